This is an optimization exercise on Yosys and OpenROAD, whose aim is small area, not a production implementation. Where RTL was checked, it was by simulation tests only, not by an equivalence proof against the original. Runs are listed by start time; runs that overlapped did not see each other's results, and the first one shown may already differ from the original design. Some runs may be left out. An edit can pass the tests and still lose a function that they never use. No functional check of the RTL was part of runs 1, 5 and 6. Power is estimated from default activity; no workload was simulated.

===== flow/design.v =====
module add #( 
    parameter BIT_WIDTH = 12,
    parameter BIAS_WIDTH = 12,
    parameter ACC_WIDTH = 17  
)(
    input clk,
    input rst_n,
    input in_enable,
    input new_bias,
    input signed [BIT_WIDTH-1:0] x_in,
    input signed [BIAS_WIDTH-1:0] bias_in,
    output signed [BIT_WIDTH-1:0] y_out_relu
);
reg signed [ACC_WIDTH-1:0] acc;
wire signed [BIT_WIDTH-1:0] y_out;
always @(posedge clk or negedge rst_n) begin
    if (!rst_n) begin
        acc <= 'b0;
    end
    else if (in_enable == 1'b1) begin
        if (new_bias == 1) begin
            acc <= x_in + bias_in;
        end
        else begin
            acc <= x_in + acc;
        end
    end
end
assign y_out = (|acc[ACC_WIDTH-1:BIT_WIDTH-1] == 1) ? 12'h7FF : acc[BIT_WIDTH-1:0];
assign y_out_relu = (acc[ACC_WIDTH-1]==0)? y_out : 0 ;  
endmodule
module conv #( 
    parameter IN_WIDTH = 12,
    parameter WEIGHT_WIDTH = 12,
    parameter MAC_WIDTH = 26,  
    parameter OUT_WIDTH = 12,
    parameter FRA_WIDTH = 8,  
    parameter N = 5  
)(
    input clk,
    input rst_n,
    input [N*IN_WIDTH-1:0] x_in,
    input [N*WEIGHT_WIDTH-1:0] h_in,
    output signed [OUT_WIDTH-1:0] y_out
);
wire signed [IN_WIDTH-1:0] x_w [0:N-1];
wire signed [WEIGHT_WIDTH-1:0] h_w [0:N-1];
wire signed [(IN_WIDTH + WEIGHT_WIDTH)-1:0] mul_line [0:N-1];
wire signed [MAC_WIDTH-1:0] sum_line [0:N-1];
genvar l;
generate
    for (l = 0; l < N; l = l + 1) begin : mul
        assign x_w[l] = x_in[l*IN_WIDTH+:IN_WIDTH];
        assign h_w[l] = h_in[(N-l-1)*WEIGHT_WIDTH+:WEIGHT_WIDTH];
        assign mul_line[l] = x_w[l] * h_w[l];
    end
endgenerate
assign sum_line[0] = mul_line[0];
genvar k;
generate
    for (k = 1; k < N; k = k + 1) begin : sum
        assign sum_line[k] = sum_line[k-1] + mul_line[k];
    end
endgenerate
assign y_out = sum_line[N-1][FRA_WIDTH+:OUT_WIDTH] + sum_line[N-1][FRA_WIDTH-1];  
endmodule
module cnn_fifo #( 
    parameter IN_WIDTH = 12,
    parameter N = 5  
)(
    input clk,
    input rst_n,
    input [IN_WIDTH-1:0] x_in,
    input  in_enable,
    output [IN_WIDTH*N-1:0] x_out
);
reg [IN_WIDTH-1:0] fifo_cell [0:N-1];
genvar i;
generate 
    for (i = 1; i < N; i = i + 1) begin : fifo
        always @(posedge clk or negedge rst_n) begin
            if (!rst_n) begin
                fifo_cell[i] <= 'b0;
            end
            else if (in_enable == 1) begin
                fifo_cell[i] <= fifo_cell[i-1];
            end
        end
    end
endgenerate
always @(posedge clk or negedge rst_n) begin
    if (!rst_n) begin
        fifo_cell[0] <= 'b0;
    end
    else if (in_enable == 1) begin
        fifo_cell[0] <= x_in;
    end
end
genvar j;
generate 
    for (j=0; j<N; j=j+1) begin : output_assign
        assign x_out[j*IN_WIDTH +: IN_WIDTH] = fifo_cell[j];
    end
endgenerate
endmodule
module maxpool #(     
    parameter BIT_WIDTH = 12,
    parameter N = 3,  
    parameter POOL_INIT = 0  
)(
    input clk,
    input rst_n,
    input in_enable,
    output out_enable,
    input [BIT_WIDTH-1:0] data_in,
    output [BIT_WIDTH-1:0] data_out
);
localparam RESET_VAL = {(BIT_WIDTH){1'b0}};
reg [1:0] pool_cyc_cnt;
wire pool_last_cyc;
wire [BIT_WIDTH-1:0] current_max;
reg [BIT_WIDTH-1:0] current_max_reg;
wire [BIT_WIDTH-1:0] next_max;
reg in_enable_reg;
always @(posedge clk or negedge rst_n) begin
    if (!rst_n) begin
        pool_cyc_cnt <= POOL_INIT;
    end
    else if(in_enable == 1) begin
        if (pool_last_cyc) begin
            pool_cyc_cnt <= 'b0;
        end
        else begin
            pool_cyc_cnt <= pool_cyc_cnt + 1'b1;
        end
    end
end
always @(posedge clk or negedge rst_n) begin
    if (!rst_n) begin
        current_max_reg <= 'b0;
    end
    else if(in_enable == 1) begin
        current_max_reg <= next_max;
    end
end
always @(posedge clk or negedge rst_n) begin
    if (!rst_n) begin
        in_enable_reg <= 1'b0;
    end
    else begin
        if(in_enable == 1) begin
            in_enable_reg <= 1'b1;
        end
        else begin
            in_enable_reg <= 1'b0;
        end
    end
end
assign current_max = pool_last_cyc ? RESET_VAL : current_max_reg ;
assign next_max = (data_in > current_max) ? data_in : current_max;
assign pool_last_cyc = ((pool_cyc_cnt + 1'b1) >= N);
assign out_enable = pool_last_cyc;  
assign data_out = current_max_reg;
endmodule
module dwt_cell #( 
    parameter IN_WIDTH = 12,
    parameter COEFF_WIDTH = 12,
    parameter MAC_WIDTH = 26,     
    parameter OUT_WIDTH = 12,
    parameter FRA_WIDTH = 8,   
    parameter N = 4,   
    parameter [COEFF_WIDTH*N -1 :0] H_IN = {12'h7C,12'hD6,12'h39,12'hFDF},
    parameter DWT_INIT = 1'b0   
)(
    input clk,
    input rst_n,
    input in_enable,
    output out_enable,
    input signed [IN_WIDTH-1:0] x_in,
    output signed [OUT_WIDTH-1:0] y_out
);
reg dwt_cyc_cnt;
reg dwt_cyc_cnt_dly1;
wire out_enable_w;
wire signed [COEFF_WIDTH-1:0] h_wire [0:N-1];
reg signed [OUT_WIDTH-1:0] y_out_reg;
reg  signed [IN_WIDTH-1:0] tap_line [0:N-1];
wire signed [(IN_WIDTH + COEFF_WIDTH)-1:0] mul_line [0:N-1];
wire signed [MAC_WIDTH-1:0] sum_line [0:N-1];
always @(posedge clk or negedge rst_n) begin
    if (!rst_n) begin
        dwt_cyc_cnt <= DWT_INIT;
    end
    else if(in_enable == 1) begin
        dwt_cyc_cnt <= dwt_cyc_cnt + 1'b1;
    end
end
always @(posedge clk or negedge rst_n) begin
    if (!rst_n) begin
        dwt_cyc_cnt_dly1 <= 1'b0;
    end
    else begin
        dwt_cyc_cnt_dly1 <= dwt_cyc_cnt;
    end
end
always @(*) begin
    tap_line[0] <= x_in;
end
genvar j;
generate
    for (j = 1; j < N; j = j + 1) begin : tap
        always @(posedge clk or negedge rst_n) begin
            if (!rst_n) begin
                tap_line[j] <= 'b0;
            end
            else if (in_enable == 1) begin
                tap_line[j] <= tap_line[j-1];
            end
        end
    end
endgenerate
always @(posedge clk or negedge rst_n) begin
    if (!rst_n) begin
        y_out_reg <= 'b0;
    end
    else if (dwt_cyc_cnt == 1 && in_enable == 1) begin
        y_out_reg <= sum_line[N-1][FRA_WIDTH+:OUT_WIDTH] + sum_line[N-1][FRA_WIDTH -1];
    end
end
genvar i;
generate
    for (i = 0; i < N; i = i + 1) begin : assign_h
        assign h_wire[i] = H_IN[i*COEFF_WIDTH +: COEFF_WIDTH];
    end
endgenerate
genvar l;
generate
    for (l = 0; l < N; l = l + 1) begin : mul
        assign mul_line[l] = tap_line[l] * h_wire[N-l-1];
    end
endgenerate
assign sum_line[0] = mul_line[0];
genvar k;
generate
    for (k = 1; k < N; k = k + 1) begin : sum
        assign sum_line[k] = sum_line[k-1] + mul_line[k];
    end
endgenerate
assign out_enable_w = (dwt_cyc_cnt_dly1 == 1 & dwt_cyc_cnt == 0) ? 1'b1 : 1'b0;
assign out_enable = out_enable_w;
assign y_out = y_out_reg;
endmodule
module dwt_nstage #( 
    parameter IN_WIDTH = 12,
    parameter OUT_WIDTH = 12,
    parameter COEFF_WIDTH = 12,
    parameter FRA_WIDTH = 8,  
    parameter MAC_WIDTH = 26,  
    parameter DEPTH = 4,
    parameter [DEPTH-1:0] DWT_INIT = {1'b0,1'b1,1'b0,1'b0}
)(
    input clk,
    input rst_n,
    input in_enable,
    output out_enable,
    input signed [IN_WIDTH-1:0] x_in,
    output [OUT_WIDTH-1:0] dwt_a_out,
    output [OUT_WIDTH-1:0] dwt_d_out
);
localparam N_DWT = 4;
parameter [COEFF_WIDTH*N_DWT -1 :0] H_IN_LP  = {12'hfdf, 12'h039, 12'h0d6, 12'h07c};
parameter [COEFF_WIDTH*N_DWT -1 :0] H_IN_HP  = {12'hf84, 12'h0d6, 12'hfc7, 12'hfdf};
wire cell_enable [0:DEPTH];
wire signed [OUT_WIDTH-1:0] cell_out [0:DEPTH];
wire signed [OUT_WIDTH-1:0] cell_hp_out; 
genvar i;
generate
    for (i=0;i<DEPTH;i=i+1) begin : LP_cells
        dwt_cell #(
            .IN_WIDTH(IN_WIDTH), 
            .COEFF_WIDTH(COEFF_WIDTH), 
            .MAC_WIDTH(MAC_WIDTH), 
            .OUT_WIDTH(OUT_WIDTH), 
            .FRA_WIDTH(FRA_WIDTH), 
            .H_IN(H_IN_LP),
            .N(N_DWT),
            .DWT_INIT(DWT_INIT[i])
        ) dwt_cell_inst (
            .clk(clk),
            .rst_n(rst_n),
            .in_enable(cell_enable[i]),
            .out_enable(cell_enable[i+1]),
            .x_in(cell_out[i]), 
            .y_out(cell_out[i+1])
        ); 
    end
endgenerate
dwt_cell #(
    .IN_WIDTH(IN_WIDTH), 
    .COEFF_WIDTH(COEFF_WIDTH), 
    .MAC_WIDTH(MAC_WIDTH), 
    .OUT_WIDTH(OUT_WIDTH), 
    .FRA_WIDTH(FRA_WIDTH), 
    .H_IN(H_IN_HP),
    .N(N_DWT),
    .DWT_INIT(DWT_INIT[DEPTH-1])
) dwt_cell_hp_inst (
    .clk(clk), 
    .rst_n(rst_n),
    .in_enable(cell_enable[DEPTH-1]),
    .out_enable(),
    .x_in(cell_out[DEPTH-1]),
    .y_out(cell_hp_out)
); 
assign cell_enable[0] = in_enable;
assign cell_out[0] = x_in;
assign out_enable = cell_enable[DEPTH];
assign dwt_a_out = cell_out[DEPTH];
assign dwt_d_out = cell_hp_out;
endmodule
module param_mem #(
    parameter WIDTH = 60,
    parameter DEPTH = 66,
    parameter ADR_WIDTH = 13
)(
    input clk,
    input cen,
    input rdwen,
    input [ADR_WIDTH-1:0] a,
    input [WIDTH-1:0] d,
    input [WIDTH-1:0] bw,
    output reg [WIDTH-1:0] q
);
reg [WIDTH-1:0] mem [0:DEPTH-1];
always @(posedge clk) begin
    if (!cen) begin
        if (!rdwen) begin
            if (a < DEPTH)
                mem[a] <= (mem[a] & ~bw) | (d & bw);
        end
        else begin
            if (a < DEPTH)
                q <= mem[a];
            else
                q <= {WIDTH{1'b0}};
        end
    end
end
endmodule
module nn_param_ram #(
    parameter WIDTH = 12,
    parameter MEM_ADR_MAX_WIDTH = 13,
    parameter N = 5  
)(
    input clk,
    input rst_n,
    input [2:0] main_fsm_state,
    input mem_ram_dest_i,
    input [MEM_ADR_MAX_WIDTH-1:0] mem_ram_adr_i,
    input [5-1:0] mem_ram_adr_offset_i,
    input [WIDTH-1:0] mem_ram_data_i,
    input [9:0] ch_in_i,
    input [9:0] ch_out_i,
    output [N*WIDTH-1:0] weight_o,
    output [WIDTH-1:0] bias_o
);
localparam MAIN_FSM_STA_IDLE = 3'b000;
localparam MAIN_FSM_STA_CONV1 = 3'b001;
localparam MAIN_FSM_STA_CONV2 = 3'b010;
localparam MAIN_FSM_STA_CONV3 = 3'b011;
localparam MAIN_FSM_STA_CONV4 = 3'b100;
localparam MAIN_FSM_STA_FC = 3'b101;
localparam MAIN_FSM_STA_MEMWR = 3'b110;
localparam MAIN_FSM_STA_CL = 3'b111;
localparam FSM_STATE_WIDTH = 6;
localparam integer BLOCK_CHN_0 = 2;   
localparam integer BLOCK_CHN_1 = 4;   
localparam integer BLOCK_CHN_2 = 4;   
localparam integer BLOCK_CHN_3 = 4;   
localparam integer BLOCK_CHN_4 = 5;   
localparam integer BLOCK_CHN_5 = 2;   
localparam CONV_K = 5;
localparam FC_K = 3;
localparam COEFF_FRA_WIDTH = 8;
localparam integer WEIGHT_OFFSET_0 = 0;
localparam integer WEIGHT_OFFSET_1 = 8;
localparam integer WEIGHT_OFFSET_2 = 24;
localparam integer WEIGHT_OFFSET_3 = 40;
localparam integer WEIGHT_OFFSET_4 = 60;
localparam integer WEIGHT_OFFSET_5 = 66;
localparam integer BIAS_OFFSET_0 = 0;
localparam integer BIAS_OFFSET_1 = 4;
localparam integer BIAS_OFFSET_2 = 8;
localparam integer BIAS_OFFSET_3 = 12;
localparam integer BIAS_OFFSET_4 = 17;
localparam integer BIAS_OFFSET_5 = 19;
localparam integer N_WEIGHTS = WEIGHT_OFFSET_5;
localparam integer N_BIAS = BIAS_OFFSET_5;
wire mem_cen_b;
wire [13-1:0] weight_ram_inst_a;
wire [60-1:0] weight_ram_inst_q;
wire [8-1:0] bias_ram_inst_a;
wire [16-1:0] bias_ram_inst_q;
reg [13-1:0] weight_a_offset;
reg [13-1:0] weight_a_chout_mul;
reg [8-1:0] bias_a_offset;
wire weight_ram_inst_wren;
wire bias_ram_inst_wren;
wire [60-1:0] ram_inst_bw;
wire [60-1:0] ram_inst_d;
wire ram_inst_deepsleep;
wire ram_inst_powergate;
wire mem_wr;
param_mem #(
    .WIDTH(60),
    .DEPTH(N_WEIGHTS),
    .ADR_WIDTH(13)
) weight_ram_inst (
    .clk(clk),
    .cen(mem_cen_b),
    .rdwen(weight_ram_inst_wren),
    .a(weight_ram_inst_a),
    .d(ram_inst_d),
    .bw(ram_inst_bw),
    .q(weight_ram_inst_q)
);
param_mem #(
    .WIDTH(16),
    .DEPTH(N_BIAS),
    .ADR_WIDTH(8)
) bias_ram_inst (
    .clk(clk),
    .cen(mem_cen_b),
    .rdwen(bias_ram_inst_wren),
    .a(bias_ram_inst_a),
    .d(ram_inst_d[16-1:0]),
    .bw(ram_inst_bw[16-1:0]),
    .q(bias_ram_inst_q)
);
always @(*) begin
    case(main_fsm_state)
        MAIN_FSM_STA_CONV1 : begin
            weight_a_offset <= WEIGHT_OFFSET_0;
            bias_a_offset <= BIAS_OFFSET_0;
            weight_a_chout_mul <= BLOCK_CHN_0;
        end
        MAIN_FSM_STA_CONV2 : begin
            weight_a_offset <= WEIGHT_OFFSET_1;
            bias_a_offset <= BIAS_OFFSET_1;
            weight_a_chout_mul <= BLOCK_CHN_1;
        end
        MAIN_FSM_STA_CONV3 : begin
            weight_a_offset <= WEIGHT_OFFSET_2;
            bias_a_offset <= BIAS_OFFSET_2;
            weight_a_chout_mul <= BLOCK_CHN_2;
        end
        MAIN_FSM_STA_CONV4 : begin
            weight_a_offset <= WEIGHT_OFFSET_3;
            bias_a_offset <= BIAS_OFFSET_3;
            weight_a_chout_mul <= BLOCK_CHN_3;
        end
        MAIN_FSM_STA_FC : begin
            weight_a_offset <= WEIGHT_OFFSET_4;
            bias_a_offset <= BIAS_OFFSET_4;
            weight_a_chout_mul <= FC_K*BLOCK_CHN_4/N;
        end
        default begin
            weight_a_offset <= 12'd0;
            bias_a_offset <= 7'd0;
            weight_a_chout_mul <= 12'd0;
        end
    endcase
end
assign ram_inst_bw = {{(60-WIDTH){1'b0}},{(WIDTH){1'b1}}} << WIDTH*mem_ram_adr_offset_i;
assign ram_inst_d = {{(60-WIDTH){1'b0}},{mem_ram_data_i}} << WIDTH*mem_ram_adr_offset_i;
assign ram_inst_deepsleep = 1'b0;
assign ram_inst_powergate = 1'b0;
assign mem_wr = (main_fsm_state != MAIN_FSM_STA_MEMWR);  
assign mem_cen_b = (main_fsm_state == MAIN_FSM_STA_IDLE) & mem_wr;
assign weight_ram_inst_wren = mem_ram_dest_i ? mem_wr : 1'b1;
assign bias_ram_inst_wren = (~mem_ram_dest_i) ? mem_wr : 1'b1;
assign weight_ram_inst_a = (mem_wr == 0) ? mem_ram_adr_i : (ch_out_i*weight_a_chout_mul + ch_in_i + weight_a_offset);
assign bias_ram_inst_a = (mem_wr == 0) ? mem_ram_adr_i : (ch_out_i + bias_a_offset);
assign weight_o = (!mem_cen_b) ? weight_ram_inst_q : {(N*WIDTH){1'b0}};
assign bias_o = (!mem_cen_b) ? bias_ram_inst_q[12-1:0] : {(WIDTH){1'b0}};
endmodule
module cnn_top #(
    parameter IN_WIDTH = 12,
    parameter OUT_WIDTH = 12,
    parameter COEFF_WIDTH = 12,
    parameter FRA_WIDTH = 8,  
    parameter N = 5,  
    parameter MAC_WIDTH = 26,  
    parameter MAC_WIDTH_FC = 23,
    parameter ACC_WIDTH = 20,  
    parameter MEM_ADR_MAX_WIDTH = 13,
    parameter Nb_MAC = 1  
)(
    input clk,
    input rst_n,
    input mode_i,  
    input mem_ram_dest_i,  
    input [MEM_ADR_MAX_WIDTH-1:0] mem_ram_adr_i,
    input [5-1:0] mem_ram_adr_offset_i,
    input mem_ram_data_en_i,
    input [IN_WIDTH-1:0] mem_ram_data_i,
    input ecg_ready_i,
    output ecg_predict_en_o,
    input signed [IN_WIDTH-1:0] ecg_data_i,
    output [1:0] ecg_predict_label_o,
    output [2*OUT_WIDTH-1:0] ecg_predict_score_o
);
localparam MAIN_FSM_STA_IDLE = 3'b000;
localparam MAIN_FSM_STA_CONV1 = 3'b001;
localparam MAIN_FSM_STA_CONV2 = 3'b010;
localparam MAIN_FSM_STA_CONV3 = 3'b011;
localparam MAIN_FSM_STA_CONV4 = 3'b100;
localparam MAIN_FSM_STA_FC = 3'b101;
localparam MAIN_FSM_STA_MEMWR = 3'b110;
localparam MAIN_FSM_STA_CL = 3'b111;
localparam FSM_STATE_WIDTH = 6;
localparam integer BLOCK_CHN_0 = 2;   
localparam integer BLOCK_CHN_1 = 4;   
localparam integer BLOCK_CHN_2 = 4;   
localparam integer BLOCK_CHN_3 = 4;   
localparam integer BLOCK_CHN_4 = 5;   
localparam integer BLOCK_CHN_5 = 2;   
localparam CONV_K = 5;
localparam FC_K = 3;
localparam COEFF_FRA_WIDTH = 8;
localparam integer WEIGHT_OFFSET_0 = 0;
localparam integer WEIGHT_OFFSET_1 = 8;
localparam integer WEIGHT_OFFSET_2 = 24;
localparam integer WEIGHT_OFFSET_3 = 40;
localparam integer WEIGHT_OFFSET_4 = 60;
localparam integer WEIGHT_OFFSET_5 = 66;
localparam integer BIAS_OFFSET_0 = 0;
localparam integer BIAS_OFFSET_1 = 4;
localparam integer BIAS_OFFSET_2 = 8;
localparam integer BIAS_OFFSET_3 = 12;
localparam integer BIAS_OFFSET_4 = 17;
localparam integer BIAS_OFFSET_5 = 19;
localparam integer N_WEIGHTS = WEIGHT_OFFSET_5;
localparam integer N_BIAS = BIAS_OFFSET_5;
localparam CYC_FC = 14; 
localparam CYC_CL = 5; 
reg [2:0] main_fsm_state;
reg [2:0] main_fsm_next_state;
wire conv_state;
wire fc_state;
wire active_state;
wire conv_next_state;
wire fc_next_state;
wire active_next_state;
wire conv_ch_in_cnt_en;
reg [9:0] conv_ch_in_cnt;
reg [9:0] conv_ch_in_cnt_dly1;
reg [10:0] conv_ch_in_cnt_max;
wire conv_ch_out_cnt_en;
reg [9:0] conv_ch_out_cnt;
reg [10:0] conv_ch_out_cnt_max;
wire conv_start;
wire conv_ch_in_first_cyc;
wire conv_ch_in_last_cyc;
reg conv_ch_in_last_cyc_dly1, conv_ch_in_last_cyc_dly2;
wire conv_ch_out_last_cyc;
wire conv_cnt_done;
wire conv_fc_done;
wire add_en_w;
reg add_en;
wire add_new_bias;
reg [9:0] pool_in_cnt;
reg pool_en;
wire pool_done;
reg pool_done_reg;
wire pool_last_cyc;
wire pool_cnt_en;
reg pool_cnt_valid;
wire [4:1] next_conv_en;
wire next_fc_en;
wire dwt_nstage_inst_in_enable;
wire signed [OUT_WIDTH-1:0] dwt_nstage_inst_a_out;
wire signed [OUT_WIDTH-1:0] dwt_nstage_inst_d_out;
wire [N*IN_WIDTH-1:0] conv1_in [0:BLOCK_CHN_0-1];
wire [N*IN_WIDTH-1:0] conv2_in [0:BLOCK_CHN_1-1];
wire [N*IN_WIDTH-1:0] conv3_in [0:BLOCK_CHN_2-1];
wire [N*IN_WIDTH-1:0] conv4_in [0:BLOCK_CHN_3-1];
wire [FC_K*IN_WIDTH-1:0] fc_in [0:BLOCK_CHN_4-1];
wire [IN_WIDTH-1:0] fc_in_vec [0:FC_K*BLOCK_CHN_4-1];
wire [N*IN_WIDTH-1:0] fc_data_sel_in [0:CYC_FC-1];
wire pred_en [0:BLOCK_CHN_5-1];
reg [OUT_WIDTH-1:0] pred [0:BLOCK_CHN_5-1];
reg [0:BLOCK_CHN_5-1] out_en_reg;
wire [N*IN_WIDTH-1:0] nn_param_mem_inst_weight_data;
wire [IN_WIDTH-1:0] nn_param_mem_inst_bias_data;
wire [OUT_WIDTH-1:0] conv_inst_result_out [0:Nb_MAC-1];
reg [N*IN_WIDTH-1:0] pe_array_conv_data_in [0:Nb_MAC-1];
wire [N*COEFF_WIDTH-1:0] pe_array_conv_weight_in [0:Nb_MAC-1];
wire [COEFF_WIDTH-1:0] pe_array_conv_bias_in [0:Nb_MAC-1];
wire [OUT_WIDTH-1:0] pe_array_accum_out [0:Nb_MAC-1];
reg [N*IN_WIDTH-1:0] conv1_to_pe [0:Nb_MAC-1];
reg [N*IN_WIDTH-1:0] conv2_to_pe [0:Nb_MAC-1];
reg [N*IN_WIDTH-1:0] conv3_to_pe [0:Nb_MAC-1];
reg [N*IN_WIDTH-1:0] conv4_to_pe [0:Nb_MAC-1];
reg [N*IN_WIDTH-1:0] fc_to_pe [0:Nb_MAC-1];
wire [BLOCK_CHN_1-1:0] pool1_en;
wire [BLOCK_CHN_2-1:0] pool2_en;
wire [BLOCK_CHN_3-1:0] pool3_en;
wire [BLOCK_CHN_4-1:0] pool4_en;
wire [BLOCK_CHN_1-1:0] pool1_out_en;
wire [BLOCK_CHN_2-1:0] pool2_out_en;
wire [BLOCK_CHN_3-1:0] pool3_out_en;
wire [BLOCK_CHN_4-1:0] pool4_out_en;
reg [OUT_WIDTH-1:0] pe_to_pool1 [0:BLOCK_CHN_1-1];
reg [OUT_WIDTH-1:0] pe_to_pool2 [0:BLOCK_CHN_2-1];
reg [OUT_WIDTH-1:0] pe_to_pool3 [0:BLOCK_CHN_3-1];
reg [OUT_WIDTH-1:0] pe_to_pool4 [0:BLOCK_CHN_4-1];
reg [OUT_WIDTH-1:0] pe_to_pred [0:BLOCK_CHN_5-1];
wire [OUT_WIDTH-1:0] pool1_to_conv2_fifo [0:BLOCK_CHN_1-1];
wire [OUT_WIDTH-1:0] pool2_to_conv3_fifo [0:BLOCK_CHN_2-1];
wire [OUT_WIDTH-1:0] pool3_to_conv4_fifo [0:BLOCK_CHN_3-1];
wire [OUT_WIDTH-1:0] pool4_to_fc_fifo [0:BLOCK_CHN_4-1];
dwt_nstage #(
    .IN_WIDTH(IN_WIDTH),
    .COEFF_WIDTH(COEFF_WIDTH),
    .OUT_WIDTH(OUT_WIDTH),
    .FRA_WIDTH(FRA_WIDTH),
    .MAC_WIDTH(MAC_WIDTH),
    .DEPTH(4),
    .DWT_INIT({1'b0,1'b0,1'b1,1'b0})
) dwt_nstage_inst (
    .clk(clk),
    .rst_n(rst_n),
    .in_enable(dwt_nstage_inst_in_enable),
    .out_enable(next_conv_en[1]),
    .x_in(ecg_data_i),
    .dwt_a_out(dwt_nstage_inst_a_out),
    .dwt_d_out(dwt_nstage_inst_d_out)
);
cnn_fifo #(
    .IN_WIDTH(IN_WIDTH),
    .N(N)
) CONV1_fifo_A (
    .clk(clk),
    .rst_n(rst_n),
    .x_in(dwt_nstage_inst_a_out),
    .in_enable(next_conv_en[1]),
    .x_out(conv1_in[0])
);
cnn_fifo #(
    .IN_WIDTH(IN_WIDTH),
    .N(N)
) CONV1_fifo_D (
    .clk(clk),
    .rst_n(rst_n),
    .x_in(dwt_nstage_inst_d_out),
    .in_enable(next_conv_en[1]),
    .x_out(conv1_in[1])
);
genvar i,j;
generate
    for (i=0; i<BLOCK_CHN_1; i = i+1) begin : P1_FIFO
        maxpool #(
            .BIT_WIDTH(IN_WIDTH),
            .N(3),
            .POOL_INIT(2)
        ) pool_inst (
            .clk(clk),
            .rst_n(rst_n),
            .in_enable(pool1_en[i]),
            .out_enable(pool1_out_en[i]),
            .data_in(pe_to_pool1[i]),
            .data_out(pool1_to_conv2_fifo[i])
        );
    end
endgenerate
generate
    for (i=0; i<BLOCK_CHN_1; i = i+1) begin : CONV2_input_fifo
        cnn_fifo #(
            .IN_WIDTH(IN_WIDTH),
            .N(N)
        ) fifo_inst (
            .clk(clk),
            .rst_n(rst_n),
            .x_in(pool1_to_conv2_fifo[i]),
            .in_enable(next_conv_en[2]),
            .x_out(conv2_in[i])
        );
    end
endgenerate
generate
    for (i=0; i<BLOCK_CHN_2; i = i+1) begin : P2_FIFO
        maxpool #(
            .BIT_WIDTH(IN_WIDTH),
            .N(3),
            .POOL_INIT(2)
        ) pool_inst (
            .clk(clk),
            .rst_n(rst_n),
            .in_enable(pool2_en[i]),
            .out_enable(pool2_out_en[i]),
            .data_in(pe_to_pool2[i]),
            .data_out(pool2_to_conv3_fifo[i])
        );
    end
endgenerate
generate
    for (i=0; i<BLOCK_CHN_2; i = i+1) begin : CONV3_input_fifo
        cnn_fifo #(
            .IN_WIDTH(IN_WIDTH),
            .N(N)
        ) fifo_inst (
            .clk(clk),
            .rst_n(rst_n),
            .x_in(pool2_to_conv3_fifo[i]),
            .in_enable(next_conv_en[3]),
            .x_out(conv3_in[i])
        );
    end
endgenerate
generate
    for (i=0; i<BLOCK_CHN_3; i = i+1) begin : P3_FIFO
        maxpool #(
            .BIT_WIDTH(IN_WIDTH),
            .N(3),
            .POOL_INIT(2)
        ) pool_inst (
            .clk(clk),
            .rst_n(rst_n),
            .in_enable(pool3_en[i]),
            .out_enable(pool3_out_en[i]),
            .data_in(pe_to_pool3[i]),
            .data_out(pool3_to_conv4_fifo[i])
        );
    end
endgenerate
generate
    for (i=0; i<BLOCK_CHN_3; i = i+1) begin : CONV4_input_fifo
        cnn_fifo #(
            .IN_WIDTH(IN_WIDTH),
            .N(N)
        ) fifo_inst (
            .clk(clk),
            .rst_n(rst_n),
            .x_in(pool3_to_conv4_fifo[i]),
            .in_enable(next_conv_en[4]),
            .x_out(conv4_in[i])
        );
    end
endgenerate
generate
    for (i=0; i<BLOCK_CHN_4; i = i+1) begin : P4_FIFO
        maxpool #(
            .BIT_WIDTH(IN_WIDTH),
            .N(3),
            .POOL_INIT(2)
        ) pool_inst (
            .clk(clk),
            .rst_n(rst_n),
            .in_enable(pool4_en[i]),
            .out_enable(pool4_out_en[i]),
            .data_in(pe_to_pool4[i]),
            .data_out(pool4_to_fc_fifo[i])
        );
    end
endgenerate
generate
    for (i=0; i<BLOCK_CHN_4; i = i+1) begin : FC_input_fifo
        cnn_fifo #(
            .IN_WIDTH(IN_WIDTH),
            .N(FC_K)
        ) fc_fifo (
            .clk(clk),
            .rst_n(rst_n),
            .x_in(pool4_to_fc_fifo[i]),
            .in_enable(next_fc_en),
            .x_out(fc_in[i])
        );
    end
endgenerate
nn_param_ram #(
    .WIDTH(12),
    .MEM_ADR_MAX_WIDTH(13),
    .N(5)  
) nn_param_ram_inst (
    .clk(clk),
    .rst_n(rst_n),
    .main_fsm_state(main_fsm_state),
    .mem_ram_dest_i(mem_ram_dest_i),
    .mem_ram_adr_i(mem_ram_adr_i),
    .mem_ram_adr_offset_i(mem_ram_adr_offset_i),
    .mem_ram_data_i(mem_ram_data_i),
    .ch_in_i(conv_ch_in_cnt),
    .ch_out_i(conv_ch_out_cnt),
    .weight_o(nn_param_mem_inst_weight_data),
    .bias_o(nn_param_mem_inst_bias_data)
);
generate
    for (i=0; i<Nb_MAC; i=i+1) begin : PE_ARRAY
        conv #(
            .IN_WIDTH(IN_WIDTH),
            .WEIGHT_WIDTH(COEFF_WIDTH),
            .MAC_WIDTH(MAC_WIDTH),
            .OUT_WIDTH(OUT_WIDTH),
            .FRA_WIDTH(FRA_WIDTH),
            .N(N)
        ) conv_inst (
            .clk(clk),
            .rst_n(rst_n),
            .x_in(pe_array_conv_data_in[i]),
            .h_in(pe_array_conv_weight_in[i]),
            .y_out(conv_inst_result_out[i])
        );
        add #(
            .BIT_WIDTH(IN_WIDTH),
            .BIAS_WIDTH(IN_WIDTH),
            .ACC_WIDTH(ACC_WIDTH)
        ) add_inst (
            .clk(clk),
            .rst_n(rst_n),
            .in_enable(add_en),
            .new_bias(add_new_bias),
            .x_in(conv_inst_result_out[i]),
            .bias_in(pe_array_conv_bias_in[i]),
            .y_out_relu(pe_array_accum_out[i])
        );
    end
endgenerate
always @(posedge clk or negedge rst_n) begin
    if (!rst_n)
        main_fsm_state <= MAIN_FSM_STA_IDLE;
    else
        main_fsm_state <= main_fsm_next_state;
end
always @(*) begin
    case(main_fsm_state)
        MAIN_FSM_STA_IDLE : begin
            if ((mem_ram_data_en_i & mode_i) == 1)
                main_fsm_next_state = MAIN_FSM_STA_MEMWR;
            else if (next_conv_en[1] == 1)
                main_fsm_next_state = MAIN_FSM_STA_CONV1;
            else
                main_fsm_next_state = main_fsm_state;
        end
        MAIN_FSM_STA_CONV1 : begin
            if (pool_done_reg == 1)
                if (next_conv_en[2] == 1)
                    main_fsm_next_state = MAIN_FSM_STA_CONV2;
                else
                    main_fsm_next_state = MAIN_FSM_STA_IDLE;
            else
                main_fsm_next_state = main_fsm_state;
        end
        MAIN_FSM_STA_CONV2 : begin
            if (pool_done_reg == 1)
                if (next_conv_en[3] == 1)
                    main_fsm_next_state = MAIN_FSM_STA_CONV3;
                else
                    main_fsm_next_state = MAIN_FSM_STA_IDLE;
            else
                main_fsm_next_state = main_fsm_state;
        end
        MAIN_FSM_STA_CONV3 : begin
            if (pool_done_reg == 1)
                if (next_conv_en[4] == 1)
                    main_fsm_next_state = MAIN_FSM_STA_CONV4;
                else
                    main_fsm_next_state = MAIN_FSM_STA_IDLE;
            else
                main_fsm_next_state = main_fsm_state;
        end
        MAIN_FSM_STA_CONV4 : begin
            if (pool_done_reg == 1)
                if (next_fc_en == 1)
                    main_fsm_next_state = MAIN_FSM_STA_FC;
                else
                    main_fsm_next_state = MAIN_FSM_STA_IDLE;
            else
                main_fsm_next_state = main_fsm_state;
        end
        MAIN_FSM_STA_FC : begin
            if (conv_fc_done == 1)
                main_fsm_next_state = MAIN_FSM_STA_IDLE;
            else
                main_fsm_next_state = main_fsm_state;
        end
        MAIN_FSM_STA_MEMWR : begin
            main_fsm_next_state = MAIN_FSM_STA_IDLE;
        end
        default begin
            main_fsm_next_state = MAIN_FSM_STA_IDLE;
        end
    endcase
end
always @(posedge clk or negedge rst_n) begin
    if (!rst_n) begin
        conv_ch_in_cnt <= 10'd0;
    end
    else if (conv_ch_in_cnt_en == 1) begin
        if (conv_ch_in_last_cyc) begin
            conv_ch_in_cnt <= 10'd0;
        end
        else begin
            conv_ch_in_cnt <= conv_ch_in_cnt + 10'd1;
        end
    end
end
always @(posedge clk or negedge rst_n) begin
    if (!rst_n) begin
        conv_ch_out_cnt <= 10'd0;
    end
    else if (conv_ch_out_cnt_en == 1) begin
        if (conv_ch_out_last_cyc) begin
            conv_ch_out_cnt <= 10'd0;
        end
        else begin
            conv_ch_out_cnt <= conv_ch_out_cnt + Nb_MAC;
        end
    end
end
always @(posedge clk or negedge rst_n) begin
    if (!rst_n) begin
        conv_ch_in_cnt_dly1 <= 10'd0;
    end
    else begin
        if (conv_start & conv_cnt_done) begin
            conv_ch_in_cnt_dly1 <= 10'd0;
        end
        else begin
            conv_ch_in_cnt_dly1 <= conv_ch_in_cnt;
        end
    end
end
always @(posedge clk or negedge rst_n) begin
    if (!rst_n) begin
        conv_ch_in_last_cyc_dly1 <= 1'b0;
    end
    else begin
        conv_ch_in_last_cyc_dly1 <= conv_ch_in_last_cyc;
    end
end
always @(posedge clk or negedge rst_n) begin
    if (!rst_n) begin
        conv_ch_in_last_cyc_dly2 <= 1'b0;
    end
    else begin
        conv_ch_in_last_cyc_dly2 <= conv_ch_in_last_cyc_dly1;
    end
end
always @(posedge clk or negedge rst_n) begin
    if (!rst_n) begin
        pool_cnt_valid <= 1'b0;
    end
    else begin
        if ((conv_ch_in_last_cyc_dly1 == 0) & (conv_ch_in_last_cyc_dly2 == 1)) begin
            pool_cnt_valid <= 1'b1;
        end
        else if (pool_last_cyc) begin
            pool_cnt_valid <= 1'b0;
        end
        else begin
            pool_cnt_valid <= pool_cnt_valid;
        end
    end
end
always @(posedge clk or negedge rst_n) begin
    if (!rst_n) begin
        pool_en <= 1'b0;
    end
    else begin
        pool_en <= (conv_ch_in_last_cyc_dly1 == 1) & (conv_ch_in_last_cyc_dly2 == 0);
    end
end
always @(posedge clk or negedge rst_n) begin
    if (!rst_n) begin
        conv_ch_in_cnt_max <= 11'd0;
        conv_ch_out_cnt_max <= 11'd0;
    end
    else begin
        case(main_fsm_next_state)
            MAIN_FSM_STA_CONV1 : begin
                conv_ch_in_cnt_max <= BLOCK_CHN_0-1;
                conv_ch_out_cnt_max <= BLOCK_CHN_1-1;
            end
            MAIN_FSM_STA_CONV2 : begin
                conv_ch_in_cnt_max <= BLOCK_CHN_1-1;
                conv_ch_out_cnt_max <= BLOCK_CHN_2-1;
            end
            MAIN_FSM_STA_CONV3 : begin
                conv_ch_in_cnt_max <= BLOCK_CHN_2-1;
                conv_ch_out_cnt_max <= BLOCK_CHN_3-1;
            end
            MAIN_FSM_STA_CONV4 : begin
                conv_ch_in_cnt_max <= BLOCK_CHN_3-1;
                conv_ch_out_cnt_max <= BLOCK_CHN_4-1;
            end
            MAIN_FSM_STA_FC : begin
                conv_ch_in_cnt_max <= 14; 
                conv_ch_out_cnt_max <= BLOCK_CHN_5-1;
            end
            default begin
                conv_ch_in_cnt_max <= 11'd0;
                conv_ch_out_cnt_max <= 11'd0;
            end
        endcase
    end
end
always @(posedge clk or negedge rst_n) begin
    if (!rst_n) begin
        add_en <= 1'b0;
    end
    else begin
        add_en <= add_en_w;
    end
end
always @(posedge clk or negedge rst_n) begin
    if (!rst_n) begin
        pool_in_cnt <= 10'd0;
    end
    else if (pool_cnt_en == 1) begin
        if (pool_last_cyc | conv_start) begin
            pool_in_cnt <= 10'd0;
        end
        else begin
            pool_in_cnt <= pool_in_cnt + Nb_MAC;
        end
    end
end
always @(posedge clk or negedge rst_n) begin
    if (!rst_n) begin
        pool_done_reg <= 1'b0;
    end
    else begin
        pool_done_reg <= pool_done;
    end
end
generate
    for (i=0; i<BLOCK_CHN_5; i = i+1) begin : pred_data_reg
        always @(posedge clk or negedge rst_n) begin
            if (!rst_n) begin
                pred[i] <= {(OUT_WIDTH){1'b0}};
            end
            else if (pred_en[i]) begin
                pred[i] <= pe_to_pred[i];
            end
        end
    end
endgenerate
generate
    for (i=0; i<BLOCK_CHN_5; i = i+1) begin : out_enable_reg
        always @(posedge clk or negedge rst_n) begin
            if (!rst_n) begin
                out_en_reg[i] <= 1'b0;
            end
            else begin
                if (active_state) begin
                    if (pred_en[i]) begin
                        out_en_reg[i] <= 1'b1;
                    end
                    else begin
                        out_en_reg[i] <= out_en_reg[i];
                    end
                end
                else begin
                    out_en_reg[i] <= 1'b0;
                end
            end
        end
    end
endgenerate
generate
    for (i=0; i<Nb_MAC; i = i+1) begin : conv_data_in_mux
        always @(*) begin
            case(main_fsm_state)
                MAIN_FSM_STA_CONV1 : begin
                    if (i >= BLOCK_CHN_1) begin
                        pe_array_conv_data_in[i] = {(N*IN_WIDTH){1'b0}};
                    end
                    else begin
                        pe_array_conv_data_in[i] = conv1_to_pe[i];
                    end
                end
                MAIN_FSM_STA_CONV2 : begin
                    if (i >= BLOCK_CHN_2) begin
                        pe_array_conv_data_in[i] = {(N*IN_WIDTH){1'b0}};
                    end
                    else begin
                        pe_array_conv_data_in[i] = conv2_to_pe[i];
                    end
                end
                MAIN_FSM_STA_CONV3 : begin
                    if (i >= BLOCK_CHN_3) begin
                        pe_array_conv_data_in[i] = {(N*IN_WIDTH){1'b0}};
                    end
                    else begin
                        pe_array_conv_data_in[i] = conv3_to_pe[i];
                    end
                end
                MAIN_FSM_STA_CONV4 : begin
                    if (i >= BLOCK_CHN_4) begin
                        pe_array_conv_data_in[i] = {(N*IN_WIDTH){1'b0}};
                    end
                    else begin
                        pe_array_conv_data_in[i] = conv4_to_pe[i];
                    end
                end
                MAIN_FSM_STA_FC : begin
                    pe_array_conv_data_in[i] = fc_to_pe[i];
                end
                default begin
                    pe_array_conv_data_in[i] = {(N*IN_WIDTH){1'b0}};
                end
            endcase
        end
    end
endgenerate
generate
    for (i=0; i<Nb_MAC; i = i+1) begin : fifo_data_out_mux
        always @(*) begin
            conv1_to_pe[i] = conv1_in[conv_ch_in_cnt_dly1];
            conv2_to_pe[i] = conv2_in[conv_ch_in_cnt_dly1];
            conv3_to_pe[i] = conv3_in[conv_ch_in_cnt_dly1];
            conv4_to_pe[i] = conv4_in[conv_ch_in_cnt_dly1];
            fc_to_pe[i] = {fc_data_sel_in[4],fc_data_sel_in[3],fc_data_sel_in[2],fc_data_sel_in[1],fc_data_sel_in[0]};  
        end
    end
endgenerate
generate
    for (i=0; i<BLOCK_CHN_1; i = i+1) begin : pool1_data_in_mux
        always @(*) begin
            if (i >= pool_in_cnt && i < pool_in_cnt+Nb_MAC) begin
                pe_to_pool1[i] = pe_array_accum_out[i-pool_in_cnt];
            end
            else begin
                pe_to_pool1[i] = {(IN_WIDTH){1'b0}};
            end
        end
    end
endgenerate
generate
    for (i=0; i<BLOCK_CHN_2; i = i+1) begin : pool2_data_in_mux
        always @(*) begin
            if (i >= pool_in_cnt && i < pool_in_cnt+Nb_MAC) begin
                pe_to_pool2[i] = pe_array_accum_out[i-pool_in_cnt];
            end
            else begin
                pe_to_pool2[i] = {(IN_WIDTH){1'b0}};
            end
        end
    end
endgenerate
generate
    for (i=0; i<BLOCK_CHN_3; i = i+1) begin : pool3_data_in_mux
        always @(*) begin
            if (i >= pool_in_cnt && i < pool_in_cnt+Nb_MAC) begin
                pe_to_pool3[i] = pe_array_accum_out[i-pool_in_cnt];
            end
            else begin
                pe_to_pool3[i] = {(IN_WIDTH){1'b0}};
            end
        end
    end
endgenerate
generate
    for (i=0; i<BLOCK_CHN_4; i = i+1) begin : pool4_data_in_mux
        always @(*) begin
            if (i >= pool_in_cnt && i < pool_in_cnt+Nb_MAC) begin
                pe_to_pool4[i] = pe_array_accum_out[i-pool_in_cnt];
            end
            else begin
                pe_to_pool4[i] = {(IN_WIDTH){1'b0}};
            end
        end
    end
endgenerate
generate
    for (i=0; i<BLOCK_CHN_5; i = i+1) begin : pred_data_in_mux
        always @(*) begin
            if (i >= pool_in_cnt && i < pool_in_cnt+Nb_MAC) begin
                pe_to_pred[i] = pe_array_accum_out[i-pool_in_cnt];
            end
            else begin
                pe_to_pred[i] = {(IN_WIDTH){1'b0}};
            end
        end
    end
endgenerate
assign dwt_nstage_inst_in_enable = ecg_ready_i & ~mode_i;
assign pe_array_conv_weight_in[0] = nn_param_mem_inst_weight_data;
assign pe_array_conv_bias_in[0] = nn_param_mem_inst_bias_data;
generate
    for (i=0; i<BLOCK_CHN_1; i = i+1) begin : pool1_en_mux
        assign pool1_en[i] = (i >= pool_in_cnt && i < pool_in_cnt+Nb_MAC) ? pool_en & (main_fsm_state == MAIN_FSM_STA_CONV1) : 1'b0;
    end
endgenerate
generate
    for (i=0; i<BLOCK_CHN_2; i = i+1) begin : pool2_en_mux
        assign pool2_en[i] = (i >= pool_in_cnt && i < pool_in_cnt+Nb_MAC) ? pool_en & (main_fsm_state == MAIN_FSM_STA_CONV2) : 1'b0;
    end
endgenerate
generate
    for (i=0; i<BLOCK_CHN_3; i = i+1) begin : pool3_en_mux
        assign pool3_en[i] = (i >= pool_in_cnt && i < pool_in_cnt+Nb_MAC) ? pool_en & (main_fsm_state == MAIN_FSM_STA_CONV3) : 1'b0;
    end
endgenerate
generate
    for (i=0; i<BLOCK_CHN_4; i = i+1) begin : pool4_en_mux
        assign pool4_en[i] = (i >= pool_in_cnt && i < pool_in_cnt+Nb_MAC) ? pool_en & (main_fsm_state == MAIN_FSM_STA_CONV4) : 1'b0;
    end
endgenerate
generate
    for (i=0; i<BLOCK_CHN_4; i = i+1) begin : fc_in_vectorized
        for (j=0; j<FC_K; j = j+1) begin : fc_in_vectorized
            assign fc_in_vec[i*FC_K+(FC_K-1-j)] = fc_in[i][j*(IN_WIDTH)+:IN_WIDTH];
        end
    end
endgenerate
generate
    for (i=0; i<N; i = i+1) begin : fc_data_vec_sel_in
        assign fc_data_sel_in[i] = (conv_ch_in_cnt_dly1*N+i > conv_ch_in_cnt_max) ? {(IN_WIDTH){1'b0}} : fc_in_vec[conv_ch_in_cnt_dly1*N+i];
    end
endgenerate
assign conv_state = (main_fsm_state == MAIN_FSM_STA_CONV1) | (main_fsm_state == MAIN_FSM_STA_CONV2) | (main_fsm_state == MAIN_FSM_STA_CONV3) | (main_fsm_state == MAIN_FSM_STA_CONV4);
assign fc_state = (main_fsm_state == MAIN_FSM_STA_FC);
assign active_state = conv_state | fc_state;
assign conv_next_state = (main_fsm_next_state == MAIN_FSM_STA_CONV1) | (main_fsm_next_state == MAIN_FSM_STA_CONV2) | (main_fsm_next_state == MAIN_FSM_STA_CONV3) | (main_fsm_next_state == MAIN_FSM_STA_CONV4);
assign fc_next_state = (main_fsm_next_state == MAIN_FSM_STA_FC);
assign active_next_state = conv_next_state | fc_next_state;
assign conv_start = (main_fsm_state != main_fsm_next_state) & active_next_state;
assign conv_ch_in_cnt_en = conv_start | (active_state & ~conv_cnt_done);  
assign conv_ch_out_cnt_en = conv_start | (active_state & conv_ch_in_last_cyc & ~conv_ch_out_last_cyc);  
assign conv_ch_in_first_cyc = (conv_ch_in_cnt == 0);
assign conv_ch_in_last_cyc = (conv_state) ? (conv_ch_in_cnt >= conv_ch_in_cnt_max) : ((conv_ch_in_cnt * N) > conv_ch_in_cnt_max);  
assign conv_ch_out_last_cyc = ((conv_ch_out_cnt + Nb_MAC) > conv_ch_out_cnt_max);
assign conv_cnt_done = conv_ch_in_last_cyc & conv_ch_out_last_cyc;
assign pool_last_cyc = ((pool_in_cnt + Nb_MAC) > conv_ch_out_cnt_max);
assign pool_cnt_en = (pool_en & ~pool_last_cyc) | conv_start;
assign pool_done = conv_ch_in_last_cyc & pool_last_cyc & pool_en;
assign add_en_w = (active_state & ((~(conv_ch_in_last_cyc_dly1 & conv_ch_out_last_cyc)) | pool_cnt_valid ));  
assign add_new_bias = ((conv_ch_in_cnt_dly1 == 0) & active_state);  
generate
    for (i=0; i<BLOCK_CHN_5; i = i+1) begin : pred_en_ctrl
        assign pred_en[i] = (fc_state & conv_ch_in_last_cyc & (conv_ch_out_cnt == i));  
    end
endgenerate
assign next_conv_en[2] = &pool1_out_en & pool_done_reg & (main_fsm_state == MAIN_FSM_STA_CONV1);
assign next_conv_en[3] = &pool2_out_en & pool_done_reg & (main_fsm_state == MAIN_FSM_STA_CONV2);
assign next_conv_en[4] = &pool3_out_en & pool_done_reg & (main_fsm_state == MAIN_FSM_STA_CONV3);
assign next_fc_en = &pool4_out_en & pool_done_reg & (main_fsm_state == MAIN_FSM_STA_CONV4);
assign conv_fc_done = &out_en_reg & (main_fsm_state == MAIN_FSM_STA_FC);
assign ecg_predict_en_o = conv_fc_done;
assign ecg_predict_label_o[0] = (pred[0] > pred[1]) ; 
assign ecg_predict_label_o[1] = (pred[1] > pred[0]) ; 
assign ecg_predict_score_o = {pred[1], pred[0]};
endmodule

===== flow/run.sh =====
#!/bin/bash
# synth_recipe.tcl (not shown) runs the flow's synth.tcl, then flattens the netlist and writes it again
# the make line also repeats each setting of config.mk as NAME=value (left out here)
make -C /OpenROAD-flow-scripts/flow DESIGN_CONFIG=/design/flow/config.mk WORK_HOME=/design/flow/orfs CLKGATE_MAP_FILE= SYNTH_SCRIPT=/design/flow/synth_recipe.tcl finish

===== flow/config.mk =====
export PLATFORM = sky130hd
export DESIGN_NAME = cnn_top
export DESIGN_NICKNAME = cnn_top
export VERILOG_FILES = /design/flow/design.v
export SDC_FILE = /design/flow/constraint.sdc
export NUM_CORES = 4
export LEC_CHECK = 0
export CAP_MARGIN = 40
export CORE_MARGIN = 2
export CORE_UTILIZATION = 30
export PLACE_DENSITY = 0.5
export SLEW_MARGIN = 40

===== flow/constraint.sdc =====
create_clock -name core_clock -period 20.0 [get_ports {clk}]
set_input_delay 4.0000 -clock core_clock [delete_from_list [all_inputs] [get_ports {clk}]]
set_output_delay 4.0000 -clock core_clock [all_outputs]
set_load 0.01 [all_outputs]

==> flow_metrics.tcl, run 1 <==
set metrics [dict create \
    syn_inst 22219 \
    rsz0062_at_grt "false" \
    io_buffers 74 \
    post-cts-setup-buffers 0 \
    initial_core_util 0.301 \
    nets 25520 \
    num_rows 366 \
    reg2regPathDepth 53 \
    gp_congestion 0.854 \
    synth_seq_area_share 0.561 \
    clock-sinks 5832 \
    vias 191629 \
    r2r-end "PE_ARRAY[0].add_inst.acc[19]" \
    fin_crit_sh 0.789 \
    fin_crit_ns 15.77 \
    crit_buf_inv 5 \
    synth_top_area_share 0.429 \
    largest_register_ffs 3960 \
    crit_type "reg -> reg" \
    grt_pass1_wl_mm 1480 \
    worst_hold_path_type "reg -> reg" \
    boundaryPins 75 \
    worstPathRequired_ns 20.98 \
    worst-path-stages 53 \
    min_delay_path_depth 0 \
    synth-edff-count 4260 \
    postCtsHoldBufs 0 \
    synth_flop_cell "edfxtp_1" \
    drv_slew 0 \
    synth_top_cell_by_area "edfxtp_1" \
    viasPerCell 5.27 \
    async_flop_share 0.270 \
    grt_start_max_net_pins 168 \
    synth_seq_cells 5832 \
    synth.top_cells.by_area "edfxtp_1, dfrtp_1, fa_1" \
    max_cap_violations 0 \
    finalSetupViolations 0 \
    die_area_sq_um 1000000 \
    finalHoldViolCount 0 \
    drive_gt1_frac 0.141 \
    grt_usage 0.204 \
    cp-endpoint "PE_ARRAY[0].add_inst.acc[19]" \
    drt_first_pass_iters 8 \
    area_growth_pct 14.2 \
    reg2reg_from "conv_ch_in_cnt_dly1[1]" \
    worst_pin_slew_ns 1.04 \
    tns_ns 0 \
    ant_nets 0 \
    yosysUniqueCellTypes 91 \
    path_max_fanout 44 \
    hpwlAfterDp_mm 670 \
    cts_root_buffer "clkbuf_16" \
    drt_first_iter_violations 20427 \
    cts_max_path_buffers 5 \
    cts_max_level 6 \
    cpPeakStageDelay_ns 0.84 \
    fp.coreArea_sq_um 992000 \
    numCtsBuffers 663 \
    wirelength_mm 1050 \
    status "no timing/DRC/antenna violations" \
    die_w_mm 1.00 \
    crit_arrival_ns 16.75 \
    endpoint_kind "register" \
    gr-total-overflow 0 \
    crit_top_cell "ha_1" \
    synth_warnings 42 \
    clk_pin_slew_ns 0.07 \
    synth.avg_cell_area_sq_um 13.4 \
    syn_area_sq_um 298000 \
    antenna_found_initial 68 \
    cp_top_family "adder cells" \
    rrSetupSlack_ns 4.23 \
    cts_tree "yes" \
    crit_path_start_kind "register" \
    regMostFlops "nn_param_ram_inst.weight_ram_inst.mem" \
    clkLatencyLatePin_ns 1.16 \
    chipHeight_mm 1.00 \
    wl_per_cell_um 28.8 \
    timing.fmax_ghz 0.0634 \
    grt_pass1_vias 191988 \
    post-route-drc-count 0 \
    setup.worst_path.start "conv_ch_in_cnt_dly1[1]" \
    cp_slowest_cell "dfrtp_4" \
    finClkSkew_ns 0.163 \
    final_common_cell "edfxtp_1" \
    final_cell_mix "edfxtp_1, inv_1, nand2_1" \
    cts_resized 0 \
    slew-limit-headroom 0.304 \
]
cell families (layout without fill, tap and decap cells):
kind of cell,after synthesis,count (layout),share of synthesized area
AO/OA/AOI/OAI,3978,3978,0.0914
XOR/XNOR,507,507,0.0150
adder cells (fa/ha/maj),2902,2902,0.162
buffers and inverters,3422,4227,0.0435
flip-flops,5832,5832,0.561
multiplexers,1521,1521,0.0645
other,1,90,0.0000126
AND/OR/NAND/NOR,4056,4056,0.0630
layer usage:
metal / GRT usage / wire, um
met4: 0.0772 / 44000
met2: 0.328 / 486000
met1: 0.273 / 431000
met3: 0.0398 / 84300
met5: 0 / 237
worst min path at each step:
stage                              from                        to  slack (ns)
5_1_grt        conv_ch_in_last_cyc_dly1  conv_ch_in_last_cyc_dly2        0.38
3_3_place_gp   conv_ch_in_last_cyc_dly1  conv_ch_in_last_cyc_dly2        0.36
6_report       conv_ch_in_last_cyc_dly1  conv_ch_in_last_cyc_dly2        0.38
3_5_place_dp   conv_ch_in_last_cyc_dly1  conv_ch_in_last_cyc_dly2        0.37
2_1_floorplan  conv_ch_in_last_cyc_dly1  conv_ch_in_last_cyc_dly2        0.35
4_1_cts        conv_ch_in_last_cyc_dly1  conv_ch_in_last_cyc_dly2        0.38
synth_stat cells (187+ instances only):
library cell and number:
ha_1 1303, nand4_1 325, nor2_1 758, mux2_2 1134, a221oi_1 345, clkbuf_1 796
dfrtp_1 1554, a21oi_1 881, a22o_1 285, xnor2_1 379, nand2b_1 297, fa_1 1595
edfxtp_1 4260, inv_1 2372, nand3_1 187, a22oi_1 1056, mux4_2 208, nand2_1 1781
o21ai_0 525
final cells by class:
type | instances | area, sq um
antenna | 73 | 183
clock buffer | 878 | 18100
clock inverter | 253 | 2250
fill | 96616 | 652000
inverter | 2372 | 8900
multi-input combinational | 12981 | 120000
sequential | 5832 | 167000
tap | 13248 | 16600
timing repair buffer | 724 | 7300
metrics by stage:
stage               area, sq um  hold slack (ns)   util  worst slack (ns)  std cells
floorplan                298000            0.354      -              6.08      22235
global placement         318000            0.364  0.321              3.62      35088
detailed placement       320000            0.371  0.322              4.12      35146
CTS                      340000            0.382  0.343              4.02      36277
global route             341000            0.385  0.343              3.16      36320
finish                   341000            0.378  0.343              4.23      36361
Power of run 1 is left out: the tool's default activity adds up to more than one toggle a clock period on the data nets, which glitch-free logic cannot reach.
==> run 2: changes to the inputs <==
==> flow/design.v (replaced) <==
module cnn_top (
    input clk,
    input rst_n,
    input mode_i,
    input mem_ram_dest_i,
    input [12:0] mem_ram_adr_i,
    input [4:0] mem_ram_adr_offset_i,
    input mem_ram_data_en_i,
    input [11:0] mem_ram_data_i,
    input ecg_ready_i,
    output ecg_predict_en_o,
    input signed [11:0] ecg_data_i,
    output [1:0] ecg_predict_label_o,
    output [23:0] ecg_predict_score_o
);
localparam NW = 48;      
localparam NB = 14;      
integer k, t, e;
reg [6:0] ph;
always @(posedge clk or negedge rst_n) begin
    if (!rst_n)
        ph <= 7'd0;
    else
        ph <= (ph == NW-1) ? 7'd0 : ph + 7'd1;
end
wire wr    = mode_i & mem_ram_data_en_i;
wire wr_w  = wr & mem_ram_dest_i;
wire wr_b  = wr & ~mem_ram_dest_i;
wire [7:0] tgt_raw = {1'b0, mem_ram_adr_i[6:0]} + 8'd47 - {1'b0, ph};
wire [6:0] tgt = (tgt_raw >= 8'd48) ? (tgt_raw - 8'd48) : tgt_raw[6:0];
wire in_ring = (mem_ram_adr_i[6:0] < 7'd48);
reg [4:0] tap_dec;
always @(*) begin
    for (t = 0; t < 5; t = t + 1)
        tap_dec[t] = (mem_ram_adr_offset_i == t);
end
reg [NW/2-1:0] pos_dec;
always @(*) begin
    for (k = 0; k < NW/2; k = k + 1)
        pos_dec[k] = wr_w & in_ring & (tgt == 2*k);
end
reg [NW*60-1:0] ring;
always @(posedge clk) begin
    for (k = 0; k < NW; k = k + 1)
        for (t = 0; t < 5; t = t + 1)
            if ((k % 2 == 0) && pos_dec[k/2] && tap_dec[t])
                ring[(k*5+t)*12 +: 12] <= mem_ram_data_i;
            else
                ring[(k*5+t)*12 +: 12] <= ring[(((k+1)%NW)*5+t)*12 +: 12];
end
wire [59:0] wword = ring[59:0];
reg [11:0] fcw [0:3];
always @(posedge clk) begin
    if (wr_w && mem_ram_adr_offset_i == 5'd4) begin
        if (mem_ram_adr_i[6:0] == 7'd60) fcw[0] <= mem_ram_data_i;
        if (mem_ram_adr_i[6:0] == 7'd61) fcw[1] <= mem_ram_data_i;
        if (mem_ram_adr_i[6:0] == 7'd63) fcw[2] <= mem_ram_data_i;
        if (mem_ram_adr_i[6:0] == 7'd64) fcw[3] <= mem_ram_data_i;
    end
end
reg [11:0] bmem [0:NB-1];
reg [11:0] bfc [0:1];
always @(posedge clk) begin
    for (k = 0; k < NB; k = k + 1)
        if (wr_b && (mem_ram_adr_i[4:0] == k))
            bmem[k] <= mem_ram_data_i;
    if (wr_b && (mem_ram_adr_i[4:0] == 5'd17))
        bfc[0] <= mem_ram_data_i;
    if (wr_b && (mem_ram_adr_i[4:0] == 5'd18))
        bfc[1] <= mem_ram_data_i;
end
reg [11:0] dt [0:15];       
reg [2:0]  dvc [0:3];       
reg [3:0]  dcnt;            
reg        dbusy;
reg [2:0]  des;             
reg [1:0]  dej;             
reg signed [20:0] dacc;
wire din_en = ecg_ready_i & ~mode_i;
wire [1:0] dline = (des == 3'd4) ? 2'd3 : des[1:0];
wire [11:0] dop_raw = dt[{dline, dej}];
wire        dop_vld = ({1'b0, dej} < dvc[dline]);
wire signed [11:0] dop = dop_vld ? dop_raw : 12'd0;
reg signed [8:0] dcoef;
always @(*) begin
    case ({des == 3'd4, dej})
        3'b000: dcoef = -9'sd33;
        3'b001: dcoef =  9'sd57;
        3'b010: dcoef =  9'sd214;
        3'b011: dcoef =  9'sd124;
        3'b100: dcoef = -9'sd124;
        3'b101: dcoef =  9'sd214;
        3'b110: dcoef = -9'sd57;
        default: dcoef = -9'sd33;
    endcase
end
wire signed [20:0] dprod = dop * dcoef;
wire signed [20:0] dsum  = ((dej == 2'd0) ? 21'sd0 : dacc) + dprod;
wire [11:0] dy = dsum[19:8] + dsum[7];
wire dlast = dbusy & (dej == 2'd3);
wire [3:0] dev;
assign dev[0] = din_en;
assign dev[1] = dlast & (des == 3'd0);
assign dev[2] = dlast & (des == 3'd1);
assign dev[3] = dlast & (des == 3'd2);
wire a_out_en = dlast & (des == 3'd3);
wire d_out_en = dlast & (des == 3'd4);
always @(posedge clk) begin
    for (k = 0; k < 4; k = k + 1)
        if (dev[k]) begin
            dt[4*k+3] <= dt[4*k+2];
            dt[4*k+2] <= dt[4*k+1];
            dt[4*k+1] <= dt[4*k+0];
            dt[4*k+0] <= (k == 0) ? ecg_data_i : dy;
        end
end
always @(posedge clk or negedge rst_n) begin
    if (!rst_n) begin
        for (k = 0; k < 4; k = k + 1)
            dvc[k] <= 3'd0;
        dcnt  <= 4'b0010;
        dbusy <= 1'b0;
        des   <= 3'd0;
        dej   <= 2'd0;
    end
    else begin
        for (k = 0; k < 4; k = k + 1)
            if (dev[k]) begin
                dcnt[k] <= ~dcnt[k];
                if (dvc[k] != 3'd4)
                    dvc[k] <= dvc[k] + 3'd1;
            end
        if (dbusy)
            dej <= dej + 2'd1;
        if (din_en & dcnt[0]) begin
            dbusy <= 1'b1;
            des   <= 3'd0;
            dej   <= 2'd0;
        end
        else if (dlast) begin
            if (des == 3'd3)
                des <= 3'd4;
            else if (des == 3'd4)
                dbusy <= 1'b0;
            else if (dcnt[des+1])
                des <= des + 3'd1;
            else
                dbusy <= 1'b0;
        end
    end
end
always @(posedge clk) begin
    if (dbusy)
        dacc <= dsum;
end
reg [11:0] f1 [0:9];        
reg [11:0] f2 [0:19];       
reg [11:0] f3 [0:19];
reg [11:0] f4 [0:19];
reg [11:0] f5 [0:3];        
reg [2:0] c1, c2, c3, c4;   
reg [1:0] c5;               
reg [1:0] pc1, pc2, pc3, pc4;
reg pend, run, fcrun, fc_out, u4b, pdone;
reg fpass;
wire start = (ph == NW-1) & (pend | d_out_en);
wire act2 = (pc1 == 2'd1);
wire act3 = act2 & (pc2 == 2'd1);
wire act4 = act3 & (pc3 == 2'd1);
wire act5 = act4 & (pc4 == 2'd1);
always @(posedge clk or negedge rst_n) begin
    if (!rst_n) begin
        pend <= 1'b0;
        run <= 1'b0;
        fcrun <= 1'b0;
        fc_out <= 1'b0;
        u4b <= 1'b0;
        pdone <= 1'b0;
        fpass <= 1'b1;
        pc1 <= 2'd2;
        pc2 <= 2'd2;
        pc3 <= 2'd2;
        pc4 <= 2'd2;
    end
    else begin
        pend <= (pend | d_out_en) & ~start;
        fc_out <= fcrun & (ph == 7'd3);
        u4b <= run & (ph == NW-1) & act4;
        pdone <= run & (ph == NW-1);
        if (ph == NW-1) begin
            run <= start;
            fcrun <= run & act5;
        end
        else if (ph == 7'd3)
            fcrun <= 1'b0;
        if (pdone)
            fpass <= 1'b0;
        if (pdone) begin
            pc1 <= (pc1 == 2'd2) ? 2'd0 : pc1 + 2'd1;
            if (act2) pc2 <= (pc2 == 2'd2) ? 2'd0 : pc2 + 2'd1;
            if (act3) pc3 <= (pc3 == 2'd2) ? 2'd0 : pc3 + 2'd1;
            if (act4) pc4 <= (pc4 == 2'd2) ? 2'd0 : pc4 + 2'd1;
        end
    end
end
wire l1 = (ph < 7'd8);
wire l2 = (ph >= 7'd8)  & (ph < 7'd24);
wire l3 = (ph >= 7'd24) & (ph < 7'd40);
wire first = fcrun ? ~ph[0] : l1 ? ~ph[0] : (ph[1:0] == 2'd0);
wire [3:0] bidx = l1 ? {2'd0, ph[2:1]} : (ph[5:2] + 4'd2);
wire [11:0] bias = fcrun ? bfc[ph[1]] : bmem[bidx];
reg [11:0] xl [0:4];
wire [11:0] fcx = ph[0] ? f5[3] : ((c5 == 2'd3) ? f5[2] : 12'd0);
always @(*) begin
    for (e = 0; e < 5; e = e + 1) begin
        if (fcrun)
            xl[e] = (e == 0) ? fcx : 12'd0;
        else if (l1)
            xl[e] = (e < c1) ? f1[5*ph[0]+e] : 12'd0;
        else if (l2)
            xl[e] = (e < c2) ? f2[5*ph[1:0]+e] : 12'd0;
        else if (l3)
            xl[e] = (e < c3) ? f3[5*ph[1:0]+e] : 12'd0;
        else
            xl[e] = (e < c4) ? f4[5*ph[1:0]+e] : 12'd0;
    end
end
wire [11:0] w4 = fcrun ? fcw[ph[1:0]] : wword[48 +: 12];
wire signed [11:0] mx0 = xl[0], mx1 = xl[1], mx2 = xl[2], mx3 = xl[3], mx4 = xl[4];
wire signed [11:0] mw4 = w4, mw3 = wword[36 +: 12], mw2 = wword[24 +: 12], mw1 = wword[12 +: 12], mw0 = wword[0 +: 12];
wire signed [25:0] msum = mx0 * mw4 + mx1 * mw3 + mx2 * mw2 + mx3 * mw1 + mx4 * mw0;
wire [11:0] my = msum[19:8] + msum[7];
reg signed [14:0] acc;
always @(posedge clk) begin
    if (run | fcrun)
        acc <= (fpass & (ph == 7'd0)) ? 15'd0 : (first ? {{3{bias[11]}}, bias} : acc) + {{3{my[11]}}, my};
end
wire [11:0] relu = acc[14] ? 12'd0 : (|acc[13:11]) ? 12'h7FF : {1'b0, acc[10:0]};
wire u1 = run & (ph >= 7'd2)  & (ph <= 7'd8)  & ~ph[0];                   
wire u2 = run & act2 & (ph >= 7'd12) & (ph <= 7'd24) & (ph[1:0] == 2'd0);  
wire u3 = run & act3 & (ph >= 7'd28) & (ph <= 7'd40) & (ph[1:0] == 2'd0);  
wire u4a = run & act4 & (ph == 7'd44);                                    
wire u4 = u4a | u4b;                                                       
wire u5 = fcrun & (ph == 7'd2);                                            
wire [1:0] uo = u1 ? (ph[2:1] - 2'd1) : u2 ? (ph[3:2] - 2'd3) : u3 ? (ph[3:2] - 2'd3) : {1'b0, u4b};
wire [1:0] upc = u1 ? pc1 : u2 ? pc2 : u3 ? pc3 : pc4;
wire ustart = (upc == 2'd2);
wire [11:0] ucur = u1 ? f2[5*uo] : u2 ? f3[5*uo] : u3 ? f4[5*uo] : (u4b ? f5[3] : f5[0]);
wire [11:0] umax = (ustart || relu > ucur) ? relu : ucur;
always @(posedge clk) begin
    for (k = 0; k < 4; k = k + 1) begin
        if (u1 && uo == k) begin
            if (ustart)
                for (e = 4; e > 0; e = e - 1)
                    f2[5*k+e] <= f2[5*k+e-1];
            f2[5*k] <= umax;
        end
        if (u2 && uo == k) begin
            if (ustart)
                for (e = 4; e > 0; e = e - 1)
                    f3[5*k+e] <= f3[5*k+e-1];
            f3[5*k] <= umax;
        end
        if (u3 && uo == k) begin
            if (ustart)
                for (e = 4; e > 0; e = e - 1)
                    f4[5*k+e] <= f4[5*k+e-1];
            f4[5*k] <= umax;
        end
    end
    if (u4a) begin
        if (ustart) begin
            f5[2] <= f5[1];
            f5[1] <= f5[0];
        end
        f5[0] <= umax;
    end
    if (u4b)
        f5[3] <= umax;
    if (a_out_en) begin
        for (e = 4; e > 0; e = e - 1)
            f1[e] <= f1[e-1];
        f1[0] <= dy;
    end
    if (d_out_en) begin
        for (e = 4; e > 0; e = e - 1)
            f1[5+e] <= f1[5+e-1];
        f1[5] <= dy;
    end
end
always @(posedge clk or negedge rst_n) begin
    if (!rst_n) begin
        c1 <= 3'd0; c2 <= 3'd0; c3 <= 3'd0; c4 <= 3'd0; c5 <= 2'd0;
    end
    else begin
        if (d_out_en && c1 != 3'd5) c1 <= c1 + 3'd1;
        if (u1 && uo == 2'd0 && ustart && c2 != 3'd5) c2 <= c2 + 3'd1;
        if (u2 && uo == 2'd0 && ustart && c3 != 3'd5) c3 <= c3 + 3'd1;
        if (u3 && uo == 2'd0 && ustart && c4 != 3'd5) c4 <= c4 + 3'd1;
        if (u4a && ustart && c5 != 2'd3) c5 <= c5 + 2'd1;
    end
end
reg [11:0] pred0;
always @(posedge clk) begin
    if (u5)
        pred0 <= relu;
end
assign ecg_predict_en_o = fc_out;
assign ecg_predict_score_o = {relu, pred0};
assign ecg_predict_label_o[0] = (pred0 > relu);
assign ecg_predict_label_o[1] = (relu > pred0);
endmodule
--- a/flow/config.mk
+++ b/flow/config.mk
@@ -7,2 +7,3 @@
 export LEC_CHECK = 0
+export ABC_AREA = 1
 export CAP_MARGIN = 40
==> flow_metrics.tcl, run 2 <==
set metrics [dict create \
    max_cap_violations 0 \
    wirelength_mm 615 \
    fp.coreArea_sq_um 578000 \
    wl_met2_mm 266 \
    postCtsHoldBufs 0 \
    stdcell_area_sq_um 199000 \
    crit_path_start_kind "register" \
    drive_gt1_frac 0.0766 \
    drv_slew 0 \
    gr-total-overflow 0 \
    worst_pin_slew_ns 0.990 \
    initial_core_util 0.301 \
    vias 127421 \
    tns_ns 0 \
    cpPeakStageDelay_ns 0.76 \
    cts_root_buffer "clkbuf_16" \
    ant_nets 0 \
    post-cts-setup-buffers 0 \
    io_buffers 66 \
    synth_warnings 12 \
    worstPathRequired_ns 20.76 \
    synth_seq_area_share 0.575 \
    synth.avg_cell_area_sq_um 10.1 \
    chipHeight_um 766 \
    timing.fmax_ghz 0.0608 \
    rsz0062_at_grt "false" \
    cts_max_path_buffers 4 \
    endpoint_kind "register" \
    grt_usage 0.205 \
    boundaryPins 75 \
    wl_per_cell_um 24.4 \
    fin_crit_sh 0.823 \
    synth_top_cell_by_area "dfxtp_1" \
    cts_max_level 5 \
    syn_area_sq_um 174000 \
    viasPerCell 5.05 \
    route.met3.wl_mm 59.8 \
    clk_pin_slew_ns 0.06 \
    dpl_cell_area_sq_um 184000 \
    largest_register_ffs 2880 \
    stdcell_count 25212 \
    synth_commonest_cells "nand2_1, dfxtp_1, o21ai_0" \
    slew-limit-headroom 0.333 \
    area_growth_pct 14.2 \
    synth_flop_cell "dfxtp_1" \
    synth-edff-count 1366 \
    grt_pass1_wl_mm 890 \
    clkLatencyLatePin_ns 1.07 \
    hpwlAfterDp_mm 410 \
    syn_inst 17183 \
    finalHoldViolCount 0 \
    drt_first_pass_iters 12 \
    rrSetupSlack_ns 3.55 \
    num_rows 279 \
    grt_start_max_net_pins 82 \
    finalSetupViolations 0 \
    grt_pass1_vias 125329 \
    final_cell_mix "nand2_1, dfxtp_1, o21ai_0" \
    final_common_cell "nand2_1" \
    r2r-end "acc[14]" \
    die_w_um 766 \
    cts_tree "yes" \
    drt_first_iter_violations 14438 \
    regMostFlops "ring" \
    holdWs_ns 0.275 \
    synth.most_common_cell "nand2_1" \
    worst_hold_path_type "reg -> reg" \
    path_max_fanout 28 \
    synth.top_cells.by_area "dfxtp_1, edfxtp_1, fa_1" \
    gp_congestion 0.972 \
    finClkSkew_ns 0.111 \
    crit_type "reg -> reg" \
    reg2reg_from "ph[0]" \
    fin_crit_ns 16.45 \
    cp_slowest_cell "clkinv_1" \
    cts_resized 0 \
    hold_end "ring[1532]" \
    nets 18269 \
    status "no timing/DRC/antenna violations" \
    placedCellCount 24402 \
    yosysUniqueCellTypes 87 \
    m1WireLength_mm 258 \
    synth_top_area_share 0.331 \
    worstHoldStart "ring[1592]" \
    post-route-drc-count 0 \
    min_delay_path_depth 0 \
    top_layer_used "met5" \
    clock-sinks 4304 \
    crit_top_cell "nand2_1" \
    antenna_found_initial 46 \
    synth_seq_cells 4304 \
    numCtsBuffers 428 \
    reg2regPathDepth 57 \
    die_area_sq_um 587000 \
    async_flop_share 0.0135 \
    crit_arrival_ns 17.21 \
]
## run 2: cell count changes in the layout (fill, tap and decap cells not counted), moves of 1119 or more
| cell | change |
|---|---|
| edfxtp_1 | -2894 |
| dfxtp_1 | +2880 |
| nand2_1 | +2058 |
| dfrtp_1 | -1501 |
| o21ai_0 | +1324 |
| mux2_2 | -1119 |
## run 2: kinds of logic (layout without fill, tap and decap cells)
family	after synthesis	in the layout	share of synthesized area
other	1	16	0.0000215
flip-flops	4304	4304	0.575
AND/OR/NAND/NOR	5551	5551	0.129
multiplexers	7	7	0.000410
AO/OA/AOI/OAI	3412	3412	0.115
adder cells (fa/ha/maj)	1110	1110	0.114
buffers and inverters	2665	2952	0.0598
XOR/XNOR	133	133	0.00678
## run 2: through the flow
| step | util | setup slack, ns |
|---|---|---|
| floorplan | - | 7.09 |
| CTS | 0.343 | 3.99 |
| finish | 0.344 | 3.55 |
| global placement | 0.318 | 3.83 |
| global route | 0.344 | 2.99 |
| detailed placement | 0.318 | 3.99 |
## run 2: cell type report
cell class	instances	area, sq um
sequential	4304	100000
tap	7727	9670
inverter	1769	6740
multi-input combinational	10215	64500
antenna	14	35.0
clock inverter	212	2340
timing repair buffer	393	3300
fill	58418	379000
clock buffer	578	12100
## run 2: worst max path at each step
stage	endpoint	startpoint	depth (start not counted)	slack [ns]
floorplan	acc[14]	ph[0]	68	7.09
global placement	acc[14]	ph[1]	65	3.83
detailed placement	acc[14]	ph[1]	65	3.99
CTS	acc[14]	ph[1]	65	3.99
global route	acc[14]	ph[1]	65	2.99
finish	acc[14]	ph[0]	57	3.55
## run 2: critical path: cells and delay by family (launching register included)
family                     cells  cell delay (ns)
adders and majority gates     13             5.99
buffers and inverters         10             3.37
DFF                            1             0.52
xor gates and xnor gates       3             0.65
AOI/OAI and AO/OA             11             2.43
and+or+nand+nor               20             3.01
## run 2: per-layer routing
| layer | vias up | GRT usage |
|---|---|---|
| met5 | - | 0 |
| met4 | 44 | 0.0877 |
| met3 | 1667 | 0.0519 |
| met2 | 6130 | 0.315 |
| met1 | 62600 | 0.274 |
| li1 | 56980 | - |
Power of run 2 is not shown: the default activity estimate is doubtful for this run.
==> run 3: too many edits to list; what changed since run 2 <==
flow/design.v: 312 -> 1924 lines; modules unchanged: 0
  mac5: new, 1301 lines, shown in part
  dmac: new, 273 lines
  cnn_top: edited, 312 -> 350 lines
==> module mac5 as of run 3, first 45 of 1301 lines <==
module mac5 (
    input [59:0] x,
    input [59:0] w,
    output [11:0] y
);
wire n0 = w[1] & ~(w[0] & 1'b0);
wire n1 = w[0] ^ 1'b0;
wire n2 = (w[1] & ~w[0] & ~1'b0) | (~w[1] & w[0] & 1'b0);
wire n3 = (n1 & x[0]) ^ n0;
wire n4 = ((n1 & x[1]) | (n2 & x[0])) ^ n0;
wire n5 = ((n1 & x[2]) | (n2 & x[1])) ^ n0;
wire n6 = ((n1 & x[3]) | (n2 & x[2])) ^ n0;
wire n7 = ((n1 & x[4]) | (n2 & x[3])) ^ n0;
wire n8 = ((n1 & x[5]) | (n2 & x[4])) ^ n0;
wire n9 = ((n1 & x[6]) | (n2 & x[5])) ^ n0;
wire n10 = ((n1 & x[7]) | (n2 & x[6])) ^ n0;
wire n11 = ((n1 & x[8]) | (n2 & x[7])) ^ n0;
wire n12 = ((n1 & x[9]) | (n2 & x[8])) ^ n0;
wire n13 = ((n1 & x[10]) | (n2 & x[9])) ^ n0;
wire n14 = ((n1 & x[11]) | (n2 & x[10])) ^ n0;
wire n15 = ((n1 & x[11]) | (n2 & x[11])) ^ n0;
wire n16 = ~n15;
wire n17 = w[3] & ~(w[2] & w[1]);
wire n18 = w[2] ^ w[1];
wire n19 = (w[3] & ~w[2] & ~w[1]) | (~w[3] & w[2] & w[1]);
wire n20 = (n18 & x[0]) ^ n17;
wire n21 = ((n18 & x[1]) | (n19 & x[0])) ^ n17;
wire n22 = ((n18 & x[2]) | (n19 & x[1])) ^ n17;
wire n23 = ((n18 & x[3]) | (n19 & x[2])) ^ n17;
wire n24 = ((n18 & x[4]) | (n19 & x[3])) ^ n17;
wire n25 = ((n18 & x[5]) | (n19 & x[4])) ^ n17;
wire n26 = ((n18 & x[6]) | (n19 & x[5])) ^ n17;
wire n27 = ((n18 & x[7]) | (n19 & x[6])) ^ n17;
wire n28 = ((n18 & x[8]) | (n19 & x[7])) ^ n17;
wire n29 = ((n18 & x[9]) | (n19 & x[8])) ^ n17;
wire n30 = ((n18 & x[10]) | (n19 & x[9])) ^ n17;
wire n31 = ((n18 & x[11]) | (n19 & x[10])) ^ n17;
wire n32 = ((n18 & x[11]) | (n19 & x[11])) ^ n17;
wire n33 = ~n32;
wire n34 = w[5] & ~(w[4] & w[3]);
wire n35 = w[4] ^ w[3];
wire n36 = (w[5] & ~w[4] & ~w[3]) | (~w[5] & w[4] & w[3]);
wire n37 = (n35 & x[0]) ^ n34;
wire n38 = ((n35 & x[1]) | (n36 & x[0])) ^ n34;
wire n39 = ((n35 & x[2]) | (n36 & x[1])) ^ n34;
==> module dmac as of run 3 <==
module dmac (
    input [11:0] x,
    input [8:0] c,
    input [20:0] a,
    output [20:0] s
);
wire n0 = c[1] & ~(c[0] & 1'b0);
wire n1 = c[0] ^ 1'b0;
wire n2 = (c[1] & ~c[0] & ~1'b0) | (~c[1] & c[0] & 1'b0);
wire n3 = (n1 & x[0]) ^ n0;
wire n4 = ((n1 & x[1]) | (n2 & x[0])) ^ n0;
wire n5 = ((n1 & x[2]) | (n2 & x[1])) ^ n0;
wire n6 = ((n1 & x[3]) | (n2 & x[2])) ^ n0;
wire n7 = ((n1 & x[4]) | (n2 & x[3])) ^ n0;
wire n8 = ((n1 & x[5]) | (n2 & x[4])) ^ n0;
wire n9 = ((n1 & x[6]) | (n2 & x[5])) ^ n0;
wire n10 = ((n1 & x[7]) | (n2 & x[6])) ^ n0;
wire n11 = ((n1 & x[8]) | (n2 & x[7])) ^ n0;
wire n12 = ((n1 & x[9]) | (n2 & x[8])) ^ n0;
wire n13 = ((n1 & x[10]) | (n2 & x[9])) ^ n0;
wire n14 = ((n1 & x[11]) | (n2 & x[10])) ^ n0;
wire n15 = ((n1 & x[11]) | (n2 & x[11])) ^ n0;
wire n16 = ~n15;
wire n17 = c[3] & ~(c[2] & c[1]);
wire n18 = c[2] ^ c[1];
wire n19 = (c[3] & ~c[2] & ~c[1]) | (~c[3] & c[2] & c[1]);
wire n20 = (n18 & x[0]) ^ n17;
wire n21 = ((n18 & x[1]) | (n19 & x[0])) ^ n17;
wire n22 = ((n18 & x[2]) | (n19 & x[1])) ^ n17;
wire n23 = ((n18 & x[3]) | (n19 & x[2])) ^ n17;
wire n24 = ((n18 & x[4]) | (n19 & x[3])) ^ n17;
wire n25 = ((n18 & x[5]) | (n19 & x[4])) ^ n17;
wire n26 = ((n18 & x[6]) | (n19 & x[5])) ^ n17;
wire n27 = ((n18 & x[7]) | (n19 & x[6])) ^ n17;
wire n28 = ((n18 & x[8]) | (n19 & x[7])) ^ n17;
wire n29 = ((n18 & x[9]) | (n19 & x[8])) ^ n17;
wire n30 = ((n18 & x[10]) | (n19 & x[9])) ^ n17;
wire n31 = ((n18 & x[11]) | (n19 & x[10])) ^ n17;
wire n32 = ((n18 & x[11]) | (n19 & x[11])) ^ n17;
wire n33 = ~n32;
wire n34 = c[5] & ~(c[4] & c[3]);
wire n35 = c[4] ^ c[3];
wire n36 = (c[5] & ~c[4] & ~c[3]) | (~c[5] & c[4] & c[3]);
wire n37 = (n35 & x[0]) ^ n34;
wire n38 = ((n35 & x[1]) | (n36 & x[0])) ^ n34;
wire n39 = ((n35 & x[2]) | (n36 & x[1])) ^ n34;
wire n40 = ((n35 & x[3]) | (n36 & x[2])) ^ n34;
wire n41 = ((n35 & x[4]) | (n36 & x[3])) ^ n34;
wire n42 = ((n35 & x[5]) | (n36 & x[4])) ^ n34;
wire n43 = ((n35 & x[6]) | (n36 & x[5])) ^ n34;
wire n44 = ((n35 & x[7]) | (n36 & x[6])) ^ n34;
wire n45 = ((n35 & x[8]) | (n36 & x[7])) ^ n34;
wire n46 = ((n35 & x[9]) | (n36 & x[8])) ^ n34;
wire n47 = ((n35 & x[10]) | (n36 & x[9])) ^ n34;
wire n48 = ((n35 & x[11]) | (n36 & x[10])) ^ n34;
wire n49 = ((n35 & x[11]) | (n36 & x[11])) ^ n34;
wire n50 = ~n49;
wire n51 = c[7] & ~(c[6] & c[5]);
wire n52 = c[6] ^ c[5];
wire n53 = (c[7] & ~c[6] & ~c[5]) | (~c[7] & c[6] & c[5]);
wire n54 = (n52 & x[0]) ^ n51;
wire n55 = ((n52 & x[1]) | (n53 & x[0])) ^ n51;
wire n56 = ((n52 & x[2]) | (n53 & x[1])) ^ n51;
wire n57 = ((n52 & x[3]) | (n53 & x[2])) ^ n51;
wire n58 = ((n52 & x[4]) | (n53 & x[3])) ^ n51;
wire n59 = ((n52 & x[5]) | (n53 & x[4])) ^ n51;
wire n60 = ((n52 & x[6]) | (n53 & x[5])) ^ n51;
wire n61 = ((n52 & x[7]) | (n53 & x[6])) ^ n51;
wire n62 = ((n52 & x[8]) | (n53 & x[7])) ^ n51;
wire n63 = ((n52 & x[9]) | (n53 & x[8])) ^ n51;
wire n64 = ((n52 & x[10]) | (n53 & x[9])) ^ n51;
wire n65 = ((n52 & x[11]) | (n53 & x[10])) ^ n51;
wire n66 = ((n52 & x[11]) | (n53 & x[11])) ^ n51;
wire n67 = ~n66;
wire n68 = c[8] & ~(c[8] & c[7]);
wire n69 = c[8] ^ c[7];
wire n70 = (c[8] & ~c[8] & ~c[7]) | (~c[8] & c[8] & c[7]);
wire n71 = (n69 & x[0]) ^ n68;
wire n72 = ((n69 & x[1]) | (n70 & x[0])) ^ n68;
wire n73 = ((n69 & x[2]) | (n70 & x[1])) ^ n68;
wire n74 = ((n69 & x[3]) | (n70 & x[2])) ^ n68;
wire n75 = ((n69 & x[4]) | (n70 & x[3])) ^ n68;
wire n76 = ((n69 & x[5]) | (n70 & x[4])) ^ n68;
wire n77 = ((n69 & x[6]) | (n70 & x[5])) ^ n68;
wire n78 = ((n69 & x[7]) | (n70 & x[6])) ^ n68;
wire n79 = ((n69 & x[8]) | (n70 & x[7])) ^ n68;
wire n80 = ((n69 & x[9]) | (n70 & x[8])) ^ n68;
wire n81 = ((n69 & x[10]) | (n70 & x[9])) ^ n68;
wire n82 = ((n69 & x[11]) | (n70 & x[10])) ^ n68;
wire n83 = ((n69 & x[11]) | (n70 & x[11])) ^ n68;
wire n84 = ~n83;
wire n85 = n11 ^ n26;
wire n86 = n11 & n26;
wire n87 = n12 ^ n27;
wire n88 = n12 & n27;
wire n89 = n13 ^ n28;
wire n90 = n13 & n28;
wire n91 = n14 ^ n29;
wire n92 = n14 & n29;
wire n93 = n16 ^ n30 ^ n45;
wire n94 = (n16 & n30) | (n16 & n45) | (n30 & n45);
wire n95 = n31 ^ n46;
wire n96 = n31 & n46;
wire n97 = n7 ^ n22;
wire n98 = n7 & n22;
wire n99 = n8 ^ n23;
wire n100 = n8 & n23;
wire n101 = n9 ^ n24 ^ n39;
wire n102 = (n9 & n24) | (n9 & n39) | (n24 & n39);
wire n103 = n54 ^ n51;
wire n104 = n54 & n51;
wire n105 = n10 ^ n25 ^ n40;
wire n106 = (n10 & n25) | (n10 & n40) | (n25 & n40);
wire n107 = n55 ^ a[7];
wire n108 = n55 & a[7];
wire n109 = n85 ^ n41 ^ n56;
wire n110 = (n85 & n41) | (n85 & n56) | (n41 & n56);
wire n111 = n71 ^ n68 ^ a[8];
wire n112 = (n71 & n68) | (n71 & a[8]) | (n68 & a[8]);
wire n113 = n86 ^ n87 ^ n42;
wire n114 = (n86 & n87) | (n86 & n42) | (n87 & n42);
wire n115 = n57 ^ n72 ^ a[9];
wire n116 = (n57 & n72) | (n57 & a[9]) | (n72 & a[9]);
wire n117 = n88 ^ n89 ^ n43;
wire n118 = (n88 & n89) | (n88 & n43) | (n89 & n43);
wire n119 = n58 ^ n73 ^ a[10];
wire n120 = (n58 & n73) | (n58 & a[10]) | (n73 & a[10]);
wire n121 = n90 ^ n91 ^ n44;
wire n122 = (n90 & n91) | (n90 & n44) | (n91 & n44);
wire n123 = n59 ^ n74 ^ a[11];
wire n124 = (n59 & n74) | (n59 & a[11]) | (n74 & a[11]);
wire n125 = n92 ^ n93 ^ n60;
wire n126 = (n92 & n93) | (n92 & n60) | (n93 & n60);
wire n127 = n75 ^ a[12] ^ 1'b1;
wire n128 = (n75 & a[12]) | (n75 & 1'b1) | (a[12] & 1'b1);
wire n129 = n94 ^ n95 ^ n61;
wire n130 = (n94 & n95) | (n94 & n61) | (n95 & n61);
wire n131 = n76 ^ a[13] ^ 1'b1;
wire n132 = (n76 & a[13]) | (n76 & 1'b1) | (a[13] & 1'b1);
wire n133 = n96 ^ n33 ^ n47;
wire n134 = (n96 & n33) | (n96 & n47) | (n33 & n47);
wire n135 = n62 ^ n77 ^ a[14];
wire n136 = (n62 & n77) | (n62 & a[14]) | (n77 & a[14]);
wire n137 = n48 ^ n63 ^ n78;
wire n138 = (n48 & n63) | (n48 & n78) | (n63 & n78);
wire n139 = a[15] ^ 1'b1;
wire n140 = a[15] & 1'b1;
wire n141 = n50 ^ n64 ^ n79;
wire n142 = (n50 & n64) | (n50 & n79) | (n64 & n79);
wire n143 = n65 ^ n80;
wire n144 = n65 & n80;
wire n145 = n5 ^ n20;
wire n146 = n5 & n20;
wire n147 = n6 ^ n21;
wire n148 = n6 & n21;
wire n149 = n97 ^ n37 ^ n34;
wire n150 = (n97 & n37) | (n97 & n34) | (n37 & n34);
wire n151 = n98 ^ n99 ^ n38;
wire n152 = (n98 & n99) | (n98 & n38) | (n99 & n38);
wire n153 = n100 ^ n101 ^ n103;
wire n154 = (n100 & n101) | (n100 & n103) | (n101 & n103);
wire n155 = n102 ^ n104 ^ n105;
wire n156 = (n102 & n104) | (n102 & n105) | (n104 & n105);
wire n157 = n106 ^ n108 ^ n109;
wire n158 = (n106 & n108) | (n106 & n109) | (n108 & n109);
wire n159 = n110 ^ n112 ^ n113;
wire n160 = (n110 & n112) | (n110 & n113) | (n112 & n113);
wire n161 = n114 ^ n116 ^ n117;
wire n162 = (n114 & n116) | (n114 & n117) | (n116 & n117);
wire n163 = n118 ^ n120 ^ n121;
wire n164 = (n118 & n120) | (n118 & n121) | (n120 & n121);
wire n165 = n122 ^ n124 ^ n125;
wire n166 = (n122 & n124) | (n122 & n125) | (n124 & n125);
wire n167 = n126 ^ n128 ^ n129;
wire n168 = (n126 & n128) | (n126 & n129) | (n128 & n129);
wire n169 = n130 ^ n132 ^ n133;
wire n170 = (n130 & n132) | (n130 & n133) | (n132 & n133);
wire n171 = n134 ^ n136 ^ n137;
wire n172 = (n134 & n136) | (n134 & n137) | (n136 & n137);
wire n173 = n138 ^ n140 ^ n141;
wire n174 = (n138 & n140) | (n138 & n141) | (n140 & n141);
wire n175 = n142 ^ n143 ^ a[17];
wire n176 = (n142 & n143) | (n142 & a[17]) | (n143 & a[17]);
wire n177 = n144 ^ n67 ^ n81;
wire n178 = (n144 & n67) | (n144 & n81) | (n67 & n81);
wire n179 = n82 ^ a[19];
wire n180 = n82 & a[19];
wire n181 = n3 ^ n0;
wire n182 = n3 & n0;
wire n183 = n4 ^ a[1];
wire n184 = n4 & a[1];
wire n185 = n145 ^ n17 ^ a[2];
wire n186 = (n145 & n17) | (n145 & a[2]) | (n17 & a[2]);
wire n187 = n146 ^ n147 ^ a[3];
wire n188 = (n146 & n147) | (n146 & a[3]) | (n147 & a[3]);
wire n189 = n148 ^ n149 ^ a[4];
wire n190 = (n148 & n149) | (n148 & a[4]) | (n149 & a[4]);
wire n191 = n150 ^ n151 ^ a[5];
wire n192 = (n150 & n151) | (n150 & a[5]) | (n151 & a[5]);
wire n193 = n152 ^ n153 ^ a[6];
wire n194 = (n152 & n153) | (n152 & a[6]) | (n153 & a[6]);
wire n195 = n154 ^ n155 ^ n107;
wire n196 = (n154 & n155) | (n154 & n107) | (n155 & n107);
wire n197 = n156 ^ n157 ^ n111;
wire n198 = (n156 & n157) | (n156 & n111) | (n157 & n111);
wire n199 = n158 ^ n159 ^ n115;
wire n200 = (n158 & n159) | (n158 & n115) | (n159 & n115);
wire n201 = n160 ^ n161 ^ n119;
wire n202 = (n160 & n161) | (n160 & n119) | (n161 & n119);
wire n203 = n162 ^ n163 ^ n123;
wire n204 = (n162 & n163) | (n162 & n123) | (n163 & n123);
wire n205 = n164 ^ n165 ^ n127;
wire n206 = (n164 & n165) | (n164 & n127) | (n165 & n127);
wire n207 = n166 ^ n167 ^ n131;
wire n208 = (n166 & n167) | (n166 & n131) | (n167 & n131);
wire n209 = n168 ^ n169 ^ n135;
wire n210 = (n168 & n169) | (n168 & n135) | (n169 & n135);
wire n211 = n170 ^ n171 ^ n139;
wire n212 = (n170 & n171) | (n170 & n139) | (n171 & n139);
wire n213 = n172 ^ n173 ^ a[16];
wire n214 = (n172 & n173) | (n172 & a[16]) | (n173 & a[16]);
wire n215 = n174 ^ n175 ^ 1'b1;
wire n216 = (n174 & n175) | (n174 & 1'b1) | (n175 & 1'b1);
wire n217 = n176 ^ n177 ^ a[18];
wire n218 = (n176 & n177) | (n176 & a[18]) | (n177 & a[18]);
wire n219 = n178 ^ n179 ^ 1'b1;
wire n220 = (n178 & n179) | (n178 & 1'b1) | (n179 & 1'b1);
wire n221 = n180 ^ n84 ^ a[20];
wire n222 = (n180 & n84) | (n180 & a[20]) | (n84 & a[20]);
wire n223 = n181 ^ a[0];
wire n224 = n181 & a[0];
wire n225 = n182 ^ n183 ^ n224;
wire n226 = (n182 & n183) | (n182 & n224) | (n183 & n224);
wire n227 = n184 ^ n185 ^ n226;
wire n228 = (n184 & n185) | (n184 & n226) | (n185 & n226);
wire n229 = n186 ^ n187 ^ n228;
wire n230 = (n186 & n187) | (n186 & n228) | (n187 & n228);
wire n231 = n188 ^ n189 ^ n230;
wire n232 = (n188 & n189) | (n188 & n230) | (n189 & n230);
wire n233 = n190 ^ n191 ^ n232;
wire n234 = (n190 & n191) | (n190 & n232) | (n191 & n232);
wire n235 = n192 ^ n193 ^ n234;
wire n236 = (n192 & n193) | (n192 & n234) | (n193 & n234);
wire n237 = n194 ^ n195 ^ n236;
wire n238 = (n194 & n195) | (n194 & n236) | (n195 & n236);
wire n239 = n196 ^ n197 ^ n238;
wire n240 = (n196 & n197) | (n196 & n238) | (n197 & n238);
wire n241 = n198 ^ n199 ^ n240;
wire n242 = (n198 & n199) | (n198 & n240) | (n199 & n240);
wire n243 = n200 ^ n201 ^ n242;
wire n244 = (n200 & n201) | (n200 & n242) | (n201 & n242);
wire n245 = n202 ^ n203 ^ n244;
wire n246 = (n202 & n203) | (n202 & n244) | (n203 & n244);
wire n247 = n204 ^ n205 ^ n246;
wire n248 = (n204 & n205) | (n204 & n246) | (n205 & n246);
wire n249 = n206 ^ n207 ^ n248;
wire n250 = (n206 & n207) | (n206 & n248) | (n207 & n248);
wire n251 = n208 ^ n209 ^ n250;
wire n252 = (n208 & n209) | (n208 & n250) | (n209 & n250);
wire n253 = n210 ^ n211 ^ n252;
wire n254 = (n210 & n211) | (n210 & n252) | (n211 & n252);
wire n255 = n212 ^ n213 ^ n254;
wire n256 = (n212 & n213) | (n212 & n254) | (n213 & n254);
wire n257 = n214 ^ n215 ^ n256;
wire n258 = (n214 & n215) | (n214 & n256) | (n215 & n256);
wire n259 = n216 ^ n217 ^ n258;
wire n260 = (n216 & n217) | (n216 & n258) | (n217 & n258);
wire n261 = n218 ^ n219 ^ n260;
wire n262 = (n218 & n219) | (n218 & n260) | (n219 & n260);
wire n263 = n220 ^ n221 ^ n262;
wire n264 = (n220 & n221) | (n220 & n262) | (n221 & n262);
assign s = {n263, n261, n259, n257, n255, n253, n251, n249, n247, n245, n243, n241, n239, n237, n235, n233, n231, n229, n227, n225, n223};
endmodule
==> module cnn_top, changes in run 3 <==
@@ -18,2 +18,26 @@
 integer k, t, e;
+function [20:0] radd;        
+    input [20:0] a, b;
+    input ci;
+    integer i;
+    reg c;
+    begin
+        c = ci;
+        for (i = 0; i < 21; i = i + 1) begin
+            radd[i] = a[i] ^ b[i] ^ c;
+            c = (a[i] & b[i]) | (a[i] & c) | (b[i] & c);
+        end
+    end
+endfunction
+function gt12;               
+    input [11:0] a, b;
+    integer i;
+    reg c;
+    begin
+        c = 1'b1;            
+        for (i = 0; i < 12; i = i + 1)
+            c = (b[i] & ~a[i]) | (b[i] & c) | (~a[i] & c);
+        gt12 = ~c;
+    end
+endfunction
 reg [6:0] ph;
@@ -77,3 +101,3 @@
 reg [1:0]  dej;             
-reg signed [20:0] dacc;
+reg [20:0] dacc;
 wire din_en = ecg_ready_i & ~mode_i;
@@ -96,5 +120,5 @@
 end
-wire signed [20:0] dprod = dop * dcoef;
-wire signed [20:0] dsum  = ((dej == 2'd0) ? 21'sd0 : dacc) + dprod;
-wire [11:0] dy = dsum[19:8] + dsum[7];
+wire [20:0] dsum;
+dmac u_dmac (.x(dop), .c(dcoef), .a((dej == 2'd0) ? 21'd128 : dacc), .s(dsum));
+wire [11:0] dy = dsum[19:8];
 wire dlast = dbusy & (dej == 2'd3);
@@ -151,6 +175,4 @@
 end
-always @(posedge clk) begin
-    if (dbusy)
-        dacc <= dsum;
-end
+always @(posedge clk)
+    dacc <= dsum;
 reg [11:0] f1 [0:9];        
@@ -213,14 +235,23 @@
 wire [11:0] fcx = ph[0] ? f5[3] : ((c5 == 2'd3) ? f5[2] : 12'd0);
+wire l4 = ~l1 & ~l2 & ~l3;
+reg [13:0] xs;
+always @(*) begin
+    xs[0] = ~fcrun & l1 & ~ph[0];
+    xs[1] = ~fcrun & l1 &  ph[0];
+    for (k = 0; k < 4; k = k + 1) begin
+        xs[2+k]  = ~fcrun & l2 & (ph[1:0] == k);
+        xs[6+k]  = ~fcrun & l3 & (ph[1:0] == k);
+        xs[10+k] = ~fcrun & l4 & (ph[1:0] == k);
+    end
+end
 always @(*) begin
     for (e = 0; e < 5; e = e + 1) begin
-        if (fcrun)
-            xl[e] = (e == 0) ? fcx : 12'd0;
-        else if (l1)
-            xl[e] = (e < c1) ? f1[5*ph[0]+e] : 12'd0;
-        else if (l2)
-            xl[e] = (e < c2) ? f2[5*ph[1:0]+e] : 12'd0;
-        else if (l3)
-            xl[e] = (e < c3) ? f3[5*ph[1:0]+e] : 12'd0;
-        else
-            xl[e] = (e < c4) ? f4[5*ph[1:0]+e] : 12'd0;
+        xl[e] = (e == 0 && fcrun) ? fcx : 12'd0;
+        for (k = 0; k < 2; k = k + 1)
+            xl[e] = xl[e] | (f1[5*k+e] & {12{xs[k] & (e < c1)}});
+        for (k = 0; k < 4; k = k + 1) begin
+            xl[e] = xl[e] | (f2[5*k+e] & {12{xs[2+k] & (e < c2)}});
+            xl[e] = xl[e] | (f3[5*k+e] & {12{xs[6+k] & (e < c3)}});
+            xl[e] = xl[e] | (f4[5*k+e] & {12{xs[10+k] & (e < c4)}});
+        end
     end
@@ -228,10 +259,9 @@
 wire [11:0] w4 = fcrun ? fcw[ph[1:0]] : wword[48 +: 12];
-wire signed [11:0] mx0 = xl[0], mx1 = xl[1], mx2 = xl[2], mx3 = xl[3], mx4 = xl[4];
-wire signed [11:0] mw4 = w4, mw3 = wword[36 +: 12], mw2 = wword[24 +: 12], mw1 = wword[12 +: 12], mw0 = wword[0 +: 12];
-wire signed [25:0] msum = mx0 * mw4 + mx1 * mw3 + mx2 * mw2 + mx3 * mw1 + mx4 * mw0;
-wire [11:0] my = msum[19:8] + msum[7];
+wire [11:0] my;
+mac5 u_mac (.x({xl[4], xl[3], xl[2], xl[1], xl[0]}),
+            .w({wword[0 +: 12], wword[12 +: 12], wword[24 +: 12], wword[36 +: 12], w4}),
+            .y(my));
 reg signed [14:0] acc;
 always @(posedge clk) begin
-    if (run | fcrun)
-        acc <= (fpass & (ph == 7'd0)) ? 15'd0 : (first ? {{3{bias[11]}}, bias} : acc) + {{3{my[11]}}, my};
+        acc <= (fpass & (ph == 7'd0)) ? 15'd0 : radd(first ? {{9{bias[11]}}, bias} : {{6{acc[14]}}, acc}, {{9{my[11]}}, my}, 1'b0);
 end
@@ -247,4 +277,12 @@
 wire ustart = (upc == 2'd2);
-wire [11:0] ucur = u1 ? f2[5*uo] : u2 ? f3[5*uo] : u3 ? f4[5*uo] : (u4b ? f5[3] : f5[0]);
-wire [11:0] umax = (ustart || relu > ucur) ? relu : ucur;
+reg [11:0] ucur;
+always @(*) begin
+    ucur = u4b ? f5[3] : f5[0];
+    for (k = 0; k < 4; k = k + 1) begin
+        if (u1 && uo == k) ucur = f2[5*k];
+        if (u2 && uo == k) ucur = f3[5*k];
+        if (u3 && uo == k) ucur = f4[5*k];
+    end
+end
+wire [11:0] umax = (ustart || gt12(relu, ucur)) ? relu : ucur;
 always @(posedge clk) begin
@@ -309,4 +347,4 @@
 assign ecg_predict_score_o = {relu, pred0};
-assign ecg_predict_label_o[0] = (pred0 > relu);
-assign ecg_predict_label_o[1] = (relu > pred0);
+assign ecg_predict_label_o[0] = gt12(pred0, relu);
+assign ecg_predict_label_o[1] = gt12(relu, pred0);
 endmodule
==> flow_metrics.tcl, run 3 <==
set metrics [dict create \
    status "no timing/DRC/antenna violations" \
    worst_pin_slew_ns 0.910 \
    p_leak_nw 62.0 \
    post-route-drc-count 0 \
    numCtsBuffers 424 \
    synth_seq_cells 4304 \
    finClkSkew_ns 0.113 \
    rsz0062_at_grt "false" \
    synth.top_cells.by_area "dfxtp_1, edfxtp_1, nand2_1" \
    boundaryPins 75 \
    final_common_cell "dfxtp_1" \
    final_cell_mix "dfxtp_1, nand2_1, o21ai_0" \
    crit_arrival_ns 17.80 \
    endpoint_kind "register" \
    fin_crit_sh 0.846 \
    nets 13763 \
    fillCellCount 49623 \
    syn_inst 13135 \
    stdcell_area_sq_um 173000 \
    cts_tree "yes" \
    hpwlAfterDp_mm 295 \
    die_area_sq_um 506000 \
    cts_max_path_buffers 4 \
    drt_first_pass_iters 6 \
    grt_usage 0.167 \
    area_growth_pct 15.4 \
    layout_setup_ws_ns 3.07 \
    ir_worst_vdd_mv 0.897 \
    synth_flop_cell "dfxtp_1" \
    post-place-ws_ns 2.93 \
    die_w_um 711 \
    crit_top_cell "fa_1" \
    synth_warnings 12 \
    clock-sinks 4304 \
    drive_gt1_frac 0.0848 \
    postCtsHoldBufs 0 \
    synth-edff-count 1331 \
    worst_hold_path_type "reg -> reg" \
    cts_resized 0 \
    yosysUniqueCellTypes 73 \
    gr-total-overflow 0 \
    cpPeakStageDelay_ns 0.87 \
    synth_top_area_share 0.389 \
    finalHoldViolCount 0 \
    max_cap_violations 0 \
    fin_crit_ns 16.93 \
    chipHeight_um 711 \
    fp.coreArea_sq_um 498000 \
    finalSetupViolations 0 \
    crit_type "reg -> reg" \
    drv_slew 0 \
    crit_path_start_kind "register" \
    synth_seq_area_share 0.665 \
    viasPerCell 4.64 \
    synth_top_cell_by_area "dfxtp_1" \
    largest_register_ffs 2880 \
    grt_pass1_vias 89781 \
    wirelength_mm 433 \
    wl_per_cell_um 21.4 \
    clk_pin_slew_ns 0.06 \
    io_buffers 66 \
    path_max_fanout 19 \
    synth.most_common_cell "dfxtp_1" \
    cts_root_buffer "clkbuf_16" \
    antenna_found_initial 32 \
    synth.avg_cell_area_sq_um 11.4 \
    timing.fmax_ghz 0.0591 \
    cts_max_level 5 \
    regMostFlops "ring" \
    ant_nets 0 \
    grt_pass1_wl_mm 632 \
    initial_core_util 0.301 \
    slew-limit-headroom 0.390 \
    syn_area_sq_um 150000 \
    vias 93598 \
    p_per_area_nw_per_um2 163 \
    synth_commonest_cells "dfxtp_1, nand2_1, o21ai_0" \
    drt_first_iter_violations 8099 \
    dpl_cell_area_sq_um 159000 \
    clkLatencyLatePin_ns 1.05 \
    async_flop_share 0.0135 \
    grt_start_max_net_pins 70 \
    cp_slowest_cell "dfrtp_1" \
    post-cts-setup-buffers 0 \
    gp_congestion 0.943 \
    post-route-util 0.348 \
    worstPathRequired_ns 20.88 \
    num_rows 259 \
    tns_ns 0 \
]
run 3: cell families after synthesis:
kind of cell	count (synthesis)	synth area share
AOI/OAI and AO/OA	2538	0.0987
DFF	4304	0.665
muxes	14	0.00102
and+or+nand+nor	3576	0.0988
adders and majority gates	537	0.0655
xor gates and xnor gates	462	0.0270
other	1	0.0000250
buffers and inverters	1703	0.0436
run 3: through the flow:
stage / std cells / total power [mW] / hold WS (ns)
2_1_floorplan: 13136 / 19.8 / 0.310
3_3_place_gp: 19389 / 20.2 / 0.310
3_5_place_dp: 19399 / 20.5 / 0.312
4_1_cts: 20177 / 28.6 / 0.206
5_1_grt: 20186 / 29.7 / 0.206
6_report: 20192 / 28.2 / 0.217
run 3: worst max-delay path, delay by kind of cell, from the launching register on:
| family | cells | cell delay [ns] |
|---|---|---|
| flops | 1 | 0.87 |
| xor+xnor | 8 | 1.53 |
| fa+ha+maj | 22 | 9.56 |
| simple gates | 9 | 1.41 |
| buf+inv | 12 | 1.87 |
| compound gates | 5 | 1.59 |
run 3: final timing paths:
kind	startpoint	to	slack (ns)	depth (start not counted)
max	ph[1]	acc[14]	3.07	56
min	ring[2450]	ring[2390]	0.22	0
max reg2reg	ph[1]	acc[14]	3.07	56
min reg2reg	ring[2450]	ring[2390]	0.22	0
max in group asynchronous	rst_n	fcrun	15.98	2
min in group asynchronous	rst_n	fc_out	2.95	1
run 3: metal layers:
| layer | vias up | share of wire | GRT usage | wire length (um) |
|---|---|---|---|---|
| li1 | 44031 | - | - | - |
| met1 | 46334 | 0.47 | 0.242 | 205000 |
| met2 | 2594 | 0.44 | 0.256 | 189000 |
| met3 | 625 | 0.054 | 0.0229 | 23300 |
| met4 | 14 | 0.035 | 0.0556 | 15200 |
| met5 | - | 0.00021 | 0 | 89 |
run 3: layout make-up:
type	instances	area, sq um	share of cell area
Sequential cell	4304	99800	0.577
Multi-Input combinational cell	7129	44300	0.256
Clock buffer	586	12000	0.0692
Tap cell	6655	8330	0.0481
Inverter	998	3810	0.0220
Timing Repair Buffer	321	2700	0.0156
Clock inverter	192	2120	0.0123
Antenna cell	7	17.5	0.000101
run 3: power by group:
part | internal (mW) | switching [mW]
logic | 3.12 | 6.77
clock network | 4.53 | 3.42
registers | 10.3 | 0.0703
total | 17.9 | 10.3
==> run 4: changes to the inputs <==
--- a/flow/config.mk
+++ b/flow/config.mk
@@ -10,4 +10,6 @@
 export CORE_MARGIN = 2
-export CORE_UTILIZATION = 30
-export PLACE_DENSITY = 0.5
+export CORE_UTILIZATION = 55
+export CTS_CLUSTER_DIAMETER = 100
+export CTS_CLUSTER_SIZE = 30
+export PLACE_DENSITY = 0.7
 export SLEW_MARGIN = 40
==> flow_metrics.tcl, run 4 <==
set metrics [dict create \
    stdcell_count 16532 \
    largest_register_ffs 2880 \
    gp_congestion 1.04 \
    slew-limit-headroom 0.371 \
    grt_pass1_vias 90636 \
    cts_max_path_buffers 4 \
    numCtsBuffers 176 \
    rsz0062_at_grt "false" \
    nets 13486 \
    synth_warnings 12 \
    setup.worst_path.start "ph[1]" \
    clk_pin_slew_ns 0.11 \
    postCtsHoldBufs 0 \
    max_cap_violations 0 \
    finalHoldViolCount 0 \
    fillCellCount 21853 \
    fin_crit_ns 17.13 \
    post-route-drc-count 0 \
    viasPerCell 5.70 \
    worst_hold_path_type "reg -> reg" \
    vias 94204 \
    gr-total-overflow 0 \
    drive_gt1_frac 0.0509 \
    grt_pass1_wl_mm 598 \
    synth_commonest_cells "dfxtp_1, nand2_1, o21ai_0" \
    grt_usage 0.289 \
    rrSetupSlack_ns 2.87 \
    crit_type "reg -> reg" \
    worst_pin_slew_ns 0.941 \
    synth_seq_area_share 0.665 \
    timing.fmax_ghz 0.0584 \
    synth_flop_cell "dfxtp_1" \
    p_per_area_nw_per_um2 150 \
    grt_start_max_net_pins 82 \
    crit_path_start_kind "register" \
    yosysUniqueCellTypes 73 \
    wirelength_mm 406 \
    ir_worst_vdd_mv 0.973 \
    die_area_sq_um 277000 \
    syn_inst 13135 \
    drv_slew 0 \
    crit_top_cell "fa_1" \
    r2r-end "acc[14]" \
    fin_crit_sh 0.857 \
    crit_arrival_ns 17.90 \
    status "no timing/DRC/antenna violations" \
    cp-endpoint "acc[14]" \
    cpPeakStageDelay_ns 0.81 \
    ant_nets 0 \
    endpoint_kind "register" \
    final_cell_mix "dfxtp_1, nand2_1, o21ai_0" \
    reg2regPathDepth 56 \
    die_w_um 526 \
    boundaryPins 75 \
    cts_resized 0 \
    finalSetupViolations 0 \
    async_flop_share 0.0135 \
    num_rows 191 \
    synth.top_cells.by_area "dfxtp_1, edfxtp_1, nand2_1" \
    placedCellCount 16291 \
    cts_tree "yes" \
    cts_root_buffer "clkbuf_16" \
    reg2reg_from "ph[1]" \
    synth.avg_cell_area_sq_um 11.4 \
    finClkSkew_ns 0.0834 \
    antenna_found_initial 22 \
    drt_first_iter_violations 11944 \
    clock-sinks 4304 \
    synth.most_common_cell "dfxtp_1" \
    post-cts-setup-buffers 0 \
    synth_seq_cells 4304 \
    final_common_cell "dfxtp_1" \
    worstPathRequired_ns 20.77 \
    drt_first_pass_iters 8 \
    path_max_fanout 21 \
    io_buffers 66 \
    cts_max_level 4 \
    synth-edff-count 1331 \
    hpwlAfterDp_mm 278 \
    synth_top_area_share 0.389 \
    initial_core_util 0.553 \
    regMostFlops "ring" \
    cp_slowest_cell "dfrtp_1" \
    clkLatencyLatePin_ns 0.91 \
    syn_area_sq_um 150000 \
    tns_ns 0 \
    wl_per_cell_um 24.6 \
    p_leak_nw 57.4 \
    chipHeight_um 526 \
    fp.coreArea_sq_um 271000 \
    synth_top_cell_by_area "dfxtp_1" \
    area_growth_pct 6.46 \
]
run 4: worst min path at each step:
| stage | from | endpoint | slack, ns | cells after the start |
|---|---|---|---|---|
| floorplan | ring[160] | ring[100] | 0.31 | 0 |
| global placement | ring[1335] | ring[1275] | 0.31 | 0 |
| detailed placement | ring[2045] | ring[1985] | 0.31 | 0 |
| CTS | ring[172] | ring[112] | 0.30 | 0 |
| global route | ring[172] | ring[112] | 0.31 | 0 |
| finish | ring[172] | ring[112] | 0.29 | 0 |
run 4: per-layer routing:
layer	routed length, um	vias up	GRT usage	part of all wire
met5	27	-	0	0.000066
met2	173000	4132	0.424	0.42
met3	37100	600	0.0485	0.091
met1	182000	46312	0.437	0.45
li1	-	43156	-	-
met4	14800	4	0.0943	0.036
run 4: logic make-up (layout without fill, tap and decap cells):
group,count (synthesis),after routing,synth area share
AO/OA/AOI/OAI,2538,2538,0.0987
XOR/XNOR,462,462,0.0270
AND/OR/NAND/NOR,3576,3576,0.0988
multiplexers,14,14,0.00102
adder cells (fa/ha/maj),537,537,0.0655
other,1,6,0.0000250
flip-flops,4304,4304,0.665
buffers and inverters,1703,1525,0.0436
run 4: layout make-up:
cell class                 count  area [sq um]  share of cell area
antenna                        4          10.0           0.0000627
inverter                     998          3810              0.0239
clock buffer                 208          4550              0.0285
sequential                  4304         99800               0.625
multi-input combinational   7129         44200               0.277
tap                         3570          4470              0.0280
clock inverter                27           418             0.00262
timing repair buffer         292          2400              0.0150
run 4: worst max-delay path: cells and delay by family, from the launching register on:
family | cells | cell delay (ns)
adders and majority gates | 22 | 9.52
buffers and inverters | 12 | 2.12
AOI/OAI and AO/OA | 5 | 1.58
xor gates and xnor gates | 8 | 1.52
and+or+nand+nor | 9 | 1.42
DFF | 1 | 0.81
run 4: power breakdown:
group	switching (mW)	total, mW	internal [mW]
Sequential	0.0734	10.2	10.2
Clock	2.59	4.27	1.68
Combinational	6.49	9.50	3.01
run 4: metrics by stage:
step / area [sq um] / power, mW / util / hold slack (ns) / worst slack [ns]
final: 160000 / 24.0 / 0.589 / 0.292 / 2.87
after detailed placement: 155000 / 20.2 / 0.570 / 0.312 / 2.82
after floorplan: 150000 / 19.8 / - / 0.310 / 5.35
after global placement: 154000 / 19.9 / 0.569 / 0.310 / 2.76
after CTS: 159000 / 24.3 / 0.588 / 0.297 / 2.85
after global routing: 160000 / 25.4 / 0.589 / 0.307 / 2.34
==> run 5: changes to the inputs <==
--- a/flow/design.v
+++ b/flow/design.v
@@ -1301,275 +1301,2 @@
 endmodule
-module dmac (
-    input [11:0] x,
-    input [8:0] c,
-    input [20:0] a,
-    output [20:0] s
-);
-wire n0 = c[1] & ~(c[0] & 1'b0);
-wire n1 = c[0] ^ 1'b0;
-wire n2 = (c[1] & ~c[0] & ~1'b0) | (~c[1] & c[0] & 1'b0);
-wire n3 = (n1 & x[0]) ^ n0;
-wire n4 = ((n1 & x[1]) | (n2 & x[0])) ^ n0;
-wire n5 = ((n1 & x[2]) | (n2 & x[1])) ^ n0;
-wire n6 = ((n1 & x[3]) | (n2 & x[2])) ^ n0;
-wire n7 = ((n1 & x[4]) | (n2 & x[3])) ^ n0;
-wire n8 = ((n1 & x[5]) | (n2 & x[4])) ^ n0;
-wire n9 = ((n1 & x[6]) | (n2 & x[5])) ^ n0;
-wire n10 = ((n1 & x[7]) | (n2 & x[6])) ^ n0;
-wire n11 = ((n1 & x[8]) | (n2 & x[7])) ^ n0;
-wire n12 = ((n1 & x[9]) | (n2 & x[8])) ^ n0;
-wire n13 = ((n1 & x[10]) | (n2 & x[9])) ^ n0;
-wire n14 = ((n1 & x[11]) | (n2 & x[10])) ^ n0;
-wire n15 = ((n1 & x[11]) | (n2 & x[11])) ^ n0;
-wire n16 = ~n15;
-wire n17 = c[3] & ~(c[2] & c[1]);
-wire n18 = c[2] ^ c[1];
-wire n19 = (c[3] & ~c[2] & ~c[1]) | (~c[3] & c[2] & c[1]);
-wire n20 = (n18 & x[0]) ^ n17;
-wire n21 = ((n18 & x[1]) | (n19 & x[0])) ^ n17;
-wire n22 = ((n18 & x[2]) | (n19 & x[1])) ^ n17;
-wire n23 = ((n18 & x[3]) | (n19 & x[2])) ^ n17;
-wire n24 = ((n18 & x[4]) | (n19 & x[3])) ^ n17;
-wire n25 = ((n18 & x[5]) | (n19 & x[4])) ^ n17;
-wire n26 = ((n18 & x[6]) | (n19 & x[5])) ^ n17;
-wire n27 = ((n18 & x[7]) | (n19 & x[6])) ^ n17;
-wire n28 = ((n18 & x[8]) | (n19 & x[7])) ^ n17;
-wire n29 = ((n18 & x[9]) | (n19 & x[8])) ^ n17;
-wire n30 = ((n18 & x[10]) | (n19 & x[9])) ^ n17;
-wire n31 = ((n18 & x[11]) | (n19 & x[10])) ^ n17;
-wire n32 = ((n18 & x[11]) | (n19 & x[11])) ^ n17;
-wire n33 = ~n32;
-wire n34 = c[5] & ~(c[4] & c[3]);
-wire n35 = c[4] ^ c[3];
-wire n36 = (c[5] & ~c[4] & ~c[3]) | (~c[5] & c[4] & c[3]);
-wire n37 = (n35 & x[0]) ^ n34;
-wire n38 = ((n35 & x[1]) | (n36 & x[0])) ^ n34;
-wire n39 = ((n35 & x[2]) | (n36 & x[1])) ^ n34;
-wire n40 = ((n35 & x[3]) | (n36 & x[2])) ^ n34;
-wire n41 = ((n35 & x[4]) | (n36 & x[3])) ^ n34;
-wire n42 = ((n35 & x[5]) | (n36 & x[4])) ^ n34;
-wire n43 = ((n35 & x[6]) | (n36 & x[5])) ^ n34;
-wire n44 = ((n35 & x[7]) | (n36 & x[6])) ^ n34;
-wire n45 = ((n35 & x[8]) | (n36 & x[7])) ^ n34;
-wire n46 = ((n35 & x[9]) | (n36 & x[8])) ^ n34;
-wire n47 = ((n35 & x[10]) | (n36 & x[9])) ^ n34;
-wire n48 = ((n35 & x[11]) | (n36 & x[10])) ^ n34;
-wire n49 = ((n35 & x[11]) | (n36 & x[11])) ^ n34;
-wire n50 = ~n49;
-wire n51 = c[7] & ~(c[6] & c[5]);
-wire n52 = c[6] ^ c[5];
-wire n53 = (c[7] & ~c[6] & ~c[5]) | (~c[7] & c[6] & c[5]);
-wire n54 = (n52 & x[0]) ^ n51;
-wire n55 = ((n52 & x[1]) | (n53 & x[0])) ^ n51;
-wire n56 = ((n52 & x[2]) | (n53 & x[1])) ^ n51;
-wire n57 = ((n52 & x[3]) | (n53 & x[2])) ^ n51;
-wire n58 = ((n52 & x[4]) | (n53 & x[3])) ^ n51;
-wire n59 = ((n52 & x[5]) | (n53 & x[4])) ^ n51;
-wire n60 = ((n52 & x[6]) | (n53 & x[5])) ^ n51;
-wire n61 = ((n52 & x[7]) | (n53 & x[6])) ^ n51;
-wire n62 = ((n52 & x[8]) | (n53 & x[7])) ^ n51;
-wire n63 = ((n52 & x[9]) | (n53 & x[8])) ^ n51;
-wire n64 = ((n52 & x[10]) | (n53 & x[9])) ^ n51;
-wire n65 = ((n52 & x[11]) | (n53 & x[10])) ^ n51;
-wire n66 = ((n52 & x[11]) | (n53 & x[11])) ^ n51;
-wire n67 = ~n66;
-wire n68 = c[8] & ~(c[8] & c[7]);
-wire n69 = c[8] ^ c[7];
-wire n70 = (c[8] & ~c[8] & ~c[7]) | (~c[8] & c[8] & c[7]);
-wire n71 = (n69 & x[0]) ^ n68;
-wire n72 = ((n69 & x[1]) | (n70 & x[0])) ^ n68;
-wire n73 = ((n69 & x[2]) | (n70 & x[1])) ^ n68;
-wire n74 = ((n69 & x[3]) | (n70 & x[2])) ^ n68;
-wire n75 = ((n69 & x[4]) | (n70 & x[3])) ^ n68;
-wire n76 = ((n69 & x[5]) | (n70 & x[4])) ^ n68;
-wire n77 = ((n69 & x[6]) | (n70 & x[5])) ^ n68;
-wire n78 = ((n69 & x[7]) | (n70 & x[6])) ^ n68;
-wire n79 = ((n69 & x[8]) | (n70 & x[7])) ^ n68;
-wire n80 = ((n69 & x[9]) | (n70 & x[8])) ^ n68;
-wire n81 = ((n69 & x[10]) | (n70 & x[9])) ^ n68;
-wire n82 = ((n69 & x[11]) | (n70 & x[10])) ^ n68;
-wire n83 = ((n69 & x[11]) | (n70 & x[11])) ^ n68;
-wire n84 = ~n83;
-wire n85 = n11 ^ n26;
-wire n86 = n11 & n26;
-wire n87 = n12 ^ n27;
-wire n88 = n12 & n27;
-wire n89 = n13 ^ n28;
-wire n90 = n13 & n28;
-wire n91 = n14 ^ n29;
-wire n92 = n14 & n29;
-wire n93 = n16 ^ n30 ^ n45;
-wire n94 = (n16 & n30) | (n16 & n45) | (n30 & n45);
-wire n95 = n31 ^ n46;
-wire n96 = n31 & n46;
-wire n97 = n7 ^ n22;
-wire n98 = n7 & n22;
-wire n99 = n8 ^ n23;
-wire n100 = n8 & n23;
-wire n101 = n9 ^ n24 ^ n39;
-wire n102 = (n9 & n24) | (n9 & n39) | (n24 & n39);
-wire n103 = n54 ^ n51;
-wire n104 = n54 & n51;
-wire n105 = n10 ^ n25 ^ n40;
-wire n106 = (n10 & n25) | (n10 & n40) | (n25 & n40);
-wire n107 = n55 ^ a[7];
-wire n108 = n55 & a[7];
-wire n109 = n85 ^ n41 ^ n56;
-wire n110 = (n85 & n41) | (n85 & n56) | (n41 & n56);
-wire n111 = n71 ^ n68 ^ a[8];
-wire n112 = (n71 & n68) | (n71 & a[8]) | (n68 & a[8]);
-wire n113 = n86 ^ n87 ^ n42;
-wire n114 = (n86 & n87) | (n86 & n42) | (n87 & n42);
-wire n115 = n57 ^ n72 ^ a[9];
-wire n116 = (n57 & n72) | (n57 & a[9]) | (n72 & a[9]);
-wire n117 = n88 ^ n89 ^ n43;
-wire n118 = (n88 & n89) | (n88 & n43) | (n89 & n43);
-wire n119 = n58 ^ n73 ^ a[10];
-wire n120 = (n58 & n73) | (n58 & a[10]) | (n73 & a[10]);
-wire n121 = n90 ^ n91 ^ n44;
-wire n122 = (n90 & n91) | (n90 & n44) | (n91 & n44);
-wire n123 = n59 ^ n74 ^ a[11];
-wire n124 = (n59 & n74) | (n59 & a[11]) | (n74 & a[11]);
-wire n125 = n92 ^ n93 ^ n60;
-wire n126 = (n92 & n93) | (n92 & n60) | (n93 & n60);
-wire n127 = n75 ^ a[12] ^ 1'b1;
-wire n128 = (n75 & a[12]) | (n75 & 1'b1) | (a[12] & 1'b1);
-wire n129 = n94 ^ n95 ^ n61;
-wire n130 = (n94 & n95) | (n94 & n61) | (n95 & n61);
-wire n131 = n76 ^ a[13] ^ 1'b1;
-wire n132 = (n76 & a[13]) | (n76 & 1'b1) | (a[13] & 1'b1);
-wire n133 = n96 ^ n33 ^ n47;
-wire n134 = (n96 & n33) | (n96 & n47) | (n33 & n47);
-wire n135 = n62 ^ n77 ^ a[14];
-wire n136 = (n62 & n77) | (n62 & a[14]) | (n77 & a[14]);
-wire n137 = n48 ^ n63 ^ n78;
-wire n138 = (n48 & n63) | (n48 & n78) | (n63 & n78);
-wire n139 = a[15] ^ 1'b1;
-wire n140 = a[15] & 1'b1;
-wire n141 = n50 ^ n64 ^ n79;
-wire n142 = (n50 & n64) | (n50 & n79) | (n64 & n79);
-wire n143 = n65 ^ n80;
-wire n144 = n65 & n80;
-wire n145 = n5 ^ n20;
-wire n146 = n5 & n20;
-wire n147 = n6 ^ n21;
-wire n148 = n6 & n21;
-wire n149 = n97 ^ n37 ^ n34;
-wire n150 = (n97 & n37) | (n97 & n34) | (n37 & n34);
-wire n151 = n98 ^ n99 ^ n38;
-wire n152 = (n98 & n99) | (n98 & n38) | (n99 & n38);
-wire n153 = n100 ^ n101 ^ n103;
-wire n154 = (n100 & n101) | (n100 & n103) | (n101 & n103);
-wire n155 = n102 ^ n104 ^ n105;
-wire n156 = (n102 & n104) | (n102 & n105) | (n104 & n105);
-wire n157 = n106 ^ n108 ^ n109;
-wire n158 = (n106 & n108) | (n106 & n109) | (n108 & n109);
-wire n159 = n110 ^ n112 ^ n113;
-wire n160 = (n110 & n112) | (n110 & n113) | (n112 & n113);
-wire n161 = n114 ^ n116 ^ n117;
-wire n162 = (n114 & n116) | (n114 & n117) | (n116 & n117);
-wire n163 = n118 ^ n120 ^ n121;
-wire n164 = (n118 & n120) | (n118 & n121) | (n120 & n121);
-wire n165 = n122 ^ n124 ^ n125;
-wire n166 = (n122 & n124) | (n122 & n125) | (n124 & n125);
-wire n167 = n126 ^ n128 ^ n129;
-wire n168 = (n126 & n128) | (n126 & n129) | (n128 & n129);
-wire n169 = n130 ^ n132 ^ n133;
-wire n170 = (n130 & n132) | (n130 & n133) | (n132 & n133);
-wire n171 = n134 ^ n136 ^ n137;
-wire n172 = (n134 & n136) | (n134 & n137) | (n136 & n137);
-wire n173 = n138 ^ n140 ^ n141;
-wire n174 = (n138 & n140) | (n138 & n141) | (n140 & n141);
-wire n175 = n142 ^ n143 ^ a[17];
-wire n176 = (n142 & n143) | (n142 & a[17]) | (n143 & a[17]);
-wire n177 = n144 ^ n67 ^ n81;
-wire n178 = (n144 & n67) | (n144 & n81) | (n67 & n81);
-wire n179 = n82 ^ a[19];
-wire n180 = n82 & a[19];
-wire n181 = n3 ^ n0;
-wire n182 = n3 & n0;
-wire n183 = n4 ^ a[1];
-wire n184 = n4 & a[1];
-wire n185 = n145 ^ n17 ^ a[2];
-wire n186 = (n145 & n17) | (n145 & a[2]) | (n17 & a[2]);
-wire n187 = n146 ^ n147 ^ a[3];
-wire n188 = (n146 & n147) | (n146 & a[3]) | (n147 & a[3]);
-wire n189 = n148 ^ n149 ^ a[4];
-wire n190 = (n148 & n149) | (n148 & a[4]) | (n149 & a[4]);
-wire n191 = n150 ^ n151 ^ a[5];
-wire n192 = (n150 & n151) | (n150 & a[5]) | (n151 & a[5]);
-wire n193 = n152 ^ n153 ^ a[6];
-wire n194 = (n152 & n153) | (n152 & a[6]) | (n153 & a[6]);
-wire n195 = n154 ^ n155 ^ n107;
-wire n196 = (n154 & n155) | (n154 & n107) | (n155 & n107);
-wire n197 = n156 ^ n157 ^ n111;
-wire n198 = (n156 & n157) | (n156 & n111) | (n157 & n111);
-wire n199 = n158 ^ n159 ^ n115;
-wire n200 = (n158 & n159) | (n158 & n115) | (n159 & n115);
-wire n201 = n160 ^ n161 ^ n119;
-wire n202 = (n160 & n161) | (n160 & n119) | (n161 & n119);
-wire n203 = n162 ^ n163 ^ n123;
-wire n204 = (n162 & n163) | (n162 & n123) | (n163 & n123);
-wire n205 = n164 ^ n165 ^ n127;
-wire n206 = (n164 & n165) | (n164 & n127) | (n165 & n127);
-wire n207 = n166 ^ n167 ^ n131;
-wire n208 = (n166 & n167) | (n166 & n131) | (n167 & n131);
-wire n209 = n168 ^ n169 ^ n135;
-wire n210 = (n168 & n169) | (n168 & n135) | (n169 & n135);
-wire n211 = n170 ^ n171 ^ n139;
-wire n212 = (n170 & n171) | (n170 & n139) | (n171 & n139);
-wire n213 = n172 ^ n173 ^ a[16];
-wire n214 = (n172 & n173) | (n172 & a[16]) | (n173 & a[16]);
-wire n215 = n174 ^ n175 ^ 1'b1;
-wire n216 = (n174 & n175) | (n174 & 1'b1) | (n175 & 1'b1);
-wire n217 = n176 ^ n177 ^ a[18];
-wire n218 = (n176 & n177) | (n176 & a[18]) | (n177 & a[18]);
-wire n219 = n178 ^ n179 ^ 1'b1;
-wire n220 = (n178 & n179) | (n178 & 1'b1) | (n179 & 1'b1);
-wire n221 = n180 ^ n84 ^ a[20];
-wire n222 = (n180 & n84) | (n180 & a[20]) | (n84 & a[20]);
-wire n223 = n181 ^ a[0];
-wire n224 = n181 & a[0];
-wire n225 = n182 ^ n183 ^ n224;
-wire n226 = (n182 & n183) | (n182 & n224) | (n183 & n224);
-wire n227 = n184 ^ n185 ^ n226;
-wire n228 = (n184 & n185) | (n184 & n226) | (n185 & n226);
-wire n229 = n186 ^ n187 ^ n228;
-wire n230 = (n186 & n187) | (n186 & n228) | (n187 & n228);
-wire n231 = n188 ^ n189 ^ n230;
-wire n232 = (n188 & n189) | (n188 & n230) | (n189 & n230);
-wire n233 = n190 ^ n191 ^ n232;
-wire n234 = (n190 & n191) | (n190 & n232) | (n191 & n232);
-wire n235 = n192 ^ n193 ^ n234;
-wire n236 = (n192 & n193) | (n192 & n234) | (n193 & n234);
-wire n237 = n194 ^ n195 ^ n236;
-wire n238 = (n194 & n195) | (n194 & n236) | (n195 & n236);
-wire n239 = n196 ^ n197 ^ n238;
-wire n240 = (n196 & n197) | (n196 & n238) | (n197 & n238);
-wire n241 = n198 ^ n199 ^ n240;
-wire n242 = (n198 & n199) | (n198 & n240) | (n199 & n240);
-wire n243 = n200 ^ n201 ^ n242;
-wire n244 = (n200 & n201) | (n200 & n242) | (n201 & n242);
-wire n245 = n202 ^ n203 ^ n244;
-wire n246 = (n202 & n203) | (n202 & n244) | (n203 & n244);
-wire n247 = n204 ^ n205 ^ n246;
-wire n248 = (n204 & n205) | (n204 & n246) | (n205 & n246);
-wire n249 = n206 ^ n207 ^ n248;
-wire n250 = (n206 & n207) | (n206 & n248) | (n207 & n248);
-wire n251 = n208 ^ n209 ^ n250;
-wire n252 = (n208 & n209) | (n208 & n250) | (n209 & n250);
-wire n253 = n210 ^ n211 ^ n252;
-wire n254 = (n210 & n211) | (n210 & n252) | (n211 & n252);
-wire n255 = n212 ^ n213 ^ n254;
-wire n256 = (n212 & n213) | (n212 & n254) | (n213 & n254);
-wire n257 = n214 ^ n215 ^ n256;
-wire n258 = (n214 & n215) | (n214 & n256) | (n215 & n256);
-wire n259 = n216 ^ n217 ^ n258;
-wire n260 = (n216 & n217) | (n216 & n258) | (n217 & n258);
-wire n261 = n218 ^ n219 ^ n260;
-wire n262 = (n218 & n219) | (n218 & n260) | (n219 & n260);
-wire n263 = n220 ^ n221 ^ n262;
-wire n264 = (n220 & n221) | (n220 & n262) | (n221 & n262);
-assign s = {n263, n261, n259, n257, n255, n253, n251, n249, n247, n245, n243, n241, n239, n237, n235, n233, n231, n229, n227, n225, n223};
-endmodule
 module cnn_top (
@@ -1590,3 +1317,2 @@
 localparam NW = 48;      
-localparam NB = 14;      
 integer k, t, e;
@@ -1649,22 +1375,72 @@
 wire [59:0] wword = ring[59:0];
-reg [11:0] fcw [0:3];
+function [3:0] bslot;
+    input [3:0] b;
+    begin
+        case (b)
+            4'd0:  bslot = 4'd0;
+            4'd1:  bslot = 4'd2;
+            4'd2:  bslot = 4'd4;
+            4'd3:  bslot = 4'd6;
+            4'd4:  bslot = 4'd8;
+            4'd5:  bslot = 4'd12;
+            4'd6:  bslot = 4'd1;
+            4'd7:  bslot = 4'd5;
+            4'd8:  bslot = 4'd9;
+            4'd9:  bslot = 4'd13;
+            4'd10: bslot = 4'd3;
+            4'd11: bslot = 4'd7;
+            4'd12: bslot = 4'd10;
+            4'd13: bslot = 4'd14;
+            default: bslot = 4'd15;
+        endcase
+    end
+endfunction
+wire [3:0] btgt = bslot(mem_ram_adr_i[3:0]) + ~ph[3:0];    
+wire bwr = wr_b & (mem_ram_adr_i[6:0] < 7'd14);
+reg [16*12-1:0] bring;
 always @(posedge clk) begin
+    for (k = 0; k < 16; k = k + 1)
+        if ((k % 2 == 0) && bwr && (btgt == k))
+            bring[k*12 +: 12] <= mem_ram_data_i;
+        else
+            bring[k*12 +: 12] <= bring[((k+1)%16)*12 +: 12];
+end
+wire [11:0] cbias = bring[11:0];
+reg [2:0] ph6;
+always @(posedge clk or negedge rst_n) begin
+    if (!rst_n)
+        ph6 <= 3'd0;
+    else
+        ph6 <= (ph6 == 3'd5) ? 3'd0 : ph6 + 3'd1;
+end
+reg [2:0] fslot;
+reg fwr;
+always @(*) begin
+    fwr = 1'b0;
+    fslot = 3'd0;
     if (wr_w && mem_ram_adr_offset_i == 5'd4) begin
-        if (mem_ram_adr_i[6:0] == 7'd60) fcw[0] <= mem_ram_data_i;
-        if (mem_ram_adr_i[6:0] == 7'd61) fcw[1] <= mem_ram_data_i;
-        if (mem_ram_adr_i[6:0] == 7'd63) fcw[2] <= mem_ram_data_i;
-        if (mem_ram_adr_i[6:0] == 7'd64) fcw[3] <= mem_ram_data_i;
+        if (mem_ram_adr_i[6:0] == 7'd60) begin fwr = 1'b1; fslot = 3'd0; end
+        if (mem_ram_adr_i[6:0] == 7'd61) begin fwr = 1'b1; fslot = 3'd1; end
+        if (mem_ram_adr_i[6:0] == 7'd63) begin fwr = 1'b1; fslot = 3'd2; end
+        if (mem_ram_adr_i[6:0] == 7'd64) begin fwr = 1'b1; fslot = 3'd3; end
+    end
+    if (wr_b) begin
+        if (mem_ram_adr_i[6:0] == 7'd17) begin fwr = 1'b1; fslot = 3'd4; end
+        if (mem_ram_adr_i[6:0] == 7'd18) begin fwr = 1'b1; fslot = 3'd5; end
     end
 end
-reg [11:0] bmem [0:NB-1];
-reg [11:0] bfc [0:1];
+wire [3:0] ftgt_raw = {1'b0, fslot} + 4'd5 - {1'b0, ph6};
+wire [2:0] ftgt = (ftgt_raw >= 4'd6) ? (ftgt_raw[2:0] - 3'd6) : ftgt_raw[2:0];
+reg [6*12-1:0] fring;
 always @(posedge clk) begin
-    for (k = 0; k < NB; k = k + 1)
-        if (wr_b && (mem_ram_adr_i[4:0] == k))
-            bmem[k] <= mem_ram_data_i;
-    if (wr_b && (mem_ram_adr_i[4:0] == 5'd17))
-        bfc[0] <= mem_ram_data_i;
-    if (wr_b && (mem_ram_adr_i[4:0] == 5'd18))
-        bfc[1] <= mem_ram_data_i;
-end
+    for (k = 0; k < 6; k = k + 1)
+        if ((k % 2 == 0) && fwr && (ftgt == k))
+            fring[k*12 +: 12] <= mem_ram_data_i;
+        else
+            fring[k*12 +: 12] <= fring[((k+1)%6)*12 +: 12];
+end
+wire [11:0] fcw_now = fring[11:0];
+wire [11:0] fcb_now = fring[36 +: 12];
+reg run, fcrun;             
+wire mac_free = ~run & ~fcrun;
 reg [11:0] dt [0:15];       
@@ -1672,36 +1448,21 @@
 reg [3:0]  dcnt;            
-reg        dbusy;
+reg        dbusy;           
 reg [2:0]  des;             
-reg [1:0]  dej;             
-reg [20:0] dacc;
+reg [11:0] sq [0:3];
+reg [1:0]  sq_wr, sq_rd;
+reg [2:0]  sq_n;
 wire din_en = ecg_ready_i & ~mode_i;
-wire [1:0] dline = (des == 3'd4) ? 2'd3 : des[1:0];
-wire [11:0] dop_raw = dt[{dline, dej}];
-wire        dop_vld = ({1'b0, dej} < dvc[dline]);
-wire signed [11:0] dop = dop_vld ? dop_raw : 12'd0;
-reg signed [8:0] dcoef;
-always @(*) begin
-    case ({des == 3'd4, dej})
-        3'b000: dcoef = -9'sd33;
-        3'b001: dcoef =  9'sd57;
-        3'b010: dcoef =  9'sd214;
-        3'b011: dcoef =  9'sd124;
-        3'b100: dcoef = -9'sd124;
-        3'b101: dcoef =  9'sd214;
-        3'b110: dcoef = -9'sd57;
-        default: dcoef = -9'sd33;
-    endcase
-end
-wire [20:0] dsum;
-dmac u_dmac (.x(dop), .c(dcoef), .a((dej == 2'd0) ? 21'd128 : dacc), .s(dsum));
-wire [11:0] dy = dsum[19:8];
-wire dlast = dbusy & (dej == 2'd3);
+wire sq_pop = ~dbusy & (sq_n != 3'd0);
+wire deval = dbusy & mac_free;          
+wire [11:0] dy;                         
 wire [3:0] dev;
-assign dev[0] = din_en;
-assign dev[1] = dlast & (des == 3'd0);
-assign dev[2] = dlast & (des == 3'd1);
-assign dev[3] = dlast & (des == 3'd2);
-wire a_out_en = dlast & (des == 3'd3);
-wire d_out_en = dlast & (des == 3'd4);
+assign dev[0] = sq_pop;
+assign dev[1] = deval & (des == 3'd0);
+assign dev[2] = deval & (des == 3'd1);
+assign dev[3] = deval & (des == 3'd2);
+wire a_out_en = deval & (des == 3'd3);
+wire d_out_en = deval & (des == 3'd4);
 always @(posedge clk) begin
+    if (din_en)
+        sq[sq_wr] <= ecg_data_i;
     for (k = 0; k < 4; k = k + 1)
@@ -1711,3 +1472,3 @@
             dt[4*k+1] <= dt[4*k+0];
-            dt[4*k+0] <= (k == 0) ? ecg_data_i : dy;
+            dt[4*k+0] <= (k == 0) ? sq[sq_rd] : dy;
         end
@@ -1721,3 +1482,5 @@
         des   <= 3'd0;
-        dej   <= 2'd0;
+        sq_wr <= 2'd0;
+        sq_rd <= 2'd0;
+        sq_n  <= 3'd0;
     end
@@ -1730,10 +1493,14 @@
             end
-        if (dbusy)
-            dej <= dej + 2'd1;
-        if (din_en & dcnt[0]) begin
-            dbusy <= 1'b1;
-            des   <= 3'd0;
-            dej   <= 2'd0;
+        if (din_en)
+            sq_wr <= sq_wr + 2'd1;
+        if (sq_pop)
+            sq_rd <= sq_rd + 2'd1;
+        sq_n <= sq_n + {2'd0, din_en} - {2'd0, sq_pop};
+        if (sq_pop) begin
+            if (dcnt[0]) begin
+                dbusy <= 1'b1;
+                des   <= 3'd0;
+            end
         end
-        else if (dlast) begin
+        else if (deval) begin
             if (des == 3'd3)
@@ -1749,4 +1516,2 @@
 end
-always @(posedge clk)
-    dacc <= dsum;
 reg [11:0] f1 [0:9];        
@@ -1759,3 +1524,3 @@
 reg [1:0] pc1, pc2, pc3, pc4;
-reg pend, run, fcrun, fc_out, u4b, pdone;
+reg pend, fc_out, u4b, pdone;
 reg fpass;
@@ -1805,4 +1570,6 @@
 wire first = fcrun ? ~ph[0] : l1 ? ~ph[0] : (ph[1:0] == 2'd0);
-wire [3:0] bidx = l1 ? {2'd0, ph[2:1]} : (ph[5:2] + 4'd2);
-wire [11:0] bias = fcrun ? bfc[ph[1]] : bmem[bidx];
+wire cbadd = run & ((ph == 7'd0) | (ph == 7'd2) | (ph == 7'd4) | (ph == 7'd6) | (ph == 7'd8) | (ph == 7'd12) |
+                    (ph == 7'd17) | (ph == 7'd21) | (ph == 7'd25) | (ph == 7'd29) | (ph == 7'd35) | (ph == 7'd39) |
+                    (ph == 7'd42) | (ph == 7'd46));
+wire [11:0] bterm = fcrun ? (((ph[1:0] == 2'd1) | (ph[1:0] == 2'd2)) ? fcb_now : 12'd0) : (cbadd ? cbias : 12'd0);
 reg [11:0] xl [0:4];
@@ -1811,9 +1578,10 @@
 reg [13:0] xs;
+wire [1:0] dline = (des == 3'd4) ? 2'd3 : des[1:0];
 always @(*) begin
-    xs[0] = ~fcrun & l1 & ~ph[0];
-    xs[1] = ~fcrun & l1 &  ph[0];
+    xs[0] = run & l1 & ~ph[0];
+    xs[1] = run & l1 &  ph[0];
     for (k = 0; k < 4; k = k + 1) begin
-        xs[2+k]  = ~fcrun & l2 & (ph[1:0] == k);
-        xs[6+k]  = ~fcrun & l3 & (ph[1:0] == k);
-        xs[10+k] = ~fcrun & l4 & (ph[1:0] == k);
+        xs[2+k]  = run & l2 & (ph[1:0] == k);
+        xs[6+k]  = run & l3 & (ph[1:0] == k);
+        xs[10+k] = run & l4 & (ph[1:0] == k);
     end
@@ -1829,2 +1597,4 @@
             xl[e] = xl[e] | (f4[5*k+e] & {12{xs[10+k] & (e < c4)}});
+            if (e < 4)
+                xl[e] = xl[e] | (dt[4*k+e] & {12{deval & (dline == k) & (e < dvc[k])}});
         end
@@ -1832,6 +1602,12 @@
 end
-wire [11:0] w4 = fcrun ? fcw[ph[1:0]] : wword[48 +: 12];
+wire [11:0] w4 = fcrun ? fcw_now : wword[48 +: 12];
+wire dhp = (des == 3'd4);
+wire [11:0] mw0 = ~deval ? w4              : dhp ? -12'sd124 : -12'sd33;
+wire [11:0] mw1 = ~deval ? wword[36 +: 12] : dhp ?  12'sd214 :  12'sd57;
+wire [11:0] mw2 = ~deval ? wword[24 +: 12] : dhp ? -12'sd57  :  12'sd214;
+wire [11:0] mw3 = ~deval ? wword[12 +: 12] : dhp ? -12'sd33  :  12'sd124;
 wire [11:0] my;
+assign dy = my;
 mac5 u_mac (.x({xl[4], xl[3], xl[2], xl[1], xl[0]}),
-            .w({wword[0 +: 12], wword[12 +: 12], wword[24 +: 12], wword[36 +: 12], w4}),
+            .w({wword[0 +: 12], mw3, mw2, mw1, mw0}),
             .y(my));
@@ -1839,3 +1615,4 @@
 always @(posedge clk) begin
-        acc <= (fpass & (ph == 7'd0)) ? 15'd0 : radd(first ? {{9{bias[11]}}, bias} : {{6{acc[14]}}, acc}, {{9{my[11]}}, my}, 1'b0);
+        acc <= (fpass & (ph == 7'd0)) ? 15'd0 :
+               radd(radd(first ? 21'd0 : {{6{acc[14]}}, acc}, {{9{my[11]}}, my}, 1'b0), {{9{bterm[11]}}, bterm}, 1'b0);
 end
--- a/flow/config.mk
+++ b/flow/config.mk
@@ -10,6 +10,6 @@
 export CORE_MARGIN = 2
-export CORE_UTILIZATION = 55
-export CTS_CLUSTER_DIAMETER = 100
+export CORE_UTILIZATION = 60
+export CTS_CLUSTER_DIAMETER = 50
 export CTS_CLUSTER_SIZE = 30
-export PLACE_DENSITY = 0.7
+export PLACE_DENSITY = 0.75
 export SLEW_MARGIN = 40
==> flow_metrics.tcl, run 5 <==
set metrics [dict create \
    endpoint_kind "register" \
    timing.fmax_ghz 0.0577 \
    fp.coreArea_sq_um 241000 \
    final_cell_mix "dfxtp_1, nand2_1, o21ai_0" \
    met3_usage 0.0881 \
    chipHeight_um 496 \
    synth_top_area_share 0.435 \
    status "no timing/DRC/antenna violations" \
    synth_seq_cells 4364 \
    cpPeakStageDelay_ns 0.71 \
    wirelength_mm 428 \
    wl_per_cell_um 26.5 \
    regMostFlops "ring" \
    num_rows 180 \
    finalHoldViolCount 0 \
    drt_first_iter_violations 11716 \
    syn_area_sq_um 146000 \
    synth_top_cell_by_area "dfxtp_1" \
    ant_nets 0 \
    boundaryPins 75 \
    postCtsHoldBufs 0 \
    drv_slew 0 \
    antenna_found_initial 16 \
    fin_crit_sh 0.867 \
    slew-limit-headroom 0.391 \
    synth.avg_cell_area_sq_um 11.4 \
    grtUsageMet1 0.511 \
    finClkSkew_ns 0.136 \
    drive_gt1_frac 0.0783 \
    synth.top_cells.by_area "dfxtp_1, edfxtp_1, nand2_1" \
    crit_arrival_ns 18.27 \
    finalSetupViolations 0 \
    async_flop_share 0.0151 \
    io_buffers 66 \
    cts_resized 0 \
    crit_type "reg -> reg" \
    final_common_cell "dfxtp_1" \
    post-cts-setup-buffers 0 \
    grt.busiest_layer "met1" \
    nets 13213 \
    grt_usage 0.344 \
    tns_ns 0 \
    cts_tree "yes" \
    synth.most_common_cell "dfxtp_1" \
    largest_register_ffs 2880 \
    rrSetupSlack_ns 2.67 \
    cp_slowest_cell "a221o_1" \
    yosysUniqueCellTypes 67 \
    rsz0062_at_grt "false" \
    area_growth_pct 11.2 \
    die_area_sq_um 246000 \
    grt_pass1_vias 90336 \
    cts_max_path_buffers 4 \
    cts_root_buffer "clkbuf_16" \
    path_max_fanout 19 \
    syn_inst 12753 \
    hpwlAfterDp_mm 290 \
    grtUsageMet2 0.500 \
    viasPerCell 5.84 \
    worst_pin_slew_ns 0.913 \
    post-route-drc-count 0 \
    gr-total-overflow 0 \
    worstPathRequired_ns 20.94 \
    gp_congestion 0.999 \
    fin_crit_ns 17.33 \
    synth_flop_cell "dfxtp_1" \
    die_w_um 496 \
    crit_top_cell "fa_1" \
    vias 94280 \
    clock-sinks 4364 \
    cts_max_level 5 \
    synth_commonest_cells "dfxtp_1, nand2_1, o21ai_0" \
    numCtsBuffers 322 \
    synth_warnings 9 \
    clkLatencyLatePin_ns 1.00 \
    clk_pin_slew_ns 0.09 \
    drt_first_pass_iters 8 \
    worst_hold_path_type "reg -> reg" \
    synth_seq_area_share 0.681 \
    grt_pass1_wl_mm 618 \
    initial_core_util 0.604 \
    crit_path_start_kind "register" \
    grt_start_max_net_pins 84 \
    max_cap_violations 0 \
    synth-edff-count 1139 \
]
==> run 5: logic make-up (layout without fill, tap and decap cells) <==
kind of cell    after synthesis  after routing  share of synthesized area
other cells                   1              9                  0.0000258
buf+inv                    1446           1631                     0.0377
simple gates               3506           3506                     0.0972
flops                      4364           4364                      0.681
compound gates             2536           2536                     0.0987
fa+ha+maj                   476            476                     0.0598
xor+xnor                    415            415                     0.0250
mux                           9              9                   0.000662
==> run 5: metal layers <==
layer	share of wire	routed length, um	up-vias
met1	0.44	188000	46449
met3	0.11	45600	787
met4	0.032	13900	12
met5	0.00020	85	-
met2	0.42	181000	4641
li1	-	-	42391
==> run 5: cell type report <==
class | instances | area [sq um]
clock buffer | 338 | 8220
fill | 17164 | 78900
inverter | 771 | 2960
tap | 3185 | 3990
clock inverter | 236 | 3320
timing repair buffer | 286 | 2500
sequential | 4364 | 99100
multi-input combinational | 6944 | 41700
antenna | 7 | 17.5
==> run 5: worst paths after layout <==
kind,start,to,depth (start not counted)
worst max-delay path,ph[0],acc[14],54
worst min-delay path,ring[2656],ring[2596],0
worst max register to register,ph[0],acc[14],54
worst min register to register,ring[2656],ring[2596],0
max in group asynchronous,rst_n,dvc[2][2],2
min in group asynchronous,rst_n,c2[0],1
==> run 5: metrics by stage <==
| stage | hold WS, ns | util | cells | worst slack, ns | instance area, sq um |
|---|---|---|---|---|---|
| floorplan | 0.310 | - | 12754 | 2.99 | 146000 |
| global placement | 0.310 | 0.621 | 15531 | 2.54 | 150000 |
| detailed placement | 0.312 | 0.623 | 15545 | 2.71 | 150000 |
| CTS | 0.248 | 0.671 | 16119 | 2.75 | 162000 |
| global route | 0.263 | 0.672 | 16125 | 2.14 | 162000 |
| finish | 0.253 | 0.672 | 16131 | 2.67 | 162000 |
==> run 5: critical path: cells and delay by family (launching register included) <==
| family | cells | cell delay [ns] |
|---|---|---|
| DFF | 1 | 0.62 |
| AOI/OAI and AO/OA | 11 | 1.79 |
| xor gates and xnor gates | 4 | 0.80 |
| buffers and inverters | 9 | 1.83 |
| adders and majority gates | 24 | 10.80 |
| and+or+nand+nor | 6 | 1.36 |
Power of run 5 is not shown: default switching activity piles up to over one toggle a cycle in this logic, so the estimate is an artifact.
==> run 6: changes to the inputs <==
--- a/flow/config.mk
+++ b/flow/config.mk
@@ -11,4 +11,5 @@
 export CORE_UTILIZATION = 60
+export CTS_BUF_LIST = sky130_fd_sc_hd__clkbuf_8
 export CTS_CLUSTER_DIAMETER = 50
-export CTS_CLUSTER_SIZE = 30
+export CTS_CLUSTER_SIZE = 20
 export PLACE_DENSITY = 0.75
==> flow_metrics.tcl, run 6 <==
set metrics [dict create \
    status "no timing/DRC/antenna violations" \
    synth.avg_cell_area_sq_um 11.4 \
    grt_start_max_net_pins 84 \
    fin_crit_ns 17.31 \
    crit_arrival_ns 18.37 \
    syn_inst 12753 \
    cts_max_path_buffers 4 \
    regMostFlops "ring" \
    finClkSkew_ns 0.137 \
    timing.fmax_ghz 0.0578 \
    clock-sinks 4364 \
    synth.top_cells.by_area "dfxtp_1, edfxtp_1, nand2_1" \
    cts_resized 0 \
    dpl_cell_area_sq_um 150000 \
    synth_top_cell_by_area "dfxtp_1" \
    stdcell_area_sq_um 157000 \
    max_cap_violations 0 \
    reg2reg_from "ph[0]" \
    reg2regPathDepth 54 \
    largest_register_ffs 2880 \
    cp-endpoint "acc[14]" \
    grt_usage 0.339 \
    drt_first_iter_violations 11176 \
    final_common_cell "dfxtp_1" \
    crit_path_start_kind "register" \
    worst_hold_path_type "reg -> reg" \
    path_max_fanout 19 \
    synth_seq_area_share 0.681 \
    cts_max_level 5 \
    fillCellCount 17883 \
    fp.coreArea_sq_um 241000 \
    chipHeight_um 496 \
    initial_core_util 0.604 \
    rsz0062_at_grt "false" \
    yosysUniqueCellTypes 67 \
    grt_pass1_wl_mm 607 \
    cpPeakStageDelay_ns 0.70 \
    postCtsHoldBufs 0 \
    setup.worst_path.start "ph[0]" \
    final_cell_mix "dfxtp_1, nand2_1, o21ai_0" \
    viasPerCell 5.80 \
    wirelength_mm 421 \
    die_w_um 496 \
    cp_slowest_cell "a221o_1" \
    crit_top_cell "fa_1" \
    nets 13230 \
    vias 93468 \
    cts_tree "yes" \
    ant_nets 0 \
    synth.most_common_cell "dfxtp_1" \
    die_area_sq_um 246000 \
    rrSetupSlack_ns 2.69 \
    r2r-end "acc[14]" \
    io_buffers 66 \
    antenna_found_initial 19 \
    endpoint_kind "register" \
    worstHoldStart "ring[2059]" \
    drv_slew 0 \
    gr-total-overflow 0 \
    synth_commonest_cells "dfxtp_1, nand2_1, o21ai_0" \
    numCtsBuffers 338 \
    synth_top_area_share 0.435 \
    drive_gt1_frac 0.0755 \
    clkLatencyLatePin_ns 1.14 \
    drt_first_pass_iters 6 \
    finalHoldViolCount 0 \
    finalSetupViolations 0 \
    async_flop_share 0.0151 \
    crit_type "reg -> reg" \
    synth_warnings 9 \
    grt_pass1_vias 88843 \
    hpwlAfterDp_mm 290 \
    worstPathRequired_ns 21.06 \
    boundaryPins 75 \
    worst_pin_slew_ns 0.942 \
    post-route-drc-count 0 \
    min_delay_path_depth 0 \
    synth_flop_cell "dfxtp_1" \
    synth-edff-count 1139 \
    clk_pin_slew_ns 0.11 \
    wl_per_cell_um 26.2 \
    cts_root_buffer "clkbuf_8" \
    syn_area_sq_um 146000 \
    fin_crit_sh 0.865 \
    tns_ns 0 \
    post-cts-setup-buffers 0 \
    gp_congestion 0.999 \
    num_rows 180 \
    slew-limit-headroom 0.372 \
    area_growth_pct 8.11 \
    synth_seq_cells 4364 \
]
==> run 6: cell counts after synthesis <==
No cell type changed its count.
==> run 6: through the flow <==
stage | util | hold slack [ns] | setup WS [ns] | std cells
finish | 0.653 | 0.256 | 2.69 | 16113
global route | 0.653 | 0.253 | 2.05 | 16106
CTS | 0.652 | 0.254 | 2.72 | 16099
detailed placement | 0.623 | 0.312 | 2.71 | 15545
global placement | 0.621 | 0.310 | 2.54 | 15531
floorplan | - | 0.310 | 2.99 | 12754
==> run 6: cells by family after synthesis <==
logic type	synth area share
buf+inv	0.0377
mux	0.000662
xor+xnor	0.0250
flops	0.681
other cells	0.0000258
fa+ha+maj	0.0598
simple gates	0.0972
compound gates	0.0987
==> run 6: how the worst min path moves through the flow <==
stage            endpoint  slack, ns
3_3_place_gp    ring[589]       0.31
2_1_floorplan  bring[108]       0.31
5_1_grt        ring[1999]       0.25
4_1_cts        ring[1999]       0.25
6_report       ring[1999]       0.26
3_5_place_dp   ring[2602]       0.31
==> run 6: area by class of cell <==
| type | count | area (sq um) | area share |
|---|---|---|---|
| flip-flops and latches | 4364 | 99100 | 0.630 |
| clock buffers | 352 | 4840 | 0.0308 |
| inverters | 771 | 2960 | 0.0188 |
| clock inverters | 202 | 2200 | 0.0140 |
| well taps | 3185 | 3990 | 0.0253 |
| diodes | 8 | 20.0 | 0.000127 |
| multi-input cells | 6944 | 41700 | 0.265 |
| repair buffers | 287 | 2510 | 0.0159 |
==> run 6: critical path: cells and delay by family (launching register included) <==
kind	cells	cell delay, ns
AO/OA/AOI/OAI	11	1.78
XOR/XNOR	4	0.79
adder cells (fa/ha/maj)	24	10.91
buffers and inverters	9	1.70
flip-flops	1	0.62
AND/OR/NAND/NOR	6	1.34
==> run 6: routing by layer <==
| layer | part of all wire | vias to the layer above | track usage |
|---|---|---|---|
| met4 | 0.032 | 16 | 0.0981 |
| li1 | - | 42285 | - |
| met2 | 0.42 | 4560 | 0.486 |
| met1 | 0.44 | 45824 | 0.510 |
| met3 | 0.11 | 783 | 0.0848 |
| met5 | 0.00023 | - | 0 |
Power of run 6 is left out for the same reason.
==> run 7: changes to the inputs <==
--- a/flow/design.v
+++ b/flow/design.v
@@ -1517,6 +1517,6 @@
 reg [11:0] f1 [0:9];        
-reg [11:0] f2 [0:19];       
-reg [11:0] f3 [0:19];
-reg [11:0] f4 [0:19];
-reg [11:0] f5 [0:3];        
+reg [10:0] f2 [0:19];       
+reg [10:0] f3 [0:19];
+reg [10:0] f4 [0:19];
+reg [10:0] f5 [0:3];        
 reg [2:0] c1, c2, c3, c4;   
@@ -1691,3 +1691,3 @@
 end
-reg [11:0] pred0;
+reg [10:0] pred0;
 always @(posedge clk) begin
@@ -1697,3 +1697,3 @@
 assign ecg_predict_en_o = fc_out;
-assign ecg_predict_score_o = {relu, pred0};
+assign ecg_predict_score_o = {relu, 1'b0, pred0};
 assign ecg_predict_label_o[0] = gt12(pred0, relu);
==> flow/config.mk (replaced) <==
export PLATFORM = sky130hd
export DESIGN_NAME = cnn_top
export DESIGN_NICKNAME = cnn_top
export VERILOG_FILES = /design/flow/design.v
export SDC_FILE = /design/flow/constraint.sdc
export NUM_CORES = 4
export LEC_CHECK = 0
export ABC_AREA = 1
export CAP_MARGIN = 20
export CORE_MARGIN = 2
export CORE_UTILIZATION = 55
export CTS_CLUSTER_DIAMETER = 100
export CTS_CLUSTER_SIZE = 25
export PLACE_DENSITY = 0.7
export SLEW_MARGIN = 20
==> flow_metrics.tcl, run 7 <==
set metrics [dict create \
    status "no timing/DRC/antenna violations" \
    nets 13121 \
    ant_nets 0 \
    numCtsBuffers 191 \
    syn_area_sq_um 144000 \
    postCtsHoldBufs 0 \
    wirelength_mm 424 \
    grt_usage 0.317 \
    largest_register_ffs 2880 \
    clock-sinks 4300 \
    r2r-end "acc[14]" \
    syn_inst 12789 \
    final_cell_mix "dfxtp_1, nand2_1, o21ai_0" \
    area_growth_pct 6.92 \
    drv_slew 0 \
    cts_max_level 4 \
    final_common_cell "dfxtp_1" \
    hpwlAfterDp_mm 297 \
    cpPeakStageDelay_ns 0.88 \
    viasPerCell 5.68 \
    synth.top_cells.by_area "dfxtp_1, edfxtp_1, nand2_1" \
    gr-total-overflow 0 \
    crit_top_cell "fa_1" \
    cts_root_buffer "clkbuf_16" \
    post-route-drc-count 0 \
    worst_pin_slew_ns 1.22 \
    multi_input_area_sq_um 41200 \
    clkLatencyLatePin_ns 0.95 \
    grt_pass1_wl_mm 610 \
    cts_tree "yes" \
    rsz0062_at_grt "false" \
    crit_type "reg -> reg" \
    drive_gt1_frac 0.0492 \
    vias 91727 \
    post-route-util 0.592 \
    gp_congestion 1.04 \
    wl_per_cell_um 26.2 \
    fin_crit_ns 17.25 \
    crit_arrival_ns 18.02 \
    grt_pass1_vias 86800 \
    drt_first_pass_iters 6 \
    synth_seq_area_share 0.675 \
    drt_first_iter_violations 11647 \
    synth_top_cell_by_area "dfxtp_1" \
    num_rows 187 \
    regMostFlops "ring" \
    chipHeight_um 516 \
    synth_seq_cells 4300 \
    slew-limit-headroom 0.189 \
    fillCellCount 20978 \
    tns_ns 0 \
    cts_max_path_buffers 3 \
    synth_warnings 9 \
    synth.most_common_cell "dfxtp_1" \
    setup.worst_path.start "c2[0]" \
    post-cts-setup-buffers 0 \
    worstPathRequired_ns 20.77 \
    fp.coreArea_sq_um 260000 \
    cts_resized 0 \
    crit_path_start_kind "register" \
    max_cap_violations 0 \
    synth-edff-count 1075 \
    synth_flop_cell "dfxtp_1" \
    worstHoldStart "ring[892]" \
    fin_crit_sh 0.863 \
    dpl_cell_area_sq_um 148000 \
    grt_start_max_net_pins 85 \
    async_flop_share 0.0153 \
    regArea_sq_um 97200 \
    endpoint_kind "register" \
    reg2reg_from "c2[0]" \
    path_max_fanout 12 \
    finalHoldViolCount 0 \
    io_buffers 66 \
    worst_hold_path_type "reg -> reg" \
    die_w_um 516 \
    hold_end "ring[832]" \
    cp_slowest_cell "xor2_2" \
    reg2regPathDepth 55 \
    min_delay_path_depth 0 \
    synth_commonest_cells "dfxtp_1, nand2_1, o21ai_0" \
    antenna_found_initial 15 \
    clk_pin_slew_ns 0.10 \
    stdcell_area_sq_um 154000 \
    synth_top_area_share 0.439 \
    timing.fmax_ghz 0.0580 \
    yosysUniqueCellTypes 72 \
    die_area_sq_um 266000 \
    rrSetupSlack_ns 2.75 \
    synth.avg_cell_area_sq_um 11.3 \
    initial_core_util 0.554 \
    finClkSkew_ns 0.0947 \
    finalSetupViolations 0 \
    holdWs_ns 0.244 \
    boundaryPins 75 \
]
-- run 7: worst max-delay path by stage --
stage	slack [ns]	endpoint	cells past startpoint
global route	2.01	acc[14]	54
floorplan	4.19	acc[14]	46
CTS	3.00	acc[14]	55
detailed placement	3.04	acc[14]	55
finish	2.75	acc[14]	55
global placement	3.07	acc[14]	54
-- run 7: critical path, delay by kind of cell (launching register included) --
family,cells,cell delay (ns)
buf+inv,8,1.08
compound gates,9,1.50
xor+xnor,9,2.50
fa+ha+maj,22,9.54
simple gates,7,1.96
flops,1,0.45
-- run 7: area by class of cell --
cell class,instances,area share
antenna,5,0.0000813
sequential,4300,0.631
clock buffer,225,0.0319
clock inverter,21,0.00338
inverter,881,0.0219
multi-input combinational,6941,0.268
timing repair buffer,282,0.0148
tap,3496,0.0284
-- run 7: metrics by stage --
step	instances	worst slack, ns
after floorplan	12790	4.19
after global placement	15900	3.07
after detailed placement	15900	3.04
after CTS	16146	3.00
after global routing	16149	2.01
final	16151	2.75
-- run 7: layer usage --
metal	vias to the layer above	track usage	share of wire
met1	45196	0.481	0.45
li1	41639	-	-
met5	-	0	0.00019
met2	4297	0.452	0.42
met4	4	0.102	0.034
met3	591	0.0673	0.098
-- run 7: cell families (layout without fill, tap and decap cells) --
| family | Yosys count | in the layout | share of synthesized area |
|---|---|---|---|
| buf+inv | 1549 | 1409 | 0.0413 |
| fa+ha+maj | 476 | 476 | 0.0604 |
| compound gates | 2504 | 2504 | 0.0976 |
| flops | 4300 | 4300 | 0.675 |
| mux | 5 | 5 | 0.000382 |
| other cells | 1 | 7 | 0.0000261 |
| xor+xnor | 415 | 415 | 0.0253 |
| simple gates | 3539 | 3539 | 0.0998 |
Power of run 7 is left out for the same reason.
==> run 8: changes to the inputs <==
--- a/flow/config.mk
+++ b/flow/config.mk
@@ -8,3 +8,3 @@
 export ABC_AREA = 1
-export CAP_MARGIN = 20
+export CAP_MARGIN = 5
 export CORE_MARGIN = 2
@@ -14,2 +14,2 @@
 export PLACE_DENSITY = 0.7
-export SLEW_MARGIN = 20
+export SLEW_MARGIN = 5
==> flow_metrics.tcl, run 8 <==
set metrics [dict create \
    slew-limit-headroom 0.157 \
    worst_hold_path_type "reg -> reg" \
    crit_path_start_kind "register" \
    initial_core_util 0.554 \
    num_rows 187 \
    drive_gt1_frac 0.0489 \
    cts_resized 0 \
    die_w_um 516 \
    finalSetupViolations 0 \
    finClkSkew_ns 0.0946 \
    post-cts-setup-buffers 0 \
    cts_tree "yes" \
    synth_top_area_share 0.439 \
    rsz0062_at_grt "false" \
    viasPerCell 5.67 \
    synth_flop_cell "dfxtp_1" \
    grt_pass1_vias 86800 \
    max_cap_violations 0 \
    antenna_found_initial 15 \
    vias 91618 \
    postCtsHoldBufs 0 \
    gp_congestion 1.04 \
    layout_setup_ws_ns 2.74 \
    worstPathRequired_ns 20.77 \
    nets 13121 \
    synth.most_common_cell "dfxtp_1" \
    grt_start_max_net_pins 85 \
    cts_max_level 4 \
    syn_inst 12789 \
    syn_area_sq_um 144000 \
    worst_pin_slew_ns 1.26 \
    synth_commonest_cells "dfxtp_1, nand2_1, o21ai_0" \
    synth_warnings 9 \
    finalHoldViolCount 0 \
    cts_root_buffer "clkbuf_16" \
    boundaryPins 75 \
    yosysUniqueCellTypes 72 \
    synth_top_cell_by_area "dfxtp_1" \
    clkLatencyLatePin_ns 0.95 \
    grt_pass1_wl_mm 610 \
    hpwlAfterDp_mm 297 \
    die_area_sq_um 266000 \
    post-route-drc-count 0 \
    drt_first_pass_iters 6 \
    holdWs_ns 0.242 \
    io_buffers 66 \
    crit_top_cell "fa_1" \
    clock-sinks 4300 \
    fin_crit_sh 0.863 \
    cp_slowest_cell "xor2_2" \
    grt_usage 0.317 \
    crit_arrival_ns 18.03 \
    status "no timing/DRC/antenna violations" \
    clk_pin_slew_ns 0.10 \
    wirelength_mm 423 \
    synth_seq_area_share 0.675 \
    endpoint_kind "register" \
    path_max_fanout 12 \
    fin_crit_ns 17.26 \
    final_common_cell "dfxtp_1" \
    area_growth_pct 6.91 \
    synth.avg_cell_area_sq_um 11.3 \
    synth.top_cells.by_area "dfxtp_1, edfxtp_1, nand2_1" \
    crit_type "reg -> reg" \
    synth-edff-count 1075 \
    cts_max_path_buffers 3 \
    drt_first_iter_violations 11653 \
    fp.coreArea_sq_um 260000 \
    synth_seq_cells 4300 \
    async_flop_share 0.0153 \
    largest_register_ffs 2880 \
    final_cell_mix "dfxtp_1, nand2_1, o21ai_0" \
    gr-total-overflow 0 \
    post-place-ws_ns 3.04 \
    timing.fmax_ghz 0.0579 \
    tns_ns 0 \
    ant_nets 0 \
    drv_slew 0 \
    regMostFlops "ring" \
    wl_per_cell_um 26.2 \
    cpPeakStageDelay_ns 0.88 \
    chipHeight_um 516 \
    post-route-util 0.592 \
    numCtsBuffers 191 \
]
## run 8: cell count changes in the layout (fill, tap and decap cells not counted), sizes merged
cell and change:
diode -1
## run 8: per-stage QoR
step,cell area [sq um],instances
final,154000,16150
after global routing,154000,16149
after CTS,154000,16146
after detailed placement,148000,15900
after global placement,148000,15900
after floorplan,144000,12790
## run 8: final timing paths
check                      cells after the start       from   endpoint  slack, ns
setup / recovery                              55      c2[0]    acc[14]       2.74
setup reg to reg                              55      c2[0]    acc[14]       2.74
hold / removal                                 0  ring[892]  ring[832]       0.24
hold reg to reg                                0  ring[892]  ring[832]       0.24
max in group asynchronous                      2      rst_n     pc2[0]      15.85
min in group asynchronous                      1      rst_n      c4[1]       2.99
## run 8: cells by family after synthesis
kind of cell               Yosys count  synth area share
DFF                               4300             0.675
and+or+nand+nor                   3539            0.0998
AOI/OAI and AO/OA                 2504            0.0976
buffers and inverters             1549            0.0413
adders and majority gates          476            0.0604
xor gates and xnor gates           415            0.0253
muxes                                5          0.000382
other                                1         0.0000261
## run 8: layer usage
layer	track usage	vias to the layer above	share of wire
li1	-	41631	-
met1	0.481	45049	0.45
met2	0.452	4332	0.41
met3	0.0673	604	0.099
met4	0.102	2	0.035
met5	0	-	0.000031
## run 8: layout make-up
| cell class | count | area (sq um) |
|---|---|---|
| Inverter | 881 | 3370 |
| Antenna cell | 4 | 10.0 |
| Sequential cell | 4300 | 97200 |
| Clock buffer | 225 | 4910 |
| Fill cell | 20982 | 106000 |
| Clock inverter | 21 | 520 |
| Timing Repair Buffer | 282 | 2280 |
| Tap cell | 3496 | 4370 |
| Multi-Input combinational cell | 6941 | 41200 |
## run 8: worst max-delay path, delay by kind of cell, from the launching register on
kind,cells,cell delay [ns]
adders and majority gates,22,9.54
xor gates and xnor gates,9,2.50
and+or+nand+nor,7,1.97
AOI/OAI and AO/OA,9,1.50
buffers and inverters,8,1.08
DFF,1,0.46
Power of run 8 is left out for the same reason.
==> run 9: changes to the inputs <==
--- a/flow/config.mk
+++ b/flow/config.mk
@@ -8,8 +8,8 @@
 export ABC_AREA = 1
-export CAP_MARGIN = 5
+export CAP_MARGIN = 20
 export CORE_MARGIN = 2
-export CORE_UTILIZATION = 55
+export CORE_UTILIZATION = 65
 export CTS_CLUSTER_DIAMETER = 100
 export CTS_CLUSTER_SIZE = 25
-export PLACE_DENSITY = 0.7
-export SLEW_MARGIN = 5
+export PLACE_DENSITY = 0.8
+export SLEW_MARGIN = 20
==> flow_metrics.tcl, run 9 <==
set metrics [dict create \
    async_flop_share 0.0153 \
    synth_seq_cells 4300 \
    synth_warnings 9 \
    gp_congestion 1.02 \
    worstPathRequired_ns 20.79 \
    crit_path_start_kind "register" \
    rsz0062_at_grt "false" \
    synth.most_common_cell "dfxtp_1" \
    syn_inst 12789 \
    grt_pass1_vias 91051 \
    stdcell_area_sq_um 153000 \
    placedCellCount 15377 \
    cts_resized 0 \
    grt_pass1_wl_mm 620 \
    crit_top_cell "fa_1" \
    crit_buf_inv 12 \
    crit_type "reg -> reg" \
    wl_per_cell_um 27.5 \
    clkLatencyLatePin_ns 0.90 \
    cts_tree "yes" \
    path_max_fanout 11 \
    worstHoldStart "ring[261]" \
    dpl_cell_area_sq_um 148000 \
    cts_root_buffer "clkbuf_16" \
    wirelength_mm 431 \
    viasPerCell 6.00 \
    setup.worst_path.start "ph[1]" \
    syn_area_sq_um 144000 \
    worst_hold_path_type "reg -> reg" \
    regMostFlops "ring" \
    chipHeight_um 475 \
    worst-path-stages 51 \
    grt_usage 0.381 \
    area_growth_pct 6.54 \
    drive_gt1_frac 0.0503 \
    nets 13139 \
    yosysUniqueCellTypes 72 \
    gr-total-overflow 0 \
    synth_top_area_share 0.439 \
    largest_register_ffs 2880 \
    worst_pin_slew_ns 1.24 \
    antenna_found_initial 27 \
    die_area_sq_um 225000 \
    numCtsBuffers 191 \
    grt_start_max_net_pins 93 \
    initial_core_util 0.654 \
    cp_slowest_cell "nor4_2" \
    num_rows 172 \
    synth_commonest_cells "dfxtp_1, nand2_1, o21ai_0" \
    synth_flop_cell "dfxtp_1" \
    fp.coreArea_sq_um 220000 \
    drt_first_iter_violations 12058 \
    cpPeakStageDelay_ns 0.93 \
    synth.top_cells.by_area "dfxtp_1, edfxtp_1, nand2_1" \
    r2r-end "acc[14]" \
    postCtsHoldBufs 0 \
    synth-edff-count 1075 \
    rrSetupSlack_ns 2.91 \
    cts_max_path_buffers 3 \
    boundaryPins 75 \
    reg2reg_from "ph[1]" \
    synth_seq_area_share 0.675 \
    finClkSkew_ns 0.0684 \
    fin_crit_sh 0.855 \
    clk_pin_slew_ns 0.10 \
    synth.avg_cell_area_sq_um 11.3 \
    final_cell_mix "dfxtp_1, nand2_1, o21ai_0" \
    die_w_um 475 \
    drt_first_pass_iters 9 \
    hpwlAfterDp_mm 300 \
    finalHoldViolCount 0 \
    ant_nets 0 \
    cp-endpoint "acc[14]" \
    cts_max_level 4 \
    tns_ns 0 \
    crit_arrival_ns 17.88 \
    synth_top_cell_by_area "dfxtp_1" \
    post-route-drc-count 0 \
    final_common_cell "dfxtp_1" \
    post-cts-setup-buffers 0 \
    timing.fmax_ghz 0.0585 \
    reg2regPathDepth 51 \
    io_buffers 66 \
    slew-limit-headroom 0.169 \
    endpoint_kind "register" \
    max_cap_violations 0 \
    stdcell_count 15637 \
    finalSetupViolations 0 \
    status "no timing/DRC/antenna violations" \
    fin_crit_ns 17.09 \
    cp_top_family "adder cells" \
    vias 93869 \
    clock-sinks 4300 \
    drv_slew 0 \
]
-- run 9: changes by cell type in the layout (fill, tap and decap cells not counted), moves of 5 or more --
cell,delta
buf_4,+12
buf_6,+5
diode_2,+7
nor2_2,-6
nor2_1,+6
nand3_1,-5
nand3_2,+5
clkinv_16,-5
-- run 9: how the worst min path moves through the flow --
| stage | cells past startpoint | slack [ns] | end |
|---|---|---|---|
| finish | 0 | 0.28 | ring[201] |
| CTS | 0 | 0.30 | ring[62] |
| global route | 0 | 0.29 | ring[62] |
| global placement | 0 | 0.31 | ring[2029] |
| detailed placement | 0 | 0.31 | ring[1504] |
| floorplan | 0 | 0.31 | bring[108] |
-- run 9: per-layer routing --
metal	up-vias	part of all wire	global-route usage
li1	41712	-	-
met1	46123	0.41	0.533
met2	5066	0.44	0.577
met3	954	0.097	0.0730
met4	14	0.054	0.177
met5	-	0.00021	0
-- run 9: cell families after synthesis --
logic type	count (synthesis)	synth area share
flops	4300	0.675
simple gates	3539	0.0998
compound gates	2504	0.0976
buf+inv	1549	0.0413
fa+ha+maj	476	0.0604
xor+xnor	415	0.0253
mux	5	0.000382
other cells	1	0.0000261
-- run 9: area by class of cell --
class,count,area (sq um)
Timing Repair Buffer,300,2440
Clock inverter,21,442
Clock buffer,225,4940
Tap cell,2958,3700
Inverter,881,3370
Antenna cell,11,27.5
Sequential cell,4300,97200
Multi-Input combinational cell,6941,41200
Fill cell,14848,66600
-- run 9: stage by stage --
| stage | worst slack (ns) | hold slack, ns | utilization |
|---|---|---|---|
| floorplan | 4.19 | 0.310 | - |
| global placement | 3.30 | 0.310 | 0.672 |
| detailed placement | 3.12 | 0.312 | 0.672 |
| CTS | 3.09 | 0.295 | 0.697 |
| global route | 2.30 | 0.292 | 0.697 |
| finish | 2.91 | 0.284 | 0.697 |
Power of run 9 is left out for the same reason.
==> run 10: changes to the inputs <==
--- a/flow/config.mk
+++ b/flow/config.mk
@@ -10,6 +10,6 @@
 export CORE_MARGIN = 2
-export CORE_UTILIZATION = 65
+export CORE_UTILIZATION = 45
 export CTS_CLUSTER_DIAMETER = 100
 export CTS_CLUSTER_SIZE = 25
-export PLACE_DENSITY = 0.8
+export PLACE_DENSITY = 0.6
 export SLEW_MARGIN = 20
==> flow_metrics.tcl, run 10 <==
set metrics [dict create \
    hpwlAfterDp_mm 319 \
    cts_max_path_buffers 4 \
    worst_hold_path_type "reg -> reg" \
    worst_pin_slew_ns 1.22 \
    gr-total-overflow 0 \
    drv_slew 0 \
    grt_pass1_vias 88917 \
    crit_path_start_kind "register" \
    r2r-end "acc[14]" \
    synth_warnings 9 \
    timing.fmax_ghz 0.0567 \
    finClkSkew_ns 0.0827 \
    drt_first_iter_violations 9766 \
    grt_pass1_wl_mm 643 \
    grt.busiest_layer "met2" \
    async_flop_share 0.0153 \
    fillCellCount 28428 \
    final_cell_mix "dfxtp_1, nand2_1, o21ai_0" \
    cts_max_level 4 \
    synth_top_area_share 0.439 \
    vias 91306 \
    gp_congestion 1.05 \
    grt_usage 0.273 \
    status "no timing/DRC/antenna violations" \
    clkLatencyLatePin_ns 0.93 \
    reg2regPathDepth 52 \
    slew-limit-headroom 0.178 \
    synth_commonest_cells "dfxtp_1, nand2_1, o21ai_0" \
    cts_root_buffer "clkbuf_16" \
    met3_usage 0.0373 \
    fin_crit_ns 17.65 \
    io_buffers 66 \
    synth_seq_cells 4300 \
    synth-edff-count 1075 \
    ant_nets 0 \
    crit_arrival_ns 18.42 \
    fin_crit_sh 0.883 \
    fp.coreArea_sq_um 318000 \
    synth.most_common_cell "dfxtp_1" \
    num_rows 207 \
    synth_flop_cell "dfxtp_1" \
    multi_input_area_sq_um 41200 \
    finalHoldViolCount 0 \
    cts_resized 0 \
    boundaryPins 75 \
    syn_inst 12789 \
    cpPeakStageDelay_ns 0.87 \
    clk_pin_slew_ns 0.11 \
    drt_first_pass_iters 8 \
    clock-sinks 4300 \
    regArea_sq_um 97200 \
    reg2reg_from "ph[0]" \
    tns_ns 0 \
    die_w_um 570 \
    wirelength_mm 450 \
    syn_area_sq_um 144000 \
    rrSetupSlack_ns 2.35 \
    max_cap_violations 0 \
    grtUsageMet1 0.373 \
    crit_type "reg -> reg" \
    worstPathRequired_ns 20.77 \
    endpoint_kind "register" \
    post-cts-setup-buffers 0 \
    crit_top_cell "fa_1" \
    synth_top_cell_by_area "dfxtp_1" \
    synth_seq_area_share 0.675 \
    synth.avg_cell_area_sq_um 11.3 \
    drive_gt1_frac 0.0505 \
    post-route-drc-count 0 \
    wl_per_cell_um 26.7 \
    cts_tree "yes" \
    numCtsBuffers 197 \
    setup.worst_path.start "ph[0]" \
    path_max_fanout 17 \
    chipHeight_um 570 \
    cp_slowest_cell "dfrtp_1" \
    initial_core_util 0.453 \
    antenna_found_initial 12 \
    largest_register_ffs 2880 \
    synth.top_cells.by_area "dfxtp_1, edfxtp_1, nand2_1" \
    viasPerCell 5.41 \
    regMostFlops "ring" \
    grtUsageMet2 0.427 \
    cp-endpoint "acc[14]" \
    postCtsHoldBufs 0 \
    final_common_cell "dfxtp_1" \
    area_growth_pct 7.65 \
    yosysUniqueCellTypes 72 \
    nets 13143 \
    rsz0062_at_grt "false" \
    grt_start_max_net_pins 93 \
    finalSetupViolations 0 \
    die_area_sq_um 324000 \
]
## run 10: cell counts after synthesis
No cell type changed its count.
## run 10: logic make-up after synthesis
kind of cell | after synthesis | synth area share
AND/OR/NAND/NOR | 3539 | 0.0998
XOR/XNOR | 415 | 0.0253
buffers and inverters | 1549 | 0.0413
flip-flops | 4300 | 0.675
other | 1 | 0.0000261
AO/OA/AOI/OAI | 2504 | 0.0976
multiplexers | 5 | 0.000382
adder cells (fa/ha/maj) | 476 | 0.0604
## run 10: how the worst min path moves through the flow
stage	start	to	slack [ns]	depth (start not counted)
finish	ring[125]	ring[65]	0.27	0
global route	ring[125]	ring[65]	0.27	0
CTS	ring[125]	ring[65]	0.27	0
detailed placement	bring[172]	bring[160]	0.31	0
global placement	ring[1734]	ring[1674]	0.31	0
floorplan	bring[120]	bring[108]	0.31	0
## run 10: metal layers
| layer | wire length [um] | share of wire | vias up |
|---|---|---|---|
| met4 | 26500 | 0.059 | 2 |
| met5 | 13 | 0.000029 | - |
| li1 | - | - | 41674 |
| met1 | 193000 | 0.43 | 45397 |
| met3 | 29700 | 0.066 | 750 |
| met2 | 200000 | 0.45 | 3483 |
## run 10: area by class of cell
type / count / area share
multi-input combinational: 6941 / 0.266
antenna: 8 / 0.000129
timing repair buffer: 298 / 0.0155
sequential: 4300 / 0.627
clock inverter: 19 / 0.00229
clock buffer: 243 / 0.0334
tap: 4180 / 0.0338
inverter: 881 / 0.0217
## run 10: worst max-delay path: cells and delay by family (launching register included)
kind	cells	cell delay, ns
flops	1	0.87
xor+xnor	4	0.80
compound gates	8	2.31
fa+ha+maj	24	11.00
buf+inv	10	1.91
simple gates	6	0.59
## run 10: stage by stage
stage	utilization	instance area [sq um]	instances	hold slack, ns	worst slack (ns)
floorplan	-	144000	12790	0.310	4.19
global placement	0.470	149000	16600	0.310	2.43
detailed placement	0.470	149000	16600	0.312	2.53
CTS	0.487	155000	16862	0.266	2.44
global route	0.487	155000	16864	0.271	1.75
finish	0.487	155000	16870	0.268	2.35
Power of run 10 is left out for the same reason.
==> run 11: changes to the inputs <==
--- a/flow/design.v
+++ b/flow/design.v
@@ -1376,20 +1376,21 @@
 function [3:0] bslot;
-    input [3:0] b;
+    input [4:0] b;
     begin
         case (b)
-            4'd0:  bslot = 4'd0;
-            4'd1:  bslot = 4'd2;
-            4'd2:  bslot = 4'd4;
-            4'd3:  bslot = 4'd6;
-            4'd4:  bslot = 4'd8;
-            4'd5:  bslot = 4'd12;
-            4'd6:  bslot = 4'd1;
-            4'd7:  bslot = 4'd5;
-            4'd8:  bslot = 4'd9;
-            4'd9:  bslot = 4'd13;
-            4'd10: bslot = 4'd3;
-            4'd11: bslot = 4'd7;
-            4'd12: bslot = 4'd10;
-            4'd13: bslot = 4'd14;
-            default: bslot = 4'd15;
+            5'd0:  bslot = 4'd0;
+            5'd1:  bslot = 4'd2;
+            5'd2:  bslot = 4'd4;
+            5'd3:  bslot = 4'd6;
+            5'd4:  bslot = 4'd8;
+            5'd5:  bslot = 4'd13;
+            5'd6:  bslot = 4'd1;
+            5'd7:  bslot = 4'd5;
+            5'd8:  bslot = 4'd9;
+            5'd9:  bslot = 4'd14;
+            5'd10: bslot = 4'd3;
+            5'd11: bslot = 4'd7;
+            5'd12: bslot = 4'd10;
+            5'd13: bslot = 4'd15;
+            5'd17: bslot = 4'd11;
+            default: bslot = 4'd12;     
         endcase
@@ -1397,4 +1398,4 @@
 endfunction
-wire [3:0] btgt = bslot(mem_ram_adr_i[3:0]) + ~ph[3:0];    
-wire bwr = wr_b & (mem_ram_adr_i[6:0] < 7'd14);
+wire [3:0] btgt = bslot(mem_ram_adr_i[4:0]) + ~ph[3:0];    
+wire bwr = wr_b & ((mem_ram_adr_i[6:0] < 7'd14) | (mem_ram_adr_i[6:0] == 7'd17) | (mem_ram_adr_i[6:0] == 7'd18));
 reg [16*12-1:0] bring;
@@ -1408,10 +1409,4 @@
 wire [11:0] cbias = bring[11:0];
-reg [2:0] ph6;
-always @(posedge clk or negedge rst_n) begin
-    if (!rst_n)
-        ph6 <= 3'd0;
-    else
-        ph6 <= (ph6 == 3'd5) ? 3'd0 : ph6 + 3'd1;
-end
-reg [2:0] fslot;
+wire [11:0] fcb_now = bring[10*12 +: 12];
+reg [1:0] fslot;
 reg fwr;
@@ -1419,19 +1414,14 @@
     fwr = 1'b0;
-    fslot = 3'd0;
+    fslot = 2'd0;
     if (wr_w && mem_ram_adr_offset_i == 5'd4) begin
-        if (mem_ram_adr_i[6:0] == 7'd60) begin fwr = 1'b1; fslot = 3'd0; end
-        if (mem_ram_adr_i[6:0] == 7'd61) begin fwr = 1'b1; fslot = 3'd1; end
-        if (mem_ram_adr_i[6:0] == 7'd63) begin fwr = 1'b1; fslot = 3'd2; end
-        if (mem_ram_adr_i[6:0] == 7'd64) begin fwr = 1'b1; fslot = 3'd3; end
-    end
-    if (wr_b) begin
-        if (mem_ram_adr_i[6:0] == 7'd17) begin fwr = 1'b1; fslot = 3'd4; end
-        if (mem_ram_adr_i[6:0] == 7'd18) begin fwr = 1'b1; fslot = 3'd5; end
+        if (mem_ram_adr_i[6:0] == 7'd60) begin fwr = 1'b1; fslot = 2'd0; end
+        if (mem_ram_adr_i[6:0] == 7'd61) begin fwr = 1'b1; fslot = 2'd1; end
+        if (mem_ram_adr_i[6:0] == 7'd63) begin fwr = 1'b1; fslot = 2'd2; end
+        if (mem_ram_adr_i[6:0] == 7'd64) begin fwr = 1'b1; fslot = 2'd3; end
     end
 end
-wire [3:0] ftgt_raw = {1'b0, fslot} + 4'd5 - {1'b0, ph6};
-wire [2:0] ftgt = (ftgt_raw >= 4'd6) ? (ftgt_raw[2:0] - 3'd6) : ftgt_raw[2:0];
-reg [6*12-1:0] fring;
+wire [1:0] ftgt = fslot + ~ph[1:0];
+reg [4*12-1:0] fring;
 always @(posedge clk) begin
-    for (k = 0; k < 6; k = k + 1)
+    for (k = 0; k < 4; k = k + 1)
         if ((k % 2 == 0) && fwr && (ftgt == k))
@@ -1439,6 +1429,5 @@
         else
-            fring[k*12 +: 12] <= fring[((k+1)%6)*12 +: 12];
+            fring[k*12 +: 12] <= fring[((k+1)%4)*12 +: 12];
 end
 wire [11:0] fcw_now = fring[11:0];
-wire [11:0] fcb_now = fring[36 +: 12];
 reg run, fcrun;             
@@ -1570,5 +1559,5 @@
 wire first = fcrun ? ~ph[0] : l1 ? ~ph[0] : (ph[1:0] == 2'd0);
-wire cbadd = run & ((ph == 7'd0) | (ph == 7'd2) | (ph == 7'd4) | (ph == 7'd6) | (ph == 7'd8) | (ph == 7'd12) |
-                    (ph == 7'd17) | (ph == 7'd21) | (ph == 7'd25) | (ph == 7'd29) | (ph == 7'd35) | (ph == 7'd39) |
-                    (ph == 7'd42) | (ph == 7'd46));
+wire cbadd = run & ((ph == 7'd0) | (ph == 7'd2) | (ph == 7'd4) | (ph == 7'd6) | (ph == 7'd8) | (ph == 7'd13) |
+                    (ph == 7'd17) | (ph == 7'd21) | (ph == 7'd25) | (ph == 7'd30) | (ph == 7'd35) | (ph == 7'd39) |
+                    (ph == 7'd42) | (ph == 7'd47));
 wire [11:0] bterm = fcrun ? (((ph[1:0] == 2'd1) | (ph[1:0] == 2'd2)) ? fcb_now : 12'd0) : (cbadd ? cbias : 12'd0);
--- a/flow/config.mk
+++ b/flow/config.mk
@@ -10,6 +10,6 @@
 export CORE_MARGIN = 2
-export CORE_UTILIZATION = 45
+export CORE_UTILIZATION = 55
 export CTS_CLUSTER_DIAMETER = 100
 export CTS_CLUSTER_SIZE = 25
-export PLACE_DENSITY = 0.6
+export PLACE_DENSITY = 0.7
 export SLEW_MARGIN = 20
==> flow_metrics.tcl, run 11 <==
set metrics [dict create \
    synth_seq_area_share 0.676 \
    synth_seq_cells 4273 \
    tns_ns 0 \
    worst_hold_path_type "reg -> reg" \
    cp_slowest_cell "nor4_2" \
    r2r-end "acc[14]" \
    finClkSkew_ns 0.118 \
    postCtsHoldBufs 0 \
    synth.top_cells.by_area "dfxtp_1, edfxtp_1, nand2_1" \
    syn_area_sq_um 143000 \
    post-route-drc-count 0 \
    worstPathRequired_ns 20.77 \
    cts_max_level 4 \
    synth.most_common_cell "dfxtp_1" \
    fin_crit_sh 0.894 \
    nets 12963 \
    chipHeight_um 514 \
    boundaryPins 75 \
    min_delay_path_depth 0 \
    hpwlAfterDp_mm 294 \
    crit_path_start_kind "register" \
    fp.coreArea_sq_um 259000 \
    crit_top_cell "fa_1" \
    finalSetupViolations 0 \
    vias 89553 \
    num_rows 187 \
    slew-limit-headroom 0.0725 \
    grt_start_max_net_pins 85 \
    die_w_um 514 \
    worst_pin_slew_ns 1.38 \
    crit_arrival_ns 18.64 \
    synth-edff-count 1075 \
    viasPerCell 5.63 \
    regMostFlops "ring" \
    cts_max_path_buffers 3 \
    layout_setup_ws_ns 2.12 \
    cts_resized 0 \
    synth_flop_cell "dfxtp_1" \
    final_common_cell "dfxtp_1" \
    wl_per_cell_um 26.4 \
    wirelength_mm 420 \
    drt_first_iter_violations 11264 \
    reg2reg_from "des[0]" \
    initial_core_util 0.552 \
    ant_nets 0 \
    grt_pass1_wl_mm 605 \
    hold_end "ring[1862]" \
    endpoint_kind "register" \
    grt_pass1_vias 84178 \
    finalHoldViolCount 0 \
    worstHoldStart "ring[1922]" \
    drt_first_pass_iters 6 \
    synth_top_area_share 0.439 \
    gp_congestion 1.02 \
    area_growth_pct 6.93 \
    cpPeakStageDelay_ns 0.90 \
    antenna_found_initial 7 \
    synth.avg_cell_area_sq_um 11.3 \
    gr-total-overflow 0 \
    syn_inst 12641 \
    rsz0062_at_grt "false" \
    die_area_sq_um 264000 \
    cts_tree "yes" \
    synth_top_cell_by_area "dfxtp_1" \
    clkLatencyLatePin_ns 0.94 \
    clk_pin_slew_ns 0.10 \
    drv_slew 0 \
    rrSetupSlack_ns 2.12 \
    numCtsBuffers 194 \
    placedCellCount 15649 \
    crit_buf_inv 12 \
    drive_gt1_frac 0.0506 \
    grt_usage 0.315 \
    timing.fmax_ghz 0.0559 \
    path_max_fanout 13 \
    yosysUniqueCellTypes 79 \
    stdcell_count 15907 \
    fin_crit_ns 17.88 \
    synth_warnings 9 \
    io_buffers 66 \
    largest_register_ffs 2880 \
    final_cell_mix "dfxtp_1, nand2_1, o21ai_0" \
    synth_commonest_cells "dfxtp_1, nand2_1, o21ai_0" \
    max_cap_violations 0 \
    post-place-ws_ns 2.28 \
    clock-sinks 4273 \
    reg2regPathDepth 51 \
    crit_type "reg -> reg" \
    async_flop_share 0.0147 \
    cts_root_buffer "clkbuf_16" \
    cp_top_family "adder cells" \
    post-cts-setup-buffers 0 \
    status "no timing/DRC/antenna violations" \
]
-- run 11: cell count changes after synthesis, moves of 14 or more --
cell / before / now
dfxtp_1: 3159 / 3135
nor4_1: 26 / 12
inv_1: 828 / 752
nand3_1: 336 / 274
o21ai_1: 15 / 30
nand4_1: 92 / 124
a22oi_1: 135 / 54
a221oi_1: 80 / 104
nor2_1: 422 / 391
a22o_1: 91 / 171
-- run 11: worst max-delay path by stage --
stage | startpoint | endpoint | slack (ns) | cells past startpoint
final | des[0] | acc[14] | 2.12 | 51
after global routing | des[0] | acc[14] | 1.56 | 51
after CTS | des[0] | acc[14] | 2.28 | 51
after detailed placement | des[0] | acc[14] | 2.28 | 51
after global placement | des[0] | acc[14] | 2.44 | 51
after floorplan | run | acc[14] | 3.64 | 48
-- run 11: kinds of logic (layout without fill, tap and decap cells) --
| kind of cell | after synthesis | in the layout | synth area share |
|---|---|---|---|
| AO/OA/AOI/OAI | 2512 | 2512 | 0.0993 |
| XOR/XNOR | 406 | 406 | 0.0249 |
| adder cells (fa/ha/maj) | 472 | 472 | 0.0604 |
| buffers and inverters | 1484 | 1342 | 0.0397 |
| flip-flops | 4273 | 4273 | 0.676 |
| multiplexers | 14 | 14 | 0.00105 |
| other | 1 | 7 | 0.0000262 |
| AND/OR/NAND/NOR | 3479 | 3479 | 0.0989 |
-- run 11: metrics by stage --
step	hold slack, ns	util	cell area, sq um
after floorplan	0.310	-	143000
after CTS	0.265	0.590	153000
after global placement	0.310	0.569	147000
after global routing	0.283	0.590	153000
final	0.271	0.590	153000
after detailed placement	0.312	0.569	147000
-- run 11: layout make-up --
cell class / count / area (sq um)
diodes: 5 / 12.5
clock buffers: 223 / 4980
clock inverters: 30 / 643
fillers: 20758 / 106000
inverters: 818 / 3140
multi-input cells: 6885 / 41100
flip-flops and latches: 4273 / 96600
well taps: 3402 / 4260
repair buffers: 271 / 2200
-- run 11: routing by layer --
layer,wire length [um],up-vias,GRT usage
met4,12700,0,0.0869
li1,-,41238,-
met3,34700,499,0.0524
met2,177000,3693,0.455
met5,0,-,0
met1,196000,44123,0.489
Power of run 11 is left out for the same reason.
==> run 12: changes to the inputs <==
--- a/flow/design.v
+++ b/flow/design.v
@@ -1505,6 +1505,12 @@
 end
-reg [11:0] f1 [0:9];        
-reg [10:0] f2 [0:19];       
-reg [10:0] f3 [0:19];
-reg [10:0] f4 [0:19];
+reg [11:0] f1 [0:1];        
+reg [10:0] f2 [0:3];        
+reg [10:0] f3 [0:3];
+reg [10:0] f4 [0:3];
+reg [11:0] r1 [0:7];        
+reg [10:0] r2 [0:15];
+reg [10:0] r3 [0:15];
+reg [10:0] r4 [0:15];
+reg [1:0] kp1, kp2, kp3, kp4;   
+reg [3:0] pw;               
 reg [10:0] f5 [0:3];        
@@ -1577,14 +1583,31 @@
 end
+reg [11:0] xq [0:3];
+reg [11:0] xe0;
+always @(*) begin
+    xe0 = 12'd0;
+    for (e = 0; e < 4; e = e + 1)
+        xq[e] = 12'd0;
+    for (k = 0; k < 2; k = k + 1) begin
+        xe0 = xe0 | (f1[k] & {12{xs[k]}});
+        for (e = 0; e < 4; e = e + 1)
+            xq[e] = xq[e] | (r1[4*k+e] & {12{xs[k]}});
+    end
+    for (k = 0; k < 4; k = k + 1) begin
+        xe0 = xe0 | (f2[k] & {12{xs[2+k]}}) | (f3[k] & {12{xs[6+k]}}) | (f4[k] & {12{xs[10+k]}});
+        for (e = 0; e < 4; e = e + 1)
+            xq[e] = xq[e] | (r2[4*k+e] & {12{xs[2+k]}}) | (r3[4*k+e] & {12{xs[6+k]}}) | (r4[4*k+e] & {12{xs[10+k]}});
+    end
+end
+wire [1:0] ksel = l1 ? kp1 : l2 ? kp2 : l3 ? kp3 : kp4;
+wire [1:0] rsel = ksel - ph[1:0];
+wire [2:0] csel = l1 ? c1 : l2 ? c2 : l3 ? c3 : c4;
 always @(*) begin
     for (e = 0; e < 5; e = e + 1) begin
-        xl[e] = (e == 0 && fcrun) ? fcx : 12'd0;
-        for (k = 0; k < 2; k = k + 1)
-            xl[e] = xl[e] | (f1[5*k+e] & {12{xs[k] & (e < c1)}});
-        for (k = 0; k < 4; k = k + 1) begin
-            xl[e] = xl[e] | (f2[5*k+e] & {12{xs[2+k] & (e < c2)}});
-            xl[e] = xl[e] | (f3[5*k+e] & {12{xs[6+k] & (e < c3)}});
-            xl[e] = xl[e] | (f4[5*k+e] & {12{xs[10+k] & (e < c4)}});
+        if (e == 0)
+            xl[e] = ((csel != 3'd0) ? xe0 : 12'd0) | (fcrun ? fcx : 12'd0);
+        else
+            xl[e] = (e < csel) ? xq[(rsel - e) & 3] : 12'd0;
+        for (k = 0; k < 4; k = k + 1)
             if (e < 4)
                 xl[e] = xl[e] | (dt[4*k+e] & {12{deval & (dline == k) & (e < dvc[k])}});
-        end
     end
@@ -1621,5 +1644,5 @@
     for (k = 0; k < 4; k = k + 1) begin
-        if (u1 && uo == k) ucur = f2[5*k];
-        if (u2 && uo == k) ucur = f3[5*k];
-        if (u3 && uo == k) ucur = f4[5*k];
+        if (u1 && uo == k) ucur = f2[k];
+        if (u2 && uo == k) ucur = f3[k];
+        if (u3 && uo == k) ucur = f4[k];
     end
@@ -1627,22 +1650,14 @@
 wire [11:0] umax = (ustart || gt12(relu, ucur)) ? relu : ucur;
+wire push1 = pw[0] & (ph[1:0] == kp1);
+wire push2 = pw[1] & (ph[1:0] == kp2);
+wire push3 = pw[2] & (ph[1:0] == kp3);
+wire push4 = pw[3] & (ph[1:0] == kp4);
 always @(posedge clk) begin
     for (k = 0; k < 4; k = k + 1) begin
-        if (u1 && uo == k) begin
-            if (ustart)
-                for (e = 4; e > 0; e = e - 1)
-                    f2[5*k+e] <= f2[5*k+e-1];
-            f2[5*k] <= umax;
-        end
-        if (u2 && uo == k) begin
-            if (ustart)
-                for (e = 4; e > 0; e = e - 1)
-                    f3[5*k+e] <= f3[5*k+e-1];
-            f3[5*k] <= umax;
-        end
-        if (u3 && uo == k) begin
-            if (ustart)
-                for (e = 4; e > 0; e = e - 1)
-                    f4[5*k+e] <= f4[5*k+e-1];
-            f4[5*k] <= umax;
-        end
+        if (u1 && uo == k)
+            f2[k] <= umax;
+        if (u2 && uo == k)
+            f3[k] <= umax;
+        if (u3 && uo == k)
+            f4[k] <= umax;
     end
@@ -1657,11 +1672,39 @@
         f5[3] <= umax;
-    if (a_out_en) begin
-        for (e = 4; e > 0; e = e - 1)
-            f1[e] <= f1[e-1];
+    if (a_out_en)
         f1[0] <= dy;
+    if (d_out_en)
+        f1[1] <= dy;
+    for (k = 0; k < 2; k = k + 1) begin
+        for (e = 0; e < 3; e = e + 1)
+            r1[4*k+e] <= r1[4*k+e+1];
+        r1[4*k+3] <= push1 ? f1[k] : r1[4*k];
+    end
+    for (k = 0; k < 4; k = k + 1) begin
+        for (e = 0; e < 3; e = e + 1) begin
+            r2[4*k+e] <= r2[4*k+e+1];
+            r3[4*k+e] <= r3[4*k+e+1];
+            r4[4*k+e] <= r4[4*k+e+1];
+        end
+        r2[4*k+3] <= push2 ? f2[k] : r2[4*k];
+        r3[4*k+3] <= push3 ? f3[k] : r3[4*k];
+        r4[4*k+3] <= push4 ? f4[k] : r4[4*k];
+    end
+end
+always @(posedge clk or negedge rst_n) begin
+    if (!rst_n) begin
+        pw <= 4'd0;
+        kp1 <= 2'd0;
+        kp2 <= 2'd0;
+        kp3 <= 2'd0;
+        kp4 <= 2'd0;
     end
-    if (d_out_en) begin
-        for (e = 4; e > 0; e = e - 1)
-            f1[5+e] <= f1[5+e-1];
-        f1[5] <= dy;
+    else begin
+        if (run & (ph == NW-1))
+            pw <= {act4, act3, act2, 1'b1};
+        else
+            pw <= pw & ~{push4, push3, push2, push1};    
+        if (push1) kp1 <= kp1 + 2'd1;
+        if (push2) kp2 <= kp2 + 2'd1;
+        if (push3) kp3 <= kp3 + 2'd1;
+        if (push4) kp4 <= kp4 + 2'd1;
     end
==> flow_metrics.tcl, run 12 <==
set metrics [dict create \
    holdWs_ns 0.291 \
    nets 13616 \
    clkLatencyLatePin_ns 0.90 \
    postCtsHoldBufs 0 \
    finalHoldViolCount 0 \
    cts_resized 0 \
    vias 91624 \
    boundaryPins 75 \
    cts_root_buffer "clkbuf_16" \
    antenna_found_initial 16 \
    gp_congestion 0.978 \
    syn_inst 13367 \
    chipHeight_um 509 \
    worstPathRequired_ns 20.80 \
    crit_top_cell "fa_1" \
    die_area_sq_um 259000 \
    syn_area_sq_um 140000 \
    crit_path_start_kind "register" \
    synth_commonest_cells "dfxtp_1, nand2_1, o21ai_0" \
    fp.coreArea_sq_um 254000 \
    grt_pass1_vias 89339 \
    dpl_cell_area_sq_um 144000 \
    die_w_um 509 \
    fin_crit_sh 0.897 \
    crit_type "reg -> reg" \
    cts_tree "yes" \
    regMostFlops "ring" \
    clk_pin_slew_ns 0.11 \
    gr-total-overflow 0 \
    viasPerCell 5.54 \
    synth_top_area_share 0.537 \
    final_cell_mix "dfxtp_1, nand2_1, o21ai_0" \
    synth.avg_cell_area_sq_um 10.5 \
    rsz0062_at_grt "false" \
    synth.top_cells.by_area "dfxtp_1, edfxtp_1, nand2_1" \
    grt_usage 0.285 \
    async_flop_share 0.0175 \
    final_common_cell "dfxtp_1" \
    finClkSkew_ns 0.0715 \
    rrSetupSlack_ns 2.06 \
    initial_core_util 0.552 \
    grt_start_max_net_pins 84 \
    drt_first_pass_iters 7 \
    numCtsBuffers 194 \
    cts_max_level 4 \
    finalSetupViolations 0 \
    synth_top_cell_by_area "dfxtp_1" \
    stdcell_area_sq_um 149000 \
    wl_per_cell_um 22.7 \
    clock-sinks 4285 \
    ant_nets 0 \
    synth_seq_cells 4285 \
    synth-edff-count 451 \
    placedCellCount 16265 \
    worst_pin_slew_ns 1.24 \
    crit_arrival_ns 18.74 \
    post-route-drc-count 0 \
    stdcell_count 16530 \
    grt_pass1_wl_mm 559 \
    endpoint_kind "register" \
    reg_top3 "ring (2880), bring (192), dt (192)" \
    drt_first_iter_violations 9473 \
    io_buffers 66 \
    num_rows 185 \
    max_cap_violations 0 \
    cpPeakStageDelay_ns 0.74 \
    slew-limit-headroom 0.171 \
    path_max_fanout 41 \
    status "no timing/DRC/antenna violations" \
    post-cts-setup-buffers 0 \
    hpwlAfterDp_mm 253 \
    synth_warnings 14 \
    synth.most_common_cell "dfxtp_1" \
    drv_slew 0 \
    timing.fmax_ghz 0.0558 \
    largest_register_ffs 2880 \
    drive_gt1_frac 0.0455 \
    fin_crit_ns 17.94 \
    synth_flop_cell "dfxtp_1" \
    cts_max_path_buffers 3 \
    cp_slowest_cell "nand2_1" \
    yosysUniqueCellTypes 79 \
    wirelength_mm 375 \
    synth_seq_area_share 0.647 \
    worst_hold_path_type "reg -> reg" \
    tns_ns 0 \
    area_growth_pct 6.52 \
]
-- run 12: changes by cell type after synthesis, sizes merged, moves of 75 or more --
| cell | before | now |
|---|---|---|
| inv | 794 | 905 |
| nand2 | 2587 | 2875 |
| dfxtp | 3135 | 3759 |
| a22o | 171 | 58 |
| o21ai | 1849 | 2067 |
| o22ai | 93 | 265 |
| nor2 | 406 | 331 |
| edfxtp | 1075 | 451 |
-- run 12: kinds of logic after synthesis --
kind of cell	after synthesis	share of synthesized area
and+or+nand+nor	3691	0.107
AOI/OAI and AO/OA	2837	0.112
xor gates and xnor gates	425	0.0265
adders and majority gates	472	0.0616
muxes	2	0.000152
other	1	0.0000267
buffers and inverters	1654	0.0460
DFF	4285	0.647
-- run 12: area by class of cell --
class,count,area [sq um]
well taps,3366,4210
multi-input cells,7429,43400
repair buffers,251,2050
fillers,20847,105000
flip-flops and latches,4285,90700
clock buffers,231,5000
inverters,935,3570
diodes,9,22.5
clock inverters,24,470
-- run 12: through the flow --
| step | worst slack, ns | utilization |
|---|---|---|
| 2_1_floorplan | 4.97 | - |
| 3_3_place_gp | 2.13 | 0.566 |
| 3_5_place_dp | 2.18 | 0.567 |
| 4_1_cts | 2.16 | 0.588 |
| 5_1_grt | 1.31 | 0.588 |
| 6_report | 2.06 | 0.588 |
-- run 12: final timing paths --
check                            end  startpoint  depth (start not counted)
max                          acc[14]       ph[3]                         57
min                        r4[10][0]   r4[11][0]                          0
max reg2reg                  acc[14]       ph[3]                         57
min reg2reg                r4[10][0]   r4[11][0]                          0
max in group asynchronous  dvc[0][0]       rst_n                          2
min in group asynchronous   sq_rd[1]       rst_n                          1
-- run 12: layer usage --
metal,global-route usage,up-vias,share of wire
met5,0,-,0.00011
met4,0.0969,6,0.038
met3,0.0474,726,0.073
met2,0.452,3215,0.45
met1,0.399,44744,0.44
li1,-,42933,-
-- run 12: critical path: cells and delay by family (launching register included) --
kind            cells  cell delay [ns]
xor+xnor            4             0.76
simple gates       12             2.06
fa+ha+maj          21             9.61
compound gates     10             2.79
flops               1             0.60
buf+inv            10             1.94
Power of run 12 is left out for the same reason.
==> run 13: changes to the inputs <==
--- a/flow/design.v
+++ b/flow/design.v
@@ -1510,3 +1510,3 @@
 reg [11:0] r1 [0:7];        
-reg [10:0] r2 [0:15];
+reg [10:0] r2 [0:15];       
 reg [10:0] r3 [0:15];
@@ -1515,2 +1515,3 @@
 reg [3:0] pw;               
+reg pwin;                   
 reg [10:0] f5 [0:3];        
@@ -1585,19 +1586,14 @@
 reg [11:0] xe0;
+wire xr1 = run & l1, xr2 = run & l2, xr3 = run & l3, xr4 = run & l4;
 always @(*) begin
     xe0 = 12'd0;
-    for (e = 0; e < 4; e = e + 1)
-        xq[e] = 12'd0;
-    for (k = 0; k < 2; k = k + 1) begin
+    for (k = 0; k < 2; k = k + 1)
         xe0 = xe0 | (f1[k] & {12{xs[k]}});
-        for (e = 0; e < 4; e = e + 1)
-            xq[e] = xq[e] | (r1[4*k+e] & {12{xs[k]}});
-    end
-    for (k = 0; k < 4; k = k + 1) begin
+    for (k = 0; k < 4; k = k + 1)
         xe0 = xe0 | (f2[k] & {12{xs[2+k]}}) | (f3[k] & {12{xs[6+k]}}) | (f4[k] & {12{xs[10+k]}});
-        for (e = 0; e < 4; e = e + 1)
-            xq[e] = xq[e] | (r2[4*k+e] & {12{xs[2+k]}}) | (r3[4*k+e] & {12{xs[6+k]}}) | (r4[4*k+e] & {12{xs[10+k]}});
-    end
+    for (e = 0; e < 4; e = e + 1)
+        xq[e] = (r1[e] & {12{xr1}}) | (r2[e] & {12{xr2}}) | (r3[e] & {12{xr3}}) | (r4[e] & {12{xr4}});
 end
 wire [1:0] ksel = l1 ? kp1 : l2 ? kp2 : l3 ? kp3 : kp4;
-wire [1:0] rsel = ksel - ph[1:0];
+wire [1:0] rsel = ksel;
 wire [2:0] csel = l1 ? c1 : l2 ? c2 : l3 ? c3 : c4;
@@ -1650,6 +1646,11 @@
 wire [11:0] umax = (ustart || gt12(relu, ucur)) ? relu : ucur;
-wire push1 = pw[0] & (ph[1:0] == kp1);
-wire push2 = pw[1] & (ph[1:0] == kp2);
-wire push3 = pw[2] & (ph[1:0] == kp3);
-wire push4 = pw[3] & (ph[1:0] == kp4);
+wire push1 = pwin & pw[0] & ~ph[1];         
+wire push2 = pwin & pw[1];
+wire push3 = pwin & pw[2];
+wire push4 = pwin & pw[3];
+wire [11:0] pv1 = f1[~ph[0]];
+wire [1:0] pch = ph[1:0] + 2'd1;
+wire [10:0] pv2 = f2[pch];
+wire [10:0] pv3 = f3[pch];
+wire [10:0] pv4 = f4[pch];
 always @(posedge clk) begin
@@ -1676,16 +1677,8 @@
         f1[1] <= dy;
-    for (k = 0; k < 2; k = k + 1) begin
-        for (e = 0; e < 3; e = e + 1)
-            r1[4*k+e] <= r1[4*k+e+1];
-        r1[4*k+3] <= push1 ? f1[k] : r1[4*k];
-    end
-    for (k = 0; k < 4; k = k + 1) begin
-        for (e = 0; e < 3; e = e + 1) begin
-            r2[4*k+e] <= r2[4*k+e+1];
-            r3[4*k+e] <= r3[4*k+e+1];
-            r4[4*k+e] <= r4[4*k+e+1];
-        end
-        r2[4*k+3] <= push2 ? f2[k] : r2[4*k];
-        r3[4*k+3] <= push3 ? f3[k] : r3[4*k];
-        r4[4*k+3] <= push4 ? f4[k] : r4[4*k];
+    for (k = 0; k < 8; k = k + 1)
+        r1[k] <= (k < 4 && push1 && kp1 == k) ? pv1 : r1[(k+4)%8];
+    for (k = 0; k < 16; k = k + 1) begin
+        r2[k] <= (k < 4 && push2 && kp2 == k) ? pv2 : r2[(k+4)%16];
+        r3[k] <= (k < 4 && push3 && kp3 == k) ? pv3 : r3[(k+4)%16];
+        r4[k] <= (k < 4 && push4 && kp4 == k) ? pv4 : r4[(k+4)%16];
     end
@@ -1695,2 +1688,3 @@
         pw <= 4'd0;
+        pwin <= 1'b0;
         kp1 <= 2'd0;
@@ -1701,10 +1695,12 @@
     else begin
-        if (run & (ph == NW-1))
+        if (run & (ph == NW-1)) begin
             pw <= {act4, act3, act2, 1'b1};
-        else
-            pw <= pw & ~{push4, push3, push2, push1};    
-        if (push1) kp1 <= kp1 + 2'd1;
-        if (push2) kp2 <= kp2 + 2'd1;
-        if (push3) kp3 <= kp3 + 2'd1;
-        if (push4) kp4 <= kp4 + 2'd1;
+            pwin <= 1'b1;
+        end
+        else if (ph == 7'd3)
+            pwin <= 1'b0;
+        if (push1 & (ph[1:0] == 2'd1)) kp1 <= kp1 + 2'd1;
+        if (push2 & (ph[1:0] == 2'd3)) kp2 <= kp2 + 2'd1;
+        if (push3 & (ph[1:0] == 2'd3)) kp3 <= kp3 + 2'd1;
+        if (push4 & (ph[1:0] == 2'd3)) kp4 <= kp4 + 2'd1;
     end
==> flow_metrics.tcl, run 13 <==
set metrics [dict create \
    status "no timing/DRC/antenna violations" \
    finClkSkew_ns 0.0870 \
    hpwlAfterDp_mm 250 \
    vias 90090 \
    reg2regPathDepth 51 \
    synth_commonest_cells "dfxtp_1, nand2_1, o21ai_0" \
    crit_arrival_ns 19.00 \
    postCtsHoldBufs 0 \
    reg_top3 "ring (2880), bring (192), dt (192)" \
    regMostFlops "ring" \
    grt_start_max_net_pins 86 \
    synth_compound_area_frac 0.110 \
    slew-limit-headroom 0.0857 \
    cts_max_path_buffers 3 \
    syn_inst 13009 \
    tns_ns 0 \
    post-place-ws_ns 2.22 \
    fillCellCount 20643 \
    cts_tree "yes" \
    initial_core_util 0.553 \
    worst_pin_slew_ns 1.36 \
    numCtsBuffers 193 \
    wirelength_mm 371 \
    area_growth_pct 6.58 \
    cts_max_level 4 \
    path_max_fanout 11 \
    synth-edff-count 451 \
    clk_pin_slew_ns 0.10 \
    cp_slowest_cell "nor2_1" \
    fin_crit_ns 18.25 \
    viasPerCell 5.58 \
    crit_type "reg -> reg" \
    synth.most_common_cell "dfxtp_1" \
    num_rows 184 \
    crit_top_cell "fa_1" \
    drt_first_iter_violations 9872 \
    post-cts-setup-buffers 0 \
    die_area_sq_um 256000 \
    finalSetupViolations 0 \
    gr-total-overflow 0 \
    timing.fmax_ghz 0.0548 \
    syn_area_sq_um 139000 \
    synth_top_area_share 0.543 \
    drt_first_pass_iters 6 \
    cts_resized 0 \
    wl_per_cell_um 23.0 \
    synth_adder_area_share 0.0640 \
    antenna_found_initial 21 \
    boundaryPins 75 \
    synth_seq_cells 4286 \
    cts_root_buffer "clkbuf_16" \
    fin_crit_sh 0.913 \
    layout_setup_ws_ns 1.75 \
    largest_register_ffs 2880 \
    clkLatencyLatePin_ns 0.92 \
    grt_pass1_wl_mm 551 \
    synth.top_cells.by_area "dfxtp_1, edfxtp_1, o21ai_0" \
    rrSetupSlack_ns 1.75 \
    fp.coreArea_sq_um 251000 \
    synth_warnings 14 \
    synth_top_cell_by_area "dfxtp_1" \
    chipHeight_um 506 \
    drive_gt1_frac 0.0470 \
    stdcell_count 16133 \
    synth_xor_area_frac 0.0260 \
    cpPeakStageDelay_ns 0.81 \
    die_w_um 506 \
    synth.avg_cell_area_sq_um 10.7 \
    crit_path_start_kind "register" \
    gp_congestion 0.986 \
    worst_hold_path_type "reg -> reg" \
    endpoint_kind "register" \
    synthSimpleGateAreaFrac 0.0974 \
    drv_slew 0 \
    final_cell_mix "dfxtp_1, nand2_1, o21ai_0" \
    yosysUniqueCellTypes 70 \
    final_common_cell "dfxtp_1" \
    finalHoldViolCount 0 \
    post-route-drc-count 0 \
    clock-sinks 4286 \
    grt_usage 0.284 \
    placedCellCount 15871 \
    synth_top_family_by_area "compound AO/OA/AOI/OAI gates" \
    async_flop_share 0.0177 \
    rsz0062_at_grt "false" \
    max_cap_violations 0 \
    synth_seq_area_share 0.654 \
    worstPathRequired_ns 20.75 \
    grt_pass1_vias 87012 \
    synthMuxAreaShare 0.00450 \
    ant_nets 0 \
    io_buffers 66 \
    nets 13258 \
    min_delay_path_depth 0 \
    synth_flop_cell "dfxtp_1" \
    post-route-util 0.589 \
]
==> run 13: cell count changes after synthesis, sizes merged, moves of 34 or more <==
cell    before   now
buf        116    72
mux2         1    51
nand2     2875  2634
clkbuf     603   637
a22o        58    19
nand4       88    51
==> run 13: worst max-delay path: cells and delay by family (launching register included) <==
family / cells / cell delay (ns)
AOI/OAI and AO/OA: 4 / 1.47
DFF: 1 / 0.56
and+or+nand+nor: 8 / 2.19
buffers and inverters: 12 / 2.13
xor gates and xnor gates: 4 / 0.67
adders and majority gates: 23 / 11.11
==> run 13: logic make-up (layout without fill, tap and decap cells) <==
logic type / Yosys count / in the layout
other: 1 / 13
flip-flops: 4286 / 4286
AND/OR/NAND/NOR: 3370 / 3370
adder cells (fa/ha/maj): 491 / 491
buffers and inverters: 1602 / 1366
AO/OA/AOI/OAI: 2791 / 2791
multiplexers: 56 / 56
XOR/XNOR: 412 / 412
==> run 13: metrics by stage <==
stage / cell area, sq um / hold slack, ns
finish: 148000 / 0.276
global route: 148000 / 0.278
CTS: 148000 / 0.275
detailed placement: 142000 / 0.312
global placement: 142000 / 0.310
floorplan: 139000 / 0.310
==> run 13: worst paths after layout <==
kind                            from       end
setup / recovery               ph[3]   acc[14]
hold / removal             r2[11][1]  r2[7][1]
setup reg to reg               ph[3]   acc[14]
hold reg to reg            r2[11][1]  r2[7][1]
max in group asynchronous      rst_n     ph[2]
min in group asynchronous      rst_n  sq_rd[0]
==> run 13: area by class of cell <==
cell class                      count  area (sq um)  share of cell area
Antenna cell                       11          27.5            0.000186
Clock buffer                      224          4950              0.0335
Clock inverter                     26           568             0.00384
Inverter                          893          3410              0.0231
Multi-Input combinational cell   7122         42100               0.285
Sequential cell                  4286         90700               0.614
Tap cell                         3348          4190              0.0283
Timing Repair Buffer              223          1850              0.0125
==> run 13: per-layer routing <==
metal	global-route usage	vias to the layer above	wire length (um)
met5	0	-	34
met4	0.107	4	15500
met3	0.0452	648	28900
met2	0.434	3519	163000
met1	0.409	44312	163000
li1	-	41607	-
Power of run 13 is left out for the same reason.
==> run 14: changes to the inputs <==
--- a/flow/design.v
+++ b/flow/design.v
@@ -1439,7 +1439,7 @@
 reg [2:0]  des;             
-reg [11:0] sq [0:3];
+reg [11:0] sq [0:2];
 reg [1:0]  sq_wr, sq_rd;
-reg [2:0]  sq_n;
+reg [1:0]  sq_n;
 wire din_en = ecg_ready_i & ~mode_i;
-wire sq_pop = ~dbusy & (sq_n != 3'd0);
+wire sq_pop = ~dbusy & (sq_n != 2'd0);
 wire deval = dbusy & mac_free;          
@@ -1473,3 +1473,3 @@
         sq_rd <= 2'd0;
-        sq_n  <= 3'd0;
+        sq_n  <= 2'd0;
     end
@@ -1483,6 +1483,6 @@
         if (din_en)
-            sq_wr <= sq_wr + 2'd1;
+            sq_wr <= (sq_wr == 2'd2) ? 2'd0 : sq_wr + 2'd1;
         if (sq_pop)
-            sq_rd <= sq_rd + 2'd1;
-        sq_n <= sq_n + {2'd0, din_en} - {2'd0, sq_pop};
+            sq_rd <= (sq_rd == 2'd2) ? 2'd0 : sq_rd + 2'd1;
+        sq_n <= sq_n + {1'b0, din_en} - {1'b0, sq_pop};
         if (sq_pop) begin
@@ -1588,7 +1588,3 @@
 always @(*) begin
-    xe0 = 12'd0;
-    for (k = 0; k < 2; k = k + 1)
-        xe0 = xe0 | (f1[k] & {12{xs[k]}});
-    for (k = 0; k < 4; k = k + 1)
-        xe0 = xe0 | (f2[k] & {12{xs[2+k]}}) | (f3[k] & {12{xs[6+k]}}) | (f4[k] & {12{xs[10+k]}});
+    xe0 = (f1[0] & {12{xr1}}) | (f2[0] & {12{xr2}}) | (f3[0] & {12{xr3}}) | (f4[0] & {12{xr4}});
     for (e = 0; e < 4; e = e + 1)
@@ -1640,5 +1636,5 @@
     for (k = 0; k < 4; k = k + 1) begin
-        if (u1 && uo == k) ucur = f2[k];
-        if (u2 && uo == k) ucur = f3[k];
-        if (u3 && uo == k) ucur = f4[k];
+        if (u1 && ((uo - ph[1:0]) & 2'd3) == k) ucur = f2[k];
+        if (u2 && ((uo - ph[1:0]) & 2'd3) == k) ucur = f3[k];
+        if (u3 && ((uo - ph[1:0]) & 2'd3) == k) ucur = f4[k];
     end
@@ -1650,15 +1646,12 @@
 wire push4 = pwin & pw[3];
-wire [11:0] pv1 = f1[~ph[0]];
-wire [1:0] pch = ph[1:0] + 2'd1;
-wire [10:0] pv2 = f2[pch];
-wire [10:0] pv3 = f3[pch];
-wire [10:0] pv4 = f4[pch];
+wire [11:0] pv1 = f1[1];         
+wire [10:0] pv2 = f2[1];
+wire [10:0] pv3 = f3[1];
+wire [10:0] pv4 = f4[1];
+wire [1:0] uj = uo - ph[1:0] - 2'd1;
 always @(posedge clk) begin
     for (k = 0; k < 4; k = k + 1) begin
-        if (u1 && uo == k)
-            f2[k] <= umax;
-        if (u2 && uo == k)
-            f3[k] <= umax;
-        if (u3 && uo == k)
-            f4[k] <= umax;
+        f2[k] <= (u1 && uj == k) ? umax : f2[(k+1)%4];
+        f3[k] <= (u2 && uj == k) ? umax : f3[(k+1)%4];
+        f4[k] <= (u3 && uj == k) ? umax : f4[(k+1)%4];
     end
@@ -1673,6 +1666,4 @@
         f5[3] <= umax;
-    if (a_out_en)
-        f1[0] <= dy;
-    if (d_out_en)
-        f1[1] <= dy;
+    f1[0] <= ((a_out_en && ph[0]) || (d_out_en && !ph[0])) ? dy : f1[1];
+    f1[1] <= ((a_out_en && !ph[0]) || (d_out_en && ph[0])) ? dy : f1[0];
     for (k = 0; k < 8; k = k + 1)
==> flow_metrics.tcl, run 14 <==
set metrics [dict create \
    finalHoldViolCount 0 \
    holdWs_ns 0.252 \
    tns_ns 0 \
    yosysUniqueCellTypes 66 \
    rrSetupSlack_ns 2.21 \
    cts_tree "yes" \
    grt_pass1_wl_mm 539 \
    grt_pass1_vias 86822 \
    fp.coreArea_sq_um 248000 \
    clk_pin_slew_ns 0.10 \
    drv_slew 0 \
    chipHeight_um 503 \
    numCtsBuffers 193 \
    viasPerCell 5.41 \
    fillCellCount 20579 \
    postCtsHoldBufs 0 \
    post-place-ws_ns 2.32 \
    drt_first_iter_violations 8683 \
    post-route-drc-count 0 \
    regMostFlops "ring" \
    worstHoldStart "ring[2455]" \
    final_common_cell "dfxtp_1" \
    grt_usage 0.280 \
    syn_area_sq_um 137000 \
    drive_gt1_frac 0.0413 \
    die_w_um 503 \
    reg_top3 "ring (2880), bring (192), dt (192)" \
    syn_inst 13251 \
    crit_arrival_ns 18.61 \
    gr-total-overflow 0 \
    fin_crit_ns 17.79 \
    synth.avg_cell_area_sq_um 10.4 \
    cts_max_level 4 \
    initial_core_util 0.552 \
    cts_root_buffer "clkbuf_16" \
    synth_flop_cell "dfxtp_1" \
    synth_warnings 14 \
    die_area_sq_um 253000 \
    status "no timing/DRC/antenna violations" \
    stdcell_area_sq_um 146000 \
    dpl_cell_area_sq_um 141000 \
    nets 13480 \
    synth_top_area_share 0.571 \
    cts_resized 0 \
    cts_max_path_buffers 3 \
    finalSetupViolations 0 \
    worst_pin_slew_ns 1.17 \
    cpPeakStageDelay_ns 0.91 \
    rsz0062_at_grt "false" \
    timing.fmax_ghz 0.0562 \
    wl_per_cell_um 21.9 \
    synth_top_cell_by_area "dfxtp_1" \
    drt_first_pass_iters 9 \
    antenna_found_initial 8 \
    max_cap_violations 0 \
    cp-endpoint "acc[14]" \
    layout_setup_ws_ns 2.21 \
    worst_hold_path_type "reg -> reg" \
    final_cell_mix "dfxtp_1, nand2_1, o21ai_0" \
    synth-edff-count 283 \
    clkLatencyLatePin_ns 0.90 \
    vias 88281 \
    reg2regPathDepth 61 \
    fin_crit_sh 0.890 \
    synth.top_cells.by_area "dfxtp_1, nand2_1, o21ai_0" \
    crit_path_start_kind "register" \
    grt_start_max_net_pins 87 \
    synth_seq_area_share 0.647 \
    path_max_fanout 26 \
    gp_congestion 0.957 \
    reg2reg_from "ph[3]" \
    endpoint_kind "register" \
    num_rows 183 \
    cp_slowest_cell "nor2_1" \
    boundaryPins 75 \
    worstPathRequired_ns 20.82 \
    synth.most_common_cell "dfxtp_1" \
    area_growth_pct 6.51 \
    clock-sinks 4273 \
    ant_nets 0 \
    setup.worst_path.start "ph[3]" \
    synth_seq_cells 4273 \
    async_flop_share 0.0176 \
    largest_register_ffs 2880 \
    r2r-end "acc[14]" \
    crit_top_cell "fa_1" \
    finClkSkew_ns 0.104 \
    io_buffers 66 \
    crit_type "reg -> reg" \
    hpwlAfterDp_mm 241 \
    post-cts-setup-buffers 0 \
    wirelength_mm 357 \
    synth_commonest_cells "dfxtp_1, nand2_1, o21ai_0" \
    slew-limit-headroom 0.213 \
]
run 14: cell count changes after synthesis, sizes merged, moves of 37 or more:
cell and change:
nand2 +263, mux2 -48, xor2 +52, nand3 +81, xnor2 -37, dfxtp +156
edfxtp -168, a21oi -40
run 14: worst max-delay path, delay by kind of cell, from the launching register on:
kind / cells / cell delay [ns]
fa+ha+maj: 22 / 9.17
simple gates: 10 / 2.92
xor+xnor: 12 / 2.28
buf+inv: 10 / 1.59
compound gates: 7 / 1.21
flops: 1 / 0.54
run 14: cells by family (layout without fill, tap and decap cells):
family	after synthesis	count (layout)	synth area share
compound gates	2663	2663	0.104
xor+xnor	427	427	0.0273
fa+ha+maj	487	487	0.0643
buf+inv	1661	1400	0.0466
flops	4273	4273	0.647
mux	14	14	0.00105
other cells	1	7	0.0000273
simple gates	3725	3725	0.110
run 14: routing by layer:
metal  vias to the layer above  global-route usage  routed length, um
met3                       595              0.0424              22900
met4                         4               0.103              14600
met1                     43025               0.385             157000
met5                         -                   0                 26
met2                      2761               0.449             163000
li1                      41896                   -                  -
run 14: layout make-up:
type	instances	area (sq um)	area share
Tap cell	3330	4170	0.0285
Sequential cell	4273	88800	0.607
Inverter	928	3540	0.0243
Timing Repair Buffer	231	1920	0.0132
Clock buffer	212	4930	0.0338
Antenna cell	5	12.5	0.0000856
Multi-Input combinational cell	7318	42200	0.289
Clock inverter	29	536	0.00367
run 14: stage by stage:
stage / utilization / std cells
floorplan: - / 13252
global placement: 0.566 / 16076
detailed placement: 0.566 / 16079
CTS: 0.588 / 16320
global route: 0.588 / 16323
finish: 0.588 / 16326
run 14: how the worst min path moves through the flow:
| stage | to | slack, ns | cells after the start |
|---|---|---|---|
| finish | ring[2395] | 0.25 | 0 |
| global placement | ring[540] | 0.31 | 0 |
| CTS | ring[914] | 0.24 | 0 |
| detailed placement | ring[1658] | 0.31 | 0 |
| global route | ring[2395] | 0.27 | 0 |
| floorplan | bring[12] | 0.31 | 0 |
Power of run 14 is left out for the same reason.
==> run 15: changes to the inputs <==
--- a/flow/config.mk
+++ b/flow/config.mk
@@ -11,4 +11,4 @@
 export CORE_UTILIZATION = 55
-export CTS_CLUSTER_DIAMETER = 100
-export CTS_CLUSTER_SIZE = 25
+export CTS_CLUSTER_DIAMETER = 90
+export CTS_CLUSTER_SIZE = 28
 export PLACE_DENSITY = 0.7
==> flow_metrics.tcl, run 15 <==
set metrics [dict create \
    top_layer_used "met5" \
    finClkSkew_ns 0.109 \
    clk_pin_slew_ns 0.11 \
    synth_commonest_cells "dfxtp_1, nand2_1, o21ai_0" \
    numCtsBuffers 177 \
    boundaryPins 75 \
    synth_top_cell_by_area "dfxtp_1" \
    io_buffers 66 \
    regMostFlops "ring" \
    cts_root_buffer "clkbuf_16" \
    antenna_found_initial 10 \
    drt_first_iter_violations 8834 \
    cts_tree "yes" \
    regArea_sq_um 88800 \
    path_max_fanout 26 \
    grt_start_max_net_pins 87 \
    clock-sinks 4273 \
    post-route-drc-count 0 \
    synth-edff-count 283 \
    crit_top_cell "fa_1" \
    synth.most_common_cell "dfxtp_1" \
    endpoint_kind "register" \
    max_cap_violations 0 \
    final_cell_mix "dfxtp_1, nand2_1, o21ai_0" \
    cts_max_path_buffers 3 \
    post-cts-setup-buffers 0 \
    synth_warnings 14 \
    reg_top3 "ring (2880), bring (192), dt (192)" \
    timing.fmax_ghz 0.0563 \
    drv_slew 0 \
    clkLatencyLatePin_ns 0.89 \
    cpPeakStageDelay_ns 0.89 \
    num_rows 183 \
    worstPathRequired_ns 20.81 \
    yosysUniqueCellTypes 66 \
    synth_flop_cell "dfxtp_1" \
    finalHoldViolCount 0 \
    status "no timing/DRC/antenna violations" \
    grt_pass1_wl_mm 538 \
    synth.avg_cell_area_sq_um 10.4 \
    grt_usage 0.279 \
    syn_area_sq_um 137000 \
    chipHeight_um 503 \
    grt_pass1_vias 86726 \
    synth_xor_area_frac 0.0273 \
    drive_gt1_frac 0.0404 \
    tns_ns 0 \
    synthSimpleGateAreaFrac 0.110 \
    fillCellCount 20629 \
    slew-limit-headroom 0.212 \
    route.met3.wl_mm 22.0 \
    gp_congestion 0.957 \
    fin_crit_ns 17.76 \
    syn_inst 13251 \
    cp_slowest_cell "nor2_1" \
    final_common_cell "dfxtp_1" \
    cts_resized 0 \
    synth_seq_cells 4273 \
    crit_path_start_kind "register" \
    drt_first_pass_iters 6 \
    synth_top_area_share 0.571 \
    rsz0062_at_grt "false" \
    ant_nets 0 \
    nets 13465 \
    m1WireLength_mm 157 \
    area_growth_pct 6.28 \
    die_w_um 503 \
    initial_core_util 0.552 \
    synth_seq_area_share 0.647 \
    gr-total-overflow 0 \
    largest_register_ffs 2880 \
    async_flop_share 0.0176 \
    multi_input_area_sq_um 42200 \
    wirelength_mm 357 \
    fin_crit_sh 0.888 \
    synth_adder_area_share 0.0643 \
    worst_pin_slew_ns 1.18 \
    cts_max_level 4 \
    finalSetupViolations 0 \
    die_area_sq_um 253000 \
    viasPerCell 5.41 \
    postCtsHoldBufs 0 \
    synth.top_cells.by_area "dfxtp_1, nand2_1, o21ai_0" \
    wl_per_cell_um 21.9 \
    vias 88292 \
    synthMuxAreaShare 0.00105 \
    synth_top_family_by_area "simple AND/OR/NAND/NOR gates" \
    worst_hold_path_type "reg -> reg" \
    synth_compound_area_frac 0.104 \
    hpwlAfterDp_mm 241 \
    crit_type "reg -> reg" \
    fp.coreArea_sq_um 248000 \
    wl_met2_mm 163 \
    crit_arrival_ns 18.57 \
]
-- run 15: layer usage --
layer  GRT usage  vias to the layer above
li1            -                    41852
met1       0.384                    43025
met2       0.449                     2811
met3      0.0411                      594
met4       0.103                       10
met5           0                        -
-- run 15: cell families (layout without fill, tap and decap cells) --
kind of cell / Yosys count / count (layout)
XOR/XNOR: 427 / 427
multiplexers: 14 / 14
AO/OA/AOI/OAI: 2663 / 2663
buffers and inverters: 1661 / 1388
other: 1 / 6
flip-flops: 4273 / 4273
adder cells (fa/ha/maj): 487 / 487
AND/OR/NAND/NOR: 3725 / 3725
-- run 15: worst paths after layout --
| check | startpoint | slack, ns | depth (start not counted) | to |
|---|---|---|---|---|
| worst min register to register | ring[2651] | 0.27 | 0 | ring[2591] |
| worst max register to register | ph[3] | 2.24 | 61 | acc[14] |
| worst max-delay path | ph[3] | 2.24 | 61 | acc[14] |
| max in group asynchronous | rst_n | 15.77 | 2 | dvc[1][2] |
| worst min-delay path | ring[2651] | 0.27 | 0 | ring[2591] |
| min in group asynchronous | rst_n | 2.97 | 1 | ph[2] |
-- run 15: critical path: cells and delay by family, from the launching register on --
kind / cells / cell delay [ns]
AO/OA/AOI/OAI: 7 / 1.23
XOR/XNOR: 12 / 2.26
adder cells (fa/ha/maj): 22 / 9.16
buffers and inverters: 10 / 1.59
flip-flops: 1 / 0.55
AND/OR/NAND/NOR: 10 / 2.90
-- run 15: final cells by class --
type | count | share of cell area
Clock inverter | 31 | 0.00397
Tap cell | 3330 | 0.0286
Antenna cell | 4 | 0.0000687
Inverter | 928 | 0.0243
Timing Repair Buffer | 232 | 0.0133
Sequential cell | 4273 | 0.609
Clock buffer | 197 | 0.0313
Multi-Input combinational cell | 7318 | 0.290
-- run 15: per-stage QoR --
stage	cell area (sq um)	worst slack (ns)	hold slack (ns)	utilization	instances
2_1_floorplan	137000	4.95	0.310	-	13252
3_3_place_gp	141000	2.39	0.310	0.566	16076
3_5_place_dp	141000	2.32	0.312	0.566	16079
4_1_cts	146000	2.29	0.261	0.587	16307
5_1_grt	146000	1.36	0.278	0.587	16311
6_report	146000	2.24	0.272	0.587	16313
Power of run 15 is left out for the same reason.
==> run 16: changes to the inputs <==
--- a/flow/config.mk
+++ b/flow/config.mk
@@ -11,4 +11,4 @@
 export CORE_UTILIZATION = 55
-export CTS_CLUSTER_DIAMETER = 90
-export CTS_CLUSTER_SIZE = 28
+export CTS_CLUSTER_DIAMETER = 80
+export CTS_CLUSTER_SIZE = 32
 export PLACE_DENSITY = 0.7
==> flow_metrics.tcl, run 16 <==
set metrics [dict create \
    fp.coreArea_sq_um 248000 \
    worstPathRequired_ns 20.77 \
    synth_seq_area_share 0.647 \
    finClkSkew_ns 0.126 \
    final_cell_mix "dfxtp_1, nand2_1, o21ai_0" \
    post-route-drc-count 0 \
    synth_commonest_cells "dfxtp_1, nand2_1, o21ai_0" \
    drt_first_iter_violations 8847 \
    chipHeight_um 503 \
    viasPerCell 5.41 \
    cts_root_buffer "clkbuf_16" \
    regMostFlops "ring" \
    io_buffers 66 \
    synth.top_cells.by_area "dfxtp_1, nand2_1, o21ai_0" \
    largest_register_ffs 2880 \
    nets 13450 \
    grt_pass1_wl_mm 537 \
    crit_type "reg -> reg" \
    crit_arrival_ns 18.68 \
    synthSimpleGateAreaFrac 0.110 \
    status "no timing/DRC/antenna violations" \
    slew-limit-headroom 0.218 \
    post-cts-setup-buffers 0 \
    placedCellCount 16079 \
    clock-sinks 4273 \
    fin_crit_ns 17.91 \
    reg_top3 "ring (2880), bring (192), dt (192)" \
    max_cap_violations 0 \
    num_rows 183 \
    synth-edff-count 283 \
    synth_top_cell_by_area "dfxtp_1" \
    die_area_sq_um 253000 \
    cts_resized 0 \
    grt_pass1_vias 86417 \
    synthMuxAreaShare 0.00105 \
    holdWs_ns 0.289 \
    postCtsHoldBufs 0 \
    crit_path_start_kind "register" \
    finalSetupViolations 0 \
    synth_compound_area_frac 0.104 \
    wirelength_mm 356 \
    cts_max_level 4 \
    synth_xor_area_frac 0.0273 \
    die_w_um 503 \
    worst_hold_path_type "reg -> reg" \
    synth_flop_cell "dfxtp_1" \
    gr-total-overflow 0 \
    synth_seq_cells 4273 \
    synth_top_area_share 0.571 \
    finalHoldViolCount 0 \
    rsz0062_at_grt "false" \
    synth_adder_area_share 0.0643 \
    path_max_fanout 26 \
    gp_congestion 0.957 \
    timing.fmax_ghz 0.0558 \
    hpwlAfterDp_mm 241 \
    syn_area_sq_um 137000 \
    synth_warnings 14 \
    grt_start_max_net_pins 87 \
    clkLatencyLatePin_ns 0.90 \
    crit_top_cell "fa_1" \
    worst_pin_slew_ns 1.17 \
    post-place-ws_ns 2.32 \
    drv_slew 0 \
    boundaryPins 75 \
    area_growth_pct 6.20 \
    numCtsBuffers 162 \
    endpoint_kind "register" \
    cts_max_path_buffers 3 \
    wl_per_cell_um 21.9 \
    layout_setup_ws_ns 2.09 \
    ant_nets 0 \
    grt_usage 0.279 \
    antenna_found_initial 8 \
    cts_tree "yes" \
    synth.most_common_cell "dfxtp_1" \
    stdcell_count 16301 \
    final_common_cell "dfxtp_1" \
    cpPeakStageDelay_ns 0.95 \
    async_flop_share 0.0176 \
    synth.avg_cell_area_sq_um 10.4 \
    drt_first_pass_iters 7 \
    reg2regPathDepth 61 \
    initial_core_util 0.552 \
    vias 88150 \
    synth_top_family_by_area "simple AND/OR/NAND/NOR gates" \
    fin_crit_sh 0.896 \
    syn_inst 13251 \
    yosysUniqueCellTypes 66 \
    drive_gt1_frac 0.0400 \
    min_delay_path_depth 0 \
    tns_ns 0 \
    cp_slowest_cell "nor2_1" \
    clk_pin_slew_ns 0.11 \
]
run 16: cell counts after synthesis:
No cell type changed its count.
run 16: per-stage QoR:
stage,utilization,cell area (sq um)
CTS,0.586,146000
global route,0.586,146000
floorplan,-,137000
finish,0.586,146000
detailed placement,0.566,141000
global placement,0.566,141000
run 16: final cells by class:
cell class,instances,area (sq um)
Antenna cell,3,7.51
Clock buffer,176,4170
Fill cell,20657,103000
Clock inverter,41,861
Tap cell,3330,4170
Sequential cell,4273,88800
Multi-Input combinational cell,7318,42200
Timing Repair Buffer,232,1940
Inverter,928,3540
run 16: metal layers:
layer / GRT usage / vias up / share of wire
li1: - / 41810 / -
met2: 0.448 / 2767 / 0.46
met1: 0.385 / 42990 / 0.44
met3: 0.0407 / 577 / 0.064
met4: 0.104 / 6 / 0.042
met5: 0 / - / 0.00011
run 16: critical path, delay by kind of cell (launching register included):
kind | cells | cell delay (ns)
simple gates | 10 | 3.03
compound gates | 7 | 1.19
flops | 1 | 0.55
fa+ha+maj | 22 | 9.18
xor+xnor | 12 | 2.26
buf+inv | 10 | 1.59
run 16: cells by family after synthesis:
| family | after synthesis |
|---|---|
| flops | 4273 |
| simple gates | 3725 |
| compound gates | 2663 |
| buf+inv | 1661 |
| fa+ha+maj | 487 |
| xor+xnor | 427 |
| mux | 14 |
| other cells | 1 |
run 16: path summary, 6_finish.rpt:
kind / startpoint / endpoint / slack, ns
max in group asynchronous: rst_n / dvc[0][0] / 15.77
setup reg to reg: ph[3] / acc[14] / 2.09
hold reg to reg: ring[2048] / ring[1988] / 0.29
min in group asynchronous: rst_n / pend / 2.97
hold / removal: ring[2048] / ring[1988] / 0.29
setup / recovery: ph[3] / acc[14] / 2.09
Power of run 16 is left out for the same reason.
==> run 17: changes to the inputs <==
--- a/flow/design.v
+++ b/flow/design.v
@@ -1513,3 +1513,2 @@
 reg [10:0] r4 [0:15];
-reg [1:0] kp1, kp2, kp3, kp4;   
 reg [3:0] pw;               
@@ -1592,4 +1591,2 @@
 end
-wire [1:0] ksel = l1 ? kp1 : l2 ? kp2 : l3 ? kp3 : kp4;
-wire [1:0] rsel = ksel;
 wire [2:0] csel = l1 ? c1 : l2 ? c2 : l3 ? c3 : c4;
@@ -1600,3 +1597,3 @@
         else
-            xl[e] = (e < csel) ? xq[(rsel - e) & 3] : 12'd0;
+            xl[e] = (e < csel) ? xq[e-1] : 12'd0;
         for (k = 0; k < 4; k = k + 1)
@@ -1669,7 +1666,7 @@
     for (k = 0; k < 8; k = k + 1)
-        r1[k] <= (k < 4 && push1 && kp1 == k) ? pv1 : r1[(k+4)%8];
+        r1[k] <= (k == 0 && push1) ? pv1 : (k < 4 && push1) ? r1[k+3] : r1[(k+4)%8];
     for (k = 0; k < 16; k = k + 1) begin
-        r2[k] <= (k < 4 && push2 && kp2 == k) ? pv2 : r2[(k+4)%16];
-        r3[k] <= (k < 4 && push3 && kp3 == k) ? pv3 : r3[(k+4)%16];
-        r4[k] <= (k < 4 && push4 && kp4 == k) ? pv4 : r4[(k+4)%16];
+        r2[k] <= (k == 0 && push2) ? pv2 : (k < 4 && push2) ? r2[k+3] : r2[(k+4)%16];
+        r3[k] <= (k == 0 && push3) ? pv3 : (k < 4 && push3) ? r3[k+3] : r3[(k+4)%16];
+        r4[k] <= (k == 0 && push4) ? pv4 : (k < 4 && push4) ? r4[k+3] : r4[(k+4)%16];
     end
@@ -1680,6 +1677,2 @@
         pwin <= 1'b0;
-        kp1 <= 2'd0;
-        kp2 <= 2'd0;
-        kp3 <= 2'd0;
-        kp4 <= 2'd0;
     end
@@ -1692,6 +1685,2 @@
             pwin <= 1'b0;
-        if (push1 & (ph[1:0] == 2'd1)) kp1 <= kp1 + 2'd1;
-        if (push2 & (ph[1:0] == 2'd3)) kp2 <= kp2 + 2'd1;
-        if (push3 & (ph[1:0] == 2'd3)) kp3 <= kp3 + 2'd1;
-        if (push4 & (ph[1:0] == 2'd3)) kp4 <= kp4 + 2'd1;
     end
--- a/flow/config.mk
+++ b/flow/config.mk
@@ -11,4 +11,4 @@
 export CORE_UTILIZATION = 55
-export CTS_CLUSTER_DIAMETER = 80
-export CTS_CLUSTER_SIZE = 32
+export CTS_CLUSTER_DIAMETER = 90
+export CTS_CLUSTER_SIZE = 28
 export PLACE_DENSITY = 0.7
==> flow_metrics.tcl, run 17 <==
set metrics [dict create \
    status "finished with violations" \
    checkFailReasons "antenna violations" \
    drv_slew 0 \
    grt_start_max_net_pins 90 \
    postCtsHoldBufs 0 \
    crit_type "reg -> reg" \
    cts_resized 0 \
    finalHoldViolCount 0 \
    gp_congestion 0.982 \
    endpoint_kind "register" \
    final_cell_mix "dfxtp_1, nand2_1, o21ai_0" \
    cts_root_buffer "clkbuf_16" \
    synth_warnings 14 \
    rsz0062_at_grt "false" \
    tns_ns 0 \
    synth.top_cells.by_area "dfxtp_1, nand2_1, o21ai_0" \
    stdcell_count 15815 \
    synth_seq_cells 4265 \
    area_growth_pct 6.18 \
    grt_usage 0.270 \
    cts_max_level 4 \
    cp_slowest_cell "a22oi_1" \
    path_max_fanout 9 \
    grtUsageMet1 0.415 \
    synth_commonest_cells "dfxtp_1, nand2_1, o21ai_0" \
    vias 85006 \
    grt_pass1_vias 81491 \
    synth_seq_area_share 0.652 \
    synth_top_cell_by_area "dfxtp_1" \
    fin_crit_sh 0.863 \
    die_area_sq_um 251000 \
    gr-total-overflow 0 \
    met3_usage 0.0447 \
    cp_top_family "adder cells" \
    viasPerCell 5.38 \
    drive_gt1_frac 0.0500 \
    max_cap_violations 0 \
    yosysUniqueCellTypes 65 \
    crit_arrival_ns 18.01 \
    synth_top_area_share 0.577 \
    grt_pass1_wl_mm 514 \
    clock-sinks 4265 \
    worst_pin_slew_ns 1.26 \
    cts_max_path_buffers 3 \
    async_flop_share 0.0157 \
    post-route-drc-count 0 \
    post-cts-setup-buffers 0 \
    synth_flop_cell "dfxtp_1" \
    boundaryPins 75 \
    syn_area_sq_um 136000 \
    grtUsageMet2 0.397 \
    drt_first_pass_iters 6 \
    worst_hold_path_type "reg -> reg" \
    drt_first_iter_violations 8304 \
    chipHeight_um 501 \
    finalSetupViolations 0 \
    wirelength_mm 343 \
    ant_nets 1 \
    num_rows 182 \
    cts_tree "yes" \
    syn_inst 12860 \
    reg_top3 "ring (2880), bring (192), dt (192)" \
    synth-edff-count 283 \
    final_common_cell "dfxtp_1" \
    regMostFlops "ring" \
    worstPathRequired_ns 20.75 \
    crit_path_start_kind "register" \
    die_w_um 501 \
    hpwlAfterDp_mm 231 \
    cpPeakStageDelay_ns 0.79 \
    antenna_found_initial 23 \
    wl_per_cell_um 21.7 \
    numCtsBuffers 179 \
    crit_top_cell "fa_1" \
    grt.busiest_layer "met1" \
    io_buffers 66 \
    synth.avg_cell_area_sq_um 10.6 \
    clk_pin_slew_ns 0.10 \
    crit_buf_inv 8 \
    timing.fmax_ghz 0.0580 \
    clkLatencyLatePin_ns 0.88 \
    synth.most_common_cell "dfxtp_1" \
    fin_crit_ns 17.25 \
    fp.coreArea_sq_um 246000 \
    initial_core_util 0.553 \
    slew-limit-headroom 0.157 \
    rrSetupSlack_ns 2.75 \
    placedCellCount 15572 \
    nets 13052 \
    largest_register_ffs 2880 \
    finClkSkew_ns 0.0448 \
]
[run 17: cell types whose count changed in the layout (fill, tap and decap cells not counted), sizes merged, moves of 23 or more]
| cell | previous run | this run |
|---|---|---|
| o21ai | 2061 | 1883 |
| nand2 | 2897 | 2723 |
| buf | 167 | 133 |
| a221oi | 39 | 16 |
| o211ai | 52 | 22 |
| mux2 | 3 | 127 |
[run 17: worst paths after layout]
path                       cells after the start         to  startpoint
max reg2reg                                   50    acc[14]       ph[3]
max in group asynchronous                      2      c4[0]       rst_n
min in group asynchronous                      1  dvc[3][1]       rst_n
max                                           50    acc[14]       ph[3]
min                                            0   ring[80]   ring[140]
min reg2reg                                    0   ring[80]   ring[140]
[run 17: cells by family after synthesis]
logic type	after synthesis	synth area share
flops	4265	0.652
compound gates	2413	0.0943
mux	134	0.0110
fa+ha+maj	471	0.0635
buf+inv	1615	0.0461
other cells	1	0.0000276
xor+xnor	427	0.0275
simple gates	3534	0.106
[run 17: final cells by class]
class | instances | area, sq um
inverter | 908 | 3470
sequential | 4265 | 88600
fill | 20224 | 101000
clock inverter | 34 | 643
multi-input combinational | 6981 | 41200
timing repair buffer | 198 | 1660
tap | 3220 | 4030
antenna | 16 | 40.0
clock buffer | 193 | 4560
[run 17: stage by stage]
step                hold WS (ns)  setup slack (ns)  utilization  area (sq um)
floorplan                  0.310              5.45            -        136000
global placement           0.310              3.03        0.566        139000
detailed placement         0.312              3.07        0.566        139000
CTS                        0.300              3.04        0.587        144000
global route               0.306              2.21        0.587        144000
finish                     0.307              2.75        0.587        144000
[run 17: per-layer routing]
| layer | up-vias | part of all wire |
|---|---|---|
| met5 | - | 0.000067 |
| met4 | 4 | 0.022 |
| met3 | 403 | 0.075 |
| met2 | 2488 | 0.42 |
| met1 | 41596 | 0.48 |
| li1 | 40515 | - |
Power of run 17 is left out for the same reason.
==> run 18: changes to the inputs <==
--- a/flow/design.v
+++ b/flow/design.v
@@ -1434,3 +1434,3 @@
 wire mac_free = ~run & ~fcrun;
-reg [11:0] dt [0:15];       
+reg [11:0] dt [0:15];
 reg [2:0]  dvc [0:3];       
@@ -1443,4 +1443,5 @@
 wire din_en = ecg_ready_i & ~mode_i;
-wire sq_pop = ~dbusy & (sq_n != 2'd0);
-wire deval = dbusy & mac_free;          
+wire sq_pop = ~dbusy & (sq_n != 2'd0) & (ph[1:0] == 2'd3);    
+wire [1:0] dln = (des == 3'd4) ? 2'd3 : des[1:0];                
+wire deval = dbusy & mac_free & (ph[1:0] == dln);   
 wire [11:0] dy;                         
@@ -1456,9 +1457,5 @@
         sq[sq_wr] <= ecg_data_i;
-    for (k = 0; k < 4; k = k + 1)
-        if (dev[k]) begin
-            dt[4*k+3] <= dt[4*k+2];
-            dt[4*k+2] <= dt[4*k+1];
-            dt[4*k+1] <= dt[4*k+0];
-            dt[4*k+0] <= (k == 0) ? sq[sq_rd] : dy;
-        end
+    for (k = 0; k < 16; k = k + 1)
+        dt[k] <= (k == 0 && dev != 4'd0) ? (dev[0] ? sq[sq_rd] : dy) :
+                 (k < 4 && dev != 4'd0) ? dt[k+3] : dt[(k+4)%16];
 end
@@ -1573,3 +1570,2 @@
 reg [13:0] xs;
-wire [1:0] dline = (des == 3'd4) ? 2'd3 : des[1:0];
 always @(*) begin
@@ -1598,5 +1594,4 @@
             xl[e] = (e < csel) ? xq[e-1] : 12'd0;
-        for (k = 0; k < 4; k = k + 1)
-            if (e < 4)
-                xl[e] = xl[e] | (dt[4*k+e] & {12{deval & (dline == k) & (e < dvc[k])}});
+        if (e < 4)
+            xl[e] = xl[e] | (dt[e] & {12{deval & (e < dvc[dln])}});
     end
==> flow_metrics.tcl, run 18 <==
set metrics [dict create \
    grt_pass1_vias 81769 \
    crit_arrival_ns 17.81 \
    drt_first_iter_violations 6928 \
    drt_first_pass_iters 8 \
    vias 82836 \
    crit_top_cell "fa_1" \
    worst_hold_path_type "reg -> reg" \
    endpoint_kind "register" \
    worstPathRequired_ns 20.75 \
    synth_warnings 14 \
    reg2regPathDepth 56 \
    fin_crit_sh 0.853 \
    wl_per_cell_um 20.2 \
    path_max_fanout 14 \
    fillCellCount 20251 \
    clk_pin_slew_ns 0.11 \
    cts_root_buffer "clkbuf_16" \
    numCtsBuffers 178 \
    synth_top_cell_by_area "dfxtp_1" \
    r2r-end "acc[14]" \
    async_flop_share 0.0157 \
    yosysUniqueCellTypes 63 \
    synth.avg_cell_area_sq_um 10.5 \
    regMostFlops "ring" \
    crit_type "reg -> reg" \
    hpwlAfterDp_mm 210 \
    wirelength_mm 317 \
    nets 12940 \
    synth-edff-count 91 \
    die_w_um 497 \
    post-route-drc-count 0 \
    gp_congestion 0.988 \
    syn_inst 12769 \
    cts_max_level 4 \
    gr-total-overflow 0 \
    grt_start_max_net_pins 96 \
    holdWs_ns 0.276 \
    initial_core_util 0.552 \
    tns_ns 0 \
    cpPeakStageDelay_ns 0.69 \
    cp-endpoint "acc[14]" \
    area_growth_pct 6.09 \
    rsz0062_at_grt "false" \
    num_rows 181 \
    synth_top_area_share 0.614 \
    fp.coreArea_sq_um 243000 \
    die_area_sq_um 247000 \
    io_buffers 66 \
    drive_gt1_frac 0.0550 \
    finalSetupViolations 0 \
    largest_register_ffs 2880 \
    setup.worst_path.start "des[0]" \
    status "no timing/DRC/antenna violations" \
    cts_resized 0 \
    final_common_cell "dfxtp_1" \
    synth_seq_cells 4265 \
    drv_slew 0 \
    syn_area_sq_um 134000 \
    chipHeight_um 497 \
    grt_usage 0.252 \
    cp_slowest_cell "nor2_1" \
    synth_seq_area_share 0.647 \
    grt_pass1_wl_mm 487 \
    rrSetupSlack_ns 2.94 \
    reg_top3 "ring (2880), bring (192), dt (192)" \
    post-cts-setup-buffers 0 \
    synth.top_cells.by_area "dfxtp_1, nand2_1, o21ai_0" \
    max_cap_violations 0 \
    synth_commonest_cells "dfxtp_1, nand2_1, o21ai_0" \
    crit_path_start_kind "register" \
    clkLatencyLatePin_ns 0.90 \
    synth.most_common_cell "dfxtp_1" \
    cts_max_path_buffers 3 \
    final_cell_mix "dfxtp_1, nand2_1, o21ai_0" \
    fin_crit_ns 17.06 \
    cts_tree "yes" \
    boundaryPins 75 \
    ant_nets 0 \
    postCtsHoldBufs 0 \
    viasPerCell 5.29 \
    antenna_found_initial 7 \
    timing.fmax_ghz 0.0586 \
    finClkSkew_ns 0.0665 \
    worst_pin_slew_ns 1.11 \
    reg2reg_from "des[0]" \
    synth_flop_cell "dfxtp_1" \
    finalHoldViolCount 0 \
    clock-sinks 4265 \
    slew-limit-headroom 0.258 \
]
==> run 18: cell types whose count changed in the layout (fill, tap and decap cells not counted), moves of 10 or more <==
cell | before | now
a21oi_1 | 128 | 158
a22oi_1 | 25 | 35
buf_4 | 132 | 118
dfxtp_1 | 3915 | 4107
edfxtp_1 | 283 | 91
inv_1 | 841 | 805
nand2_1 | 2700 | 2585
nand3_1 | 391 | 290
nand3_2 | 2 | 92
nor2_1 | 261 | 286
nor3_2 | 20 | 10
o21ai_0 | 1858 | 1921
o22ai_1 | 268 | 232
==> run 18: cells by family (layout without fill, tap and decap cells) <==
kind of cell,Yosys count,count (layout),synth area share
compound gates,2472,2472,0.0973
xor+xnor,429,429,0.0281
fa+ha+maj,469,469,0.0642
buf+inv,1574,1268,0.0458
flops,4265,4265,0.647
mux,126,126,0.0105
other cells,1,9,0.0000280
simple gates,3433,3433,0.107
==> run 18: worst max-delay path, delay by kind of cell, from the launching register on <==
kind                     cells  cell delay (ns)
XOR/XNOR                    11             2.45
AND/OR/NAND/NOR              8             2.29
adder cells (fa/ha/maj)     23             9.17
buffers and inverters       11             2.14
flip-flops                   1             0.43
AO/OA/AOI/OAI                3             0.37
==> run 18: worst min-delay path by stage <==
stage          startpoint  slack, ns        end  depth (start not counted)
4_1_cts         ring[289]       0.27  ring[229]                          0
3_5_place_dp    bring[73]       0.31  bring[61]                          0
5_1_grt         ring[289]       0.28  ring[229]                          0
6_report        ring[289]       0.28  ring[229]                          0
3_3_place_gp    r3[10][8]       0.31   r3[6][8]                          0
2_1_floorplan   bring[24]       0.31  bring[12]                          0
==> run 18: routing by layer <==
metal | track usage | part of all wire | routed length (um)
met5 | 0 | 0 | 0
met4 | 0.0844 | 0.035 | 11100
met3 | 0.0347 | 0.054 | 17200
met2 | 0.404 | 0.45 | 144000
met1 | 0.354 | 0.46 | 144000
==> run 18: layout make-up <==
class,count,area (sq um),share of cell area
Sequential cell,4265,86600,0.610
Multi-Input combinational cell,6931,41400,0.291
Clock buffer,192,4590,0.0323
Tap cell,3202,4010,0.0282
Inverter,863,3300,0.0232
Timing Repair Buffer,184,1560,0.0110
Clock inverter,29,597,0.00420
Antenna cell,7,17.5,0.000123
==> run 18: metrics by stage <==
step	util	area (sq um)	worst slack, ns	std cells
floorplan	-	134000	5.39	12770
global placement	0.564	137000	2.99	15444
detailed placement	0.564	137000	2.93	15444
CTS	0.585	142000	2.87	15665
global route	0.585	142000	2.08	15669
finish	0.585	142000	2.94	15673
Power of run 18 is left out for the same reason.
==> run 19: changes to the inputs <==
--- a/flow/config.mk
+++ b/flow/config.mk
@@ -10,6 +10,6 @@
 export CORE_MARGIN = 2
-export CORE_UTILIZATION = 55
+export CORE_UTILIZATION = 62
 export CTS_CLUSTER_DIAMETER = 90
 export CTS_CLUSTER_SIZE = 28
-export PLACE_DENSITY = 0.7
+export PLACE_DENSITY = 0.78
 export SLEW_MARGIN = 20
==> flow_metrics.tcl, run 19 <==
set metrics [dict create \
    status "no timing/DRC/antenna violations" \
    chipHeight_um 469 \
    viasPerCell 5.48 \
    synth.most_common_cell "dfxtp_1" \
    clkLatencyLatePin_ns 0.91 \
    crit_buf_inv 12 \
    fin_crit_sh 0.824 \
    async_flop_share 0.0157 \
    synthMuxAreaShare 0.0105 \
    cts_resized 0 \
    nets 12944 \
    synth_seq_area_share 0.647 \
    synth_top_area_share 0.614 \
    postCtsHoldBufs 0 \
    final_cell_mix "dfxtp_1, nand2_1, o21ai_0" \
    cp_slowest_cell "fa_1" \
    synth_top_cell_by_area "dfxtp_1" \
    antenna_found_initial 8 \
    cts_tree "yes" \
    numCtsBuffers 174 \
    gp_congestion 0.978 \
    fp.coreArea_sq_um 215000 \
    synth_xor_area_frac 0.0281 \
    worstPathRequired_ns 20.76 \
    worst_pin_slew_ns 1.08 \
    fin_crit_ns 16.48 \
    finClkSkew_ns 0.0932 \
    final_common_cell "dfxtp_1" \
    die_area_sq_um 220000 \
    tns_ns 0 \
    gr-total-overflow 0 \
    reg_top3 "ring (2880), bring (192), dt (192)" \
    synth_flop_cell "dfxtp_1" \
    cp_top_family "adder cells" \
    finalHoldViolCount 0 \
    die_w_um 469 \
    crit_top_cell "fa_1" \
    largest_register_ffs 2880 \
    vias 83845 \
    clock-sinks 4265 \
    crit_path_start_kind "register" \
    drv_slew 0 \
    area_growth_pct 5.62 \
    wl_per_cell_um 21.0 \
    synthSimpleGateAreaFrac 0.107 \
    grt_pass1_vias 82810 \
    synth.avg_cell_area_sq_um 10.5 \
    boundaryPins 75 \
    synth.top_cells.by_area "dfxtp_1, nand2_1, o21ai_0" \
    crit_type "reg -> reg" \
    timing.fmax_ghz 0.0607 \
    synth_compound_area_frac 0.0973 \
    synth_commonest_cells "dfxtp_1, nand2_1, o21ai_0" \
    cts_root_buffer "clkbuf_16" \
    drive_gt1_frac 0.0551 \
    ant_nets 0 \
    worst_hold_path_type "reg -> reg" \
    path_max_fanout 42 \
    grt_usage 0.291 \
    io_buffers 66 \
    syn_inst 12769 \
    grt_pass1_wl_mm 491 \
    reg2reg_from "des[0]" \
    max_cap_violations 0 \
    post-route-drc-count 0 \
    synth_adder_area_share 0.0642 \
    finalSetupViolations 0 \
    slew-limit-headroom 0.274 \
    rrSetupSlack_ns 3.52 \
    cts_max_level 4 \
    clk_pin_slew_ns 0.10 \
    endpoint_kind "register" \
    grt_start_max_net_pins 90 \
    wirelength_mm 321 \
    syn_area_sq_um 134000 \
    drt_first_iter_violations 7685 \
    drt_first_pass_iters 6 \
    synth-edff-count 91 \
    cts_max_path_buffers 3 \
    crit_arrival_ns 17.23 \
    rsz0062_at_grt "false" \
    synth_warnings 14 \
    worstHoldStart "ring[2528]" \
    synth_seq_cells 4265 \
    cpPeakStageDelay_ns 0.95 \
    post-cts-setup-buffers 0 \
    initial_core_util 0.624 \
    yosysUniqueCellTypes 63 \
    num_rows 170 \
    hpwlAfterDp_mm 214 \
    regMostFlops "ring" \
    synth_top_family_by_area "simple AND/OR/NAND/NOR gates" \
    setup.worst_path.start "des[0]" \
]
[run 19: changes by cell type in the layout (fill, tap and decap cells not counted), sizes merged]
cell,change
buf,+8
clkbuf,-6
clkinv,-2
clkinvlp,+2
inv,-5
[run 19: layout make-up]
type | count | area, sq um
multi-input combinational | 6931 | 41400
clock inverter | 24 | 482
fill | 16057 | 73200
tap | 2838 | 3550
clock buffer | 186 | 4480
sequential | 4265 | 86600
timing repair buffer | 192 | 1600
inverter | 863 | 3300
antenna | 7 | 17.5
[run 19: final timing paths]
kind                            depth (start not counted)          to
worst max-delay path                                   52     acc[14]
worst min-delay path                                    0  ring[2468]
worst max register to register                         52     acc[14]
worst min register to register                          0  ring[2468]
max in group asynchronous                               1       ph[4]
min in group asynchronous                               1      pc3[0]
[run 19: logic make-up (layout without fill, tap and decap cells)]
group / count (synthesis) / in the layout
AND/OR/NAND/NOR: 3433 / 3433
buffers and inverters: 1574 / 1265
other: 1 / 9
flip-flops: 4265 / 4265
AO/OA/AOI/OAI: 2472 / 2472
XOR/XNOR: 429 / 429
multiplexers: 126 / 126
adder cells (fa/ha/maj): 469 / 469
[run 19: per-stage QoR]
step / utilization / hold slack (ns) / worst slack [ns] / instances / cell area, sq um
global route: 0.659 / 0.283 / 2.88 / 15305 / 141000
finish: 0.659 / 0.273 / 3.52 / 15306 / 141000
floorplan: - / 0.310 / 5.39 / 12770 / 134000
global placement: 0.636 / 0.310 / 3.57 / 15086 / 136000
detailed placement: 0.636 / 0.312 / 3.52 / 15086 / 136000
CTS: 0.659 / 0.263 / 3.48 / 15296 / 141000
[run 19: worst register-to-register path, delay by kind of cell, from the launching register on]
family                     cells  cell delay, ns
xor gates and xnor gates       6            1.12
buffers and inverters         12            2.03
adders and majority gates     25           11.15
AOI/OAI and AO/OA              2            0.38
DFF                            1            0.43
and+or+nand+nor                7            1.20
[run 19: layer usage]
layer / wire length (um) / global-route usage
met4: 12400 / 0.111
met2: 149000 / 0.472
met5: 11 / 0
met1: 142000 / 0.402
met3: 17400 / 0.0345
Power of run 19 is left out for the same reason.
==> run 20: changes to the inputs <==
--- a/flow/config.mk
+++ b/flow/config.mk
@@ -10,6 +10,6 @@
 export CORE_MARGIN = 2
-export CORE_UTILIZATION = 62
-export CTS_CLUSTER_DIAMETER = 90
-export CTS_CLUSTER_SIZE = 28
-export PLACE_DENSITY = 0.78
+export CORE_UTILIZATION = 55
+export CTS_CLUSTER_DIAMETER = 100
+export CTS_CLUSTER_SIZE = 25
+export PLACE_DENSITY = 0.7
 export SLEW_MARGIN = 20
==> flow_metrics.tcl, run 20 <==
set metrics [dict create \
    boundaryPins 75 \
    drt_first_iter_violations 7064 \
    path_max_fanout 14 \
    rsz0062_at_grt "false" \
    grt_pass1_vias 82021 \
    crit_type "reg -> reg" \
    chipHeight_um 497 \
    crit_arrival_ns 17.82 \
    synth.top_cells.by_area "dfxtp_1, nand2_1, o21ai_0" \
    hold_end "r2[7][10]" \
    worst_pin_slew_ns 1.13 \
    synth_commonest_cells "dfxtp_1, nand2_1, o21ai_0" \
    drv_slew 0 \
    wirelength_mm 316 \
    viasPerCell 5.30 \
    cts_tree "yes" \
    rrSetupSlack_ns 2.92 \
    hpwlAfterDp_mm 210 \
    io_buffers 66 \
    postCtsHoldBufs 0 \
    grt_usage 0.252 \
    finClkSkew_ns 0.0905 \
    syn_area_sq_um 134000 \
    endpoint_kind "register" \
    synth_seq_cells 4265 \
    synth_seq_area_share 0.647 \
    final_common_cell "dfxtp_1" \
    async_flop_share 0.0157 \
    synth.avg_cell_area_sq_um 10.5 \
    post-route-drc-count 0 \
    grt_start_max_net_pins 96 \
    synth.most_common_cell "dfxtp_1" \
    die_w_um 497 \
    drive_gt1_frac 0.0548 \
    fin_crit_sh 0.854 \
    nets 12951 \
    crit_top_cell "fa_1" \
    initial_core_util 0.552 \
    r2r-end "acc[14]" \
    final_cell_mix "dfxtp_1, nand2_1, o21ai_0" \
    synth_top_area_share 0.614 \
    ant_nets 0 \
    gr-total-overflow 0 \
    tns_ns 0 \
    largest_register_ffs 2880 \
    syn_inst 12769 \
    synth_top_cell_by_area "dfxtp_1" \
    worst_hold_path_type "reg -> reg" \
    wl_per_cell_um 20.2 \
    reg2regPathDepth 56 \
    drt_first_pass_iters 6 \
    cpPeakStageDelay_ns 0.68 \
    cp_slowest_cell "nor2_1" \
    die_area_sq_um 247000 \
    regMostFlops "ring" \
    synth_flop_cell "dfxtp_1" \
    fillCellCount 20226 \
    max_cap_violations 0 \
    fp.coreArea_sq_um 243000 \
    min_delay_path_depth 0 \
    num_rows 181 \
    timing.fmax_ghz 0.0585 \
    slew-limit-headroom 0.250 \
    crit_path_start_kind "register" \
    cts_max_path_buffers 3 \
    cts_resized 0 \
    cts_max_level 4 \
    clk_pin_slew_ns 0.11 \
    status "no timing/DRC/antenna violations" \
    grt_pass1_wl_mm 487 \
    finalSetupViolations 0 \
    cts_root_buffer "clkbuf_16" \
    post-cts-setup-buffers 0 \
    numCtsBuffers 189 \
    clock-sinks 4265 \
    fin_crit_ns 17.08 \
    yosysUniqueCellTypes 63 \
    synth-edff-count 91 \
    antenna_found_initial 6 \
    area_growth_pct 6.08 \
    gp_congestion 0.988 \
    finalHoldViolCount 0 \
    vias 83053 \
    reg2reg_from "des[0]" \
    worstHoldStart "r2[11][10]" \
    reg_top3 "ring (2880), bring (192), dt (192)" \
    synth_warnings 14 \
    clkLatencyLatePin_ns 0.92 \
    worstPathRequired_ns 20.74 \
]
==> run 20: cell types whose count changed in the layout (fill, tap and decap cells not counted), sizes merged <==
cell,change
clkbuf,+18
bufinv,-1
diode,-4
clkinvlp,-2
buf,-8
clkinv,-3
==> run 20: stage by stage <==
stage | instances | hold WS (ns) | util | instance area, sq um | setup slack, ns
after floorplan | 12770 | 0.310 | - | 134000 | 5.39
after global placement | 15444 | 0.310 | 0.564 | 137000 | 2.99
after detailed placement | 15444 | 0.312 | 0.564 | 137000 | 2.93
after CTS | 15666 | 0.259 | 0.585 | 142000 | 2.88
after global routing | 15669 | 0.265 | 0.585 | 142000 | 2.08
final | 15670 | 0.263 | 0.585 | 142000 | 2.92
==> run 20: cell families (layout without fill, tap and decap cells) <==
| group | after synthesis | after routing | share of synthesized area |
|---|---|---|---|
| flip-flops | 4265 | 4265 | 0.647 |
| AND/OR/NAND/NOR | 3433 | 3433 | 0.107 |
| AO/OA/AOI/OAI | 2472 | 2472 | 0.0973 |
| buffers and inverters | 1574 | 1269 | 0.0458 |
| adder cells (fa/ha/maj) | 469 | 469 | 0.0642 |
| XOR/XNOR | 429 | 429 | 0.0281 |
| multiplexers | 126 | 126 | 0.0105 |
| other | 1 | 5 | 0.0000280 |
==> run 20: area by class of cell <==
cell class                      instances  area (sq um)  area share
Inverter                              863          3300      0.0232
Clock buffer                          204          4820      0.0339
Clock inverter                         18           378     0.00266
Multi-Input combinational cell       6931         41400       0.291
Tap cell                             3202          4010      0.0282
Sequential cell                      4265         86600       0.610
Timing Repair Buffer                  184          1560      0.0110
Antenna cell                            3          7.51   0.0000528
==> run 20: how the worst max path moves through the flow <==
stage	startpoint	end	cells after the start
2_1_floorplan	des[0]	acc[14]	55
5_1_grt	des[0]	acc[14]	56
6_report	des[0]	acc[14]	56
3_3_place_gp	des[0]	acc[14]	56
4_1_cts	des[0]	acc[14]	56
3_5_place_dp	des[0]	acc[14]	56
==> run 20: layer usage <==
layer | global-route usage | wire (um) | vias to the layer above
li1 | - | - | 39990
met1 | 0.355 | 144000 | 40331
met2 | 0.406 | 145000 | 2256
met3 | 0.0341 | 17400 | 476
met4 | 0.0784 | 10200 | 0
met5 | 0 | 0 | -
==> run 20: critical path: cells and delay by family, from the launching register on <==
kind	cells	cell delay, ns
flops	1	0.43
xor+xnor	11	2.49
buf+inv	11	2.14
compound gates	3	0.37
fa+ha+maj	23	9.17
simple gates	8	2.30
Power of run 20 is left out for the same reason.

==> separate check: timing with driven ports <==
The flow's constraints put no driver on any port. The routed layouts listed below were extracted and timed again, unchanged, in two steps. Step 1, drivers: a clkbuf_16 drives clk and a buf_2 each remaining input, both assumed. Step 2 moves the port delays by t, midway between the first and last clock arrival at a register: inputs arrive t later, outputs are due t later. That takes back most of the time a late clock gives input paths. Three values: ideal, step 1, step 2; two values: the first two.
| run | t (ns) | setup WS [ns] | slew at the worst register clock pin (ns) |
|---|---|---|---|
| run 1 | 1.217 | 4.228 / 4.228 / 4.228 | 0.07 / 0.07 |
| run 2 | 1.139 | 3.548 / 3.548 / 3.548 | 0.07 / 0.07 |
| run 3 | 1.094 | 3.075 / 3.075 / 3.075 | 0.07 / 0.07 |
| run 4 | 0.970 | 2.870 / 2.870 / 2.870 | 0.12 / 0.12 |
| run 5 | 1.040 | 2.668 / 2.668 / 2.668 | 0.10 / 0.10 |
| run 6 | 1.175 | 2.691 / 2.691 / 2.691 | 0.12 / 0.12 |
| run 7 | 0.989 | 2.747 / 2.747 / 2.747 | 0.11 / 0.11 |
| run 8 | 0.989 | 2.737 / 2.737 / 2.737 | 0.11 / 0.11 |
| run 9 | 0.973 | 2.907 / 2.907 / 2.907 | 0.11 / 0.11 |
| run 10 | 0.984 | 2.348 / 2.348 / 2.348 | 0.11 / 0.11 |
| run 11 | 0.978 | 2.121 / 2.121 / 2.121 | 0.11 / 0.11 |
| run 12 | 0.958 | 2.064 / 2.064 / 2.064 | 0.11 / 0.11 |
| run 13 | 0.972 | 1.748 / 1.748 / 1.748 | 0.11 / 0.11 |
| run 14 | 0.948 | 2.209 / 2.209 / 2.209 | 0.11 / 0.11 |
| run 15 | 0.936 | 2.242 / 2.242 / 2.242 | 0.11 / 0.11 |
| run 16 | 0.938 | 2.087 / 2.087 / 2.087 | 0.12 / 0.12 |
| run 17 | 0.955 | 2.748 / 2.748 / 2.748 | 0.11 / 0.11 |
| run 18 | 0.964 | 2.941 / 2.941 / 2.941 | 0.11 / 0.11 |
| run 19 | 0.958 | 3.521 / 3.521 / 3.521 | 0.12 / 0.12 |
| run 20 | 0.970 | 2.920 / 2.920 / 2.920 | 0.11 / 0.11 |
